Background: an optimization exercise with open tools, aiming at small area and a short achievable clock period. Do not read the settings as production practice. Where RTL was checked, it was by simulation tests only, not by an equivalence proof against the original. The runs stand in the order in which they began. Some may have run side by side, so a run need not build on the results above it, and the first need not be the original design. Some runs may be left out. An edit can pass the tests and still lose a function that they never use. No functional check of the RTL was part of run 2. Power and IR drop assume default switching activity.

<file path="design/flow/run.sh">
#!/bin/bash
# synth_recipe.tcl (not shown) runs the flow's synth.tcl, then flattens the netlist and writes it again
# the make line also repeats each setting of config.mk as NAME=value (left out here)
make -C /OpenROAD-flow-scripts/flow DESIGN_CONFIG=/design/flow/config.mk WORK_HOME=/design/flow/orfs CLKGATE_MAP_FILE= SYNTH_SCRIPT=/design/flow/synth_recipe.tcl finish
</file>
<file path="design/flow/config.mk">
export PLATFORM = sky130hd
export DESIGN_NAME = core
export DESIGN_NICKNAME = core
export VERILOG_FILES = /design/flow/design.v
export SDC_FILE = /design/flow/constraint.sdc
export NUM_CORES = 4
export LEC_CHECK = 0
export CAP_MARGIN = 20
export CORE_MARGIN = 2
export CORE_UTILIZATION = 30
export SETUP_SLACK_MARGIN = 0.5
export SLEW_MARGIN = 20
</file>
<file path="design/flow/constraint.sdc">
create_clock -name core_clock -period 11.5 [get_ports {clk}]
set_input_delay 2.3000 -clock core_clock [delete_from_list [all_inputs] [get_ports {clk}]]
set_output_delay 2.3000 -clock core_clock [all_outputs]
set_load 0.01 [all_outputs]
</file>
<file path="design/flow/design.v">
module core(clk,
            rst_n,
            mem_wen_D,
            mem_addr_D,
            mem_wdata_D,
            mem_rdata_D,
            mem_addr_I,
            mem_rdata_I
);
input         clk, rst_n ;
output        mem_wen_D  ;   
output [31:0] mem_addr_D ;   
output [31:0] mem_wdata_D;   
input  [31:0] mem_rdata_D;   
output [31:0] mem_addr_I ;   
input  [31:0] mem_rdata_I;   
function [31:0] ble_conv ;
    input [31:0] data;
    ble_conv = {data[7:0], data[15:8], data[23:16], data[31:24]};
endfunction
wire [31:0] instruction;  
wire [31:0] reg_write_data;  
wire [31:0] d_mem_mux;
wire [31:0] alu_data_2;   
wire [31:0] pc_next ;     
wire [31:0] pc_mux ;      
wire [31:0] pc_add4;      
wire [31:0] adder_sum;    
reg [31:0] pc;           
wire [31:0] read_data1;
wire [31:0] read_data2;
wire reg_write;
register regfile0(
    .clk(clk), 
    .rst_n(rst_n), 
    .read_reg1(instruction[19:15]), 
    .read_reg2(instruction[24:20]),
    .write_reg(instruction[11:7]),
    .write_data(reg_write_data),
    .reg_write(reg_write),
    .read_data1(read_data1),
    .read_data2(read_data2)
);
wire jalr, jal, branch, mem_read, mem_write;
wire mem_to_reg, alu_src;
Control ctrl0(
    .instruction(instruction[6:0]),
    .jalr(jalr),
    .jal(jal),
    .branch(branch),
    .mem_read(mem_read),
    .mem_write(mem_write),
    .mem_to_reg(mem_to_reg),
    .alu_src(alu_src),
    .reg_write(reg_write)
);
wire [3:0] alu_ctrl;
ALU_control alu_control0(
    .op_43(instruction[4:3]),
    .funct3(instruction[14:12]),
    .funct7_5(instruction[30]),
    .alu_ctrl(alu_ctrl)
);
wire [31:0] alu_result;
wire        alu_zero;
ALU alu0(
    .data1(read_data1),
    .data2(alu_data_2),
    .alu_ctrl(alu_ctrl),
    .zero(alu_zero),
    .result(alu_result)
);
wire [31:0] imm;
Imm_Gen imm_gen0(
    .instruction(instruction),
    .imm(imm)
);
assign instruction = ble_conv(mem_rdata_I);  
assign pc_add4 = pc + 4;
assign adder_sum = pc + imm;
assign mem_addr_I = pc;
assign mem_addr_D = alu_result;
assign mem_wen_D = mem_write;
assign mem_wdata_D = ble_conv(read_data2);  
assign pc_next = (jalr) ? ((read_data1 + imm) & 32'hFFFFFFFE) : pc_mux;
assign pc_mux = (jal | branch & alu_zero) ? adder_sum : pc_add4;
assign d_mem_mux = (mem_read) ? ble_conv(mem_rdata_D) : alu_result;
assign alu_data_2 = (alu_src) ? imm : read_data2;
assign reg_write_data = (jal | jalr) ? pc_add4 : d_mem_mux;
always @(posedge clk) begin
    if (~rst_n) begin  
        pc <= 32'b0 ;
    end else begin
        pc <= pc_next ;
    end
end
endmodule
module Control (
    instruction,
    jalr,
    jal,
    branch,
    mem_read,
    mem_write,
    mem_to_reg,
    alu_src,
    reg_write
);
    input [6:0]     instruction ;
    output          jalr ;
    output          jal ;
    output          branch ;
    output          mem_read ;
    output          mem_write ;
    output          mem_to_reg ;
    output          alu_src ;
    output          reg_write ;
    assign jalr         = (instruction == 7'b1100111) ? 1'b1 : 1'b0 ;
    assign jal          = (instruction == 7'b1101111) ? 1'b1 : 1'b0 ;
    assign branch       = (instruction == 7'b1100011) ? 1'b1 : 1'b0 ;
    assign mem_read     = (instruction == 7'b0000011) ? 1'b1 : 1'b0 ;
    assign mem_write    = (instruction == 7'b0100011) ? 1'b1 : 1'b0 ;
    assign mem_to_reg   = (instruction == 7'b0000011) ? 1'b1 : 1'b0 ;
    assign alu_src      = (instruction == 7'b0110011 || instruction == 7'b1100011) ? 1'b0 : 1'b1 ;  
    assign reg_write    = (instruction == 7'b0100011 || instruction == 7'b1100011) ? 1'b0 : 1'b1 ;  
endmodule
module Imm_Gen (
    input       [31:0]      instruction,
    output  reg [31:0]      imm
);
always @(*) begin
    case(instruction[6:0])
        7'b0000011, 7'b1100111:  
            imm = {{21{instruction[31]}}, instruction[30:20]};
        7'b0100011:  
            imm = {{21{instruction[31]}}, instruction[30:25], instruction[11:7]};
        7'b1100011:  
            imm = {{20{instruction[31]}}, instruction[7], instruction[30:25], instruction[11:8], 1'b0};
        7'b0110111:  
            imm = {instruction[31:12], 12'b0};
        7'b1101111:  
            imm = {{12{instruction[31]}}, instruction[19:12], instruction[20], instruction[30:21], 1'b0};
        default: 
            imm = 32'b0; 
    endcase
end
endmodule
module ALU(
    input       [31:0] data1,
    input       [31:0] data2,
    input       [ 3:0] alu_ctrl,
    output             zero,
    output reg  [31:0] result
);
    assign zero = data1 == data2;  
    always @(*) begin
        case(alu_ctrl)
            4'b0000: result = data1 & data2;
            4'b0001: result = data1 | data2;
            4'b0010: result = data1 + data2;
            4'b0110: result = data1 - data2;
            4'b1000: result = ($signed(data1) < $signed(data2)) ? 32'b1 : 32'b0;
            default: result = 32'b0;
        endcase
    end
endmodule
module ALU_control (
    op_43,
    funct3,
    funct7_5,
    alu_ctrl
);
    input   [4:3] op_43;  
    input   [2:0] funct3;
    input   [5:5] funct7_5;  
    output  [3:0] alu_ctrl;
    assign alu_ctrl[0] = op_43[4] & funct3[2] & funct3[1] & (!funct3[0]);
    assign alu_ctrl[1] = !(op_43[4] & (!op_43[3]) & funct3[1]);
    assign alu_ctrl[2] = ((!op_43[4]) & (!funct3[1])) | (funct7_5 & op_43[4]);
    assign alu_ctrl[3] = op_43[4] & (!funct3[2]) & funct3[1];
endmodule
module register( 
    clk,
    rst_n,
    reg_write,
    read_reg1,
    read_reg2,
    write_reg,
    write_data,
    read_data1,
    read_data2
);
    input                   clk;
    input                   rst_n;
    input                   reg_write;
    input  [4:0]            read_reg1;
    input  [4:0]            read_reg2;
    input  [4:0]            write_reg;
    input  [31:0]           write_data;
    output [31:0]           read_data1;
    output [31:0]           read_data2;
    reg [31:0] regfile      [0:31];
    reg [31:0] regfile_next [1:31];
    assign read_data1 = regfile[read_reg1];
    assign read_data2 = regfile[read_reg2];
    integer i;
    always @(*) begin
        for (i = 1; i < 32; i = i + 1) begin
            regfile_next[i] = regfile[i];
        end
        if (reg_write && (write_reg != 5'b0)) begin 
            regfile_next[write_reg] = write_data;
        end 
    end
    always @(posedge clk) begin
        regfile[0] <= 32'b0;  
        if (~rst_n) begin  
            for (i = 1; i < 32; i = i + 1) begin
                regfile[i] <= 32'b0;
            end
        end else begin
            for (i = 1; i < 32; i = i + 1) begin
                regfile[i] <= regfile_next[i];
            end
        end
    end
endmodule
</file>
==> results of run 1 <==
-- cell usage after synthesis (18+ instances only) --
cell type	instances
clkbuf_1	669
o211ai_1	47
o31ai_1	47
nand3_1	471
dfxtp_1	1024
a22o_1	123
o21ai_1	100
o41ai_2	31
a21oi_1	651
a21o_1	58
nand2_1	397
a211oi_1	265
buf_1	25
o21ai_0	685
inv_1	140
nor3_1	98
a221oi_1	121
nand2b_1	25
o21bai_1	26
a222oi_1	50
o31ai_2	32
and3_1	19
xor2_1	34
xnor2_1	59
nor2b_1	18
a31oi_1	75
nand4_1	111
a22oi_1	690
ha_1	158
buf_2	47
nor4_1	36
o21a_1	28
nor2_1	591
or4_1	50
-- power by group through the flow --
stage	sequential, mW	combinational, mW	clock, mW
floorplan	3.74	0.668	0
global placement	3.78	1.34	0
detailed placement	3.78	1.34	0
CTS	3.70	1.35	3.91
global route	3.71	1.45	4.05
finish	3.71	1.43	3.92
-- registers in the layout (all words and copies together) (netlist names), named ones only --
register / count
regfile0.regfile: 992
pc: 31
-- metal layers --
metal	GRT usage [%]	vias to the layer above	routed length (um)
met3	13.85	1705	53310
met4	27.83	26	34240
met1	47.34	33140	145100
met5	0.8189	-	379
li1	-	27800	-
met2	54.74	5942	157400
-- critical path, stage by stage --
cell	delay, ns
clkdlybuf4s50_1	0.71
or3b_2	0.35
nor2_4	0.19
buf_4	0.27
a22o_1	0.25
a221oi_1	0.31
nand3_1	0.11
or4_1	0.83
ha_2	0.60
inv_2	0.07
o31ai_1	0.30
a41oi_1	0.26
o21a_1	0.30
a21o_1	0.21
a2111oi_0	0.48
buf_4	0.20
nor2_4	0.04
buf_12	0.14
inv_1	0.07
clkdlybuf4s50_1	0.53
-- metrics by stage --
step                      cell area (um^2)  total power [mW]  setup WS, ns  TNS, ns  utilization [%]
after detailed placement             64710             5.117       -0.1529  -0.2578            34.10
after global routing                 69230             9.212        0.5284        0            36.48
after global placement               64710             5.120       -0.2270  -0.5115            34.10
after CTS                            68970             8.958        0.5058        0            36.34
final                                69280             9.061        0.5967        0            36.50
after floorplan                      57190             4.406         2.249        0                -
-- cell type report --
cell class | count | area share (%)
flip-flops and latches | 1024 | 29.59
multi-input cells | 5348 | 49.71
well taps | 2511 | 4.535
clock buffers | 155 | 4.584
clock inverters | 51 | 0.9789
inverters | 145 | 0.7965
diodes | 27 | 0.09753
repair buffers | 761 | 9.709
-- kinds of logic (layout without fill, tap and decap cells) --
group,after synthesis,in the layout,synth area share [%]
xor+xnor,93,93,1.424
compound gates,3153,3153,36.87
fa+ha+maj,162,162,3.597
buf+inv,896,1112,6.089
other cells,0,27,0
simple gates,1917,1917,15.75
flops,1024,1024,35.84
mux,23,23,0.4222
-- what timing repair did --
item	CTS	global route
pin swaps	15	7
hold buffers	0	0
setup endpoints to repair	19	14
cloned	0	0
resized for setup	18	45
buffers inserted	38	6
-- path summary, 6_finish.rpt --
| check | startpoint | end | cells after the start |
|---|---|---|---|
| worst min-delay path | regfile0.regfile[19][16] | regfile0.regfile[19][16] | 2 |
| worst max-delay path | mem_rdata_I[10] | mem_addr_D[29] | 20 |
| worst max register to register | regfile0.regfile[25][8] | regfile0.regfile[26][27] | 20 |
| worst min register to register | regfile0.regfile[19][16] | regfile0.regfile[19][16] | 2 |
==> run_results.csv, run 1 <==
group,metric,value,unit
outcome,status,"timing/DRC/antenna clean",
synthesis,synth_area_per_cell,7.869,um^2
worst_setup_path,required,9.20,ns
pwr,cellInternalPower,6.235,mW
clocking,numCtsBuffers,113,
place,routabilityCongestion,1.118,
clocking,cts_tree,"built",
worst_setup_path,path_max_fanout,11,
cells_and_area,final_cell_mix,"dfxtp_1 (1024), a22oi_1 (690), o21ai_0 (674), a21oi_1 (643), buf_4 (551)",
die,fp.dieH,440.6,um
pwr,p_clk_share,43.3,%
pwr,peakVddDrop,0.1140,mV
synthesis,synth_cells,7268,
drt,route.vias.total,68610,
clocking,clockRootBuffer,"clkbuf_16",
synthesis,netlist_area,57190,um^2
die,dieArea,194100,um^2
clocking,clk_pin_slew,0.06,ns
global_route,grt_pass1_vias,61540,
drt,drt-initial-drc-count,12660,
die,core_area,189800,um^2
hold_path,hp-class,"register to register",
place,place_hpwl,267100,um
drt,drc_errors,0,
sta,timing.final.max_slew_violations,0,
cells_and_area,multi_input_area,34440,um^2
synthesis,synth_ff_type,"dfxtp_1",
sta,holdWs,0.4797,ns
worst_setup_path,endpoint_kind,"primary output",
synthesis,synth_top_cell_by_area,"dfxtp_1",
synthesis,synthTopCellsByArea,"dfxtp_1 (36%), a22oi_1 (9.1%), o21ai_0 (6.0%)",
cells_and_area,fillerInstances,19680,
synthesis,synth_top_area_share,35.84,%
drt,via_per_inst,6.846,
run,cap_violations,0,
synthesis,ys_seq_area_share,35.84,%
synthesis,synth_cell_types,102,
drt,wire_per_inst,38.95,um
sta,hold_violations,0,
global_route,grt_start_max_net_pins,195,
pwr,power.switching,2.826,mW
cells_and_area,syn_to_final_growth,21.13,%
synthesis,async_flop_share,0,%
die,die_w,440.6,um
pwr,p_sw_share,31.19,%
clocking,cts_max_level,3,
clocking,insertion_delay,0.82,ns
sta,fin_skew,0.05796,ns
drt,drt_pass1_iterations,12,
pwr,cellLeakagePower,26.01,nW
worst_setup_path,rrSetupSlack,5.42,ns
synthesis,synth_edf_count,0,
worst_setup_path,cp.arrival,8.60,ns
global_route,antenna_found_initial,32,
clocking,clockBufferDepth,3,
global_route,grtUsageTotal,38.41,%
worst_setup_path,worstSetupPathType,"input port to primary output",
sta,period_minus_slack,10.90,ns
drt,wirelength,390400,um
cells_and_area,instances_no_fill,10020,
drt,antenna_left,0,
sta,worstMarginPinSlew,1.339,ns
sta,fmax,91.72,MHz
sta,min_period_over_period,94.81,%
global_route,grt_pass1_wl,523600,um
cells_and_area,final_common_cell,"dfxtp_1",
place,dp_cells,9745,
die,start_util,30.14,%
sta,slew_headroom,10.53,%
sta,grt_setup_unrepaired,"no",
cells_and_area,seqCellArea,20500,um^2
clocking,cts_sinks,1024,
pwr,p_seq_share,40.9,%
place,portBuffers,162,
pwr,p_comb_share,15.8,%
worst_setup_path,critPathLaunchType,"input port",
die,io_pins,163,
cells_and_area,drive_above_1_share,14.58,%
die,rows,160,
pwr,power-per-cell-area,130.8,nW/um^2
synthesis,yosysWarnings,6,
cells_and_area,final_nets,7621,
sta,finalSetupViolations,0,
global_route,grt_overflow,0,
synthesis,ys_ff_latch,1024,
==> inputs of run 2 (changes only) <==
==> design/flow/design.v (replaced) <==
module core(clk,
            rst_n,
            mem_wen_D,
            mem_addr_D,
            mem_wdata_D,
            mem_rdata_D,
            mem_addr_I,
            mem_rdata_I
);
input         clk, rst_n;
output        mem_wen_D;
output [31:0] mem_addr_D;
output [31:0] mem_wdata_D;
input  [31:0] mem_rdata_D;
output [31:0] mem_addr_I;
input  [31:0] mem_rdata_I;
function [31:0] bswap;
    input [31:0] d;
    bswap = {d[7:0], d[15:8], d[23:16], d[31:24]};
endfunction
wire [31:0] inst = bswap(mem_rdata_I);
wire [4:0]  rs1  = inst[19:15];
wire [4:0]  rs2  = inst[24:20];
wire [4:0]  rd   = inst[11:7];
wire op_r    = inst[4];
wire op_lw   = ~inst[5];
wire op_sw   = ~inst[6] & inst[5] & ~inst[4];
wire op_beq  = inst[6] & ~inst[2];
wire op_jal  = inst[3];
wire op_jalr = inst[6] & inst[2] & ~inst[3];
wire op_link = inst[2];                       
wire reg_we  = inst[4] | ~inst[5] | inst[2];  
reg  [31:0] pc;
reg  [31:0] rf [1:31];
reg  [31:0] rdata1, rdata2;
integer i;
always @(*) begin
    rdata1 = 32'b0;
    rdata2 = 32'b0;
    for (i = 1; i < 32; i = i + 1) begin
        rdata1 = rdata1 | (rf[i] & {32{rs1 == i}});
        rdata2 = rdata2 | (rf[i] & {32{rs2 == i}});
    end
end
wire [31:0] imm_ls = {{21{inst[31]}}, inst[30:25], (inst[5] & ~inst[6]) ? inst[11:7] : inst[24:20]};
wire [31:0] addr   = rdata1 + imm_ls;
wire        is_sub = inst[30];
wire [31:0] addsub = is_sub ? (rdata1 - rdata2) : (rdata1 + rdata2);
wire [32:0] diff   = {1'b0, rdata1} - {1'b0, rdata2};
wire        lt     = (rdata1[31] ^ rdata2[31]) ? rdata1[31] : diff[31];
reg  [31:0] alu;
always @(*) begin
    if (inst[14])
        alu = inst[12] ? (rdata1 & rdata2) : (rdata1 | rdata2);
    else if (inst[13])
        alu = {31'b0, lt};
    else
        alu = addsub;
end
wire [31:0] pc4    = pc + 32'd4;
wire [31:0] imm_bj = inst[3] ? {{12{inst[31]}}, inst[19:12], inst[20], inst[30:21], 1'b0}
                             : {{20{inst[31]}}, inst[7], inst[30:25], inst[11:8], 1'b0};
wire [31:0] pc_tgt = pc + imm_bj;
wire        eq     = rdata1 == rdata2;
wire [31:0] pc_nxt = op_jalr ? {addr[31:1], 1'b0} :
                     (op_jal | (op_beq & eq)) ? pc_tgt : pc4;
wire [31:0] wdata = op_link ? pc4 : (op_lw ? bswap(mem_rdata_D) : alu);
always @(posedge clk) begin
    if (~rst_n) pc <= 32'b0;
    else        pc <= pc_nxt;
end
wire [31:0] wdata_g = wdata & {32{rst_n}};
integer j;
always @(posedge clk) begin
    for (j = 1; j < 32; j = j + 1)
        if (~rst_n | (reg_we & (rd == j)))
            rf[j] <= wdata_g;
end
assign mem_addr_I  = pc;
assign mem_wen_D   = op_sw;
assign mem_addr_D  = addr;
assign mem_wdata_D = bswap(rdata2);
endmodule
--- a/design/flow/config.mk
+++ b/design/flow/config.mk
@@ -9,4 +9,4 @@
 export CORE_MARGIN = 2
-export CORE_UTILIZATION = 30
-export SETUP_SLACK_MARGIN = 0.5
+export CORE_UTILIZATION = 50
+export SETUP_SLACK_MARGIN = 3.0
 export SLEW_MARGIN = 20
==> run 2 against run 1 <==
  * Still clean on timing, DRC and antenna
  * First-iteration DRC count decreased by 5.7%
  * Setup slack improved by 1.8 ns
  * Maximum frequency increased by 20%
  * Sequential power increased by 34%
  * Clock skew decreased by 0.021 ns
  * Largest cell class is now registers
==> run_results.csv, run 2 <==
group,metric,value,unit
cells_and_area,post-route-util,62.65,%
sta,worstMarginPinSlew,1.163,ns
place,routabilityCongestion,1.019,
synthesis,yosysMostFrequentCell,"edfxtp_1",
drt,antenna_left,0,
pwr,power-per-cell-area,178.3,nW/um^2
worst_setup_path,rrSetupSlack,5.46,ns
clocking,clockBufferDepth,3,
pwr,finalPower,11.38,mW
worst_setup_path,required,9.20,ns
worst_setup_path,cp.arrival,6.78,ns
sta,fmax,110.1,MHz
global_route,grt_pass1_wl,358200,um
cells_and_area,syn_to_final_growth,24.31,%
synthesis,synth_cell_types,98,
worst_setup_path,r2r_start,"rf[12][0]",
synthesis,netlist_area,51350,um^2
cells_and_area,instances_no_fill,6140,
synthesis,async_flop_share,0,%
worst_setup_path,path_max_fanout,7,
synthesis,netlist_top_cells_count,"edfxtp_1 (992), a22oi_1 (634), nand3_1 (236), clkbuf_1 (230), nor2_1 (228)",
synthesis,ys_ff_latch,1023,
synthesis,synth_top_area_share,58.01,%
cells_and_area,final_common_cell,"edfxtp_1",
clocking,postCtsHoldBufs,0,
cells_and_area,final_nets,4899,
clocking,cts_tree,"built",
die,core_area,101900,um^2
worst_setup_path,critPathLaunchType,"input port",
clocking,cts_max_level,3,
cells_and_area,final_cell_mix,"edfxtp_1 (992), a22oi_1 (629), buf_4 (387), nand3_1 (234), nand2_1 (175)",
clocking,numCtsBuffers,106,
cells_and_area,largest_register_ff_count,992,
drt,drc_errors,0,
synthesis,synth_edf_count,992,
drt,wire_per_inst,43.89,um
synthesis,synth_ff_type,"edfxtp_1",
global_route,grt_pass1_vias,44510,
synthesis,yosysWarnings,2,
die,rows,117,
worst_setup_path,rr_worst_depth,18,
pwr,cellLeakagePower,23.11,nW
sta,slew_headroom,22.48,%
drt,drt-initial-drc-count,11940,
sta,period_minus_slack,9.081,ns
die,dieArea,105300,um^2
synthesis,ys_seq_area_share,59.22,%
global_route,grt_start_max_net_pins,64,
cells_and_area,drive_above_1_share,21.43,%
worst_setup_path,setup.worst_path.end,"mem_addr_D[31]",
synthesis,synthTopCellsByArea,"edfxtp_1 (58%), a22oi_1 (9.3%), ha_1 (3.8%)",
global_route,grt_overflow,0,
sta,fin_skew,0.03705,ns
place,dp_cells,5648,
worst_setup_path,worstSetupPathType,"input port to primary output",
die,io_pins,163,
synthesis,synth_cells,4190,
synthesis,synth_top_cell_by_area,"edfxtp_1",
hold_path,hp-class,"register to register",
run,cap_violations,0,
synthesis,synth_area_per_cell,12.25,um^2
worst_setup_path,reg2reg_to,"rf[28][22]",
sta,holdWs,0.6340,ns
sta,finalSetupViolations,0,
clocking,cts_sinks,1023,
global_route,antenna_found_initial,22,
pwr,peakVddDrop,0.1832,mV
clocking,clockRootBuffer,"clkbuf_16",
sta,hold_violations,0,
place,portBuffers,159,
die,fp.dieH,324.5,um
sta,grt_setup_unrepaired,"yes",
global_route,grtUsageTotal,49.08,%
sta,min_period_over_period,78.97,%
drt,route.vias.total,48730,
die,die_w,324.5,um
cells_and_area,regMostFlops,"rf",
drt,via_per_inst,7.936,
outcome,status,"timing/DRC/antenna clean",
clocking,clk_pin_slew,0.06,ns
sta,fin_setup_tns,0,ns
worst_setup_path,crit_path_start,"mem_rdata_I[10]",
drt,drt_pass1_iterations,12,
place,place_hpwl,155700,um
worst_setup_path,endpoint_kind,"primary output",
clocking,insertion_delay,0.72,ns
drt,wirelength,269500,um
cells_and_area,reg.largest.list,"rf: 992 flops, pc: 31 flops",
die,start_util,50.40,%
sta,timing.final.max_slew_violations,0,
-- run 2: cell types whose count changed in the layout (fill, tap and decap cells not counted), sizes merged, moves of 56 or more --
cell    delta
a211oi   -236
a21oi    -503
a22oi     -56
a31oi     -62
buf       -90
dfxtp    -993
edfxtp   +992
nand2    -214
nand3    -234
nor2     -358
nor3      -61
o21ai    -626
o31ai     -64
-- run 2: repair_timing --
| item | CTS | global route |
|---|---|---|
| setup endpoints to repair | 626 | 286 |
| resized for setup | 318 | 98 |
| setup buffers | 233 | 39 |
| cloned | 7 | 2 |
| pin swaps | 131 | 73 |
-- run 2: final cells by class --
class / count / area [um^2]
fillers: 7916 / 38060
flip-flops and latches: 1023 / 30410
multi-input cells: 2768 / 21590
repair buffers: 646 / 6130
clock buffers: 127 / 2795
well taps: 1368 / 1712
clock inverters: 64 / 680.7
inverters: 126 / 473.0
diodes: 18 / 45.04
-- run 2: worst max-delay path, cell delays in order --
cell and delay, ns:
buf_12 0.10, nand2b_4 0.19, buf_12 0.14, buf_4 0.12, nor2_4 0.05, buf_4 0.19
buf_4 0.21, a22oi_1 0.32, nand4_1 0.20, or4_4 0.55, ha_1 0.25, a21oi_1 0.20
nand2b_4 0.18, nor2b_2 0.18, or3b_4 0.42, o2111ai_4 0.22, a21oi_2 0.09, o41a_1 0.36
a21oi_2 0.19, xnor2_2 0.14, buf_2 0.16
-- run 2: how the worst min path moves through the flow --
stage,startpoint,slack [ns],cells after the start,endpoint
after floorplan,pc[1],0.63,3,pc[1]
after global placement,pc[1],0.61,3,pc[1]
after detailed placement,pc[1],0.62,3,pc[1]
after CTS,pc[1],0.62,3,pc[1]
after global routing,pc[1],0.66,3,pc[1]
final,pc[1],0.63,3,pc[1]
-- run 2: cells by family (layout without fill, tap and decap cells) --
family / after synthesis / count (layout) / synth area share, %
AOI/OAI and AO/OA: 1533 / 1534 / 22.40
DFF: 1023 / 1023 / 59.22
and+or+nand+nor: 946 / 949 / 9.150
buffers and inverters: 403 / 963 / 3.034
adders and majority gates: 162 / 162 / 4.021
xor gates and xnor gates: 103 / 103 / 1.772
muxes: 19 / 19 / 0.3948
other: 1 / 19 / 0.007303
-- run 2: report_power, final --
group	leakage [nW]	internal (mW)	switching, mW
Clock	1.66	1.98	1.53
Sequential	10.4	4.66	0.296
Combinational	11.0	1.01	1.90
-- run 2: through the flow --
stage / worst slack, ns / instance area (um^2)
floorplan: 3.005 / 51360
global placement: 0.6369 / 56290
detailed placement: 0.6152 / 56290
CTS: 2.591 / 63020
global route: 2.378 / 63790
finish: 2.419 / 63830
-- run 2: routing by layer --
| metal | vias up | track usage, % | part of all wire [%] |
|---|---|---|---|
| met2 | 5579 | 68.44 | 40 |
| met4 | 30 | 37.26 | 10 |
| li1 | 18150 | - | - |
| met3 | 1754 | 24.50 | 18 |
| met1 | 23220 | 57.71 | 32 |
| met5 | - | 0.3623 | 0.18 |
==> inputs of run 3 (changes only) <==
--- a/design/flow/design.v
+++ b/design/flow/design.v
@@ -24,3 +24,2 @@
 wire [4:0]  rd   = inst[11:7];
-wire op_r    = inst[4];
 wire op_lw   = ~inst[5];
@@ -34,18 +33,30 @@
 reg  [31:0] rf [1:31];
-reg  [31:0] rdata1, rdata2;
+wire [32*32-1:0] rf_flat;
+assign rf_flat[31:0] = 32'b0;
+genvar g;
+generate
+    for (g = 1; g < 32; g = g + 1) begin : flat
+        assign rf_flat[g*32 +: 32] = rf[g];
+    end
+endgenerate
+wire [31:0] rdata1, rdata2;
+reg  [31:0] rdata1_r, rdata2_r;
 integer i;
 always @(*) begin
-    rdata1 = 32'b0;
-    rdata2 = 32'b0;
-    for (i = 1; i < 32; i = i + 1) begin
-        rdata1 = rdata1 | (rf[i] & {32{rs1 == i}});
-        rdata2 = rdata2 | (rf[i] & {32{rs2 == i}});
+    rdata1_r = 32'b0;
+    rdata2_r = 32'b0;
+    for (i = 0; i < 32; i = i + 1) begin
+        rdata1_r = rdata1_r | (rf_flat[i*32 +: 32] & {32{rs1 == i}});
+        rdata2_r = rdata2_r | (rf_flat[i*32 +: 32] & {32{rs2 == i}});
     end
 end
+assign rdata1 = rdata1_r;
+assign rdata2 = rdata2_r;
 wire [31:0] imm_ls = {{21{inst[31]}}, inst[30:25], (inst[5] & ~inst[6]) ? inst[11:7] : inst[24:20]};
-wire [31:0] addr   = rdata1 + imm_ls;
-wire        is_sub = inst[30];
-wire [31:0] addsub = is_sub ? (rdata1 - rdata2) : (rdata1 + rdata2);
-wire [32:0] diff   = {1'b0, rdata1} - {1'b0, rdata2};
-wire        lt     = (rdata1[31] ^ rdata2[31]) ? rdata1[31] : diff[31];
+wire [31:0] addr;
+ks_add32 addr_add(.a(rdata1), .b(imm_ls), .ci(1'b0), .s(addr));
+wire        inv_b  = inst[30] | inst[13] | inst[6];    
+wire [31:0] addsub;
+ks_add32 alu_add(.a(rdata1), .b(rdata2 ^ {32{inv_b}}), .ci(inv_b), .s(addsub));
+wire        lt     = (rdata1[31] ^ rdata2[31]) ? rdata1[31] : addsub[31];
 reg  [31:0] alu;
@@ -83 +94,55 @@
 endmodule
+module ks_add32(
+    input  [31:0] a,
+    input  [31:0] b,
+    input         ci,
+    output [31:0] s
+);
+wire [31:0] p0, g0;
+ks_pg    pg(.a(a), .b(b), .ci(ci), .p(p0), .g(g0));
+wire [31:0] gn1, pn1, g2, p2, gn3, pn3, g4, p4, gn5, pn5;
+ks_lvl_n #(.D(1))  l1(.g(g0),  .p(p0),  .go(gn1), .po(pn1));
+ks_lvl_p #(.D(2))  l2(.gn(gn1), .pn(pn1), .go(g2),  .po(p2));
+ks_lvl_n #(.D(4))  l3(.g(g2),  .p(p2),  .go(gn3), .po(pn3));
+ks_lvl_p #(.D(8))  l4(.gn(gn3), .pn(pn3), .go(g4),  .po(p4));
+ks_lvl_n #(.D(16)) l5(.g(g4),  .p(p4),  .go(gn5), .po(pn5));
+ks_sum   sm(.p(p0), .ci(ci), .cn(gn5), .s(s));
+endmodule
+module ks_pg(
+    input  [31:0] a,
+    input  [31:0] b,
+    input         ci,
+    output [31:0] p,
+    output [31:0] g
+);
+assign p = a ^ b;
+assign g = {a[31:1] & b[31:1], (a[0] & b[0]) | ((a[0] | b[0]) & ci)};
+endmodule
+module ks_lvl_n #(parameter D = 1) (
+    input  [31:0] g,
+    input  [31:0] p,
+    output [31:0] go,
+    output [31:0] po
+);
+localparam [31:0] LOW = (32'd1 << D) - 32'd1;
+assign go = ~(g | (p & (g << D)));
+assign po = ~(p & ((p << D) | LOW));
+endmodule
+module ks_lvl_p #(parameter D = 1) (
+    input  [31:0] gn,
+    input  [31:0] pn,
+    output [31:0] go,
+    output [31:0] po
+);
+localparam [31:0] LOW = (32'd1 << D) - 32'd1;
+assign go = ~(gn & (pn | (gn << D) | LOW));
+assign po = ~(pn | (pn << D));
+endmodule
+module ks_sum(
+    input  [31:0] p,
+    input         ci,
+    input  [31:0] cn,
+    output [31:0] s
+);
+assign s = p ^ {~cn[30:0], ci};
+endmodule
--- a/design/flow/config.mk
+++ b/design/flow/config.mk
@@ -12 +12,3 @@
 export SLEW_MARGIN = 20
+export SYNTH_HIERARCHICAL = 1
+export SYNTH_MINIMUM_KEEP_SIZE = 0
==> run 3 against run 2 <==
  * Count of clock-buffer cells in the layout fell by 11
  * Setup slack gained 0.28 ns
  * Critical path depth shrank 11
  * Core utilization shrank 0.96 points
  * Critical endpoint is now mem_wdata_D[12]
  * Clock skew shrank 0.0067 ns
  * Largest power group unchanged
  * Synthesized area shrank 0.76%
  * Largest cell class unchanged
==> run_results.csv, run 3 <==
group,metric,value,unit
synthesis,synth_area_per_cell,12.20,um^2
cells_and_area,final_cell_mix,"edfxtp_1 (992), a22oi_1 (615), buf_4 (339), nand2_1 (227), nand3_1 (214)",
worst_setup_path,path_max_fanout,32,
global_route,antenna_found_initial,23,
pwr,p_seq_share,43.1,%
drt,wirelength,269800,um
die,io_pins,163,
cells_and_area,final_common_cell,"edfxtp_1",
drt,antenna_left,0,
place,routabilityCongestion,1.027,
run,cap_violations,0,
worst_setup_path,crit_family,"buffers and inverters",
worst_setup_path,cp_num_buf_inv,4,
pwr,p_clk_share,30.9,%
synthesis,netlist_area,50960,um^2
worst_setup_path,worstSetupPathType,"input port to primary output",
clocking,clk_pin_slew,0.06,ns
global_route,grtUsageTotal,50.39,%
global_route,grt_pass1_vias,43370,
cells_and_area,final_nets,4818,
drt,via_per_inst,7.880,
sta,worstMarginPinSlew,1.235,ns
cells_and_area,syn_to_final_growth,22.81,%
die,die_w,323.2,um
pwr,power.switching,3.674,mW
sta,fin_setup_tns,0,ns
cells_and_area,reg.largest.list,"rf: 992 flops, pc: 31 flops",
sta,hold_violations,0,
clocking,numCtsBuffers,104,
pwr,power-per-cell-area,178.4,nW/um^2
clocking,clockBufferDepth,3,
drt,drt_pass1_iterations,10,
die,fp.dieH,323.2,um
pwr,cellLeakagePower,22.52,nW
pwr,peakVddDrop,0.1707,mV
cells_and_area,largest_register_ff_count,992,
pwr,p_sw_share,32.90,%
clocking,clockRootBuffer,"clkbuf_16",
sta,min_period_over_period,76.52,%
outcome,status,"timing/DRC/antenna clean",
place,place_hpwl,158100,um
global_route,grt_overflow,0,
clocking,cts_max_level,3,
place,dp_cells,5650,
sta,fmax,113.6,MHz
pwr,p_comb_share,26.0,%
hold_path,hp-class,"register to register",
die,start_util,50.23,%
die,dieArea,104500,um^2
clocking,cts_tree,"built",
sta,timing.final.max_slew_violations,0,
synthesis,yosysWarnings,8,
drt,drt-initial-drc-count,12110,
worst_setup_path,path_cells,"clkdlybuf4s50_1 > or2_2 > nor2_4 > buf_4 > a22o_1 > a221oi_1 > nand4_1 > or3_1 > buf_4 > clkdlybuf4s50_1",
worst_setup_path,slowest_delay,0.80,ns
place,placed_area,55920,um^2
cells_and_area,drive_above_1_share,20.68,%
sta,fin_skew,0.03033,ns
sta,period_minus_slack,8.800,ns
clocking,cts_sinks,1023,
worst_setup_path,required,9.20,ns
sta,slew_headroom,17.11,%
pwr,cellInternalPower,7.493,mW
drt,drc_errors,0,
cells_and_area,regMostFlops,"rf",
cells_and_area,instances_no_fill,6055,
sta,finalSetupViolations,0,
worst_setup_path,slowest_stage,"buf_4",
place,portBuffers,159,
sta,grt_setup_unrepaired,"yes",
worst_setup_path,cp.arrival,6.50,ns
global_route,grt_start_max_net_pins,67,
die,core_area,101400,um^2
clocking,insertion_delay,0.73,ns
worst_setup_path,endpoint_kind,"primary output",
clocking,postCtsHoldBufs,0,
drt,route.vias.total,47710,
synthesis,synth_cells,4177,
die,rows,117,
cells_and_area,fin_area,62580,um^2
global_route,grt_pass1_wl,355900,um
drt,wire_per_inst,44.55,um
worst_setup_path,critPathLaunchType,"input port",
## run 3: worst reg2reg max path, delay by kind of cell (launching register included)
| family | cells | cell delay, ns |
|---|---|---|
| muxes | 1 | 0.15 |
| DFF | 1 | 0.41 |
| AOI/OAI and AO/OA | 3 | 0.53 |
| buffers and inverters | 1 | 0.22 |
| adders and majority gates | 1 | 0.38 |
| and+or+nand+nor | 9 | 3.62 |
## run 3: power groups by stage
| stage | combinational (mW) | sequential [mW] | clock [mW] |
|---|---|---|---|
| after CTS | 2.68 | 4.79 | 3.42 |
| after global placement | 2.46 | 4.86 | 0 |
| after floorplan | 1.32 | 4.79 | 0 |
| final | 2.90 | 4.81 | 3.45 |
| after global routing | 2.98 | 4.83 | 3.56 |
| after detailed placement | 2.46 | 4.86 | 0 |
## run 3: final timing paths
check | startpoint | end | slack [ns] | cells past startpoint
min | pc[1] | pc[1] | 0.68 | 2
max reg2reg | rf[27][31] | pc[12] | 6.13 | 15
min reg2reg | pc[1] | pc[1] | 0.68 | 2
max | mem_rdata_I[12] | mem_wdata_D[12] | 2.70 | 10
## run 3: cell type report
class,count,area [um^2]
timing repair buffer,559,5275
sequential,1023,30410
fill,7930,38870
antenna,21,52.55
tap,1368,1712
clock inverter,66,666.9
inverter,143,536.8
clock buffer,116,2690
multi-input combinational,2759,21240
## run 3: what timing repair did
item / CTS / global route
resized for setup: 236 / 106
gates cloned: 2 / 3
setup buffers: 171 / 22
pin swaps: 95 / 50
setup endpoints to repair: 555 / 370
## run 3: per-stage QoR
| step | total power [mW] | hold WS (ns) | worst slack (ns) | util (%) |
|---|---|---|---|---|
| final | 11.17 | 0.6776 | 2.700 | 61.69 |
| after global routing | 11.38 | 0.6907 | 2.869 | 61.65 |
| after CTS | 10.89 | 0.6664 | 2.902 | 60.96 |
| after detailed placement | 7.323 | 0.6577 | 1.011 | 55.13 |
| after global placement | 7.320 | 0.6310 | 0.9804 | 55.08 |
| after floorplan | 6.110 | 0.5273 | 4.007 | - |
## run 3: metal layers
layer  share of wire [%]  track usage (%)  wire length (um)
met1                  31            58.09             84690
met2                  40            69.62            107000
met3                  18            26.48             49130
met4                  11            40.29             28550
met5                0.15           0.2778               402
==> inputs of run 4 (changes only) <==
==> design/flow/flow/run.sh (new file) <==
#!/bin/bash
# The standard layout, with the port buffers made as buf_4 instead of the
# default choice (a delay buffer). Runs in the standard flow's work folder.
set -euo pipefail
export BUFFER_PORTS_ARGS="-buffer_cell sky130_fd_sc_hd__buf_4"
bash standard.sh > standard.log 2>&1
==> design/flow/standard.sh (new file) <==
#!/bin/bash
# synth_recipe.tcl (not shown) runs the flow's synth.tcl, then flattens the netlist and writes it again
# the make line also repeats each setting of config.mk as NAME=value (left out here)
make -C /OpenROAD-flow-scripts/flow DESIGN_CONFIG=/design/flow/config.mk WORK_HOME=/design/flow/orfs CLKGATE_MAP_FILE= SYNTH_SCRIPT=/design/flow/synth_recipe.tcl "${@:-finish}"
--- a/design/flow/config.mk
+++ b/design/flow/config.mk
@@ -9,3 +9,3 @@
 export CORE_MARGIN = 2
-export CORE_UTILIZATION = 50
+export CORE_UTILIZATION = 40
 export SETUP_SLACK_MARGIN = 3.0
removed: design/flow/run.sh
==> run 4 against run 3 <==
  * Core utilization shrank 14 points
  * Highest routed layer unchanged
  * Via count fell by 3.1%
  * Sequential share of layout area grew 1.8 points
  * First-iteration DRC count fell by 10%
  * Clock skew increased by 0.021 ns
  * Count of clock-buffer cells in the layout up 5
  * Synthesized area unchanged
  * Sequential power barely moved
  * Final area shrank 3.6%
  * Clock power is essentially flat
  * Die area grew 25%
==> run_results.csv, run 4 <==
group,metric,value,unit
sta,slew_headroom,17.32,%
place,place_hpwl,152200,um
worst_setup_path,crit_path_start,"mem_rdata_I[10]",
hold_path,hp-class,"register to register",
sta,min_period_over_period,75.19,%
sta,fmax,115.6,MHz
clocking,cts_max_level,3,
cells_and_area,largest_register_ff_count,992,
drt,wl_met2,103400,um
drt,drc_errors,0,
drt,wirelength,261500,um
place,routabilityCongestion,0.9969,
drt,met1_length,85340,um
synthesis,synth_cells,4177,
clocking,postCtsHoldBufs,0,
synthesis,netlist_area,50960,um^2
sta,grt_setup_unrepaired,"yes",
cells_and_area,final_cell_mix,"edfxtp_1 (992), a22oi_1 (616), buf_4 (356), nand2_1 (232), nand3_1 (215)",
pwr,peakVddDrop,0.1171,mV
global_route,antenna_found_initial,12,
die,fp.dieH,360.9,um
run,cap_violations,0,
drt,drt-initial-drc-count,10860,
worst_setup_path,required,9.20,ns
global_route,grt_pass1_wl,346500,um
sta,fin_skew,0.05095,ns
worst_setup_path,worstSetupPathType,"input port to primary output",
place,portBuffers,159,
die,die_w,360.9,um
sta,finalSetupViolations,0,
pwr,finalPower,10.88,mW
drt,via_per_inst,7.491,
clocking,cts_tree,"built",
die,dieArea,130300,um^2
hold_path,worst_hold_path.num_cells,2,
synthesis,yosysWarnings,8,
cells_and_area,syn_to_final_growth,18.42,%
hold_path,min_from,"pc[1]",
drt,highest_layer,"met5",
global_route,grt_overflow,0,
drt,drt_pass1_iterations,11,
die,io_pins,163,
sta,holdWs,0.5764,ns
drt,dr_wl_met3,49080,um
cells_and_area,final_nets,4655,
cells_and_area,regMostFlops,"rf",
outcome,status,"timing/DRC/antenna clean",
sta,worstMarginPinSlew,1.240,ns
cells_and_area,reg.largest.list,"rf: 992 flops, pc: 31 flops",
worst_setup_path,rr_worst_depth,16,
sta,timing.final.max_slew_violations,0,
sta,period_minus_slack,8.647,ns
global_route,grt_start_max_net_pins,67,
drt,route.vias.total,46220,
global_route,grt_pass1_vias,42280,
pwr,cellLeakagePower,21.54,nW
worst_setup_path,r2r_start,"rf[27][15]",
clocking,clockBufferDepth,3,
clocking,clockRootBuffer,"clkbuf_16",
cells_and_area,drive_above_1_share,19.00,%
clocking,numCtsBuffers,104,
sta,hold_violations,0,
worst_setup_path,critPathLaunchType,"input port",
worst_setup_path,cp.arrival,6.35,ns
die,start_util,40.42,%
worst_setup_path,endpoint_kind,"primary output",
clocking,insertion_delay,0.72,ns
global_route,grtUsageTotal,38.44,%
synthesis,synth_area_per_cell,12.20,um^2
drt,wire_per_inst,42.38,um
sta,fin_setup_tns,0,ns
cells_and_area,final_common_cell,"edfxtp_1",
pwr,power-per-cell-area,180.3,nW/um^2
worst_setup_path,path_max_fanout,13,
cells_and_area,multi_input_area,20500,um^2
clocking,clk_pin_slew,0.07,ns
clocking,cts_sinks,1023,
die,core_area,126100,um^2
die,rows,130,
cells_and_area,fillerInstances,11110,
drt,antenna_left,0,
cells_and_area,seqCellArea,30410,um^2
run 4: what timing repair did:
item | CTS | global route
setup buffers | 44 | 29
pin swaps | 12 | 24
resized for setup | 61 | 70
setup endpoints to repair | 93 | 183
cloned | 1 | 2
run 4: power by group:
part	internal, mW	switching (mW)	total (mW)	leakage, nW
logic	0.837	1.77	2.60	9.46
clock network	1.95	1.52	3.47	1.63
registers	4.56	0.249	4.81	10.5
total	7.35	3.53	10.9	21.5
run 4: layout make-up:
class / instances / area share, %
diodes: 9 / 0.03732
clock inverters: 69 / 1.136
well taps: 1650 / 3.421
clock buffers: 121 / 4.487
inverters: 143 / 0.8895
multi-input cells: 2757 / 33.97
repair buffers: 398 / 5.669
flip-flops and latches: 1023 / 50.39
run 4: per-layer routing:
layer	GRT usage (%)	up-vias
met1	46.38	22160
met3	19.16	1397
met2	53.12	5212
li1	-	17440
met4	26.88	10
met5	0.4070	-
run 4: path summary, 6_finish.rpt:
path / end / slack (ns)
min reg2reg: pc[1] / 0.58
max reg2reg: rf[17][16] / 5.74
min: pc[1] / 0.58
max: mem_addr_D[24] / 2.85
run 4: through the flow:
stage               cells  instance area [um^2]  setup WS (ns)  util, %
finish               6170                 60350          2.853    47.87
global route         6164                 60330          2.912    47.86
CTS                  6124                 59620          2.961    47.29
detailed placement   5889                 55500          2.006    44.02
global placement     5889                 55490          2.040    44.02
floorplan            4179                 50970          4.007        -
run 4: worst max-delay path, cell delays in order:
cell,delay [ns]
buf_4,0.18
nand3_2,0.24
nor2_4,0.86
buf_4,0.39
a22o_1,0.18
a221oi_1,0.05
nand3_1,0.11
nor2_1,0.07
nand2_2,0.36
ha_2,0.42
a21oi_1,0.20
o21ai_1,0.12
a21oi_1,0.13
o21ai_1,0.09
a21oi_2,0.21
xnor2_2,0.21
buf_4,0.19
==> inputs of run 5 (changes only) <==
--- a/design/flow/design.v
+++ b/design/flow/design.v
@@ -42,20 +42,11 @@
 wire [31:0] rdata1, rdata2;
-reg  [31:0] rdata1_r, rdata2_r;
-integer i;
-always @(*) begin
-    rdata1_r = 32'b0;
-    rdata2_r = 32'b0;
-    for (i = 0; i < 32; i = i + 1) begin
-        rdata1_r = rdata1_r | (rf_flat[i*32 +: 32] & {32{rs1 == i}});
-        rdata2_r = rdata2_r | (rf_flat[i*32 +: 32] & {32{rs2 == i}});
-    end
-end
-assign rdata1 = rdata1_r;
-assign rdata2 = rdata2_r;
+wire [31:0] rdata1_a, rdata2_a;    
+rf_port rp1(.sel(rs1), .regs(rf_flat), .q(rdata1_a), .q2(rdata1));
+rf_port rp2(.sel(rs2), .regs(rf_flat), .q(rdata2_a), .q2(rdata2));
 wire [31:0] imm_ls = {{21{inst[31]}}, inst[30:25], (inst[5] & ~inst[6]) ? inst[11:7] : inst[24:20]};
 wire [31:0] addr;
-ks_add32 addr_add(.a(rdata1), .b(imm_ls), .ci(1'b0), .s(addr));
+ks_add32 #(.CI(0)) addr_add(.a(rdata1_a), .b(imm_ls), .ci(1'b0), .s(addr));
 wire        inv_b  = inst[30] | inst[13] | inst[6];    
 wire [31:0] addsub;
-ks_add32 alu_add(.a(rdata1), .b(rdata2 ^ {32{inv_b}}), .ci(inv_b), .s(addsub));
+ks_add32 #(.CI(1)) alu_add(.a(rdata1), .b(rdata2 ^ {32{inv_b}}), .ci(inv_b), .s(addsub));
 wire        lt     = (rdata1[31] ^ rdata2[31]) ? rdata1[31] : addsub[31];
@@ -92,5 +83,5 @@
 assign mem_addr_D  = addr;
-assign mem_wdata_D = bswap(rdata2);
-endmodule
-module ks_add32(
+assign mem_wdata_D = bswap(rdata2_a);
+endmodule
+module ks_add32 #(parameter CI = 1) (
     input  [31:0] a,
@@ -101,3 +92,4 @@
 wire [31:0] p0, g0;
-ks_pg    pg(.a(a), .b(b), .ci(ci), .p(p0), .g(g0));
+wire ci_u = CI ? ci : 1'b0;
+ks_pg #(.CI(CI)) pg(.a(a), .b(b), .ci(ci_u), .p(p0), .g(g0));
 wire [31:0] gn1, pn1, g2, p2, gn3, pn3, g4, p4, gn5, pn5;
@@ -108,5 +100,5 @@
 ks_lvl_n #(.D(16)) l5(.g(g4),  .p(p4),  .go(gn5), .po(pn5));
-ks_sum   sm(.p(p0), .ci(ci), .cn(gn5), .s(s));
-endmodule
-module ks_pg(
+ks_sum #(.CI(CI)) sm(.p(p0), .ci(ci_u), .cn(gn5), .s(s));
+endmodule
+module ks_pg #(parameter CI = 1) (
     input  [31:0] a,
@@ -117,4 +109,11 @@
 );
-assign p = a ^ b;
-assign g = {a[31:1] & b[31:1], (a[0] & b[0]) | ((a[0] | b[0]) & ci)};
+ks_xor  px(.a(a), .b(b), .y(p));
+ks_gen #(.CI(CI)) gx(.a(a), .b(b), .ci(ci), .g(g));
+endmodule
+module ks_xor(input [31:0] a, input [31:0] b, output [31:0] y);
+assign y = a ^ b;
+endmodule
+module ks_gen #(parameter CI = 1) (input [31:0] a, input [31:0] b, input ci, output [31:0] g);
+wire c = CI ? ci : 1'b0;
+assign g = {a[31:1] & b[31:1], (a[0] & b[0]) | ((a[0] | b[0]) & c)};
 endmodule
@@ -140,3 +139,3 @@
 endmodule
-module ks_sum(
+module ks_sum #(parameter CI = 1) (
     input  [31:0] p,
@@ -146,3 +145,70 @@
 );
-assign s = p ^ {~cn[30:0], ci};
-endmodule
+wire c = CI ? ci : 1'b0;
+assign s = p ^ {~cn[30:0], c};
+endmodule
+module rf_port(
+    input  [4:0]       sel,
+    input  [32*32-1:0] regs,
+    output [31:0]      q,
+    output [31:0]      q2
+);
+wire [3:0] lo_n;
+wire [7:0] hi_n;
+rf_pre2 p2(.s(sel[1:0]), .y_n(lo_n));
+rf_pre3 p3(.s(sel[4:2]), .y_n(hi_n));
+wire [31:0] oh_l, oh_h;
+rf_dec dl(.lo_n(lo_n), .hi_n(hi_n), .oh(oh_l));
+rf_dec dh(.lo_n(lo_n), .hi_n(hi_n), .oh(oh_h));
+genvar r, k;
+generate
+    for (k = 0; k < 32; k = k + 1) begin : bt
+        wire [31:1] col;
+        for (r = 1; r < 32; r = r + 1) begin : c
+            assign col[r] = regs[r*32 + k];
+        end
+        if (k < 16) begin : l
+            rf_bit m(.oh(oh_l[31:1]), .d(col), .q(q[k]), .q2(q2[k]));
+        end else begin : h
+            rf_bit m(.oh(oh_h[31:1]), .d(col), .q(q[k]), .q2(q2[k]));
+        end
+    end
+endgenerate
+endmodule
+module rf_pre2(input [1:0] s, output [3:0] y_n);
+assign y_n = ~(4'd1 << s);
+endmodule
+module rf_pre3(input [2:0] s, output [7:0] y_n);
+assign y_n = ~(8'd1 << s);
+endmodule
+module rf_dec(input [3:0] lo_n, input [7:0] hi_n, output [31:0] oh);
+genvar r;
+generate
+    for (r = 0; r < 32; r = r + 1) begin : d
+        g_nor2 n(.a(lo_n[r % 4]), .b(hi_n[r / 4]), .y(oh[r]));
+    end
+endgenerate
+endmodule
+module rf_bit(input [31:1] oh, input [31:1] d, output q, output q2);
+wire [3:0] o;
+wire [1:0] n;
+rf_oct7 g0(.oh(oh[7:1]), .d(d[7:1]), .q(o[0]));
+rf_oct g1(.oh(oh[15:8]),  .d(d[15:8]),  .q(o[1]));
+rf_oct g2(.oh(oh[23:16]), .d(d[23:16]), .q(o[2]));
+rf_oct g3(.oh(oh[31:24]), .d(d[31:24]), .q(o[3]));
+g_nor2  n0(.a(o[0]), .b(o[1]), .y(n[0]));
+g_nor2  n1(.a(o[2]), .b(o[3]), .y(n[1]));
+g_nand2 n2(.a(n[0]), .b(n[1]), .y(q));
+g_nand2 n3(.a(n[0]), .b(n[1]), .y(q2));
+endmodule
+module rf_oct(input [7:0] oh, input [7:0] d, output q);
+assign q = |(oh & d);
+endmodule
+module rf_oct7(input [7:1] oh, input [7:1] d, output q);
+assign q = |(oh & d);
+endmodule
+module g_nor2(input a, input b, output y);
+assign y = ~(a | b);
+endmodule
+module g_nand2(input a, input b, output y);
+assign y = ~(a & b);
+endmodule
--- a/design/flow/config.mk
+++ b/design/flow/config.mk
@@ -10,3 +10,3 @@
 export CORE_UTILIZATION = 40
-export SETUP_SLACK_MARGIN = 3.0
+export SETUP_SLACK_MARGIN = 3.5
 export SLEW_MARGIN = 20
@@ -14 +14,2 @@
 export SYNTH_MINIMUM_KEEP_SIZE = 0
+export TNS_END_PERCENT = 5
==> run 5 against run 4 <==
  * Still clean on timing, DRC and antenna
  * First-iteration DRC count shrank 41%
  * Sequential share of layout area shrank 0.70 points
  * Clock skew shrank 0.024 ns
  * Worst hold slack gained 0.13 ns
  * Combinational power is essentially flat
  * Critical path depth grew 1
  * Critical endpoint is now mem_addr_D[8]
  * Largest cell class unchanged
==> run_results.csv, run 5 <==
group,metric,value,unit
outcome,status,"timing/DRC/antenna clean",
hold_path,min_to,"pc[1]",
worst_setup_path,reg2reg_to,"pc[10]",
run,cap_violations,0,
cells_and_area,final_common_cell,"edfxtp_1",
cells_and_area,drive_above_1_share,19.66,%
sta,slew_headroom,18.28,%
die,dieArea,129700,um^2
worst_setup_path,endpoint_kind,"primary output",
sta,period_minus_slack,8.147,ns
sta,timing.final.max_slew_violations,0,
hold_path,worst_hold_path.num_cells,2,
sta,finalSetupViolations,0,
global_route,grt_overflow,0,
clocking,cts_tree,"built",
die,die_w,360.1,um
sta,min_period_over_period,70.84,%
drt,drc_errors,0,
worst_setup_path,path_max_fanout,13,
worst_setup_path,critPathLaunchType,"input port",
synthesis,netlist_area,50730,um^2
clocking,clk_pin_slew,0.06,ns
worst_setup_path,cp.arrival,5.85,ns
sta,setup_ws,3.353,ns
cells_and_area,regMostFlops,"rf",
sta,fin_skew,0.02744,ns
place,preCtsSetupSlack,2.445,ns
worst_setup_path,r2r_start,"rf[1][26]",
drt,drt-initial-drc-count,6432,
drt,route.vias.total,42160,
global_route,antenna_found_initial,10,
sta,fin_setup_tns,0,ns
sta,grt_setup_unrepaired,"yes",
place,place_hpwl,129500,um
place,portBuffers,159,
drt,wire_per_inst,30.76,um
sta,worstMarginPinSlew,1.226,ns
synthesis,synth_area_per_cell,11.90,um^2
cells_and_area,fillerInstances,11050,
synthesis,yosysWarnings,8,
drt,wirelength,197600,um
global_route,grtUsageTotal,28.93,%
clocking,numCtsBuffers,103,
place,routabilityCongestion,0.9810,
drt,drt_pass1_iterations,7,
cells_and_area,fin_area,61200,um^2
global_route,grt_pass1_vias,38750,
cells_and_area,instances_no_fill,6424,
cells_and_area,syn_to_final_growth,20.63,%
pwr,cellLeakagePower,21.59,nW
die,rows,130,
worst_setup_path,rr_worst_depth,14,
hold_path,hp-class,"register to register",
sta,fmax,122.8,MHz
cells_and_area,largest_register_ff_count,992,
clocking,insertion_delay,0.75,ns
sta,hold_violations,0,
die,fp.dieH,360.1,um
cells_and_area,final_nets,4852,
clocking,cts_max_level,3,
pwr,peakVddDrop,0.1344,mV
clocking,clockRootBuffer,"clkbuf_16",
place,placed_area,55540,um^2
cells_and_area,final_cell_mix,"edfxtp_1 (992), a22oi_1 (926), buf_4 (364), nand2_1 (292), nor2_1 (283)",
drt,antenna_left,0,
die,start_util,40.35,%
clocking,cts_sinks,1023,
cells_and_area,reg.largest.list,"rf: 992 flops, pc: 31 flops",
clocking,postCtsHoldBufs,0,
hold_path,min_from,"pc[1]",
global_route,grt_pass1_wl,271400,um
die,io_pins,163,
worst_setup_path,required,9.20,ns
global_route,grt_start_max_net_pins,66,
pwr,power-per-cell-area,176.1,nW/um^2
clocking,clockBufferDepth,3,
pwr,finalPower,10.78,mW
synthesis,synth_cells,4264,
place,dp_cells,6179,
worst_setup_path,worstSetupPathType,"input port to primary output",
worst_setup_path,rrSetupSlack,6.20,ns
drt,via_per_inst,6.564,
die,core_area,125700,um^2
-- run 5: cell type report --
type | count | area (um^2) | share of cell area, %
antenna | 3 | 7.507 | 0.01227
clock buffer | 128 | 2714 | 4.434
clock inverter | 58 | 628.1 | 1.026
inverter | 134 | 503.0 | 0.8219
multi-input combinational | 3044 | 21780 | 35.59
sequential | 1023 | 30410 | 49.69
tap | 1650 | 2064 | 3.373
timing repair buffer | 384 | 3090 | 5.050
-- run 5: worst max path at each step --
stage | start | endpoint | slack [ns] | cells after the start
finish | mem_rdata_I[23] | mem_addr_D[8] | 3.35 | 18
global route | mem_rdata_I[8] | mem_addr_D[8] | 3.34 | 17
CTS | mem_rdata_I[9] | mem_addr_D[26] | 3.42 | 17
detailed placement | mem_rdata_I[9] | mem_addr_D[26] | 2.44 | 15
global placement | mem_rdata_I[9] | mem_addr_D[26] | 2.54 | 15
floorplan | mem_rdata_I[11] | mem_addr_D[30] | 4.23 | 13
-- run 5: report_power, final --
| part | total (mW) | internal [mW] | switching [mW] | leakage (nW) |
|---|---|---|---|---|
| combinational | 2.63 | 0.863 | 1.77 | 9.51 |
| clock | 3.38 | 1.92 | 1.46 | 1.62 |
| sequential | 4.77 | 4.56 | 0.209 | 10.5 |
| total | 10.8 | 7.34 | 3.44 | 21.6 |
-- run 5: metrics by stage --
step           utilization, %  hold WS, ns
2_1_floorplan               -       0.5921
3_3_place_gp            44.17       0.6703
3_5_place_dp            44.17       0.6778
4_1_cts                 47.55       0.6948
5_1_grt                 48.67       0.7226
6_report                48.67       0.7088
-- run 5: routing by layer --
metal  track usage [%]  share of wire, %  vias to the layer above
met4             12.56               4.6                       12
met1             38.58                39                    21030
met3             6.792                12                      393
li1                  -                 -                    18000
met2             45.06                45                     2727
met5                 0             0.044                        -
-- run 5: what timing repair did --
item                       4_1_cts  5_1_grt
gates cloned                     0        2
pin swaps                       22       79
setup endpoints to repair       31       29
buffers inserted                22       32
resized for setup              134      228
-- run 5: critical path: stages --
cell and delay, ns:
buf_4 0.13, or2_4 0.19, clkbuf_16 0.20, nor2_4 0.06, buf_12 0.15, buf_4 0.13
a22oi_1 0.20, nand4_1 0.35, nor2_4 0.29, nand2_2 0.17, xor2_4 0.29, nand2_2 0.16
o21ai_2 0.23, a21oi_2 0.07, inv_1 0.19, inv_1 0.11, xnor2_1 0.37, buf_4 0.20
==> inputs of run 6 (changes only) <==
--- a/design/flow/design.v
+++ b/design/flow/design.v
@@ -24,3 +24,3 @@
 wire [4:0]  rd   = inst[11:7];
-wire op_lw   = ~inst[5];
+wire op_lw_n = inst[5];
 wire op_sw   = ~inst[6] & inst[5] & ~inst[4];
@@ -47,16 +47,7 @@
 wire [31:0] addr;
-ks_add32 #(.CI(0)) addr_add(.a(rdata1_a), .b(imm_ls), .ci(1'b0), .s(addr));
+ks_add32 #(.CI(0), .INV(0)) addr_add(.a(rdata1_a), .b(imm_ls), .ci(1'b0), .s(addr));
 wire        inv_b  = inst[30] | inst[13] | inst[6];    
 wire [31:0] addsub;
-ks_add32 #(.CI(1)) alu_add(.a(rdata1), .b(rdata2 ^ {32{inv_b}}), .ci(inv_b), .s(addsub));
+ks_add32 #(.CI(1), .INV(1)) alu_add(.a(rdata1), .b(rdata2), .ci(inv_b), .s(addsub));    
 wire        lt     = (rdata1[31] ^ rdata2[31]) ? rdata1[31] : addsub[31];
-reg  [31:0] alu;
-always @(*) begin
-    if (inst[14])
-        alu = inst[12] ? (rdata1 & rdata2) : (rdata1 | rdata2);
-    else if (inst[13])
-        alu = {31'b0, lt};
-    else
-        alu = addsub;
-end
 wire [31:0] pc4    = pc + 32'd4;
@@ -68,3 +59,17 @@
                      (op_jal | (op_beq & eq)) ? pc_tgt : pc4;
-wire [31:0] wdata = op_link ? pc4 : (op_lw ? bswap(mem_rdata_D) : alu);
+wire        r_op    = ~op_link & op_lw_n & ~inst[14];           
+wire        sel_add = rst_n & r_op & ~inst[13];
+wire        sel_slt = rst_n & r_op & inst[13];
+wire [31:0] logic_r = inst[12] ? (rdata1 & rdata2) : (rdata1 | rdata2);
+wire [31:0] rest    = {32{rst_n}} & (op_link ? pc4 :
+                                    (~op_lw_n ? bswap(mem_rdata_D) :
+                                    (inst[14] ? logic_r : 32'b0)));
+wire [31:0] wdata_g;
+g_ao221 wb0(.a1(addsub[0]), .a2(sel_add), .b1(lt), .b2(sel_slt), .c(rest[0]), .y(wdata_g[0]));
+genvar w;
+generate
+    for (w = 1; w < 32; w = w + 1) begin : wb
+        g_ao21 m(.a1(addsub[w]), .a2(sel_add), .b(rest[w]), .y(wdata_g[w]));
+    end
+endgenerate
 always @(posedge clk) begin
@@ -73,3 +78,2 @@
 end
-wire [31:0] wdata_g = wdata & {32{rst_n}};
 integer j;
@@ -85,3 +89,3 @@
 endmodule
-module ks_add32 #(parameter CI = 1) (
+module ks_add32 #(parameter CI = 1, parameter INV = 0) (
     input  [31:0] a,
@@ -93,3 +97,3 @@
 wire ci_u = CI ? ci : 1'b0;
-ks_pg #(.CI(CI)) pg(.a(a), .b(b), .ci(ci_u), .p(p0), .g(g0));
+ks_pg #(.CI(CI), .INV(INV)) pg(.a(a), .b(b), .ci(ci_u), .p(p0), .g(g0));
 wire [31:0] gn1, pn1, g2, p2, gn3, pn3, g4, p4, gn5, pn5;
@@ -102,3 +106,3 @@
 endmodule
-module ks_pg #(parameter CI = 1) (
+module ks_pg #(parameter CI = 1, parameter INV = 0) (
     input  [31:0] a,
@@ -109,11 +113,13 @@
 );
-ks_xor  px(.a(a), .b(b), .y(p));
-ks_gen #(.CI(CI)) gx(.a(a), .b(b), .ci(ci), .g(g));
-endmodule
-module ks_xor(input [31:0] a, input [31:0] b, output [31:0] y);
-assign y = a ^ b;
-endmodule
-module ks_gen #(parameter CI = 1) (input [31:0] a, input [31:0] b, input ci, output [31:0] g);
+ks_xor #(.INV(INV)) px(.a(a), .b(b), .inv(ci), .y(p));
+ks_gen #(.CI(CI), .INV(INV)) gx(.a(a), .b(b), .ci(ci), .g(g));
+endmodule
+module ks_xor #(parameter INV = 0) (input [31:0] a, input [31:0] b, input inv, output [31:0] y);
+wire i = INV ? inv : 1'b0;
+assign y = a ^ b ^ {32{i}};
+endmodule
+module ks_gen #(parameter CI = 1, parameter INV = 0) (input [31:0] a, input [31:0] b, input ci, output [31:0] g);
 wire c = CI ? ci : 1'b0;
-assign g = {a[31:1] & b[31:1], (a[0] & b[0]) | ((a[0] | b[0]) & c)};
+wire [31:0] bx = INV ? (b ^ {32{ci}}) : b;
+assign g = {a[31:1] & bx[31:1], (a[0] & bx[0]) | ((a[0] | bx[0]) & c)};
 endmodule
@@ -214 +220,7 @@
 endmodule
+module g_ao21(input a1, input a2, input b, output y);
+assign y = (a1 & a2) | b;
+endmodule
+module g_ao221(input a1, input a2, input b1, input b2, input c, output y);
+assign y = (a1 & a2) | (b1 & b2) | c;
+endmodule
--- a/design/flow/config.mk
+++ b/design/flow/config.mk
@@ -10,2 +10,4 @@
 export CORE_UTILIZATION = 40
+export CTS_CLUSTER_DIAMETER = 80
+export CTS_CLUSTER_SIZE = 20
 export SETUP_SLACK_MARGIN = 3.5
==> run 6 against run 5 <==
  * Still clean on timing, DRC and antenna
  * Core utilization shrank 1.7 points
  * Worst hold slack lost 0.014 ns
  * Combinational power barely moved
  * Critical path type unchanged
==> run_results.csv, run 6 <==
group,metric,value,unit
global_route,grt_use_met2,44.74,%
drt,antenna_left,0,
sta,slew_headroom,22.82,%
sta,fmax,124.4,MHz
global_route,grt_start_max_net_pins,69,
die,die_w,361.9,um
sta,setup_ws,3.462,ns
die,io_pins,163,
sta,hold_violations,0,
clocking,cts_tree,"built",
sta,period_minus_slack,8.038,ns
synthesis,synth_cells,4259,
worst_setup_path,critPathLaunchType,"input port",
clocking,clockBufferDepth,3,
run,cap_violations,0,
cells_and_area,largest_register_ff_count,992,
cells_and_area,final_nets,4820,
clocking,cts_sinks,1023,
hold_path,hp-class,"register to register",
worst_setup_path,required,9.20,ns
die,fp.dieH,361.9,um
drt,via_per_inst,6.664,
sta,holdWs,0.6950,ns
place,preCtsSetupSlack,2.202,ns
cells_and_area,regMostFlops,"rf",
clocking,clk_pin_slew,0.08,ns
drt,wirelength,200900,um
clocking,numCtsBuffers,60,
die,core_area,127400,um^2
place,routabilityCongestion,1.028,
pwr,cellLeakagePower,21.22,nW
pwr,peakVddDrop,0.1255,mV
global_route,grtUsageTotal,29.26,%
cells_and_area,final_common_cell,"edfxtp_1",
clocking,insertion_delay,0.70,ns
sta,min_period_over_period,69.90,%
drt,drt-initial-drc-count,6633,
sta,worstMarginPinSlew,1.158,ns
place,portBuffers,159,
worst_setup_path,endpoint_kind,"primary output",
die,dieArea,131000,um^2
worst_setup_path,cp.arrival,5.74,ns
synthesis,synth_area_per_cell,12.03,um^2
die,rows,131,
global_route,grt_overflow,0,
sta,grt_setup_unrepaired,"yes",
drt,route.vias.total,42300,
global_route,grt_pass1_wl,276300,um
global_route,antenna_found_initial,6,
cells_and_area,reg.largest.list,"rf: 992 flops, pc: 31 flops",
sta,fin_setup_tns,0,ns
cells_and_area,final_cell_mix,"edfxtp_1 (992), a22oi_1 (896), buf_4 (365), nor2_1 (328), nand2_1 (274)",
global_route,grtUsageMet1,40.97,%
global_route,grt_pass1_vias,38680,
pwr,power-per-cell-area,161.6,nW/um^2
cells_and_area,drive_above_1_share,17.44,%
drt,drt_pass1_iterations,7,
global_route,grt-busiest-layer,"met2",
drt,drc_errors,0,
global_route,grt_util_met3,5.898,%
clocking,clockRootBuffer,"clkbuf_16",
synthesis,yosysWarnings,8,
worst_setup_path,path_max_fanout,9,
outcome,status,"timing/DRC/antenna clean",
drt,wire_per_inst,31.65,um
die,start_util,40.23,%
clocking,postCtsHoldBufs,0,
sta,timing.final.max_slew_violations,0,
sta,fin_skew,0.04860,ns
cells_and_area,syn_to_final_growth,16.66,%
cells_and_area,fillerInstances,11400,
place,place_hpwl,132600,um
worst_setup_path,worstSetupPathType,"input port to primary output",
sta,finalSetupViolations,0,
synthesis,netlist_area,51240,um^2
clocking,cts_max_level,2,
## run 6: area by class of cell
cell class	count	area, um^2	share of cell area [%]
repair buffers	398	3256	5.447
flip-flops and latches	1023	30410	50.87
inverters	141	529.3	0.8854
clock inverters	9	107.6	0.1800
multi-input cells	3034	21790	36.46
diodes	1	2.502	0.004186
clock buffers	80	1598	2.673
well taps	1662	2079	3.479
## run 6: path summary, 6_finish.rpt
path	startpoint	endpoint	slack (ns)	cells past startpoint
worst max-delay path	mem_rdata_I[9]	mem_addr_D[31]	3.46	17
worst min-delay path	pc[1]	pc[1]	0.69	2
worst max register to register	rf[1][28]	pc[28]	6.44	13
worst min register to register	pc[1]	pc[1]	0.69	2
## run 6: repair_timing
item | CTS | global route
endpoints found under the setup margin | 31 | 29
buffers inserted | 42 | 31
pin swaps | 27 | 62
resized for setup | 161 | 146
cloned | 0 | 2
## run 6: report_power, final
| group | internal, mW | total, mW | switching, mW |
|---|---|---|---|
| Combinational | 0.882 | 2.66 | 1.77 |
| Sequential | 4.58 | 4.80 | 0.217 |
| Clock | 0.982 | 2.21 | 1.22 |
| Total | 6.45 | 9.66 | 3.21 |
## run 6: metrics by stage
stage | total power, mW | cell area, um^2 | cells | util, %
finish | 9.661 | 59770 | 6348 | 46.93
global route | 9.973 | 59770 | 6348 | 46.93
detailed placement | 7.258 | 55870 | 6182 | 43.87
global placement | 7.232 | 55870 | 6182 | 43.87
CTS | 9.504 | 58770 | 6313 | 46.15
floorplan | 6.238 | 51240 | 4259 | -
## run 6: layer usage
metal  routed length, um  up-vias
met5                  38        -
met4                8468        6
met3               24280      352
met2               88850     2796
met1               79260    21230
li1                    -    17920
## run 6: critical path, stage by stage
cell	delay (ns)
buf_6	0.15
nand3b_1	0.20
buf_12	0.16
nor2_4	0.04
buf_4	0.17
a22oi_1	0.20
nand4_1	0.30
nor2_1	0.40
nand2_2	0.22
xor2_4	0.28
nand2_1	0.17
nor2_2	0.22
nand2_1	0.13
o21ai_2	0.21
a21oi_2	0.11
xnor2_2	0.27
buf_4	0.19
==> inputs of run 7 (changes only) <==
--- a/design/flow/config.mk
+++ b/design/flow/config.mk
@@ -12,3 +12,3 @@
 export CTS_CLUSTER_SIZE = 20
-export SETUP_SLACK_MARGIN = 3.5
+export SETUP_SLACK_MARGIN = 4.0
 export SLEW_MARGIN = 20
==> run 7 against run 6 <==
  * Still clean
  * Non-clock buffer count is 31 higher
  * Total power up 1.5%
  * Worst hold slack worse by 0.0018 ns
  * Die area stayed put
  * Maximum frequency is 0.70% higher
  * Setup slack better by 0.056 ns
  * Sequential power about the same
  * Combinational power is 5% higher
  * Synthesized cell count did not move
  * Via count grew 0.55%
  * Flip-flop and latch count is the same
  * Cell count up 0.55%
  * Critical path type unchanged
  * Critical endpoint is now mem_addr_D[21]
==> run_results.csv, run 7 <==
group,metric,value,unit
sta,fmax,125.3,MHz
place,dp_cells,6182,
sta,fin_setup_tns,0,ns
drt,drt-initial-drc-count,6852,
cells_and_area,post-route-util,47.91,%
pwr,power-per-cell-area,160.7,nW/um^2
cells_and_area,final_common_cell,"edfxtp_1",
worst_setup_path,cp.arrival,5.68,ns
pwr,peakVddDrop,0.1297,mV
synthesis,synth_area_per_cell,12.03,um^2
worst_setup_path,worstSetupPathType,"input port to primary output",
clocking,numCtsBuffers,60,
worst_setup_path,required,9.20,ns
worst_setup_path,cpMostUsedCell,"nor2_4",
worst_setup_path,r2r_start,"rf[1][28]",
die,rows,131,
clocking,insertion_delay,0.70,ns
drt,wirelength,203100,um
global_route,grtUsageTotal,29.71,%
worst_setup_path,path_max_fanout,9,
die,fp.dieH,361.9,um
place,place_hpwl,132600,um
drt,drt_pass1_iterations,7,
worst_setup_path,setup.worst_path.end,"mem_addr_D[21]",
sta,fin_skew,0.04464,ns
drt,drc_errors,0,
synthesis,synth_cells,4259,
sta,min_period_over_period,69.41,%
worst_setup_path,slowest_stage,"or3b_4",
global_route,grt_overflow,0,
cells_and_area,regMostFlops,"rf",
cells_and_area,fillerInstances,11220,
sta,hold_violations,0,
worst_setup_path,critPathLaunchType,"input port",
run,cap_violations,0,
place,portBuffers,159,
place,routabilityCongestion,1.028,
cells_and_area,final_cell_mix,"edfxtp_1 (992), a22oi_1 (893), buf_4 (384), nor2_1 (309), nand2_1 (244)",
worst_setup_path,path_cells,"buf_6 > or3b_4 > nor2_4 > buf_4 > a22oi_1 > nand4_1 > nor2_4 > nand2_2 > xor2_4 > nand2_2 > nor2_4 > nand2_1 > o21ai_1 > a21oi_2 > xnor2_2 > buf_4",
cells_and_area,largest_register_ff_count,992,
sta,setup_ws,3.518,ns
hold_path,min_from,"pc[1]",
cells_and_area,drive_above_1_share,19.97,%
outcome,status,"timing/DRC/antenna clean",
cells_and_area,instances_no_fill,6383,
die,die_w,361.9,um
die,core_area,127400,um^2
die,start_util,40.23,%
sta,finalSetupViolations,0,
drt,wire_per_inst,31.81,um
clocking,clockRootBuffer,"clkbuf_16",
clocking,clockBufferDepth,3,
clocking,cts_max_level,2,
cells_and_area,multi_input_area,22660,um^2
worst_setup_path,rr_worst_depth,13,
worst_setup_path,endpoint_kind,"primary output",
cells_and_area,reg.largest.list,"rf: 992 flops, pc: 31 flops",
drt,route.vias.total,42530,
sta,slew_headroom,21.13,%
drt,antenna_left,0,
global_route,grt_pass1_wl,280500,um
global_route,grtUsageMet1,41.27,%
worst_setup_path,rrSetupSlack,6.46,ns
synthesis,yosysWarnings,8,
drt,via_per_inst,6.664,
global_route,antenna_found_initial,9,
cells_and_area,seqCellArea,30410,um^2
sta,worstMarginPinSlew,1.183,ns
clocking,cts_tree,"built",
clocking,cts_sinks,1023,
die,dieArea,131000,um^2
worst_setup_path,slowest_delay,0.51,ns
global_route,grt_use_met2,45.50,%
place,placed_area,55870,um^2
die,io_pins,163,
sta,period_minus_slack,7.982,ns
worst_setup_path,reg2reg_to,"pc[28]",
worst_setup_path,crit_path_start,"mem_rdata_I[10]",
global_route,grt_pass1_vias,39280,
cells_and_area,syn_to_final_growth,19.10,%
global_route,grt_start_max_net_pins,69,
global_route,grt_util_met3,6.233,%
hold_path,hp-class,"register to register",
cells_and_area,final_nets,4851,
synthesis,netlist_area,51240,um^2
place,preCtsSetupSlack,2.202,ns
clocking,clk_pin_slew,0.08,ns
global_route,grt-busiest-layer,"met2",
cells_and_area,fin_area,61020,um^2
sta,grt_setup_unrepaired,"yes",
pwr,cellLeakagePower,21.69,nW
sta,timing.final.max_slew_violations,0,
## run 7: how the worst min path moves through the flow
stage | end | slack, ns | cells after the start
4_1_cts | pc[1] | 0.68 | 2
3_3_place_gp | pc[1] | 0.68 | 2
2_1_floorplan | pc[1] | 0.59 | 2
6_report | pc[1] | 0.69 | 2
3_5_place_dp | pc[1] | 0.67 | 2
5_1_grt | pc[1] | 0.71 | 2
## run 7: area by class of cell
type | count | area share (%)
inverters | 141 | 0.8674
multi-input cells | 3034 | 37.13
clock buffers | 80 | 2.618
diodes | 5 | 0.02050
flip-flops and latches | 1023 | 49.83
well taps | 1662 | 3.408
repair buffers | 429 | 5.944
clock inverters | 9 | 0.1763
## run 7: what timing repair did
| item | 4_1_cts | 5_1_grt |
|---|---|---|
| buffers inserted | 90 | 10 |
| setup endpoints to repair | 36 | 56 |
| gates cloned | 6 | 0 |
| hold buffers | 0 | 0 |
| gates resized for setup | 438 | 74 |
| pin swaps | 120 | 68 |
## run 7: critical path, delay by kind of cell
kind,cells,cell delay [ns]
XOR/XNOR,2,0.57
buffers and inverters,3,0.54
AO/OA/AOI/OAI,3,0.39
AND/OR/NAND/NOR,8,1.86
## run 7: stage by stage
stage	total power, mW	hold WS, ns
3_5_place_dp	7.258	0.6685
4_1_cts	9.673	0.6797
2_1_floorplan	6.238	0.5923
3_3_place_gp	7.232	0.6777
5_1_grt	10.12	0.7108
6_report	9.806	0.6932
## run 7: where the power goes
part           switching (mW)  internal [mW]  total [mW]
registers               0.217           4.58        4.80
logic                    1.85          0.950        2.80
clock network            1.22          0.982        2.21
total                    3.29           6.51        9.81
## run 7: layer usage
metal  wire length [um]  vias up
met4               9198        8
li1                   -    17980
met2              89840     2880
met3              24740      394
met5                 50        -
met1              79230    21270
==> inputs of run 8 (changes only) <==
--- a/design/flow/design.v
+++ b/design/flow/design.v
@@ -42,11 +42,13 @@
 wire [31:0] rdata1, rdata2;
-wire [31:0] rdata1_a, rdata2_a;    
-rf_port rp1(.sel(rs1), .regs(rf_flat), .q(rdata1_a), .q2(rdata1));
-rf_port rp2(.sel(rs2), .regs(rf_flat), .q(rdata2_a), .q2(rdata2));
+wire [31:0] rdata2_a;              
+wire [31:0] rd1_n0, rd1_n1;        
+wire [31:0] unused_q;
+rf_port rp1(.sel(rs1), .regs(rf_flat), .q(unused_q), .q2(rdata1), .n0(rd1_n0), .n1(rd1_n1));
+rf_port rp2(.sel(rs2), .regs(rf_flat), .q(rdata2_a), .q2(rdata2), .n0(), .n1());
 wire [31:0] imm_ls = {{21{inst[31]}}, inst[30:25], (inst[5] & ~inst[6]) ? inst[11:7] : inst[24:20]};
 wire [31:0] addr;
-ks_add32 #(.CI(0), .INV(0)) addr_add(.a(rdata1_a), .b(imm_ls), .ci(1'b0), .s(addr));
+ks_addr32 addr_add(.an0(rd1_n0), .an1(rd1_n1), .a(rdata1), .b(imm_ls), .s(addr));
 wire        inv_b  = inst[30] | inst[13] | inst[6];    
 wire [31:0] addsub;
-ks_add32 #(.CI(1), .INV(1)) alu_add(.a(rdata1), .b(rdata2), .ci(inv_b), .s(addsub));    
+ks_add32 #(.CI(1), .INV(0)) alu_add(.a(rdata1), .b(rdata2 ^ {32{inv_b}}), .ci(inv_b), .s(addsub));
 wire        lt     = (rdata1[31] ^ rdata2[31]) ? rdata1[31] : addsub[31];
@@ -106,2 +108,46 @@
 endmodule
+module ks_addr32(
+    input  [31:0] an0,
+    input  [31:0] an1,
+    input  [31:0] a,
+    input  [31:0] b,
+    output [31:0] s
+);
+wire [31:0] g0, t0, p0;
+ks_gt    gt(.an0(an0), .an1(an1), .b(b), .g(g0), .t(t0));
+ks_xor #(.INV(0)) px(.a(a), .b(b), .inv(1'b0), .y(p0));
+wire [31:0] gn1, pn1, g2, p2, gn3, pn3, g4, p4, gn5, pn5;
+ks_lvl_n #(.D(1))  l1(.g(g0),  .p(t0),  .go(gn1), .po(pn1));
+ks_lvl_p #(.D(2))  l2(.gn(gn1), .pn(pn1), .go(g2),  .po(p2));
+ks_lvl_n #(.D(4))  l3(.g(g2),  .p(p2),  .go(gn3), .po(pn3));
+ks_lvl_p #(.D(8))  l4(.gn(gn3), .pn(pn3), .go(g4),  .po(p4));
+ks_lvl_n #(.D(16)) l5(.g(g4),  .p(p4),  .go(gn5), .po(pn5));
+ks_sum #(.CI(0)) sm(.p(p0), .ci(1'b0), .cn(gn5), .s(s));
+endmodule
+module ks_gt(
+    input  [31:0] an0,
+    input  [31:0] an1,
+    input  [31:0] b,
+    output [31:0] g,
+    output [31:0] t
+);
+wire [31:0] bn;
+ks_inv32 ib(.a(b), .y(bn));
+genvar i;
+generate
+    for (i = 0; i < 32; i = i + 1) begin : b_
+        g_aoi21 ga(.a1(an0[i]), .a2(an1[i]), .b(bn[i]), .y(g[i]));
+        g_nand3 ta(.a(an0[i]), .b(an1[i]), .c(bn[i]), .y(t[i]));
+    end
+endgenerate
+endmodule
+module ks_inv32(input [31:0] a, output [31:0] y);
+assign y = ~a;
+endmodule
+module g_aoi21(input a1, input a2, input b, output y);
+assign y = ~((a1 & a2) | b);
+endmodule
+module g_nand3(input a, input b, input c, output y);
+assign y = ~(a & b & c);
+endmodule
 module ks_pg #(parameter CI = 1, parameter INV = 0) (
@@ -158,3 +204,5 @@
     output [31:0]      q,
-    output [31:0]      q2
+    output [31:0]      q2,
+    output [31:0]      n0,
+    output [31:0]      n1
 );
@@ -175,5 +223,5 @@
         if (k < 16) begin : l
-            rf_bit m(.oh(oh_l[31:1]), .d(col), .q(q[k]), .q2(q2[k]));
+            rf_bit m(.oh(oh_l[31:1]), .d(col), .q(q[k]), .q2(q2[k]), .h0(n0[k]), .h1(n1[k]));
         end else begin : h
-            rf_bit m(.oh(oh_h[31:1]), .d(col), .q(q[k]), .q2(q2[k]));
+            rf_bit m(.oh(oh_h[31:1]), .d(col), .q(q[k]), .q2(q2[k]), .h0(n0[k]), .h1(n1[k]));
         end
@@ -196,3 +244,3 @@
 endmodule
-module rf_bit(input [31:1] oh, input [31:1] d, output q, output q2);
+module rf_bit(input [31:1] oh, input [31:1] d, output q, output q2, output h0, output h1);
 wire [3:0] o;
@@ -207,2 +255,4 @@
 g_nand2 n3(.a(n[0]), .b(n[1]), .y(q2));
+assign h0 = n[0];
+assign h1 = n[1];
 endmodule
--- a/design/flow/config.mk
+++ b/design/flow/config.mk
@@ -12,3 +12,3 @@
 export CTS_CLUSTER_SIZE = 20
-export SETUP_SLACK_MARGIN = 4.0
+export SETUP_SLACK_MARGIN = 3.5
 export SLEW_MARGIN = 20
==> run 8 against run 7 <==
  * Critical path type unchanged
  * Wire length fell by 2.5%
  * Largest power group unchanged
  * Largest cell class unchanged
  * Synthesized cell count rose by 0.19%
  * Critical endpoint is now mem_addr_D[12]
  * Still clean
  * Count of clock-buffer cells in the layout fell by 9
==> run_results.csv, run 8 <==
group,metric,value,unit
drt,wire_per_inst,31.52,um
cells_and_area,multi_input_area,20520,um^2
worst_setup_path,r2r_start,"rf[8][29]",
worst_setup_path,cp.arrival,5.92,ns
worst_setup_path,worstSetupPathType,"input port to primary output",
sta,fmax,121.7,MHz
die,core_area,125900,um^2
die,fp.dieH,360.5,um
synthesis,synth_cells,4267,
place,portBuffers,159,
drt,drt-initial-drc-count,6415,
cells_and_area,syn_to_final_growth,13.93,%
hold_path,hp-class,"register to register",
worst_setup_path,reg2reg_to,"pc[28]",
global_route,grtUsageTotal,29.13,%
worst_setup_path,rrSetupSlack,6.24,ns
global_route,grt_overflow,0,
worst_setup_path,setup.worst_path.end,"mem_addr_D[12]",
cells_and_area,regMostFlops,"rf",
die,start_util,40.38,%
drt,drc_errors,0,
sta,fin_setup_tns,0,ns
die,rows,130,
clocking,clockBufferDepth,3,
place,placed_area,55450,um^2
sta,finalSetupViolations,0,
cells_and_area,final_common_cell,"edfxtp_1",
outcome,status,"timing/DRC/antenna clean",
clocking,cts_tree,"built",
die,dieArea,130000,um^2
cells_and_area,largest_register_ff_count,992,
global_route,grt_start_max_net_pins,67,
place,place_hpwl,130700,um
cells_and_area,reg.largest.list,"rf: 992 flops, pc: 31 flops",
sta,worstMarginPinSlew,1.192,ns
global_route,antenna_found_initial,13,
synthesis,netlist_area,50840,um^2
cells_and_area,fin_area,57920,um^2
clocking,clockRootBuffer,"clkbuf_16",
die,die_w,360.5,um
run,cap_violations,0,
sta,period_minus_slack,8.216,ns
worst_setup_path,path_max_fanout,11,
sta,grt_setup_unrepaired,"yes",
clocking,cts_max_level,2,
cells_and_area,fillerInstances,11600,
sta,fin_skew,0.03359,ns
pwr,cellLeakagePower,20.37,nW
cells_and_area,final_cell_mix,"edfxtp_1 (992), a22oi_1 (896), nor2_1 (363), buf_4 (317), nand2_1 (269)",
global_route,grt_pass1_vias,38420,
cells_and_area,drive_above_1_share,14.23,%
die,io_pins,163,
clocking,insertion_delay,0.70,ns
pwr,power-per-cell-area,164.2,nW/um^2
synthesis,yosysWarnings,8,
worst_setup_path,required,9.20,ns
cells_and_area,final_nets,4767,
drt,route.vias.total,41750,
sta,slew_headroom,20.55,%
drt,drt_pass1_iterations,6,
cells_and_area,seqCellArea,30410,um^2
hold_path,min_from,"pc[1]",
worst_setup_path,endpoint_kind,"primary output",
drt,wirelength,197900,um
sta,min_period_over_period,71.44,%
drt,antenna_left,0,
clocking,cts_sinks,1023,
worst_setup_path,rr_worst_depth,14,
sta,timing.final.max_slew_violations,0,
global_route,grt_pass1_wl,274700,um
sta,hold_violations,0,
worst_setup_path,critPathLaunchType,"input port",
drt,via_per_inst,6.650,
clocking,clk_pin_slew,0.08,ns
place,routabilityCongestion,0.9702,
worst_setup_path,crit_path_start,"mem_rdata_I[11]",
synthesis,synth_area_per_cell,11.91,um^2
clocking,numCtsBuffers,59,
pwr,peakVddDrop,0.1551,mV
-- run 8: where the power goes --
part	leakage (nW)	internal, mW	switching, mW
logic	9.14	0.772	1.75
clock network	0.803	0.975	1.22
registers	10.4	4.58	0.215
-- run 8: metrics by stage --
| stage | total power, mW | setup WS [ns] | hold WS [ns] | std cells | utilization [%] |
|---|---|---|---|---|---|
| 2_1_floorplan | 6.196 | 4.498 | 0.5263 | 4267 | - |
| 3_3_place_gp | 7.216 | 2.608 | 0.5757 | 6171 | 44.02 |
| 3_5_place_dp | 7.250 | 2.591 | 0.5869 | 6172 | 44.04 |
| 4_1_cts | 9.414 | 3.333 | 0.5978 | 6269 | 45.77 |
| 5_1_grt | 9.817 | 3.291 | 0.6288 | 6274 | 46.00 |
| 6_report | 9.511 | 3.284 | 0.6070 | 6278 | 46.01 |
-- run 8: how the worst min path moves through the flow --
stage                     slack (ns)  endpoint  cells after the start
after floorplan                 0.53     pc[1]                      2
after global placement          0.58     pc[1]                      2
after detailed placement        0.59     pc[1]                      2
after CTS                       0.60     pc[1]                      2
after global routing            0.63     pc[1]                      2
final                           0.61     pc[1]                      2
-- run 8: metal layers --
layer	part of all wire [%]	global-route usage [%]
met5	0.043	0
met4	4.5	11.62
met3	12	6.062
met2	44	44.84
met1	39	40.22
-- run 8: final cells by class --
type                            count  share of cell area, %
Inverter                          172                  1.115
Clock buffer                       71                  2.663
Sequential cell                  1023                  52.50
Multi-Input combinational cell   3019                  35.43
Clock inverter                      8                 0.1944
Antenna cell                        5                0.02160
Tap cell                         1650                  3.564
Timing Repair Buffer              330                  4.517
-- run 8: critical path: stages --
cell	delay [ns]
buf_4	0.18
or3b_4	0.55
nor2_2	0.34
buf_4	0.30
a22oi_1	0.14
nand4_1	0.17
nor2_2	0.10
nand3_1	0.15
nand2_1	0.13
nor2_1	0.23
nand2_1	0.11
o21ai_1	0.28
inv_1	0.13
xnor2_1	0.52
buf_4	0.24
-- run 8: what timing repair did --
action / in CTS / in global routing
setup buffers: 17 / 4
cloned: 1 / 0
resized for setup: 71 / 53
pin swaps: 8 / 4
hold buffers: 0 / 0
hold endpoints to repair: 0 / 0
setup endpoints to repair: 32 / 30
==> inputs of run 9 (changes only) <==
--- a/design/flow/config.mk
+++ b/design/flow/config.mk
@@ -7,3 +7,3 @@
 export LEC_CHECK = 0
-export CAP_MARGIN = 20
+export CAP_MARGIN = 10
 export CORE_MARGIN = 2
@@ -13,3 +13,3 @@
 export SETUP_SLACK_MARGIN = 3.5
-export SLEW_MARGIN = 20
+export SLEW_MARGIN = 10
 export SYNTH_HIERARCHICAL = 1
==> run 9 against run 8 <==
  * Via count barely moved
  * Flip-flop and latch count did not move
  * Combinational power barely moved
  * Sequential share of layout area rose by 0.094 points
  * Largest cell class unchanged
  * Largest power group unchanged
==> run_results.csv, run 9 <==
group,metric,value,unit
drt,via_per_inst,6.664,
cells_and_area,final_cell_mix,"edfxtp_1 (992), a22oi_1 (896), nor2_1 (366), buf_4 (316), nand2_1 (269)",
die,core_area,125900,um^2
cells_and_area,post-route-util,45.93,%
clocking,numCtsBuffers,59,
die,start_util,40.38,%
place,routabilityCongestion,0.9702,
clocking,clockBufferDepth,3,
cells_and_area,final_nets,4763,
hold_path,hp-class,"register to register",
sta,slew_headroom,8.224,%
synthesis,yosysWarnings,8,
clocking,cts_tree,"built",
drt,wirelength,197800,um
cells_and_area,drive_above_1_share,13.71,%
synthesis,synth_area_per_cell,11.91,um^2
cells_and_area,largest_register_ff_count,992,
cells_and_area,final_common_cell,"edfxtp_1",
clocking,clockRootBuffer,"clkbuf_16",
sta,fmax,122.1,MHz
cells_and_area,seqCellArea,30410,um^2
pwr,cellLeakagePower,20.37,nW
clocking,cts_sinks,1023,
sta,fin_skew,0.03771,ns
drt,drc_errors,0,
cells_and_area,syn_to_final_growth,13.72,%
worst_setup_path,required,9.20,ns
place,dp_cells,6171,
drt,route.vias.total,41780,
global_route,grtUsageTotal,29.12,%
clocking,insertion_delay,0.70,ns
place,portBuffers,159,
die,fp.dieH,360.5,um
die,die_w,360.5,um
worst_setup_path,path_max_fanout,16,
pwr,peakVddDrop,0.1314,mV
sta,period_minus_slack,8.192,ns
die,rows,130,
sta,min_period_over_period,71.24,%
drt,drt-initial-drc-count,6304,
worst_setup_path,critPathLaunchType,"input port",
outcome,status,"timing/DRC/antenna clean",
worst_setup_path,worstSetupPathType,"input port to primary output",
sta,timing.final.max_slew_violations,0,
cells_and_area,fillerInstances,11690,
worst_setup_path,cp.arrival,5.89,ns
clocking,cts_max_level,2,
run,cap_violations,0,
global_route,grt_pass1_wl,274300,um
synthesis,synth_cells,4267,
clocking,clk_pin_slew,0.07,ns
die,dieArea,130000,um^2
clocking,postCtsHoldBufs,0,
global_route,grt_overflow,0,
cells_and_area,instances_no_fill,6270,
synthesis,netlist_area,50840,um^2
pwr,power-per-cell-area,164.6,nW/um^2
drt,wire_per_inst,31.54,um
sta,fin_setup_tns,0,ns
sta,grt_setup_unrepaired,"yes",
place,place_hpwl,130700,um
die,io_pins,163,
worst_setup_path,endpoint_kind,"primary output",
global_route,antenna_found_initial,15,
cells_and_area,reg.largest.list,"rf: 992 flops, pc: 31 flops",
sta,worstMarginPinSlew,1.377,ns
cells_and_area,multi_input_area,20470,um^2
sta,finalSetupViolations,0,
sta,hold_violations,0,
drt,antenna_left,0,
global_route,grt_start_max_net_pins,67,
cells_and_area,regMostFlops,"rf",
global_route,grt_pass1_vias,38400,
drt,drt_pass1_iterations,9,
[run 9: critical path: stages]
cell and delay, ns:
buf_4 0.18, nand3b_1 0.21, buf_12 0.14, nor2_1 0.05, buf_4 0.23, a22oi_1 0.26, nand4_1 0.40, nor2_4 0.31
nand3_1 0.15, a21oi_1 0.28, o21ai_1 0.17, a21oi_1 0.31, o21ai_1 0.13, a21oi_2 0.15, xnor2_1 0.35, buf_4 0.24
[run 9: layout make-up]
cell class	instances	share of cell area, %
antenna	4	0.01731
clock buffer	67	2.605
clock inverter	9	0.2986
inverter	172	1.117
multi-input combinational	3019	35.40
sequential	1023	52.59
tap	1650	3.571
timing repair buffer	326	4.402
[run 9: through the flow]
step	area [um^2]	hold slack, ns	total power [mW]	setup WS, ns
detailed placement	55420	0.5771	7.250	2.561
floorplan	50840	0.5263	6.196	4.498
finish	57820	0.5984	9.516	3.308
global placement	55420	0.5757	7.216	2.608
CTS	57470	0.5875	9.425	3.316
global route	57810	0.6279	9.839	3.318
[run 9: final timing paths]
check | start | to | slack (ns) | depth (start not counted)
setup reg to reg | rf[1][31] | pc[28] | 6.22 | 14
setup / recovery | mem_rdata_I[9] | mem_addr_D[17] | 3.31 | 16
hold reg to reg | pc[1] | pc[1] | 0.60 | 2
hold / removal | pc[1] | pc[1] | 0.60 | 2
[run 9: routing by layer]
| metal | GRT usage (%) | wire (um) | vias up |
|---|---|---|---|
| met5 | 0 | 111 | - |
| met4 | 10.99 | 8432 | 16 |
| met3 | 6.329 | 24030 | 391 |
| met2 | 45.10 | 87840 | 2744 |
| met1 | 40.06 | 77360 | 20860 |
| li1 | - | - | 17780 |
[run 9: report_power, final]
group / internal, mW / leakage, nW / switching (mW)
sequential: 4.58 / 10.4 / 0.215
combinational: 0.767 / 9.13 / 1.74
clock: 0.984 / 0.813 / 1.22
[run 9: repair_timing]
action / CTS / global route
pin swaps: 3 / 7
gates cloned: 1 / 0
gates resized for setup: 67 / 49
setup endpoints to repair: 32 / 31
buffers inserted: 11 / 7
==> inputs of run 10 (changes only) <==
--- a/design/flow/design.v
+++ b/design/flow/design.v
@@ -58,5 +58,7 @@
 wire [31:0] pc_tgt = pc + imm_bj;
-wire        eq     = rdata1 == rdata2;
-wire [31:0] pc_nxt = op_jalr ? {addr[31:1], 1'b0} :
-                     (op_jal | (op_beq & eq)) ? pc_tgt : pc4;
+wire        eq;
+eq32 cmp(.a(rdata1), .b(rdata2), .eq(eq));
+wire        to_tgt = op_jal | (op_beq & eq);
+wire [31:0] pc_br  = to_tgt ? pc_tgt : pc4;
+wire [31:0] pc_nxt = op_jalr ? {addr[31:1], 1'b0} : pc_br;
 wire        r_op    = ~op_link & op_lw_n & ~inst[14];           
@@ -276 +278,25 @@
 endmodule
+module eq32(input [31:0] a, input [31:0] b, output eq);
+wire [31:0] x;
+wire [15:0] l1;
+wire [7:0]  l2;
+wire [3:0]  l3;
+wire [1:0]  l4;
+ks_xor #(.INV(0)) dx(.a(a), .b(b), .inv(1'b0), .y(x));
+genvar i;
+generate
+    for (i = 0; i < 16; i = i + 1) begin : e1
+        g_nor2 n(.a(x[2*i]), .b(x[2*i+1]), .y(l1[i]));
+    end
+    for (i = 0; i < 8; i = i + 1) begin : e2
+        g_nand2 n(.a(l1[2*i]), .b(l1[2*i+1]), .y(l2[i]));
+    end
+    for (i = 0; i < 4; i = i + 1) begin : e3
+        g_nor2 n(.a(l2[2*i]), .b(l2[2*i+1]), .y(l3[i]));
+    end
+    for (i = 0; i < 2; i = i + 1) begin : e4
+        g_nand2 n(.a(l3[2*i]), .b(l3[2*i+1]), .y(l4[i]));
+    end
+endgenerate
+g_nor2 e5(.a(l4[0]), .b(l4[1]), .y(eq));
+endmodule
--- a/design/flow/config.mk
+++ b/design/flow/config.mk
@@ -7,3 +7,3 @@
 export LEC_CHECK = 0
-export CAP_MARGIN = 10
+export CAP_MARGIN = 20
 export CORE_MARGIN = 2
@@ -13,5 +13,5 @@
 export SETUP_SLACK_MARGIN = 3.5
-export SLEW_MARGIN = 10
+export SLEW_MARGIN = 20
 export SYNTH_HIERARCHICAL = 1
 export SYNTH_MINIMUM_KEEP_SIZE = 0
-export TNS_END_PERCENT = 5
+export TNS_END_PERCENT = 100
==> run 10 against run 9 <==
  * Still clean on timing, DRC and antenna
  * Global-route usage grew 0.23 points
  * Cell count grew 1.2%
  * Register-to-register slack gained 0.44 ns
  * Core utilization grew 0.42 points
  * Maximum frequency grew 1.3%
  * Largest cell class unchanged
  * Largest power group unchanged
  * Highest routed layer unchanged
==> run_results.csv, run 10 <==
group,metric,value,unit
drt,antenna_left,0,
worst_setup_path,crit_family,"simple AND/OR/NAND/NOR gates",
synthesis,synth_cells,4296,
cells_and_area,final_cell_mix,"edfxtp_1 (992), a22oi_1 (899), nor2_1 (414), buf_4 (342), nand2_1 (293)",
drt,drc_errors,0,
worst_setup_path,worstSetupPathType,"input port to primary output",
synthesis,yosysWarnings,8,
global_route,grt_pass1_wl,274700,um
sta,fin_setup_tns,0,ns
sta,min_period_over_period,70.35,%
drt,wirelength,198500,um
cells_and_area,largest_register_ff_count,992,
worst_setup_path,critPathLaunchType,"input port",
cells_and_area,reg.largest.list,"rf: 992 flops, pc: 31 flops",
worst_setup_path,cp_num_buf_inv,3,
cells_and_area,drive_above_1_share,15.18,%
worst_setup_path,slowest_delay,0.52,ns
clocking,insertion_delay,0.72,ns
outcome,status,"timing/DRC/antenna clean",
place,preCtsSetupSlack,2.603,ns
die,rows,130,
worst_setup_path,path_cells,"buf_4 > or3_4 > nor2_1 > buf_4 > a222oi_1 > nand3_1 > nor2_4 > nand3_1 > nand2_1 > nor2_1 > nand2_1 > o21ai_1 > a21oi_2 > xnor2_1 > buf_4",
worst_setup_path,cpMostUsedCell,"buf_4",
place,routabilityCongestion,0.9886,
sta,setup_ws,3.410,ns
sta,holdWs,0.6613,ns
global_route,grt_pass1_vias,38570,
pwr,cellLeakagePower,20.45,nW
sta,fmax,123.6,MHz
worst_setup_path,path_max_fanout,12,
sta,timing.final.max_slew_violations,0,
global_route,grt_start_max_net_pins,64,
place,portBuffers,159,
worst_setup_path,endpoint_kind,"primary output",
worst_setup_path,slowest_stage,"xnor2_1",
global_route,grt_overflow,0,
pwr,power-per-cell-area,166.0,nW/um^2
sta,fin_skew,0.05372,ns
synthesis,synth_area_per_cell,11.78,um^2
run,cap_violations,0,
sta,worstMarginPinSlew,1.284,ns
sta,period_minus_slack,8.090,ns
clocking,numCtsBuffers,61,
drt,drt-initial-drc-count,6436,
pwr,peakVddDrop,0.1290,mV
cells_and_area,regMostFlops,"rf",
sta,slew_headroom,14.20,%
clocking,cts_sinks,1023,
cells_and_area,fillerInstances,11500,
drt,wire_per_inst,31.28,um
sta,hold_violations,0,
drt,drt_pass1_iterations,6,
die,core_area,125600,um^2
pwr,finalPower,9.662,mW
clocking,cts_tree,"built",
clocking,clockBufferDepth,3,
drt,via_per_inst,6.634,
worst_setup_path,cp.arrival,5.79,ns
die,start_util,40.30,%
clocking,clk_pin_slew,0.07,ns
cells_and_area,final_nets,4763,
die,fp.dieH,359.7,um
synthesis,netlist_area,50610,um^2
global_route,grtUsageTotal,29.35,%
global_route,antenna_found_initial,9,
die,io_pins,163,
drt,route.vias.total,42090,
sta,finalSetupViolations,0,
die,die_w,359.7,um
cells_and_area,final_common_cell,"edfxtp_1",
clocking,clockRootBuffer,"clkbuf_16",
hold_path,hp-class,"register to register",
cells_and_area,syn_to_final_growth,15.01,%
place,place_hpwl,133400,um
die,dieArea,129400,um^2
sta,grt_setup_unrepaired,"yes",
worst_setup_path,required,9.20,ns
clocking,cts_max_level,2,
cells_and_area,post-route-util,46.35,%
## run 10: cell types whose count changed in the layout (fill, tap and decap cells not counted), moves of 15 or more
cell,delta
a21o_1,-16
inv_1,-32
a21o_2,+15
a211oi_1,-36
xor2_1,+31
nand2_1,+24
nor2_1,+48
buf_4,+26
ha_1,-62
o22ai_1,+24
## run 10: power by group
part           total [mW]  switching [mW]  internal (mW)
registers            4.81           0.220           4.59
clock network        2.23            1.24          0.990
logic                2.62            1.81          0.809
## run 10: final timing paths
| check | depth (start not counted) | slack (ns) | startpoint | end |
|---|---|---|---|---|
| worst max-delay path | 15 | 3.41 | mem_rdata_I[11] | mem_addr_D[21] |
| worst max register to register | 15 | 6.66 | rf[1][18] | rf[27][0] |
| worst min register to register | 2 | 0.66 | pc[1] | pc[1] |
| worst min-delay path | 2 | 0.66 | pc[1] | pc[1] |
## run 10: routing by layer
metal | vias up | share of wire, % | GRT usage (%)
li1 | 18000 | - | -
met1 | 21010 | 39 | 39.66
met2 | 2703 | 44 | 44.69
met3 | 367 | 13 | 7.819
met4 | 12 | 4.7 | 12.18
met5 | - | 0.038 | 0
## run 10: area by class of cell
| class | count | area, um^2 | share of cell area (%) |
|---|---|---|---|
| inverters | 140 | 525.5 | 0.9029 |
| clock buffers | 79 | 1594 | 2.739 |
| flip-flops and latches | 1023 | 30410 | 52.25 |
| diodes | 5 | 12.51 | 0.02150 |
| repair buffers | 357 | 2863 | 4.919 |
| well taps | 1650 | 2064 | 3.547 |
| multi-input cells | 3080 | 20580 | 35.36 |
| clock inverters | 11 | 151.4 | 0.2601 |
## run 10: timing repair
item / 4_1_cts / 5_1_grt
hold buffers: 0 / 0
cloned: 2 / 0
gates resized for setup: 102 / 62
setup buffers: 22 / 16
endpoints found under the setup margin: 32 / 29
pin swaps: 16 / 23
## run 10: stage by stage
stage	area, um^2	instances
global placement	55260	6208
detailed placement	55260	6208
global route	58190	6340
floorplan	50610	4296
finish	58200	6345
CTS	57670	6322
## run 10: tightest hold or removal path: stages, from the launching register on
cell	delay, ns
dfxtp_1	0.43
nand2_1	0.11
a311oi_1	0.08
==> inputs of run 11 (changes only) <==
--- a/design/flow/config.mk
+++ b/design/flow/config.mk
@@ -16,2 +16,2 @@
 export SYNTH_MINIMUM_KEEP_SIZE = 0
-export TNS_END_PERCENT = 100
+export TNS_END_PERCENT = 30
==> run 11 against run 10 <==
  * Combinational power about the same
  * Worst hold slack about the same
  * Flip-flop and latch count stayed put
  * Setup slack worse by 0.032 ns
  * Maximum frequency shrank 0.40%
  * First-iteration DRC count up 0.71%
  * Non-clock buffer count down 8
  * Sequential share of layout area increased by 0.15 points
  * Synthesized cell count unchanged
  * Core utilization shrank 0.14 points
  * Final area fell by 0.29%
  * Critical path depth grew 1
  * Critical path type unchanged
  * Highest routed layer unchanged
==> run_results.csv, run 11 <==
group,metric,value,unit
sta,slew_headroom,15.48,%
synthesis,yosysWarnings,8,
synthesis,synth_cells,4296,
sta,min_period_over_period,70.63,%
sta,worstMarginPinSlew,1.265,ns
pwr,cellLeakagePower,20.34,nW
worst_setup_path,cp.arrival,5.82,ns
sta,holdWs,0.6612,ns
worst_setup_path,slowest_stage,"nand4_1",
worst_setup_path,critPathLaunchType,"input port",
place,place_hpwl,133400,um
global_route,grtUsageMet1,39.69,%
die,start_util,40.30,%
clocking,clk_pin_slew,0.07,ns
worst_setup_path,endpoint_kind,"primary output",
worst_setup_path,path_cells,"buf_4 > nand2b_1 > buf_12 > nor2_1 > buf_4 > a22oi_1 > nand4_1 > nor2_4 > nand3_1 > a21oi_2 > o21ai_1 > a21oi_1 > o21ai_1 > a21oi_2 > xnor2_1 > buf_4",
die,die_w,359.7,um
sta,hold_violations,0,
global_route,grt_overflow,0,
worst_setup_path,slowest_delay,0.37,ns
clocking,insertion_delay,0.71,ns
cells_and_area,syn_to_final_growth,14.67,%
sta,grt_setup_unrepaired,"yes",
pwr,p_comb_share,26.9,%
sta,fin_setup_tns,0,ns
cells_and_area,regMostFlops,"rf",
drt,drt-initial-drc-count,6482,
sta,timing.final.max_slew_violations,0,
clocking,numCtsBuffers,61,
synthesis,synth_area_per_cell,11.78,um^2
global_route,grt_pass1_wl,274700,um
synthesis,netlist_area,50610,um^2
drt,via_per_inst,6.604,
cells_and_area,reg.largest.list,"rf: 992 flops, pc: 31 flops",
drt,route.vias.total,41870,
drt,drt_pass1_iterations,7,
outcome,status,"timing/DRC/antenna clean",
sta,period_minus_slack,8.122,ns
die,dieArea,129400,um^2
place,routabilityCongestion,0.9886,
sta,fin_skew,0.05113,ns
cells_and_area,final_nets,4755,
die,fp.dieH,359.7,um
pwr,cellInternalPower,6.375,mW
clocking,clockRootBuffer,"clkbuf_16",
clocking,cts_sinks,1023,
pwr,peakVddDrop,0.1284,mV
global_route,grt_start_max_net_pins,64,
cells_and_area,fillerInstances,11520,
worst_setup_path,path_max_fanout,16,
clocking,cts_max_level,2,
die,rows,130,
global_route,grt_pass1_vias,38560,
drt,wirelength,198400,um
hold_path,hp-class,"register to register",
pwr,p_clk_share,23.2,%
global_route,grtUsageTotal,29.35,%
clocking,postCtsHoldBufs,0,
die,core_area,125600,um^2
sta,finalSetupViolations,0,
global_route,grt_use_met2,44.67,%
place,portBuffers,159,
cells_and_area,final_common_cell,"edfxtp_1",
pwr,power-per-cell-area,166.0,nW/um^2
clocking,cts_tree,"built",
drt,wire_per_inst,31.30,um
global_route,grt-busiest-layer,"met2",
run,cap_violations,0,
clocking,clockBufferDepth,3,
pwr,p_seq_share,49.9,%
cells_and_area,final_cell_mix,"edfxtp_1 (992), a22oi_1 (899), nor2_1 (416), buf_4 (334), nand2_1 (293)",
cells_and_area,drive_above_1_share,14.55,%
sta,fmax,123.1,MHz
global_route,grt_util_met3,7.780,%
cells_and_area,largest_register_ff_count,992,
pwr,power.switching,3.260,mW
die,io_pins,163,
worst_setup_path,cpMostUsedCell,"buf_4",
global_route,antenna_found_initial,9,
worst_setup_path,required,9.20,ns
pwr,p_sw_share,33.83,%
drt,antenna_left,0,
drt,drc_errors,0,
worst_setup_path,worstSetupPathType,"input port to primary output",
run 11: path summary, 6_finish.rpt:
kind | slack, ns | end | cells past startpoint | from
max | 3.38 | mem_addr_D[17] | 16 | mem_rdata_I[23]
min | 0.66 | pc[1] | 2 | pc[1]
max reg2reg | 6.58 | rf[14][0] | 15 | rf[13][12]
min reg2reg | 0.66 | pc[1] | 2 | pc[1]
run 11: what timing repair did:
action,in CTS,in global routing
pin swaps,13,16
endpoints found under the setup margin,32,31
resized for setup,86,55
buffers inserted,20,9
gates cloned,2,0
run 11: final cells by class:
type	instances	area, um^2	area share (%)
tap	1650	2064	3.557
antenna	8	20.02	0.03450
inverter	140	525.5	0.9055
timing repair buffer	349	2810	4.842
multi-input combinational	3080	20460	35.25
clock buffer	79	1594	2.747
sequential	1023	30410	52.40
clock inverter	11	151.4	0.2609
run 11: per-layer routing:
layer | part of all wire, % | vias to the layer above | wire, um
met5 | 0.020 | - | 39
met4 | 4.5 | 6 | 8993
met3 | 13 | 353 | 24960
met2 | 44 | 2615 | 87750
met1 | 39 | 20890 | 76680
li1 | - | 18010 | -
run 11: critical path: cells and delay by family:
kind                      cells  cell delay [ns]
AOI/OAI and AO/OA             6             1.22
xor gates and xnor gates      1             0.34
buffers and inverters         4             0.82
and+or+nand+nor               5             1.13
run 11: power by group through the flow:
stage	registers [mW]	clock network, mW	logic [mW]
after floorplan	4.85	0	1.41
after global placement	4.86	0	2.42
after detailed placement	4.88	0	2.43
after CTS	4.80	2.24	2.48
after global routing	4.85	2.38	2.72
final	4.81	2.23	2.59
run 11: per-stage QoR:
| stage | cell area [um^2] | worst slack [ns] | cells | total power, mW | util, % |
|---|---|---|---|---|---|
| floorplan | 50610 | 4.498 | 4296 | 6.257 | - |
| global placement | 55260 | 2.633 | 6208 | 7.287 | 44.01 |
| detailed placement | 55260 | 2.603 | 6208 | 7.319 | 44.01 |
| CTS | 57580 | 3.404 | 6320 | 9.523 | 45.85 |
| global route | 58010 | 3.272 | 6332 | 9.959 | 46.20 |
| finish | 58030 | 3.378 | 6340 | 9.635 | 46.22 |
==> inputs of run 12 (changes only) <==
--- a/design/flow/design.v
+++ b/design/flow/design.v
@@ -233,6 +233,26 @@
 module rf_pre2(input [1:0] s, output [3:0] y_n);
-assign y_n = ~(4'd1 << s);
+wire [1:0] sn;
+g_inv i0(.a(s[0]), .y(sn[0]));
+g_inv i1(.a(s[1]), .y(sn[1]));
+genvar k;
+generate
+    for (k = 0; k < 4; k = k + 1) begin : o
+        g_nand2 n(.a(k[0] ? s[0] : sn[0]), .b(k[1] ? s[1] : sn[1]), .y(y_n[k]));
+    end
+endgenerate
 endmodule
 module rf_pre3(input [2:0] s, output [7:0] y_n);
-assign y_n = ~(8'd1 << s);
+wire [2:0] sn;
+g_inv i0(.a(s[0]), .y(sn[0]));
+g_inv i1(.a(s[1]), .y(sn[1]));
+g_inv i2(.a(s[2]), .y(sn[2]));
+genvar k;
+generate
+    for (k = 0; k < 8; k = k + 1) begin : o
+        g_nand3 n(.a(k[0] ? s[0] : sn[0]), .b(k[1] ? s[1] : sn[1]), .c(k[2] ? s[2] : sn[2]), .y(y_n[k]));
+    end
+endgenerate
+endmodule
+module g_inv(input a, output y);
+assign y = ~a;
 endmodule
--- a/design/flow/config.mk
+++ b/design/flow/config.mk
@@ -16,2 +16,2 @@
 export SYNTH_MINIMUM_KEEP_SIZE = 0
-export TNS_END_PERCENT = 30
+export TNS_END_PERCENT = 100
==> run 12 against run 11 <==
  * First-iteration DRC count rose by 8.9%
  * Total power rose by 0.10%
  * Register-to-register slack barely moved
  * Maximum frequency rose by 1.2%
  * Highest routed layer unchanged
  * Critical path type unchanged
  * Still clean on timing, DRC and antenna
==> run_results.csv, run 12 <==
group,metric,value,unit
pwr,peakVddDrop,0.1432,mV
die,fp.dieH,359.8,um
sta,grt_setup_unrepaired,"yes",
worst_setup_path,path_max_fanout,16,
pwr,power-per-cell-area,165.8,nW/um^2
worst_setup_path,worstSetupPathType,"input port to primary output",
clocking,postCtsHoldBufs,0,
sta,period_minus_slack,8.028,ns
global_route,grt-busiest-layer,"met2",
sta,hold_violations,0,
worst_setup_path,crit_cells,16,
worst_setup_path,required,9.20,ns
sta,finalSetupViolations,0,
pwr,cellLeakagePower,20.51,nW
cells_and_area,fillerInstances,11480,
sta,holdWs,0.6241,ns
worst_setup_path,crit_path_start,"mem_rdata_I[10]",
die,dieArea,129400,um^2
clocking,cts_sinks,1023,
drt,via_per_inst,6.670,
cells_and_area,syn_to_final_growth,14.89,%
pwr,p_clk_share,22.7,%
worst_setup_path,slowest_delay,0.40,ns
clocking,clockBufferDepth,3,
die,start_util,40.32,%
sta,min_period_over_period,69.81,%
place,routabilityCongestion,1.013,
cells_and_area,instances_no_fill,6346,
pwr,cellInternalPower,6.384,mW
synthesis,netlist_area,50630,um^2
cells_and_area,final_cell_mix,"edfxtp_1 (992), a22oi_1 (896), nor2_1 (413), buf_4 (342), nand2_1 (289)",
outcome,status,"timing/DRC/antenna clean",
worst_setup_path,endpoint_kind,"primary output",
sta,fin_skew,0.04337,ns
global_route,grt_use_met2,45.51,%
pwr,p_seq_share,49.9,%
sta,slew_headroom,17.55,%
die,die_w,359.8,um
worst_setup_path,cp_num_buf_inv,4,
worst_setup_path,slowest_stage,"a222oi_1",
sta,fmax,124.6,MHz
synthesis,synth_cells,4318,
global_route,grt_overflow,0,
die,core_area,125600,um^2
global_route,grt_pass1_vias,38680,
cells_and_area,drive_above_1_share,15.38,%
die,io_pins,163,
die,rows,130,
sta,worstMarginPinSlew,1.237,ns
cells_and_area,regMostFlops,"rf",
worst_setup_path,crit_family,"compound AO/OA/AOI/OAI gates",
global_route,grtUsageTotal,29.53,%
synthesis,yosysWarnings,8,
worst_setup_path,rrSetupSlack,6.58,ns
drt,antenna_left,0,
hold_path,hp-class,"register to register",
global_route,antenna_found_initial,12,
sta,timing.final.max_slew_violations,0,
clocking,cts_max_level,2,
global_route,grt_pass1_wl,277600,um
global_route,grt_util_met3,7.944,%
clocking,cts_tree,"built",
synthesis,synth_area_per_cell,11.72,um^2
place,place_hpwl,131800,um
worst_setup_path,reg2reg_to,"rf[19][14]",
place,dp_cells,6241,
clocking,numCtsBuffers,59,
worst_setup_path,r2r_start,"rf[11][5]",
cells_and_area,final_common_cell,"edfxtp_1",
clocking,insertion_delay,0.71,ns
worst_setup_path,setup.worst_path.end,"mem_addr_D[25]",
sta,fin_setup_tns,0,ns
pwr,p_sw_share,33.81,%
clocking,clk_pin_slew,0.09,ns
run,cap_violations,0,
global_route,grtUsageMet1,40.17,%
place,portBuffers,159,
drt,wirelength,199100,um
global_route,grt_start_max_net_pins,64,
worst_setup_path,path_cells,"buf_6 > clkinvlp_4 > nand3_4 > nor2_1 > buf_4 > a222oi_1 > nand3_1 > nor2_4 > nand3_1 > a21oi_2 > o21ai_1 > a21oi_1 > o21ai_1 > a21oi_2 > xnor2_2 > buf_4",
drt,route.vias.total,42330,
drt,wire_per_inst,31.38,um
drt,drc_errors,0,
worst_setup_path,rr_worst_depth,13,
cells_and_area,reg.largest.list,"rf: 992 flops, pc: 31 flops",
cells_and_area,final_nets,4769,
worst_setup_path,critPathLaunchType,"input port",
cells_and_area,largest_register_ff_count,992,
worst_setup_path,cp.arrival,5.73,ns
clocking,clockRootBuffer,"clkbuf_16",
pwr,power.switching,3.261,mW
drt,drt_pass1_iterations,9,
drt,drt-initial-drc-count,7062,
pwr,p_comb_share,27.4,%
run 12: cell type report:
class                      instances  area, um^2  share of cell area [%]
antenna                            9       22.52                 0.03872
inverter                         150       574.3                  0.9874
multi-input combinational       3082       20690                   35.57
sequential                      1023       30410                   52.28
clock buffer                      70        1539                   2.646
tap                             1650        2064                   3.549
timing repair buffer             353        2741                   4.713
clock inverter                     9       122.6                  0.2108
run 12: worst min path at each step:
stage | cells past startpoint | startpoint | end | slack, ns
after floorplan | 2 | pc[1] | pc[1] | 0.53
after global placement | 2 | pc[1] | pc[1] | 0.62
after detailed placement | 2 | pc[1] | pc[1] | 0.62
after CTS | 2 | pc[1] | pc[1] | 0.63
after global routing | 2 | pc[1] | pc[1] | 0.65
final | 2 | pc[1] | pc[1] | 0.62
run 12: repair_timing:
| item | 4_1_cts | 5_1_grt |
|---|---|---|
| endpoints found under the setup margin | 31 | 31 |
| pin swaps | 6 | 29 |
| setup buffers | 4 | 11 |
| hold endpoints to repair | 0 | 0 |
| resized for setup | 104 | 103 |
run 12: worst min-delay path, cell delays in order (launching register included):
cell and delay (ns):
dfxtp_1 0.41, nand2_1 0.10, a311oi_1 0.08
run 12: power groups by stage:
stage	Sequential, mW	Combinational (mW)	Clock [mW]
detailed placement	4.88	2.44	0
CTS	4.80	2.49	2.20
floorplan	4.84	1.42	0
global placement	4.86	2.43	0
global route	4.85	2.78	2.32
finish	4.81	2.64	2.19
run 12: metal layers:
layer  share of wire, %  vias up  wire (um)
li1                   -    18040          -
met1                 38    21000      76240
met2                 44     2893      88310
met3                 13      376      26220
met4                4.1       12       8216
met5              0.076        -        151
run 12: stage by stage:
step | cell area, um^2 | worst slack, ns | power [mW] | util, %
2_1_floorplan | 50630 | 4.676 | 6.268 | -
3_3_place_gp | 55370 | 2.724 | 7.296 | 44.09
5_1_grt | 58150 | 3.388 | 9.954 | 46.31
6_report | 58160 | 3.472 | 9.645 | 46.32
3_5_place_dp | 55370 | 2.683 | 7.321 | 44.10
4_1_cts | 57500 | 3.427 | 9.489 | 45.79
==> inputs of run 13 (changes only) <==
--- a/design/flow/config.mk
+++ b/design/flow/config.mk
@@ -12,3 +12,3 @@
 export CTS_CLUSTER_SIZE = 20
-export SETUP_SLACK_MARGIN = 3.5
+export SETUP_SLACK_MARGIN = 3.75
 export SLEW_MARGIN = 20
==> run 13 against run 12 <==
  * Still clean
  * Synthesized area is the same
  * Total power grew 1.7%
  * Cell count grew 1.1%
  * Maximum frequency grew 2.1%
  * Clock skew shrank 0.0028 ns
  * Combinational power grew 6%
  * Non-clock buffer count grew 68
  * Clock power is essentially flat
  * Final area grew 3.0%
  * Worst hold slack gained 0.0049 ns
  * Largest cell class unchanged
  * Highest routed layer unchanged
==> run_results.csv, run 13 <==
group,metric,value,unit
outcome,status,"timing/DRC/antenna clean",
die,io_pins,163,
clocking,cts_tree,"built",
place,portBuffers,159,
clocking,clockBufferDepth,3,
place,routabilityCongestion,1.013,
die,dieArea,129400,um^2
sta,fmax,127.2,MHz
drt,route.vias.total,42820,
cells_and_area,final_common_cell,"edfxtp_1",
sta,period_minus_slack,7.864,ns
sta,timing.final.max_slew_violations,0,
synthesis,netlist_area,50630,um^2
worst_setup_path,required,9.20,ns
drt,antenna_left,0,
synthesis,synth_cells,4318,
run,cap_violations,0,
cells_and_area,final_cell_mix,"edfxtp_1 (992), a22oi_1 (880), nor2_1 (402), buf_4 (363), nand2_1 (280)",
global_route,grtUsageTotal,29.67,%
worst_setup_path,cp.arrival,5.56,ns
global_route,grt_pass1_wl,279200,um
place,preCtsSetupSlack,2.683,ns
sta,fin_skew,0.04056,ns
drt,drc_errors,0,
cells_and_area,reg.largest.list,"rf: 992 flops, pc: 31 flops",
drt,drt_pass1_iterations,8,
synthesis,synth_area_per_cell,11.72,um^2
clocking,clk_pin_slew,0.09,ns
die,rows,130,
synthesis,yosysWarnings,8,
cells_and_area,regMostFlops,"rf",
clocking,cts_max_level,2,
pwr,peakVddDrop,0.1437,mV
global_route,grt_pass1_vias,38980,
worst_setup_path,path_max_fanout,16,
sta,worstMarginPinSlew,1.291,ns
sta,setup_ws,3.636,ns
cells_and_area,syn_to_final_growth,18.34,%
drt,wire_per_inst,31.52,um
drt,via_per_inst,6.677,
sta,hold_violations,0,
global_route,grt_overflow,0,
sta,min_period_over_period,68.38,%
global_route,grt_start_max_net_pins,64,
sta,finalSetupViolations,0,
cells_and_area,post-route-util,47.71,%
drt,wirelength,202100,um
global_route,antenna_found_initial,13,
clocking,numCtsBuffers,59,
pwr,power-per-cell-area,163.8,nW/um^2
die,start_util,40.32,%
sta,grt_setup_unrepaired,"yes",
die,fp.dieH,359.8,um
hold_path,hp-class,"register to register",
cells_and_area,final_nets,4839,
drt,drt-initial-drc-count,6959,
clocking,cts_sinks,1023,
worst_setup_path,worstSetupPathType,"input port to primary output",
worst_setup_path,critPathLaunchType,"input port",
cells_and_area,drive_above_1_share,18.92,%
clocking,clockRootBuffer,"clkbuf_16",
pwr,cellLeakagePower,21.19,nW
sta,fin_setup_tns,0,ns
place,place_hpwl,131800,um
cells_and_area,largest_register_ff_count,992,
sta,slew_headroom,13.91,%
die,die_w,359.8,um
die,core_area,125600,um^2
worst_setup_path,endpoint_kind,"primary output",
clocking,insertion_delay,0.70,ns
[run 13: worst max-delay path, cell delays in order]
cell        delay, ns
buf_16           0.12
clkinvlp_4       0.18
nand3_4          0.24
nor2_1           0.10
buf_6            0.18
a22oi_1          0.22
nand4_1          0.41
nor2_4           0.29
nand3_2          0.16
a21oi_2          0.21
o21ai_2          0.09
a21oi_2          0.21
o21ai_2          0.13
a21oi_2          0.25
xnor2_2          0.25
buf_4            0.20
[run 13: final timing paths]
| kind | end | cells after the start | slack [ns] | start |
|---|---|---|---|---|
| setup / recovery | mem_addr_D[26] | 16 | 3.64 | mem_rdata_I[9] |
| hold / removal | pc[1] | 2 | 0.63 | pc[1] |
| setup reg to reg | rf[18][14] | 13 | 6.49 | rf[11][5] |
| hold reg to reg | pc[1] | 2 | 0.63 | pc[1] |
[run 13: cell type report]
class / instances / area (um^2)
clock buffer: 70 / 1539
fill: 11280 / 65660
sequential: 1023 / 30410
inverter: 150 / 574.3
tap: 1650 / 2064
timing repair buffer: 421 / 3561
antenna: 6 / 15.01
clock inverter: 9 / 122.6
multi-input combinational: 3084 / 21630
[run 13: stage by stage]
step	instance area (um^2)	total power [mW]	cells	hold WS, ns
2_1_floorplan	50630	6.268	4318	0.5271
3_3_place_gp	55370	7.296	6241	0.6199
3_5_place_dp	55370	7.321	6241	0.6223
4_1_cts	58240	9.564	6341	0.6309
5_1_grt	59900	10.12	6408	0.6474
6_report	59910	9.814	6413	0.6289
[run 13: what timing repair did]
action | 4_1_cts | 5_1_grt
pin swaps | 46 | 122
buffers inserted | 19 | 59
hold buffers | 0 | 0
setup endpoints to repair | 31 | 29
cloned | 2 | 5
resized for setup | 222 | 208
[run 13: power breakdown]
| group | switching [mW] | internal, mW |
|---|---|---|
| clock network | 1.22 | 0.973 |
| logic | 1.90 | 0.914 |
| registers | 0.224 | 4.59 |
[run 13: layer usage]
metal	global-route usage (%)	share of wire [%]	vias to the layer above
met5	0	0.052	-
li1	-	-	18200
met4	10.59	4.5	16
met3	7.924	13	414
met1	40.31	38	21210
met2	45.72	44	2988
==> inputs of run 14 (changes only) <==
--- a/design/flow/design.v
+++ b/design/flow/design.v
@@ -49,3 +49,4 @@
 wire [31:0] addr;
-ks_addr32 addr_add(.an0(rd1_n0), .an1(rd1_n1), .a(rdata1), .b(imm_ls), .s(addr));
+wire [31:0] addr_pc;    
+ks_addr32 addr_add(.an0(rd1_n0), .an1(rd1_n1), .a(rdata1), .b(imm_ls), .s(addr), .s2(addr_pc));
 wire        inv_b  = inst[30] | inst[13] | inst[6];    
@@ -62,3 +63,3 @@
 wire [31:0] pc_br  = to_tgt ? pc_tgt : pc4;
-wire [31:0] pc_nxt = op_jalr ? {addr[31:1], 1'b0} : pc_br;
+wire [31:0] pc_nxt = op_jalr ? {addr_pc[31:1], 1'b0} : pc_br;
 wire        r_op    = ~op_link & op_lw_n & ~inst[14];           
@@ -115,3 +116,4 @@
     input  [31:0] b,
-    output [31:0] s
+    output [31:0] s,
+    output [31:0] s2
 );
@@ -127,2 +129,3 @@
 ks_sum #(.CI(0)) sm(.p(p0), .ci(1'b0), .cn(gn5), .s(s));
+ks_sum #(.CI(0)) sm2(.p(p0), .ci(1'b0), .cn(gn5), .s(s2));
 endmodule
--- a/design/flow/config.mk
+++ b/design/flow/config.mk
@@ -12,3 +12,3 @@
 export CTS_CLUSTER_SIZE = 20
-export SETUP_SLACK_MARGIN = 3.75
+export SETUP_SLACK_MARGIN = 3.5
 export SLEW_MARGIN = 20
==> run 14 against run 13 <==
  * Still clean on timing, DRC and antenna
  * Via count fell by 0.48%
  * Wire length increased by 1.2%
  * Count of clock-buffer cells in the layout increased by 9
  * Die area is 0.53% higher
  * Core utilization decreased by 0.83 points
  * Clock skew fell by 0.0047 ns
  * Worst hold slack worse by 0.083 ns
  * Setup slack lost 0.15 ns
==> run_results.csv, run 14 <==
group,metric,value,unit
cells_and_area,multi_input_area,21140,um^2
sta,slew_headroom,17.09,%
worst_setup_path,cp.arrival,5.71,ns
place,portBuffers,159,
cells_and_area,instances_no_fill,6411,
synthesis,netlist_area,50900,um^2
clocking,clk_pin_slew,0.09,ns
synthesis,synth_cells,4349,
sta,worstMarginPinSlew,1.241,ns
worst_setup_path,path_max_fanout,16,
drt,wire_per_inst,31.92,um
die,rows,130,
cells_and_area,final_nets,4831,
drt,met1_length,79790,um
drt,dr_wl_met3,25770,um
place,place_hpwl,137100,um
sta,fmax,124.9,MHz
worst_setup_path,worstSetupPathType,"input port to primary output",
global_route,antenna_found_initial,15,
worst_setup_path,r2r_start,"rf[11][4]",
sta,grt_setup_unrepaired,"yes",
worst_setup_path,slowest_stage,"nand4_1",
drt,route.vias.total,42610,
outcome,status,"timing/DRC/antenna clean",
clocking,clockRootBuffer,"clkbuf_16",
worst_setup_path,crit_path_start,"mem_rdata_I[9]",
sta,hold_violations,0,
die,core_area,125900,um^2
clocking,cts_max_level,2,
global_route,grt_pass1_wl,282200,um
synthesis,yosysWarnings,8,
sta,fin_setup_tns,0,ns
die,fp.dieH,360.7,um
sta,finalSetupViolations,0,
cells_and_area,syn_to_final_growth,15.96,%
clocking,clockBufferDepth,3,
cells_and_area,largest_register_ff_count,992,
drt,drc_errors,0,
pwr,p_comb_share,28.5,%
place,routabilityCongestion,1.005,
global_route,grt_overflow,0,
sta,min_period_over_period,69.65,%
pwr,peakVddDrop,0.1240,mV
cells_and_area,drive_above_1_share,16.55,%
clocking,cts_sinks,1023,
worst_setup_path,endpoint_kind,"primary output",
sta,holdWs,0.5458,ns
sta,timing.final.max_slew_violations,0,
pwr,cellInternalPower,6.469,mW
die,die_w,360.7,um
cells_and_area,fin_area,59020,um^2
worst_setup_path,reg2reg_to,"rf[10][0]",
worst_setup_path,rr_worst_depth,15,
drt,wl_met2,89680,um
drt,drt_pass1_iterations,7,
run,cap_violations,0,
drt,antenna_left,0,
hold_path,min_to,"pc[1]",
clocking,cts_tree,"built",
sta,fin_skew,0.03589,ns
synthesis,synth_area_per_cell,11.70,um^2
drt,wirelength,204600,um
drt,highest_layer,"met5",
pwr,cellLeakagePower,20.76,nW
cells_and_area,regMostFlops,"rf",
pwr,p_sw_share,34.23,%
pwr,finalPower,9.837,mW
global_route,grtUsageTotal,30.06,%
place,dp_cells,6250,
cells_and_area,fillerInstances,11460,
drt,drt-initial-drc-count,7096,
cells_and_area,seqCellArea,30410,um^2
die,start_util,40.43,%
clocking,insertion_delay,0.70,ns
pwr,p_seq_share,48.9,%
worst_setup_path,slowest_delay,0.33,ns
cells_and_area,final_cell_mix,"edfxtp_1 (992), a22oi_1 (897), nor2_1 (390), buf_4 (357), nand2_1 (292)",
place,placed_area,55510,um^2
sta,period_minus_slack,8.009,ns
worst_setup_path,cpMostUsedCell,"a21oi_2",
pwr,power.switching,3.368,mW
global_route,grt_pass1_vias,38880,
pwr,p_clk_share,22.6,%
hold_path,hp-class,"register to register",
cells_and_area,final_common_cell,"edfxtp_1",
worst_setup_path,critPathLaunchType,"input port",
worst_setup_path,path_cells,"buf_6 > clkinvlp_4 > nand3_4 > nor2_2 > buf_6 > a22oi_1 > nand4_1 > nor2_4 > buf_4 > a21oi_2 > a21oi_2 > o21ai_2 > a21oi_2 > o21ai_2 > a21oi_4 > xnor2_2 > buf_4",
hold_path,min_from,"pc[1]",
hold_path,worst_hold_path.num_cells,2,
pwr,power-per-cell-area,166.7,nW/um^2
worst_setup_path,required,9.20,ns
die,dieArea,130100,um^2
die,io_pins,163,
global_route,grt_start_max_net_pins,64,
cells_and_area,reg.largest.list,"rf: 992 flops, pc: 31 flops",
clocking,numCtsBuffers,60,
worst_setup_path,rrSetupSlack,6.60,ns
drt,via_per_inst,6.647,
[run 14: per-stage QoR]
step,utilization [%],setup WS [ns]
after floorplan,-,4.650
after CTS,46.06,3.343
after global routing,46.88,3.448
after detailed placement,44.09,2.458
final,46.88,3.491
after global placement,44.08,2.505
[run 14: per-layer routing]
layer | track usage [%] | vias to the layer above
li1 | - | 18190
met1 | 41.41 | 21250
met2 | 45.55 | 2778
met3 | 7.720 | 389
met4 | 11.35 | 16
met5 | 0 | -
[run 14: repair_timing]
action / CTS / global route
setup buffers: 29 / 37
gates resized for setup: 111 / 134
pin swaps: 11 / 67
cloned: 1 / 0
hold buffers: 0 / 0
setup endpoints to repair: 32 / 31
[run 14: area by class of cell]
class / instances / area share (%)
Timing Repair Buffer: 382 / 5.251
Multi-Input combinational cell: 3114 / 35.81
Tap cell: 1650 / 3.498
Antenna cell: 5 / 0.02120
Clock buffer: 79 / 2.737
Inverter: 150 / 0.9730
Sequential cell: 1023 / 51.52
Clock inverter: 8 / 0.1865
[run 14: worst max-delay path by stage]
stage | to | slack (ns) | cells past startpoint
6_report | mem_addr_D[29] | 3.49 | 17
5_1_grt | mem_addr_D[29] | 3.45 | 18
4_1_cts | mem_addr_D[30] | 3.34 | 16
3_5_place_dp | mem_addr_D[9] | 2.46 | 15
3_3_place_gp | mem_addr_D[9] | 2.50 | 15
2_1_floorplan | mem_addr_D[25] | 4.65 | 13
[run 14: worst max-delay path, delay by kind of cell]
family / cells / cell delay [ns]
XOR/XNOR: 1 / 0.20
AO/OA/AOI/OAI: 7 / 1.24
AND/OR/NAND/NOR: 4 / 1.02
buffers and inverters: 5 / 0.89
[run 14: power groups by stage]
stage / logic [mW] / clock network, mW / registers [mW]
finish: 2.80 / 2.23 / 4.81
global route: 2.95 / 2.36 / 4.85
CTS: 2.60 / 2.24 / 4.80
detailed placement: 2.55 / 0 / 4.88
global placement: 2.54 / 0 / 4.86
floorplan: 1.48 / 0 / 4.84
==> inputs of run 15 (changes only) <==
--- a/design/flow/config.mk
+++ b/design/flow/config.mk
@@ -9,3 +9,3 @@
 export CORE_MARGIN = 2
-export CORE_UTILIZATION = 40
+export CORE_UTILIZATION = 45
 export CTS_CLUSTER_DIAMETER = 80
==> run 15 against run 14 <==
  * Die area shrank 11%
  * Setup slack better by 0.015 ns
  * Sequential power is essentially flat
  * Clock power increased by 2%
  * Cell count down 2.6%
  * Critical path depth is 1 lower
  * Still clean on timing, DRC and antenna
  * Count of clock-buffer cells in the layout is 5 higher
  * Critical path type unchanged
  * Final area fell by 0.99%
  * Total power hardly changed
  * Global-route usage up 3.7 points
  * Wire length down 0.83%
  * Non-clock buffer count down 25
==> run_results.csv, run 15 <==
group,metric,value,unit
worst_setup_path,r2r_start,"rf[8][4]",
sta,grt_setup_unrepaired,"yes",
sta,period_minus_slack,7.994,ns
global_route,antenna_found_initial,6,
place,preCtsSetupSlack,2.775,ns
cells_and_area,final_common_cell,"edfxtp_1",
drt,via_per_inst,6.800,
sta,finalSetupViolations,0,
worst_setup_path,path_max_fanout,16,
worst_setup_path,worstSetupPathType,"input port to primary output",
global_route,grtUsageTotal,33.74,%
clocking,clockRootBuffer,"clkbuf_16",
place,dp_cells,6100,
clocking,clk_pin_slew,0.07,ns
worst_setup_path,required,9.20,ns
hold_path,worst_hold_path.num_cells,2,
sta,worstMarginPinSlew,1.211,ns
clocking,clockBufferDepth,3,
place,place_hpwl,134300,um
clocking,numCtsBuffers,61,
synthesis,synth_cells,4349,
cells_and_area,drive_above_1_share,15.50,%
die,start_util,45.31,%
pwr,cellLeakagePower,20.54,nW
sta,timing.final.max_slew_violations,0,
place,portBuffers,159,
clocking,postCtsHoldBufs,0,
die,fp.dieH,340.3,um
die,io_pins,163,
die,dieArea,115800,um^2
global_route,grt_overflow,0,
hold_path,min_from,"pc[1]",
drt,drc_errors,0,
drt,route.vias.total,42460,
pwr,finalPower,9.832,mW
worst_setup_path,rrSetupSlack,6.59,ns
worst_setup_path,crit_family,"simple AND/OR/NAND/NOR gates",
pwr,power-per-cell-area,168.3,nW/um^2
worst_setup_path,slowest_stage,"nor2_2",
hold_path,min_to,"pc[1]",
cells_and_area,syn_to_final_growth,14.81,%
place,placed_area,55360,um^2
worst_setup_path,critPathLaunchType,"input port",
sta,fin_skew,0.04210,ns
cells_and_area,fin_area,58440,um^2
outcome,status,"timing/DRC/antenna clean",
clocking,cts_sinks,1023,
sta,slew_headroom,19.04,%
die,rows,123,
global_route,grt_pass1_vias,39030,
worst_setup_path,cpMostUsedCell,"buf_4",
worst_setup_path,path_cells,"buf_4 > nand2_2 > buf_8 > nor2_1 > buf_4 > a22oi_1 > nand4_1 > nor2_2 > nand3_1 > a21oi_1 > o21ai_1 > a21oi_1 > o21ai_1 > a21oi_4 > xnor2_1 > buf_4",
die,die_w,340.3,um
sta,setup_ws,3.506,ns
cells_and_area,final_nets,4806,
clocking,cts_tree,"built",
worst_setup_path,slowest_delay,0.43,ns
global_route,grt_start_max_net_pins,64,
sta,fmax,125.1,MHz
global_route,grt_pass1_wl,281300,um
synthesis,netlist_area,50900,um^2
drt,wirelength,202900,um
worst_setup_path,reg2reg_to,"rf[12][0]",
drt,wire_per_inst,32.51,um
worst_setup_path,endpoint_kind,"primary output",
drt,drt_pass1_iterations,8,
cells_and_area,regMostFlops,"rf",
sta,hold_violations,0,
hold_path,hp-class,"register to register",
run,cap_violations,0,
worst_setup_path,cp_num_buf_inv,4,
worst_setup_path,rr_worst_depth,15,
drt,antenna_left,0,
place,routabilityCongestion,1.042,
worst_setup_path,cp.arrival,5.69,ns
drt,drt-initial-drc-count,6691,
cells_and_area,final_cell_mix,"edfxtp_1 (992), a22oi_1 (895), nor2_1 (391), buf_4 (341), nand2_1 (290)",
sta,min_period_over_period,69.51,%
cells_and_area,reg.largest.list,"rf: 992 flops, pc: 31 flops",
synthesis,yosysWarnings,8,
cells_and_area,largest_register_ff_count,992,
clocking,cts_max_level,2,
cells_and_area,instances_no_fill,6243,
clocking,insertion_delay,0.72,ns
sta,fin_setup_tns,0,ns
synthesis,synth_area_per_cell,11.70,um^2
pwr,peakVddDrop,0.1304,mV
die,core_area,112300,um^2
## run 15: worst reg2reg max path: cells and delay by family, from the launching register on
family / cells / cell delay (ns)
multiplexers: 1 / 0.33
XOR/XNOR: 3 / 0.94
AND/OR/NAND/NOR: 3 / 1.18
AO/OA/AOI/OAI: 7 / 1.47
buffers and inverters: 1 / 0.24
flip-flops: 1 / 0.39
## run 15: routing by layer
layer  share of wire, %  global-route usage [%]
met2                 43                   50.39
met1                 39                   47.98
met4                4.1                   11.90
met5                  0                       0
met3                 13                   8.205
## run 15: timing repair
action,4_1_cts,5_1_grt
setup endpoints to repair,31,30
gates resized for setup,129,81
buffers inserted,17,25
pin swaps,32,47
## run 15: worst max-delay path by stage
stage                    startpoint              to  cells past startpoint
floorplan            mem_rdata_I[8]  mem_addr_D[25]                     13
global placement     mem_rdata_I[9]   mem_addr_D[9]                     16
detailed placement  mem_rdata_I[23]  mem_addr_D[25]                     17
CTS                 mem_rdata_I[10]  mem_addr_D[10]                     16
global route        mem_rdata_I[11]  mem_addr_D[29]                     17
finish              mem_rdata_I[23]  mem_addr_D[26]                     16
## run 15: through the flow
| step | util [%] | hold slack (ns) |
|---|---|---|
| after floorplan | - | 0.5270 |
| after global placement | 49.25 | 0.5582 |
| after detailed placement | 49.28 | 0.5676 |
| after CTS | 51.46 | 0.5776 |
| after global routing | 52.01 | 0.6082 |
| final | 52.01 | 0.5839 |
## run 15: report_power, final
group / total (mW) / switching [mW] / internal, mW / leakage (nW)
clock network: 2.27 / 1.25 / 1.02 / 0.857
registers: 4.81 / 0.220 / 4.59 / 10.4
logic: 2.75 / 1.89 / 0.868 / 9.26
## run 15: final cells by class
type,instances,area [um^2]
clock buffers,84,1655
repair buffers,357,2803
multi-input cells,3113,20990
clock inverters,10,116.4
flip-flops and latches,1023,30410
fillers,9991,53910
diodes,6,15.01
well taps,1500,1877
inverters,150,574.3
==> inputs of run 16 (changes only) <==
--- a/design/flow/config.mk
+++ b/design/flow/config.mk
@@ -7,3 +7,3 @@
 export LEC_CHECK = 0
-export CAP_MARGIN = 20
+export CAP_MARGIN = 10
 export CORE_MARGIN = 2
@@ -13,3 +13,3 @@
 export SETUP_SLACK_MARGIN = 3.5
-export SLEW_MARGIN = 20
+export SLEW_MARGIN = 10
 export SYNTH_HIERARCHICAL = 1
==> run 16 against run 15 <==
  * Global-route usage decreased by 0.10 points
  * Count of clock-buffer cells in the layout down 1
  * Cell count shrank 0.11%
  * Total power grew 0.10%
  * Clock skew decreased by 0.011 ns
  * Setup slack worse by 0.043 ns
  * Combinational power about the same
  * Synthesized area is the same
  * First-iteration DRC count is 2.3% lower
  * Sequential power is essentially flat
  * Core utilization is essentially flat
  * Non-clock buffer count decreased by 8
  * Critical endpoint is now mem_addr_D[18]
  * Largest power group unchanged
==> run_results.csv, run 16 <==
group,metric,value,unit
outcome,status,"timing/DRC/antenna clean",
run,cap_violations,0,
pwr,peakVddDrop,0.1317,mV
cells_and_area,fillerInstances,10070,
clocking,postCtsHoldBufs,0,
cells_and_area,largest_register_ff_count,992,
sta,setup_ws,3.463,ns
die,io_pins,163,
worst_setup_path,endpoint_kind,"primary output",
drt,via_per_inst,6.851,
hold_path,worst_hold_path.num_cells,2,
sta,finalSetupViolations,0,
die,fp.dieH,340.3,um
worst_setup_path,cp.arrival,5.74,ns
die,dieArea,115800,um^2
drt,wirelength,203000,um
clocking,insertion_delay,0.72,ns
clocking,clockBufferDepth,3,
sta,fin_skew,0.03147,ns
worst_setup_path,r2r_start,"rf[8][4]",
clocking,cts_tree,"built",
sta,slew_headroom,9.718,%
pwr,power.switching,3.369,mW
worst_setup_path,rr_worst_depth,13,
worst_setup_path,worstSetupPathType,"input port to primary output",
sta,hold_violations,0,
worst_setup_path,rrSetupSlack,6.40,ns
cells_and_area,final_cell_mix,"edfxtp_1 (992), a22oi_1 (897), nor2_1 (387), buf_4 (339), nand2_1 (290)",
clocking,numCtsBuffers,61,
pwr,p_sw_share,34.23,%
clocking,cts_max_level,2,
drt,drc_errors,0,
global_route,antenna_found_initial,8,
sta,min_period_over_period,69.89,%
worst_setup_path,critPathLaunchType,"input port",
place,portBuffers,159,
die,core_area,112300,um^2
sta,grt_setup_unrepaired,"yes",
worst_setup_path,slowest_delay,0.41,ns
synthesis,netlist_area,50900,um^2
global_route,grt_pass1_vias,38940,
place,preCtsSetupSlack,2.787,ns
sta,fmax,124.4,MHz
pwr,cellLeakagePower,20.58,nW
clocking,clk_pin_slew,0.07,ns
synthesis,yosysWarnings,8,
drt,drt_pass1_iterations,8,
worst_setup_path,path_cells,"buf_6 > clkinvlp_4 > nand3_4 > nor2_1 > buf_4 > a222oi_1 > nand3_1 > nor2_4 > buf_4 > a21oi_2 > a21oi_2 > o21ai_1 > a21oi_2 > o21ai_1 > a21oi_2 > buf_4 > xnor2_1 > buf_4",
hold_path,hp-class,"register to register",
synthesis,synth_area_per_cell,11.70,um^2
die,die_w,340.3,um
global_route,grt_start_max_net_pins,64,
worst_setup_path,required,9.20,ns
cells_and_area,syn_to_final_growth,14.82,%
sta,fin_setup_tns,0,ns
place,place_hpwl,134200,um
worst_setup_path,path_max_fanout,16,
drt,wire_per_inst,32.56,um
sta,period_minus_slack,8.037,ns
worst_setup_path,slowest_stage,"a222oi_1",
worst_setup_path,reg2reg_to,"rf[1][29]",
pwr,power-per-cell-area,168.4,nW/um^2
global_route,grt_pass1_wl,280400,um
drt,drt-initial-drc-count,6535,
synthesis,synth_cells,4349,
cells_and_area,final_common_cell,"edfxtp_1",
global_route,grt_overflow,0,
sta,worstMarginPinSlew,1.354,ns
pwr,p_seq_share,48.9,%
cells_and_area,reg.largest.list,"rf: 992 flops, pc: 31 flops",
pwr,cellInternalPower,6.473,mW
hold_path,min_from,"pc[1]",
cells_and_area,final_nets,4798,
clocking,cts_sinks,1023,
sta,timing.final.max_slew_violations,0,
drt,route.vias.total,42720,
pwr,p_clk_share,23.1,%
drt,antenna_left,0,
pwr,p_comb_share,28.1,%
cells_and_area,regMostFlops,"rf",
place,routabilityCongestion,1.042,
die,rows,123,
hold_path,min_to,"pc[1]",
global_route,grtUsageTotal,33.64,%
die,start_util,45.31,%
clocking,clockRootBuffer,"clkbuf_16",
cells_and_area,drive_above_1_share,15.55,%
## run 16: cell type report
type | instances | area [um^2] | area share (%)
Clock buffer | 83 | 1652 | 2.826
Clock inverter | 10 | 127.6 | 0.2184
Timing Repair Buffer | 349 | 2714 | 4.644
Sequential cell | 1023 | 30410 | 52.04
Antenna cell | 8 | 20.02 | 0.03426
Tap cell | 1500 | 1877 | 3.212
Inverter | 150 | 570.5 | 0.9763
Multi-Input combinational cell | 3113 | 21070 | 36.05
## run 16: power groups by stage
stage          registers, mW  logic [mW]  clock network [mW]
2_1_floorplan           4.84        1.48                   0
3_3_place_gp            4.86        2.52                   0
3_5_place_dp            4.88        2.53                   0
4_1_cts                 4.80        2.60                2.29
5_1_grt                 4.85        2.89                2.41
6_report                4.81        2.76                2.27
## run 16: worst max path at each step
stage,startpoint,endpoint,slack (ns),cells after the start
5_1_grt,mem_rdata_I[9],mem_addr_D[24],3.44,17
4_1_cts,mem_rdata_I[10],mem_addr_D[27],3.44,16
3_5_place_dp,mem_rdata_I[23],mem_addr_D[26],2.79,17
6_report,mem_rdata_I[10],mem_addr_D[18],3.46,18
2_1_floorplan,mem_rdata_I[8],mem_addr_D[25],4.65,13
3_3_place_gp,mem_rdata_I[9],mem_addr_D[9],2.83,16
## run 16: layer usage
metal  vias to the layer above  track usage, %  share of wire (%)
li1                      18130               -                  -
met1                     21280           48.14                 39
met2                      2913           50.16                 44
met3                       400           7.719                 13
met4                         2           12.05                4.0
met5                         -               0             0.0044
## run 16: what timing repair did
item	4_1_cts	5_1_grt
buffers inserted	9	27
cloned	0	0
pin swaps	27	66
gates resized for setup	122	101
setup endpoints to repair	31	30
## run 16: worst max-delay path: cells and delay by family
family          cells  cell delay (ns)
buf+inv             6             1.14
compound gates      7             1.20
simple gates        4             0.82
xor+xnor            1             0.23
## run 16: through the flow
stage	std cells	cell area (um^2)	hold WS (ns)	util [%]	total power, mW
finish	6236	58440	0.5711	52.02	9.842
global route	6233	58430	0.6021	52.01	10.15
CTS	6201	57670	0.5707	51.33	9.682
detailed placement	6099	55330	0.5612	49.25	7.411
global placement	6099	55330	0.5582	49.25	7.384
floorplan	4349	50900	0.5270	-	6.327
==> inputs of run 17 (changes only) <==
--- a/design/flow/design.v
+++ b/design/flow/design.v
@@ -49,4 +49,3 @@
 wire [31:0] addr;
-wire [31:0] addr_pc;    
-ks_addr32 addr_add(.an0(rd1_n0), .an1(rd1_n1), .a(rdata1), .b(imm_ls), .s(addr), .s2(addr_pc));
+ks_addr32 addr_add(.an0(rd1_n0), .an1(rd1_n1), .a(rdata1), .b(imm_ls), .s(addr));
 wire        inv_b  = inst[30] | inst[13] | inst[6];    
@@ -63,3 +62,3 @@
 wire [31:0] pc_br  = to_tgt ? pc_tgt : pc4;
-wire [31:0] pc_nxt = op_jalr ? {addr_pc[31:1], 1'b0} : pc_br;
+wire [31:0] pc_nxt = op_jalr ? {addr[31:1], 1'b0} : pc_br;
 wire        r_op    = ~op_link & op_lw_n & ~inst[14];           
@@ -116,4 +115,3 @@
     input  [31:0] b,
-    output [31:0] s,
-    output [31:0] s2
+    output [31:0] s
 );
@@ -129,3 +127,2 @@
 ks_sum #(.CI(0)) sm(.p(p0), .ci(1'b0), .cn(gn5), .s(s));
-ks_sum #(.CI(0)) sm2(.p(p0), .ci(1'b0), .cn(gn5), .s(s2));
 endmodule
--- a/design/flow/config.mk
+++ b/design/flow/config.mk
@@ -7,3 +7,3 @@
 export LEC_CHECK = 0
-export CAP_MARGIN = 10
+export CAP_MARGIN = 20
 export CORE_MARGIN = 2
@@ -13,3 +13,3 @@
 export SETUP_SLACK_MARGIN = 3.5
-export SLEW_MARGIN = 10
+export SLEW_MARGIN = 20
 export SYNTH_HIERARCHICAL = 1
==> run 17 against run 16 <==
  * Worst hold slack improved by 0.016 ns
  * Global-route usage is 0.37 points lower
  * Largest cell class unchanged
  * Total power shrank 1.4%
  * Flip-flop and latch count did not move
  * Wire length shrank 1.2%
  * Die area down 0.53%
  * Final area grew 0.37%
  * Critical path type unchanged
  * Maximum frequency down 0.27%
  * Count of clock-buffer cells in the layout is 14 lower
  * Synthesized area fell by 0.53%
  * Register-to-register slack better by 0.19 ns
  * Highest routed layer unchanged
==> run_results.csv, run 17 <==
group,metric,value,unit
pwr,peakVddDrop,0.1367,mV
cells_and_area,drive_above_1_share,16.93,%
die,core_area,112000,um^2
cells_and_area,regMostFlops,"rf",
global_route,antenna_found_initial,6,
global_route,grt_start_max_net_pins,64,
worst_setup_path,required,9.20,ns
clocking,cts_max_level,2,
worst_setup_path,path_max_fanout,16,
outcome,status,"timing/DRC/antenna clean",
die,fp.dieH,339.4,um
sta,fin_skew,0.04393,ns
pwr,cellLeakagePower,20.64,nW
synthesis,netlist_area,50630,um^2
sta,fin_setup_tns,0,ns
sta,slew_headroom,19.56,%
run,cap_violations,0,
drt,antenna_left,0,
synthesis,synth_cells,4318,
worst_setup_path,critPathLaunchType,"input port",
synthesis,synth_area_per_cell,11.72,um^2
cells_and_area,post-route-util,52.35,%
clocking,clockBufferDepth,3,
cells_and_area,seqCellArea,30410,um^2
sta,min_period_over_period,70.07,%
drt,wire_per_inst,32.34,um
place,routabilityCongestion,0.9857,
clocking,insertion_delay,0.72,ns
sta,fmax,124.1,MHz
clocking,clockRootBuffer,"clkbuf_16",
worst_setup_path,cp.arrival,5.76,ns
sta,grt_setup_unrepaired,"yes",
worst_setup_path,slowest_delay,0.48,ns
clocking,cts_tree,"built",
drt,via_per_inst,6.847,
clocking,cts_sinks,1023,
die,die_w,339.4,um
place,place_hpwl,132600,um
sta,period_minus_slack,8.059,ns
drt,drt-initial-drc-count,6619,
global_route,grt_overflow,0,
place,portBuffers,159,
global_route,grt_pass1_vias,38860,
cells_and_area,multi_input_area,21050,um^2
cells_and_area,largest_register_ff_count,992,
place,dp_cells,6066,
cells_and_area,final_nets,4778,
sta,timing.final.max_slew_violations,0,
worst_setup_path,slowest_stage,"nand3_1",
sta,worstMarginPinSlew,1.204,ns
cells_and_area,fillerInstances,9936,
clocking,postCtsHoldBufs,0,
worst_setup_path,endpoint_kind,"primary output",
cells_and_area,instances_no_fill,6201,
worst_setup_path,cp_num_buf_inv,3,
clocking,clk_pin_slew,0.09,ns
drt,drc_errors,0,
drt,drt_pass1_iterations,6,
clocking,numCtsBuffers,60,
drt,route.vias.total,42460,
die,io_pins,163,
drt,wirelength,200500,um
pwr,power-per-cell-area,165.4,nW/um^2
global_route,grtUsageTotal,33.27,%
sta,finalSetupViolations,0,
worst_setup_path,crit_family,"simple AND/OR/NAND/NOR gates",
worst_setup_path,path_cells,"buf_6 > nand3_1 > nor2_1 > buf_4 > a22oi_1 > nand4_1 > nor2_4 > nand3_4 > nand2_1 > nor2_1 > nand2_1 > o21ai_2 > a21oi_2 > xnor2_2 > buf_4",
sta,hold_violations,0,
cells_and_area,final_common_cell,"edfxtp_1",
die,start_util,45.19,%
cells_and_area,syn_to_final_growth,15.86,%
worst_setup_path,worstSetupPathType,"input port to primary output",
global_route,grt_pass1_wl,277700,um
cells_and_area,final_cell_mix,"edfxtp_1 (992), a22oi_1 (894), nor2_1 (375), buf_4 (325), nand2_1 (288)",
hold_path,hp-class,"register to register",
die,dieArea,115200,um^2
die,rows,123,
synthesis,yosysWarnings,8,
cells_and_area,reg.largest.list,"rf: 992 flops, pc: 31 flops",
-- run 17: cell type report --
type / count / share of cell area (%)
diodes: 6 / 0.02560
clock buffers: 69 / 2.654
clock inverters: 10 / 0.2453
inverters: 150 / 0.9919
multi-input cells: 3084 / 35.89
flip-flops and latches: 1023 / 51.84
well taps: 1500 / 3.200
repair buffers: 359 / 5.154
-- run 17: per-layer routing --
layer	global-route usage, %	up-vias	share of wire, %
li1	-	18040	-
met1	46.24	21130	39
met2	51.12	2895	44
met3	7.992	393	13
met4	11.60	4	4.2
met5	0	-	0.0085
-- run 17: path summary, 6_finish.rpt --
| check | start | end | slack, ns | cells past startpoint |
|---|---|---|---|---|
| hold reg to reg | pc[1] | pc[1] | 0.59 | 2 |
| setup / recovery | mem_rdata_I[9] | mem_addr_D[28] | 3.44 | 15 |
| setup reg to reg | rf[10][4] | rf[9][0] | 6.59 | 15 |
| hold / removal | pc[1] | pc[1] | 0.59 | 2 |
-- run 17: repair_timing --
| action | in CTS | in global routing |
|---|---|---|
| hold endpoints to repair | 0 | 0 |
| setup buffers | 13 | 34 |
| gates resized for setup | 157 | 112 |
| setup endpoints to repair | 32 | 30 |
| gates cloned | 0 | 3 |
| pin swaps | 29 | 71 |
-- run 17: report_power, final --
group,switching (mW),internal (mW),total (mW)
registers,0.219,4.59,4.81
clock network,1.24,0.973,2.22
logic,1.84,0.838,2.68
total,3.30,6.40,9.70
-- run 17: through the flow --
stage | area (um^2) | setup WS (ns) | power, mW | hold slack, ns
floorplan | 50630 | 4.676 | 6.268 | 0.5271
finish | 58660 | 3.441 | 9.702 | 0.5876
CTS | 57700 | 3.424 | 9.550 | 0.5736
global placement | 55040 | 2.521 | 7.290 | 0.5457
detailed placement | 55080 | 2.444 | 7.321 | 0.5625
global route | 58650 | 3.441 | 10.01 | 0.6039
-- run 17: worst register-to-register path, cell delays in order, from the launching register on --
cell and delay, ns:
edfxtp_1 0.40, a22oi_1 0.21, nand4_1 0.25, nor2_1 0.62, nand2_1 0.39, xnor2_1 0.31, xor2_1 0.40, a21oi_1 0.15
o21ai_1 0.23, a21oi_1 0.11, o21ai_1 0.30, a21oi_2 0.13, xnor2_1 0.15, mux2_2 0.34, a221o_1 0.35, buf_4 0.24

==> separate check: timing with driven ports <==
In the flow no input, the clock included, has a driving cell. The finished layouts below were timed again as built, in two steps. Step 1 (the two cells are an assumption about what drives the block):
set clk [get_ports {clk}]
set_driving_cell -lib_cell sky130_fd_sc_hd__clkbuf_16 $clk
set_driving_cell -lib_cell sky130_fd_sc_hd__buf_2 [delete_from_list [all_inputs] $clk]
Step 2, shift: input delay + t, output delay - t, t = (earliest + latest rising clock arrival at the registers) / 2. This alone moves slack from input paths to output paths. a / b / c = ideal ports / drivers / drivers and shift; a / b = the first two.
run | shift t [ns] | setup WS [ns] | hold WS [ns] | worst register clock-pin slew, ns | pins driven straight from the clock port
run 1 | 0.886 | 0.597 / 0.447 / 0.447 | 0.480 / 0.480 / 0.480 | 0.07 / 0.07 | 1
run 2 | 0.776 | 2.419 / 2.318 / 2.230 | 0.634 / 0.634 / 0.634 | 0.07 / 0.07 | 1
run 3 | 0.786 | 2.700 / 2.669 / 2.410 | 0.678 / 0.678 / 0.678 | 0.07 / 0.07 | 1
run 4 | 0.772 | 2.853 / 2.818 / 2.220 | 0.576 / 0.576 / 0.576 | 0.07 / 0.07 | 1
run 5 | 0.805 | 3.353 / 3.320 / 2.763 | 0.709 / 0.709 / 0.709 | 0.07 / 0.07 | 1
run 6 | 0.748 | 3.462 / 3.415 / 2.981 | 0.695 / 0.695 / 0.695 | 0.09 / 0.09 | 1
run 7 | 0.749 | 3.518 / 3.420 / 2.978 | 0.693 / 0.693 / 0.693 | 0.09 / 0.09 | 1
run 8 | 0.756 | 3.284 / 3.236 / 2.815 | 0.607 / 0.607 / 0.607 | 0.09 / 0.09 | 1
run 9 | 0.754 | 3.308 / 3.275 / 2.700 | 0.598 / 0.598 / 0.598 | 0.09 / 0.09 | 1
run 10 | 0.769 | 3.410 / 3.379 / 2.995 | 0.661 / 0.661 / 0.661 | 0.09 / 0.09 | 1
run 11 | 0.768 | 3.378 / 3.342 / 2.937 | 0.661 / 0.661 / 0.661 | 0.09 / 0.09 | 1
run 12 | 0.760 | 3.472 / 3.429 / 3.115 | 0.624 / 0.624 / 0.624 | 0.10 / 0.10 | 1
run 13 | 0.761 | 3.636 / 3.544 / 3.028 | 0.629 / 0.629 / 0.629 | 0.10 / 0.10 | 1
run 14 | 0.754 | 3.491 / 3.452 / 2.978 | 0.546 / 0.546 / 0.546 | 0.09 / 0.09 | 1
run 15 | 0.766 | 3.506 / 3.476 / 3.085 | 0.584 / 0.584 / 0.584 | 0.10 / 0.10 | 1
run 16 | 0.773 | 3.463 / 3.425 / 2.929 | 0.571 / 0.571 / 0.571 | 0.09 / 0.09 | 1
run 17 | 0.775 | 3.441 / 3.398 / 3.365 | 0.588 / 0.588 / 0.588 | 0.09 / 0.09 | 1
After both steps every run listed still meets setup and hold. For run 4, which loses most, drivers alone change the setup slack by -0.035 ns; drivers and shift together by -0.633 ns.
